Context: an optimization exercise on an open-source flow, tuned for small area. The choices shown serve that exercise and are no tape-out recipe. RTL that was checked went through simulation tests only; none was proved equivalent to the original. Runs are listed by start time; runs that overlapped did not see each other's results, and the first one shown may already differ from the original design. Some runs may be left out. An edit can pass the tests and still lose a function that they never use. For runs 5 to 7, only the layout was checked, not whether the RTL still works. The clock cells of runs 7 to 16 come from the design's own scripts or RTL, not from TritonCTS. The clock input has no modelled driver; a real chip could not lean on it and would need a root buffer or a full tree.

==> flow/config.mk <==
export PLATFORM = sky130hd
export DESIGN_NAME = UART_top
export DESIGN_NICKNAME = UART_top
export VERILOG_FILES = /design/flow/design.v
export SDC_FILE = /design/flow/constraint.sdc
export NUM_CORES = 4
export LEC_CHECK = 0
export CAP_MARGIN = 20
export CORE_MARGIN = 2
export CORE_UTILIZATION = 40
export SLEW_MARGIN = 20
==> flow/constraint.sdc <==
create_clock -name core_clock -period 10.0 [get_ports {clk}]
set_input_delay 2.0000 -clock core_clock [delete_from_list [all_inputs] [get_ports {clk}]]
set_output_delay 2.0000 -clock core_clock [all_outputs]
set_load 0.01 [all_outputs]
==> flow/design.v <==
`timescale 1ns/10ps
module  UART_RXer(
                 clk,
		           res,
                 RX,
                 data_out,
                 en_data_out
                  );
input            clk;
input            res;
input            RX;
output[7:0]      data_out;      
output           en_data_out;   
reg[7:0]         data_out;
reg[7:0]         state ;        
reg[12:0]        con;          
reg[3:0]         con_bits ;     
reg              RX_delay;     
reg              en_data_out;
always@(posedge clk or negedge res )
   if (~res )begin 
   state<=0; con<=0;con_bits<=0; RX_delay<=0;
   data_out<=0;en_data_out<=0;
   end
   else begin 
      RX_delay <=RX;
      case(state)
      0: 
        begin 
        if (con==4999)begin
            con<=0; 
            end 
        else begin 
            con<=con+1; 
            end 
        if(con==0) begin
           if (RX) begin 
               con_bits<=con_bits+1;
               end
            else begin 
               con_bits<=0;
               end
         if (con_bits==12)begin 
            state<=1;
            end 
        end
        end 
      1: 
        begin 
        en_data_out<=0;  
        if (~RX & RX_delay)begin 
            state<=2;
            end
        end
      2:  
        begin 
        if (con==7500-1)begin 
              con<=0;
              data_out[0]<=RX;
              state<=3;
              end
        else begin 
             con<=con+1;
             end
        end 
        3:  
        begin 
          if (con==5000-1)begin 
              con<=0;
              data_out[1]<=RX;
              state<=4;
              end
          else begin 
             con<=con+1;
             end
        end
       4:  
        begin 
          if (con==5000-1)begin 
              con<=0;
              data_out[2]<=RX;
              state<=5;
              end
          else begin 
             con<=con+1;
             end
        end
        5:  
        begin 
          if (con==5000-1)begin 
              con<=0;
              data_out[3]<=RX;
              state<=6;
              end
          else begin 
             con<=con+1;
             end
        end
        6:  
        begin 
          if (con==5000-1)begin 
              con<=0;
              data_out[4]<=RX;
              state<=7;
              end
          else begin 
             con<=con+1;
             end
        end
        7:  
        begin 
          if (con==5000-1)begin 
              con<=0;
              data_out[5]<=RX;
              state<=8;
              end
          else begin 
             con<=con+1;
             end
        end
        8:  
        begin 
          if (con==5000-1)begin 
              con<=0;
              data_out[6]<=RX;
              state<=9;
              end
          else begin 
             con<=con+1;
             end
        end
        9:  
        begin 
          if (con==5000-1)begin 
              con<=0;
              data_out[7]<=RX;
              state<=10;
              end
          else begin 
             con<=con+1;
             end
        end
        10: 
        begin
          en_data_out<=1;
          state<=1;
        end 
        default:
        begin 
           state<=0;
           con<=0;
           con_bits<=0;
           en_data_out<=0;
        end
        endcase
   end
endmodule
`timescale 1ns/10ps
module  UART_TXer(
                 clk,
		             res,           
                 data_in,
                 en_data_in,
                 TX,
                 rdy
                  );
input            clk;
input            res;
input[7:0]       data_in;      
input            en_data_in;   
output           rdy;          
output           TX;   
reg[3:0]         state ;        
reg[10:0]        send_buf;      
reg[12:0]        con;           
assign            TX=send_buf[0];  
reg[9:0]           send_flag;  
reg                rdy;
always@(posedge clk or negedge res )
   if (~res )begin 
   state<=0; send_buf<=11'h7ff;con<=0;  
  send_flag<= 10'b10_0000_0000;
   rdy<=0;
   end
   else begin 
      case(state)
      0: 
        begin 
        if (en_data_in)begin
            send_buf={1'b1,data_in,1'b0} ;
            con<=1;  
            send_flag<= 10'b10_0000_0000;
            rdy<=1;
            state<=1; 
            end 
        end 
      1: 
        begin 
            if (con==5000-1)begin 
                  con<=0;
                  end
            else begin 
                 con<=con+1;
                 end
            if (con==0)begin 
                send_buf[8:0]<=send_buf[9:1];
                send_flag[8:0]<=send_flag[9:1];
            end
            if (send_flag[0]) begin 
                rdy<=0;
                state<=0;
            end 
        end 
        endcase
   end
endmodule
`timescale 1ns/10ps
module  cmd_pro(
                 clk,
		         res,           
                 din_pro,
                 en_din_pro,
                 dout_pro,
                 en_dout_pro,
                 rdy
                  );
input            clk;
input            res;
input[7:0]       din_pro;     
input            en_din_pro;  
output[7:0]      dout_pro;    
output           en_dout_pro; 
output           rdy;         
reg              en_dout_pro;
reg[2:0]         state ;      
reg[7:0]         cmd_reg,A_reg,B_reg; 
reg[7:0]         dout_pro;
parameter        add_ab=8'h0a;
parameter        sub_ab=8'h0b;
parameter        and_ab=8'h0c;
parameter        or_ab =8'h0d;
always@(posedge clk or negedge res )
   if (~res )begin 
   state<=0; 
   cmd_reg<=0;A_reg<=0;B_reg<=0;dout_pro<=0;
   en_dout_pro<=0;
   end
   else begin 
      case(state)
      0: 
        begin 
        en_dout_pro<=0;
        if (en_din_pro)begin
            cmd_reg<=din_pro;
            state<=1; 
            end 
        end 
      1: 
        begin 
            if (en_din_pro)begin 
                   A_reg<=din_pro;
                   state<=2;
                  end
        end 
      2: 
        begin 
            if (en_din_pro)begin 
                   B_reg<=din_pro;
                   state<=3;
                  end
        end 
      3: 
        begin 
            state<=4;
            case(cmd_reg)
            add_ab:begin dout_pro<=A_reg+B_reg;  end
            sub_ab:begin dout_pro<=A_reg-B_reg;  end
            and_ab:begin dout_pro<=A_reg&B_reg;  end
            or_ab:begin  dout_pro<=A_reg|B_reg;  end
            endcase
        end 
        4: 
        begin 
            if (~rdy)begin 
                   en_dout_pro<=1;
                   state<=0;
                  end
        end 
        default:
        begin 
        state <=0;
        en_dout_pro<=0;
        end 
        endcase
   end
endmodule
`timescale 1ns/10ps
module UART_top(
                 clk,
                 res,
                 RX,
                 TX
);
 input           clk;
 input           res;
 input           RX;
 output          TX;
wire[7:0]        din_pro;
wire             en_din_pro;
wire[7:0]        dout_pro;
wire             en_dout_pro;
wire             rdy;
UART_RXer  UART_RXer(
                      .clk(clk),
                      .res(res),
                      .RX(RX),
                      .data_out(din_pro),
                      .en_data_out(en_din_pro)
                  ); 
UART_TXer  UART_TXer(
                      .clk(clk),
                      .res(res),
                      .data_in(dout_pro),
                      .en_data_in(en_dout_pro),
                      .TX(TX),
                      .rdy(rdy)
                  );
cmd_pro  cmd_pro(
                .clk(clk),
                .res(res),          
                .din_pro(din_pro),
                .en_din_pro(en_din_pro),
                .dout_pro(dout_pro),
                .en_dout_pro(en_dout_pro),
                .rdy(rdy)
                  );
endmodule
==> flow/run.sh <==
#!/bin/bash
# synth_recipe.tcl (not shown) runs the flow's synth.tcl, then flattens the netlist and writes it again
# the make line also repeats each setting of config.mk as NAME=value (left out here)
make -C /OpenROAD-flow-scripts/flow DESIGN_CONFIG=/design/flow/config.mk WORK_HOME=/design/flow/orfs CLKGATE_MAP_FILE= SYNTH_SCRIPT=/design/flow/synth_recipe.tcl finish
==> results_dict.tcl, run 1 <==
set metrics [dict create \
    clkLatencyLatePin_ns 0.35 \
    synthXorXnorAreaFrac_pct 3.17 \
    drc_errors 0 \
    r2r_slack_ns 6.83 \
    maxCapViolCount 0 \
    synth.distinct_cells 59 \
    slew_violations 0 \
    setup_violations 0 \
    hold_buffers 0 \
    grt_pass1_vias 3549 \
    synth-simple-area-share_pct 18.2 \
    rsz0062_at_grt "false" \
    layout_common_cells "dfrtp_1 (90), nand2_1 (65), o21ai_0 (57)" \
    synthMuxAreaShare_pct 7.95 \
    synth_top_family_by_area "simple AND/OR/NAND/NOR gates" \
    drtIter0Drc 264 \
    avgSynthCellArea_sq_um 9.62 \
    viasPerCell 5.31 \
    path_class "input pin to flop" \
    worst_pin_slew_ns 0.978 \
    relSlewSlack_pct 34.7 \
    grt_antenna_before_repair 0 \
    ys_ff_latch 99 \
    ys.flop_type "dfrtp_1" \
    clockBufferDepth 2 \
    grt_first_pass_wirelength_microns 17200 \
    cts.repair.resized 0 \
    cp-start-kind "input pin" \
    gp_routability_congestion 0.819 \
    post_drt_wl_per_cell_microns 13.8 \
    drive_above_1_share_pct 12.8 \
    fillers 1259 \
    dieArea_sq_um 14100 \
    crit_fanout 11 \
    drt_wl_total_microns 9910 \
    hpwl_microns 6860 \
    reg.largest.list "UART_RXer.con (13), UART_TXer.con (13)" \
    synth_compound_area_share_pct 16.2 \
    initial_core_util_pct 41.3 \
    synth-edff-count 0 \
    ys_seq_area_share_pct 47.4 \
    synth_adder_area_share_pct 4.19 \
    nets 561 \
    r2r-end "cmd_pro.dout_pro[7]" \
    tritoncts "built" \
    post-route-min-period_ns 3.45 \
    rows 41 \
    path_clk_slew_ns 0.07 \
    period_share_pct 34.5 \
    numClockSinks 99 \
    yosysWarnings 3 \
    finClkSkew_ns 0.00583 \
    grt_max_degree 64 \
    post_cts_buffers 0 \
    overflow 0 \
    worst_ep_arrival_time_ns 3.68 \
    fin_util_pct 45.2 \
    max_freq_ghz 0.290 \
    yosysTopAreaCellShare_pct 42.9 \
    root_buffer "clkbuf_16" \
    die_y_microns 119 \
    syn-instance-count 546 \
    layout_commonest_cell "dfrtp_1" \
    via_count 3809 \
    holdPathStages 1 \
    async_flop_share_pct 100 \
    crit_required_ns 10.23 \
    hold_path_end "UART_TXer.state[0]" \
    synth_area_leaders "dfrtp_1 (43%), mux2_2 (6.2%), o21ai_0 (5.5%)" \
    r2r_cells 10 \
    htree_levels 3 \
    r2r_start "cmd_pro.cmd_reg[5]" \
    ant_nets 0 \
    status "finished clean" \
    port_buffers 3 \
    finalHoldViolCount 0 \
    yosys.area.top_type "dfrtp_1" \
    dr.pass1.iters 5 \
    die_w_microns 119 \
    antennaDiodeCount 0 \
    cts_buffers 9 \
    syn_area_sq_um 5260 \
    worstSetupEndpointType "flop" \
    synth_fp_nets 566 \
    grt_usage_pct 14.8 \
    pin_count 4 \
    hold_start "UART_TXer.send_flag[0]" \
    coreArea_sq_um 12700 \
    fin_setup_tns_ns 0 \
    min_path_type "flop to flop" \
    area_growth_pct 9.40 \
]
[area by class of cell]
cell class	instances	area (sq um)	share of cell area [%]
multi-input combinational	408	2620	45.5
sequential	99	2490	43.3
clock buffer	12	256	4.46
tap	172	215	3.74
timing repair buffer	7	65.1	1.13
inverter	16	60.1	1.04
clock inverter	4	48.8	0.849
[cells in the mapped netlist, drive strengths merged, types with 8 or more instances]
library cell  number
dfrtp             90
nand2             65
o21ai             59
a21oi             37
nor2              33
mux2              30
clkbuf            20
ha                16
inv               16
nand2b            16
nand3             13
and3              12
o22ai             12
nor3              11
xor2              11
nor2b             10
dfstp              9
mux2i              8
nor4               8
xnor2              8
[worst max-delay path: stages]
cell	delay [ns]
clkdlybuf4s50_1	0.56
nand2b_1	0.22
a32o_1	0.30
nor3b_2	0.25
mux2_1	0.34
[per-layer routing]
| metal | vias to the layer above | share of wire (%) | track usage (%) |
|---|---|---|---|
| met5 | - | 0 | 0 |
| met4 | 0 | 1.6 | 5.21 |
| met3 | 13 | 2.7 | 4.05 |
| met2 | 33 | 45 | 22.3 |
| met1 | 1833 | 51 | 20.5 |
| li1 | 1930 | - | - |
[kinds of logic after synthesis]
group / count (synthesis)
compound gates: 143
xor+xnor: 19
fa+ha+maj: 17
buf+inv: 39
flops: 99
mux: 38
simple gates: 191
[how the worst max path moves through the flow]
stage,from,to,cells past startpoint
2_1_floorplan,RX,UART_RXer.state[0],5
3_3_place_gp,RX,UART_RXer.state[0],5
3_5_place_dp,RX,UART_RXer.state[0],5
4_1_cts,RX,UART_RXer.state[0],5
5_1_grt,RX,UART_RXer.state[0],5
6_report,RX,UART_RXer.state[0],5
[per-stage QoR]
stage	instances	hold slack, ns	area (sq um)	worst slack [ns]
finish	718	0.453	5750	6.55
CTS	717	0.453	5730	6.55
global placement	701	0.438	5420	6.26
floorplan	546	0.423	5260	6.76
global route	718	0.503	5750	6.48
detailed placement	701	0.448	5420	6.17
Power of run 1 is not shown: the default activity estimate is doubtful for this run.
==> inputs of run 2 (changes only) <==
==> flow/design.v (replaced) <==
`timescale 1ns/10ps
module UART_top(
    input  clk,
    input  res,
    input  RX,
    output TX
);
localparam [12:0] K5000 = 13'd4999;
localparam [12:0] K7500 = 13'd7499;
localparam [12:0] K7499 = 13'd7498;
reg  [4:0]  rs;
reg  [12:0] rc;
reg         rxd;
wire        rtc   = (rc == 13'd0);
wire        init  = (rs == 5'h1f);
wire        idle  = rs[4];
wire        recv  = ~rs[4] & rs[3];
wire        waitst = ~rs[4] & ~rs[3] & ~rs[1];
wire        samp  = recv & rtc;
wire        last  = samp & (rs[2:0] == 3'd7);
wire [3:0]  cb    = init ? 4'd0 : rs[3:0];
always @(posedge clk or negedge res)
  if (~res) rs <= 5'h1f;
  else if (idle) begin
    if (init | rtc) rs <= (cb == 4'd12) ? 5'd1 : (RX ? {1'b1, cb + 4'd1} : 5'h10);
  end else if (waitst) begin
    if (~RX & rxd) rs <= 5'd8;
  end else if (recv) begin
    if (rtc) rs <= (rs[2:0] == 3'd7) ? 5'd2 : rs + 5'd1;
  end else
    rs <= 5'd0;
always @(posedge clk) begin
  rxd <= RX;
  if ((idle & init) | (rtc & (idle | recv))) rc <= K5000;
  else if (waitst & ~RX & rxd) rc <= rs[0] ? K7499 : K7500;
  else rc <= rc - 13'd1;
end
reg [1:0] bc;           
reg       o0, o2, v;    
reg       c;            
reg [7:0] R;            
wire sub = o0 & ~o2;
wire a   = R[0];
wire bb  = RX ^ sub;
wire f   = o2 ? (o0 ? (a | RX) : (a & RX)) : (a ^ bb ^ c);
wire co  = (a & bb) | (a & c) | (bb & c);
reg  [3:0]  t;          
reg  [12:0] tcnt;
wire ttc    = (tcnt == 13'd0);
wire active = t[3] | (t == 4'd7);
wire rot    = t[3] & ttc;
always @(posedge clk or negedge res)
  if (~res) bc <= 2'd0;
  else if (last) bc <= (bc == 2'd2) ? 2'd0 : bc + 2'd1;
always @(posedge clk) begin
  if (samp & (bc == 2'd0)) begin
    case (rs[2:0])
      3'd0: begin o0 <= RX; v <= 1'b1; end
      3'd1: o2 <= RX;
      3'd2: begin v <= v & (RX ^ o2); o2 <= RX; end
      3'd3: v <= v & RX;
      default: v <= v & ~RX;
    endcase
  end
  if (samp & (bc == 2'd1)) c <= sub;
  else if (samp & (bc == 2'd2) & v) c <= co;
end
always @(posedge clk or negedge res)
  if (~res) R <= 8'd0;
  else if (rot) R <= {R[0], R[7:1]};
  else if (samp & v & (bc == 2'd1)) R <= {RX, R[7:1]};
  else if (samp & v & (bc == 2'd2)) R <= {f, R[7:1]};
always @(posedge clk or negedge res)
  if (~res) t <= 4'd0;
  else if (last & (bc == 2'd2)) t <= 4'd2;
  else if ((t != 4'd0 & ~active) | (active & ttc)) t <= t + 4'd1;
always @(posedge clk)
  if (~active | ttc) tcnt <= K5000;
  else tcnt <= tcnt - 13'd1;
assign TX = t[3] ? R[0] : (t != 4'd7);
endmodule
==> results_dict.tcl, run 2 <==
set metrics [dict create \
    relSlewSlack_pct 38.8 \
    die_y_microns 86.6 \
    synth_fp_nets 312 \
    synth.most_common_cell "nor2_1" \
    drt_wl_total_microns 5110 \
    use_met3_pct 3.43 \
    overflow 0 \
    port_buffers 3 \
    max_freq_ghz 0.263 \
    synth-edff-count 4 \
    numClockSinks 50 \
    hold_buffers 0 \
    rows 30 \
    worst_ep_arrival_time_ns 4.05 \
    ant_nets 0 \
    grt_first_pass_wirelength_microns 9180 \
    r2r_slack_ns 7.66 \
    layout_commonest_cell "nor2_1" \
    ys.flop_type "dfxtp_1" \
    yosysWarnings 1 \
    root_buffer "clkbuf_8" \
    grt_max_degree 20 \
    yosys.area.top_type "dfxtp_1" \
    cts.repair.resized 0 \
    nets 316 \
    met1_usage_pct 21.1 \
    maxCapViolCount 0 \
    clkLatencyLatePin_ns 0.31 \
    rsz0062_at_grt "false" \
    initial_core_util_pct 40.8 \
    post-route-min-period_ns 3.81 \
    via_count 1993 \
    top_usage_layer "met2" \
    reg.largest.list "rc (13), tcnt (13), R (8)" \
    drive_above_1_share_pct 7.38 \
    die_w_microns 86.6 \
    coreArea_sq_um 6680 \
    dr.pass1.iters 4 \
    dieArea_sq_um 7500 \
    clockBufferDepth 2 \
    path_class "input pin to flop" \
    setup_violations 0 \
    hpwl_microns 3750 \
    worst_pin_slew_ns 0.910 \
    grt_pass1_vias 1928 \
    fin_setup_tns_ns 0 \
    grt_antenna_before_repair 0 \
    antennaDiodeCount 0 \
    htree_levels 2 \
    post_drt_wl_per_cell_microns 13.5 \
    drc_errors 0 \
    avgSynthCellArea_sq_um 9.31 \
    worstSetupEndpointType "flop" \
    cts_buffers 5 \
    grtUsageMet2_pct 24.1 \
    crit_required_ns 10.25 \
    synthTopCellsByCount "nor2_1 (33), dfxtp_1 (27), nand2_1 (27)" \
    yosysTopAreaCellShare_pct 19.8 \
    path_clk_slew_ns 0.10 \
    viasPerCell 5.27 \
    synth_area_leaders "dfxtp_1 (20%), dfrtp_1 (13%), ha_1 (6.9%)" \
    drtIter0Drc 94 \
    status "finished clean" \
    gp_routability_congestion 0.784 \
    finClkSkew_ns 0.0126 \
    syn_area_sq_um 2730 \
    finalHoldViolCount 0 \
    ys_seq_area_share_pct 41.9 \
    min_path_type "flop to flop" \
    slew_violations 0 \
    synth.distinct_cells 54 \
    syn-instance-count 293 \
    period_share_pct 38.1 \
    cp-start-kind "input pin" \
    area_growth_pct 7.06 \
    crit_fanout 15 \
    layout_common_cells "nor2_1 (33), nand2_1 (27), dfxtp_1 (27)" \
    async_flop_share_pct 38.0 \
    pin_count 4 \
    tritoncts "built" \
    grt_usage_pct 15.3 \
    ys_ff_latch 50 \
    post_cts_buffers 0 \
]
[run 2: cell types whose count changed after synthesis, moves of 15 or more]
| cell | before | now |
|---|---|---|
| clkbuf_1 | 20 | 5 |
| o21ai_0 | 58 | 11 |
| dfxtp_1 | 0 | 27 |
| nand2_1 | 65 | 27 |
| a21oi_1 | 37 | 15 |
| dfrtp_1 | 90 | 14 |
| mux2_2 | 29 | 2 |
[run 2: layer usage]
layer	wire, microns	up-vias	share of wire, %
met5	0	-	0
met4	59	0	1.2
met3	97	7	1.9
met2	2280	10	45
met1	2670	933	52
li1	-	1043	-
[run 2: cell type report]
| class | count | area, sq um |
|---|---|---|
| clock inverters | 2 | 13.8 |
| repair buffers | 3 | 30.0 |
| well taps | 80 | 100 |
| clock buffers | 6 | 72.6 |
| inverters | 13 | 48.8 |
| multi-input cells | 224 | 1510 |
| flip-flops and latches | 50 | 1140 |
| fillers | 663 | 3760 |
[run 2: cells by family (layout without fill, tap and decap cells)]
group                      count (synthesis)  in the layout  synth area share [%]
muxes                                      9              9                  3.71
buffers and inverters                     19             24                  2.66
and+or+nand+nor                          122            122                  23.9
adders and majority gates                 16             16                  7.61
DFF                                       50             50                  41.9
AOI/OAI and AO/OA                         54             54                  12.9
xor gates and xnor gates                  23             23                  7.38
[run 2: path summary, 6_finish.rpt]
kind,startpoint,endpoint,depth (start not counted)
worst max-delay path,RX,R[7],8
worst min-delay path,tcnt[0],tcnt[0],1
worst max register to register,rs[1],rs[2],10
worst min register to register,tcnt[0],tcnt[0],1
max in group asynchronous,res,bc[0],1
min in group asynchronous,res,R[2],1
[run 2: stage by stage]
step / worst slack [ns] / util [%] / cells / instance area (sq um) / hold WS (ns)
2_1_floorplan: 6.48 / - / 293 / 2730 / 0.382
3_3_place_gp: 5.89 / 42.4 / 370 / 2840 / 0.400
3_5_place_dp: 5.87 / 42.4 / 370 / 2840 / 0.405
4_1_cts: 6.19 / 43.7 / 378 / 2920 / 0.427
5_1_grt: 6.00 / 43.7 / 378 / 2920 / 0.449
6_report: 6.19 / 43.7 / 378 / 2920 / 0.421
[run 2: critical path: stages]
cell and delay, ns:
clkdlybuf4s50_1 0.79, xnor2_1 0.20, fa_1 0.44, nand2b_1 0.08, a22o_1 0.12, nand2_1 0.05, a211o_1 0.27, a21oi_1 0.11
Power of run 2 is not shown: the default activity estimate is doubtful for this run.
==> inputs of run 3 (changes only) <==
==> flow/design.v (replaced) <==
`timescale 1ns/10ps
module UART_top(
    input  clk,
    input  res,
    input  RX,
    output TX
);
localparam [12:0] T_RX   = 13'b1111111111111;
localparam [12:0] K5000  = 13'b0100001011111;
localparam [12:0] K7500  = 13'b0000110011100;
localparam [12:0] K7499  = 13'b0001100111000;
localparam [12:0] T_TX   = 13'b1111111111111;
localparam [12:0] KT5000 = 13'b0100001011111;
function [12:0] step(input [12:0] x);
  step = {x[11:0], x[12] ^ x[3] ^ x[2] ^ x[0]};
endfunction
reg  [4:0]  rs;
reg  [12:0] rc;
reg         rxd;
wire        rtc    = (rc == T_RX);
wire        init   = (rs == 5'd0);
wire        idle   = rs[4];
wire        recv   = ~rs[4] & rs[3];
wire        waitst = ~rs[4] & ~rs[3] & rs[0];
wire        det    = waitst & ~RX & rxd;
wire        samp   = recv & rtc;
wire        last   = samp & (rs[2:0] == 3'd7);
always @(posedge clk or negedge res)
  if (~res) rs <= 5'd0;
  else if (init) rs <= {4'b1000, RX};
  else if (idle) begin
    if (rtc) rs <= (rs[3:0] == 4'd12) ? 5'd1 : (RX ? rs + 5'd1 : 5'h10);
  end else if (waitst) begin
    if (~RX & rxd) rs <= 5'd8;
  end else if (recv) begin
    if (rtc) rs <= (rs[2:0] == 3'd7) ? 5'd2 : rs + 5'd1;
  end else
    rs <= 5'd3;
always @(posedge clk) begin
  rxd <= RX;
  if (init | (rtc & (idle | recv))) rc <= K5000;
  else if (det) rc <= rs[1] ? K7500 : K7499;
  else rc <= step(rc);
end
reg [1:0] bc;           
reg       o0, o2, v;    
reg       c;            
reg [7:0] R;            
wire sub = o0 & ~o2;
wire a   = R[0];
wire bb  = RX ^ sub;
wire f   = o2 ? (o0 ? (a | RX) : (a & RX)) : (a ^ bb ^ c);
wire co  = (a & bb) | (a & c) | (bb & c);
reg  [3:0]  t;          
reg  [12:0] tcnt;
wire ttc    = (tcnt == T_TX);
wire active = t[3] | (t == 4'd7);
wire rot    = t[3] & ttc;
always @(posedge clk or negedge res)
  if (~res) bc <= 2'd0;
  else if (last) bc <= (bc == 2'd2) ? 2'd0 : bc + 2'd1;
always @(posedge clk) begin
  if (samp & (bc == 2'd0)) begin
    case (rs[2:0])
      3'd0: begin o0 <= RX; v <= 1'b1; end
      3'd1: o2 <= RX;
      3'd2: begin v <= v & (RX ^ o2); o2 <= RX; end
      3'd3: v <= v & RX;
      default: v <= v & ~RX;
    endcase
  end
  if (samp & (bc == 2'd1)) c <= sub;
  else if (samp & (bc == 2'd2) & v) c <= co;
end
always @(posedge clk or negedge res)
  if (~res) R <= 8'd0;
  else if (rot) R <= {R[0], R[7:1]};
  else if (samp & v & (bc == 2'd1)) R <= {RX, R[7:1]};
  else if (samp & v & (bc == 2'd2)) R <= {f, R[7:1]};
always @(posedge clk or negedge res)
  if (~res) t <= 4'd0;
  else if (last & (bc == 2'd2)) t <= 4'd2;
  else if ((t != 4'd0 & ~active) | (active & ttc)) t <= t + 4'd1;
always @(posedge clk)
  if (~active | ttc) tcnt <= KT5000;
  else tcnt <= step(tcnt);
assign TX = t[3] ? R[0] : (t != 4'd7);
endmodule
==> results_dict.tcl, run 3 <==
set metrics [dict create \
    gp_routability_congestion 0.821 \
    rows 27 \
    status "finished clean" \
    hold_path_end "tcnt[6]" \
    path_class "flop to output pin" \
    via_count 1647 \
    min_path_type "flop to flop" \
    slew_violations 0 \
    async_flop_share_pct 38.0 \
    synthTopCellsByCount "dfxtp_1 (27), nand2_1 (21), dfrtp_1 (19)" \
    synth_compound_area_share_pct 11.8 \
    ys_seq_area_share_pct 48.2 \
    crit_fanout 4 \
    dr.pass1.iters 4 \
    ys_ff_latch 50 \
    yosys.area.top_type "dfxtp_1" \
    synth_fp_nets 246 \
    initial_core_util_pct 42.0 \
    post-route-min-period_ns 3.78 \
    area_growth_pct 8.28 \
    fin_ws_ns 6.22 \
    crit_required_ns 8.00 \
    synth.distinct_cells 49 \
    layout_common_cells "dfxtp_1 (27), nand2_1 (21), dfrtp_1 (19)" \
    r2r_start "rs[0]" \
    synth-simple-area-share_pct 23.4 \
    worstSetupEndpointType "output pin" \
    antennaDiodeCount 0 \
    clkLatencyLatePin_ns 0.31 \
    die_y_microns 80.8 \
    reg.largest.list "rc (13), tcnt (13), R (8)" \
    port_buffers 3 \
    synthMuxAreaShare_pct 5.68 \
    coreArea_sq_um 5610 \
    synth_top_family_by_area "simple AND/OR/NAND/NOR gates" \
    hpwl_microns 2960 \
    period_share_pct 37.8 \
    syn_area_sq_um 2360 \
    pin_count 4 \
    grt_pass1_vias 1605 \
    numClockSinks 50 \
    drc_errors 0 \
    synth.most_common_cell "dfxtp_1" \
    tritoncts "built" \
    grt_max_degree 20 \
    hold_ws_ns 0.454 \
    post-place-ws_ns 5.92 \
    syn-instance-count 235 \
    r2r_cells 7 \
    die_w_microns 80.8 \
    grt_antenna_before_repair 0 \
    cp-start-kind "flop" \
    finalHoldViolCount 0 \
    ys.flop_type "dfxtp_1" \
    post_drt_wl_per_cell_microns 13.1 \
    drtIter0Drc 63 \
    finClkSkew_ns 0.00900 \
    setup_violations 0 \
    ant_nets 0 \
    holdPathStages 1 \
    htree_levels 2 \
    grt_first_pass_wirelength_microns 7530 \
    yosysTopAreaCellShare_pct 22.9 \
    viasPerCell 5.26 \
    worst_ep_arrival_time_ns 1.78 \
    maxCapViolCount 0 \
    clockBufferDepth 2 \
    hold_buffers 0 \
    cts_buffers 5 \
    yosysWarnings 1 \
    max_freq_ghz 0.265 \
    fin_setup_tns_ns 0 \
    drt_wl_total_microns 4120 \
    path_clk_slew_ns 0.10 \
    post_cts_buffers 0 \
    fillers 556 \
    grt_usage_pct 14.9 \
    r2r-end "rs[3]" \
    drive_above_1_share_pct 11.6 \
    synthXorXnorAreaFrac_pct 3.34 \
    synth-edff-count 4 \
    nets 251 \
    hold_start "tcnt[5]" \
    layout_commonest_cell "dfxtp_1" \
    r2r_slack_ns 7.96 \
    cts.repair.resized 0 \
    fin_util_pct 45.5 \
    synth_area_leaders "dfxtp_1 (23%), dfrtp_1 (20%), mux2_2 (5.3%)" \
    relSlewSlack_pct 41.0 \
    dieArea_sq_um 6520 \
    rsz0062_at_grt "false" \
    avgSynthCellArea_sq_um 10.0 \
    overflow 0 \
    synth_adder_area_share_pct 4.99 \
    root_buffer "clkbuf_8" \
    worst_pin_slew_ns 0.882 \
]
-- run 3: metal layers --
layer  global-route usage, %  part of all wire [%]  vias to the layer above
li1                        -                     -                      843
met1                    20.0                    52                      782
met2                    23.1                    44                       16
met3                    4.78                   3.4                        6
met4                    4.41                   1.2                        0
met5                       0                     0                        -
-- run 3: through the flow --
stage               cells  area (sq um)
global placement      305          2450
global route          313          2550
detailed placement    305          2450
floorplan             235          2360
finish                313          2550
CTS                   313          2550
-- run 3: worst max-delay path by stage --
stage	start	end	depth (start not counted)
final	t[1]	TX	5
after global routing	t[1]	TX	5
after CTS	t[1]	TX	5
after detailed placement	RX	R[7]	7
after global placement	RX	R[7]	7
after floorplan	RX	R[7]	7
-- run 3: final cells by class --
type | count | area (sq um) | share of cell area (%)
sequential | 50 | 1140 | 44.5
clock inverter | 3 | 28.8 | 1.13
tap | 72 | 90.1 | 3.53
inverter | 10 | 37.5 | 1.47
clock buffer | 5 | 68.8 | 2.70
timing repair buffer | 3 | 30.0 | 1.18
multi-input combinational | 170 | 1160 | 45.5
-- run 3: logic make-up (layout without fill, tap and decap cells) --
| family | after synthesis | in the layout |
|---|---|---|
| multiplexers | 12 | 12 |
| XOR/XNOR | 9 | 9 |
| adder cells (fa/ha/maj) | 9 | 9 |
| AO/OA/AOI/OAI | 40 | 40 |
| flip-flops | 50 | 50 |
| AND/OR/NAND/NOR | 100 | 100 |
| buffers and inverters | 15 | 21 |
-- run 3: worst max-delay path, stage by stage (launching register included) --
cell and delay (ns):
dfrtp_1 0.43, ha_1 0.23, nand2_1 0.07, nor2_1 0.04, a21oi_1 0.14, clkdlybuf4s50_1 0.55
Power of run 3 is not shown: the default activity estimate is doubtful for this run.
==> inputs of run 4 (changes only) <==
==> flow/design.v (replaced) <==
`timescale 1ns/10ps
module UART_top(
    input  clk,
    input  res,
    input  RX,
    output TX
);
localparam [12:0] T_RX   = 13'b1000100010000;
localparam [12:0] K5000  = 13'b1000010110000;
localparam [12:0] T_TX   = 13'b1000100010000;
localparam [12:0] KT5000 = 13'b1000010110000;
function [12:0] step(input [12:0] x);
  step = {x[11:0], x[12] ^ x[9] ^ x[7] ^ x[4]};
endfunction
reg  [5:0]  s;
reg  [12:0] rc;
reg         rxd;
wire        idle  = s[5];
wire        init  = s[5] & s[4];
wire [1:0]  bc    = s[4:3];
wire [2:0]  bi    = s[2:0];
wire        rtc   = (rc == T_RX);
wire        wt    = ~idle & (rc == 13'd0);
wire        det   = wt & ~RX & rxd;
wire        first = (bc == 2'd3);
wire        samp  = ~idle & rtc;
wire        last  = samp & (bi == 3'd7);
wire        leave = idle & rtc & (s[3:0] == 4'd12);
wire        clr   = last | leave;
always @(posedge clk or negedge res)
  if (~res) s <= 6'b110000;
  else if (init) s <= {5'b10000, RX};
  else if (idle) begin
    if (rtc) s <= leave ? 6'b011000 : (RX ? {2'b10, s[3:0] + 4'd1} : 6'b100000);
  end else if (det & first) s <= 6'b000000;
  else if (samp) begin
    if (bi == 3'd7) s <= {1'b0, (bc == 2'd2) ? 2'd0 : bc + 2'd1, 3'd0};
    else s <= s + 6'd1;
  end
wire [12:0] rs = step(rc);
always @(posedge clk) begin
  rxd <= RX & ~last;
  if (init | (rtc & ~clr)) rc <= K5000;
  else rc <= {rs[12:10], rs[9] & ~clr, rs[8:6], rs[5] & ~clr, rs[4],
              rs[3] | (det & first), rs[2] | (det & ~first), rs[1:0]};
end
reg       o0, o2, v;    
reg       c;            
reg [7:0] R;            
wire sub = o0 & ~o2;
wire a   = R[0];
wire bb  = RX ^ sub;
wire f   = o2 ? (o0 ? (a | RX) : (a & RX)) : (a ^ bb ^ c);
wire co  = (a & bb) | (a & c) | (bb & c);
reg  [3:0]  t;          
reg  [12:0] tcnt;
wire ttc    = (tcnt == T_TX);
wire active = t[3] | (t == 4'd7);
wire rot    = t[3] & ttc;
always @(posedge clk) begin
  if (samp & (bc == 2'd0)) begin
    case (bi)
      3'd0: begin o0 <= RX; v <= 1'b1; end
      3'd1: o2 <= RX;
      3'd2: begin v <= v & (RX ^ o2); o2 <= RX; end
      3'd3: v <= v & RX;
      default: v <= v & ~RX;
    endcase
  end
  if (samp & (bc == 2'd1)) c <= sub;
  else if (samp & (bc == 2'd2) & v) c <= co;
end
always @(posedge clk or negedge res)
  if (~res) R <= 8'd0;
  else if (rot) R <= {R[0], R[7:1]};
  else if (samp & v & (bc == 2'd1)) R <= {RX, R[7:1]};
  else if (samp & v & (bc == 2'd2)) R <= {f, R[7:1]};
always @(posedge clk or negedge res)
  if (~res) t <= 4'd0;
  else if (last & (bc == 2'd2)) t <= 4'd2;
  else if ((t != 4'd0 & ~active) | (active & ttc)) t <= t + 4'd1;
always @(posedge clk)
  if (~active | ttc) tcnt <= KT5000;
  else tcnt <= step(tcnt);
assign TX = t[3] ? R[0] : (t != 4'd7);
endmodule
==> results_dict.tcl, run 4 <==
set metrics [dict create \
    min_path_type "flop to flop" \
    fin_ws_ns 6.20 \
    path_clk_slew_ns 0.09 \
    ant_nets 0 \
    ys_seq_area_share_pct 47.6 \
    post-route-min-period_ns 3.80 \
    synth_area_leaders "dfxtp_1 (23%), dfrtp_1 (17%), edfxtp_1 (5.1%)" \
    port_buffers 3 \
    hpwl_microns 2920 \
    root_buffer "clkbuf_8" \
    synth.most_common_cell "dfxtp_1" \
    fin_util_pct 45.0 \
    drtIter0Drc 93 \
    cts_buffers 5 \
    yosysWarnings 1 \
    initial_core_util_pct 42.0 \
    coreArea_sq_um 5570 \
    dr.pass1.iters 4 \
    grt_usage_pct 14.6 \
    clkLatencyLatePin_ns 0.30 \
    hold_ws_ns 0.450 \
    crit_chain "clkdlybuf4s50_1 -> xnor2_1 -> fa_1 -> nor2b_1 -> a31oi_1 -> mux2i_1 -> o31ai_1" \
    status "finished clean" \
    die_y_microns 80.5 \
    synthTopCellsByCount "dfxtp_1 (27), dfrtp_1 (16), nor2_1 (16)" \
    post-place-ws_ns 5.90 \
    period_share_pct 38.0 \
    layout_commonest_cell "dfxtp_1" \
    fillers 549 \
    avgSynthCellArea_sq_um 10.2 \
    fin_setup_tns_ns 0 \
    via_count 1574 \
    yosysTopAreaCellShare_pct 23.1 \
    htree_levels 2 \
    setup_violations 0 \
    reg.largest.list "rc (13), tcnt (13), R (8)" \
    tritoncts "built" \
    rows 27 \
    layout_common_cells "dfxtp_1 (27), dfrtp_1 (16), nor2_1 (16)" \
    synth.distinct_cells 49 \
    relSlewSlack_pct 45.9 \
    finClkSkew_ns 0.00673 \
    grt_antenna_before_repair 0 \
    path_delay_family "buffers and inverters" \
    cts.repair.resized 0 \
    max_freq_ghz 0.263 \
    pin_count 4 \
    ys.flop_type "dfxtp_1" \
    grt_pass1_vias 1541 \
    syn_area_sq_um 2340 \
    crit_path_top_delay_cell "clkdlybuf4s50_1" \
    post_cts_buffers 0 \
    post_drt_wl_per_cell_microns 13.4 \
    overflow 0 \
    area_growth_pct 7.27 \
    ys_ff_latch 49 \
    path_buf_inv 1 \
    dieArea_sq_um 6480 \
    grt_max_degree 19 \
    drt_wl_total_microns 4090 \
    drive_above_1_share_pct 12.0 \
    async_flop_share_pct 36.7 \
    worstSetupEndpointType "flop" \
    worst_pin_slew_ns 0.809 \
    cp-start-kind "input pin" \
    slew_violations 0 \
    crit_fanout 15 \
    viasPerCell 5.16 \
    drc_errors 0 \
    grt_first_pass_wirelength_microns 7270 \
    path_class "input pin to flop" \
    nets 244 \
    clockBufferDepth 2 \
    cp_slowest_stage_delay_ns 0.68 \
    worst_ep_arrival_time_ns 4.01 \
    yosys.area.top_type "dfxtp_1" \
    synth_fp_nets 242 \
    hold_buffers 0 \
    numClockSinks 49 \
    gp_routability_congestion 0.808 \
    syn-instance-count 230 \
    crit_required_ns 10.21 \
    maxCapViolCount 0 \
    die_w_microns 80.5 \
    synth-edff-count 4 \
    finalHoldViolCount 0 \
    antennaDiodeCount 0 \
    rsz0062_at_grt "false" \
]
==> run 4: changes by cell type in the layout (fill, tap and decap cells not counted), sizes merged, moves of 4 or more <==
cell	previous run	this run
nand2	22	12
a21o	7	0
a21oi	9	14
and2	8	12
mux2	11	7
o22ai	4	0
==> run 4: final cells by class <==
| class | count | area (sq um) | area share (%) |
|---|---|---|---|
| multi-input combinational | 162 | 1150 | 45.8 |
| sequential | 49 | 1110 | 44.4 |
| tap | 72 | 90.1 | 3.59 |
| clock buffer | 7 | 76.3 | 3.04 |
| inverter | 11 | 41.3 | 1.65 |
| timing repair buffer | 3 | 30.0 | 1.20 |
| clock inverter | 1 | 8.76 | 0.349 |
==> run 4: path summary, 6_finish.rpt <==
check	to	startpoint	slack, ns	depth (start not counted)
worst min-delay path	tcnt[4]	tcnt[3]	0.45	1
max in group asynchronous	s[1]	res	7.33	1
min in group asynchronous	t[3]	res	2.16	1
worst min register to register	tcnt[4]	tcnt[3]	0.45	1
worst max register to register	rc[9]	s[0]	7.95	7
worst max-delay path	R[7]	RX	6.20	7
==> run 4: logic make-up (layout without fill, tap and decap cells) <==
logic type / count (synthesis) / after routing / synth area share, %
AOI/OAI and AO/OA: 38 / 38 / 11.0
xor gates and xnor gates: 10 / 10 / 3.74
muxes: 9 / 9 / 4.22
adders and majority gates: 9 / 9 / 5.13
and+or+nand+nor: 96 / 96 / 25.0
buffers and inverters: 19 / 22 / 3.26
DFF: 49 / 49 / 47.6
==> run 4: per-stage QoR <==
| step | std cells | area (sq um) |
|---|---|---|
| CTS | 305 | 2510 |
| detailed placement | 297 | 2420 |
| global placement | 297 | 2420 |
| finish | 305 | 2510 |
| floorplan | 230 | 2340 |
| global route | 305 | 2510 |
==> run 4: metal layers <==
| metal | share of wire [%] | GRT usage, % |
|---|---|---|
| met2 | 45 | 22.3 |
| met4 | 1.8 | 6.10 |
| met1 | 51 | 19.9 |
| met5 | 0 | 0 |
| met3 | 2.8 | 3.37 |
Power of run 4 is not shown: the default activity estimate is doubtful for this run.
==> inputs of run 5 (changes only) <==
--- a/flow/design.v
+++ b/flow/design.v
@@ -12,9 +12,11 @@
 function [12:0] step(input [12:0] x);
   step = {x[11:0], x[12] ^ x[9] ^ x[7] ^ x[4]};
 endfunction
+localparam [12:0] P = 13'b1010101010101;
 reg  [5:0]  s;
-reg  [12:0] rc;
+reg  [12:0] rcq;          
 reg         rxd;
+wire [12:0] rc    = rcq ^ P;
 wire        idle  = s[5];
 wire        init  = s[5] & s[4];
 wire [1:0]  bc    = s[4:3];
@@ -40,9 +42,9 @@
 wire [12:0] rs = step(rc);
 always @(posedge clk) begin
   rxd <= RX & ~last;
-  if (init | (rtc & ~clr)) rc <= K5000;
-  else rc <= {rs[12:10], rs[9] & ~clr, rs[8:6], rs[5] & ~clr, rs[4],
-              rs[3] | (det & first), rs[2] | (det & ~first), rs[1:0]};
+  if (init | (rtc & ~clr)) rcq <= K5000 ^ P;
+  else rcq <= {rs[12:10], rs[9] & ~clr, rs[8:6], rs[5] & ~clr, rs[4],
+               rs[3] | (det & first), rs[2] | (det & ~first), rs[1:0]} ^ P;
 end
 reg       o0, o2, v;    
 reg       c;            
@@ -53,7 +55,8 @@
 wire f   = o2 ? (o0 ? (a | RX) : (a & RX)) : (a ^ bb ^ c);
 wire co  = (a & bb) | (a & c) | (bb & c);
 reg  [3:0]  t;          
-reg  [12:0] tcnt;
+reg  [12:0] tq;           
+wire [12:0] tcnt = tq ^ P;
 wire ttc    = (tcnt == T_TX);
 wire active = t[3] | (t == 4'd7);
 wire rot    = t[3] & ttc;
@@ -80,7 +83,7 @@
   else if (last & (bc == 2'd2)) t <= 4'd2;
   else if ((t != 4'd0 & ~active) | (active & ttc)) t <= t + 4'd1;
 always @(posedge clk)
-  if (~active | ttc) tcnt <= KT5000;
-  else tcnt <= step(tcnt);
+  if (~active | ttc) tq <= KT5000 ^ P;
+  else tq <= step(tcnt) ^ P;
 assign TX = t[3] ? R[0] : (t != 4'd7);
 endmodule
--- a/flow/config.mk
+++ b/flow/config.mk
@@ -8,4 +8,7 @@
 export CAP_MARGIN = 20
 export CORE_MARGIN = 2
 export CORE_UTILIZATION = 40
+export CTS_BUF_LIST = sky130_fd_sc_hd__clkbuf_4 sky130_fd_sc_hd__clkbuf_8
+export CTS_CLUSTER_DIAMETER = 300
+export CTS_CLUSTER_SIZE = 60
 export SLEW_MARGIN = 20
==> results_dict.tcl, run 5 <==
set metrics [dict create \
    viasPerCell 5.35 \
    finalHoldViolCount 0 \
    initial_core_util_pct 41.0 \
    ant_nets 0 \
    ys.flop_type "dfxtp_1" \
    reg.largest.list "rcq (13), tq (13), R (8)" \
    grt_antenna_before_repair 0 \
    setup_violations 0 \
    relSlewSlack_pct 34.6 \
    synth.most_common_cell "dfxtp_1" \
    max_freq_ghz 0.245 \
    min_path_type "flop to flop" \
    drtIter0Drc 56 \
    slew_violations 0 \
    post_cts_buffers 0 \
    numClockSinks 49 \
    worst_pin_slew_ns 0.977 \
    htree_levels 2 \
    crit_required_ns 10.23 \
    yosys.area.top_type "dfxtp_1" \
    gp_routability_congestion 0.758 \
    grt_pass1_vias 1648 \
    rows 28 \
    drt_wl_total_microns 4700 \
    die_y_microns 81.5 \
    cts_buffers 5 \
    worst_ep_arrival_time_ns 4.32 \
    post_drt_wl_per_cell_microns 14.3 \
    ys_ff_latch 49 \
    drive_above_1_share_pct 8.66 \
    finClkSkew_ns 0.00732 \
    worstSetupEndpointType "flop" \
    rsz0062_at_grt "false" \
    pin_count 4 \
    area_growth_pct 7.66 \
    syn-instance-count 252 \
    clockBufferDepth 2 \
    dr.pass1.iters 5 \
    status "finished clean" \
    via_count 1761 \
    avgSynthCellArea_sq_um 9.53 \
    grt_usage_pct 15.6 \
    path_class "input pin to flop" \
    coreArea_sq_um 5850 \
    fin_setup_tns_ns 0 \
    path_clk_slew_ns 0.09 \
    async_flop_share_pct 36.7 \
    ys_seq_area_share_pct 46.4 \
    yosysWarnings 1 \
    yosysTopAreaCellShare_pct 22.5 \
    synth_area_leaders "dfxtp_1 (23%), dfrtp_1 (17%), edfxtp_1 (5.0%)" \
    grt_max_degree 19 \
    hpwl_microns 3290 \
    port_buffers 3 \
    hold_buffers 0 \
    dieArea_sq_um 6640 \
    grt_first_pass_wirelength_microns 7880 \
    overflow 0 \
    antennaDiodeCount 0 \
    tritoncts "built" \
    crit_fanout 15 \
    synth.distinct_cells 50 \
    maxCapViolCount 0 \
    post-route-min-period_ns 4.09 \
    cts.repair.resized 0 \
    clkLatencyLatePin_ns 0.31 \
    root_buffer "clkbuf_8" \
    die_w_microns 81.5 \
    cp-start-kind "input pin" \
    layout_commonest_cell "dfxtp_1" \
    syn_area_sq_um 2400 \
    nets 265 \
    synth-edff-count 4 \
    period_share_pct 40.9 \
    synthTopCellsByCount "dfxtp_1 (27), nand2_1 (26), nor2_1 (21)" \
    layout_common_cells "dfxtp_1 (27), nand2_1 (26), nor2_1 (21)" \
    drc_errors 0 \
    synth_fp_nets 264 \
]
-- run 5: worst max-delay path, cell delays in order --
cell	delay, ns
clkdlybuf4s50_1	0.71
xnor2_1	0.33
fa_1	0.44
nor2_1	0.13
a211oi_1	0.06
or4_1	0.48
a31oi_1	0.16
-- run 5: logic make-up (layout without fill, tap and decap cells) --
| group | Yosys count | count (layout) | share of synthesized area, % |
|---|---|---|---|
| AOI/OAI and AO/OA | 53 | 53 | 13.2 |
| DFF | 49 | 49 | 46.4 |
| buffers and inverters | 20 | 22 | 3.23 |
| xor gates and xnor gates | 9 | 9 | 3.28 |
| muxes | 12 | 12 | 5.42 |
| and+or+nand+nor | 99 | 99 | 23.0 |
| adders and majority gates | 10 | 10 | 5.42 |
-- run 5: layout make-up --
type,count,area [sq um]
timing repair buffer,3,30.0
clock buffer,6,82.6
clock inverter,2,13.8
sequential,49,1110
inverter,11,41.3
tap,75,93.8
fill,569,3270
multi-input combinational,183,1210
-- run 5: per-layer routing --
layer	GRT usage, %	wire length (microns)	vias to the layer above
met1	20.0	2300	832
li1	-	-	900
met2	26.3	2200	21
met5	0	0	-
met4	5.08	69	0
met3	3.30	130	8
-- run 5: path summary, 6_finish.rpt --
| check | startpoint | end | slack, ns | depth (start not counted) |
|---|---|---|---|---|
| max | RX | R[7] | 5.91 | 7 |
| min | rcq[6] | rcq[7] | 0.39 | 1 |
| max reg2reg | rcq[7] | R[2] | 7.62 | 4 |
| min reg2reg | rcq[6] | rcq[7] | 0.39 | 1 |
| max in group asynchronous | res | R[2] | 7.18 | 1 |
| min in group asynchronous | res | t[0] | 2.22 | 1 |
-- run 5: per-stage QoR --
stage	util, %	instances	worst slack [ns]	instance area [sq um]	hold slack [ns]
CTS	44.2	329	5.91	2580	0.403
global route	44.2	329	5.74	2580	0.416
global placement	42.5	321	5.66	2490	0.374
floorplan	-	252	6.31	2400	0.359
finish	44.2	329	5.91	2580	0.392
detailed placement	42.5	321	5.63	2490	0.381
Power of run 5 is not shown: the default activity estimate is doubtful for this run.
==> inputs of run 6 (changes only) <==
--- a/flow/design.v
+++ b/flow/design.v
@@ -46,14 +46,15 @@
   else rcq <= {rs[12:10], rs[9] & ~clr, rs[8:6], rs[5] & ~clr, rs[4],
                rs[3] | (det & first), rs[2] | (det & ~first), rs[1:0]} ^ P;
 end
-reg       o0, o2, v;    
-reg       c;            
+reg       o0, o2, c;
+reg       rz;           
 reg [7:0] R;            
-wire sub = o0 & ~o2;
+wire ok  = ~(o2 & o0);
 wire a   = R[0];
-wire bb  = RX ^ sub;
-wire f   = o2 ? (o0 ? (a | RX) : (a & RX)) : (a ^ bb ^ c);
+wire bb  = RX ^ o0;
+wire f   = o2 ? (c ? (a | RX) : (a & RX)) : (a ^ bb ^ c);
 wire co  = (a & bb) | (a & c) | (bb & c);
+wire vf  = c & ~RX;
 reg  [3:0]  t;          
 reg  [12:0] tq;           
 wire [12:0] tcnt = tq ^ P;
@@ -63,21 +64,23 @@
 always @(posedge clk) begin
   if (samp & (bc == 2'd0)) begin
     case (bi)
-      3'd0: begin o0 <= RX; v <= 1'b1; end
+      3'd0: begin o0 <= RX; c <= 1'b1; end
       3'd1: o2 <= RX;
-      3'd2: begin v <= v & (RX ^ o2); o2 <= RX; end
-      3'd3: v <= v & RX;
-      default: v <= v & ~RX;
+      3'd2: begin c <= c & (RX ^ o2); o2 <= RX; end
+      3'd3: c <= c & RX;
+      3'd7: begin o2 <= o2 | ~vf; o0 <= ~vf | (~o2 & o0); c <= o0; end
+      default: c <= c & ~RX;
     endcase
   end
-  if (samp & (bc == 2'd1)) c <= sub;
-  else if (samp & (bc == 2'd2) & v) c <= co;
+  if (samp & (bc == 2'd2) & ~o2) c <= co;
 end
 always @(posedge clk or negedge res)
-  if (~res) R <= 8'd0;
-  else if (rot) R <= {R[0], R[7:1]};
-  else if (samp & v & (bc == 2'd1)) R <= {RX, R[7:1]};
-  else if (samp & v & (bc == 2'd2)) R <= {f, R[7:1]};
+  if (~res) rz <= 1'b0;
+  else if (samp & (bc == 2'd1) & ok) rz <= 1'b1;
+always @(posedge clk)
+  if (rot) R <= {R[0], R[7:1]};
+  else if (samp & ok & (bc == 2'd1)) R <= {RX, R[7:1]};
+  else if (samp & ok & (bc == 2'd2)) R <= {f, R[7:1]};
 always @(posedge clk or negedge res)
   if (~res) t <= 4'd0;
   else if (last & (bc == 2'd2)) t <= 4'd2;
@@ -85,5 +88,5 @@
 always @(posedge clk)
   if (~active | ttc) tq <= KT5000 ^ P;
   else tq <= step(tcnt) ^ P;
-assign TX = t[3] ? R[0] : (t != 4'd7);
+assign TX = t[3] ? (R[0] & rz) : (t != 4'd7);
 endmodule
==> flow/flow/run.sh (new file) <==
#!/bin/bash
# Own layout flow: the standard flow (standard.sh), with two changes:
#  - synthesis maps the logic with an area-oriented ABC script (flow/area.abc)
#    instead of ORFS's speed script, and without ORFS's adder extraction;
#    the Yosys script is otherwise the standard flow's own (synth_recipe.tcl), so the
#    registers, their names and cell types are those of the standard synthesis;
#  - clock tree synthesis builds a small tree (no dummy loads).
# Each tool's output goes to a log file in this folder.
set -euo pipefail
W=$PWD
sed '/^source \$::env(SCRIPTS_DIR)\/synth_preamble.tcl/a set abc_args [lreplace $abc_args 1 1 $::env(MY_ABC_SCRIPT)]' \
  "$FLOW_HOME/scripts/synth.tcl" > "$W/synth_area.tcl"
grep -q 'MY_ABC_SCRIPT' "$W/synth_area.tcl"
sed "s#source \$::env(SCRIPTS_DIR)/synth.tcl#source $W/synth_area.tcl#" "$W/synth_recipe.tcl" > "$W/my_synth.tcl"
grep -q "synth_area.tcl" "$W/my_synth.tcl"
CTS="-sink_clustering_enable -repair_clock_nets -dont_use_dummy_load ${MY_CTS_EXTRA:-}"
bash "$W/standard.sh" SYNTH_SCRIPT="$W/my_synth.tcl" MY_ABC_SCRIPT="$W/flow/area.abc" ADDER_MAP_FILE= \
  "CTS_ARGS=$CTS" finish > "$W/flow_make.log" 2>&1
==> flow/flow/area.abc (new file) <==
strash
dch -f
amap
strash
dch -f
amap
strash
dch -f
amap
==> flow/standard.sh (new file) <==
#!/bin/bash
# synth_recipe.tcl (not shown) runs the flow's synth.tcl, then flattens the netlist and writes it again
# the make line also repeats each setting of config.mk as NAME=value (left out here)
make -C /OpenROAD-flow-scripts/flow DESIGN_CONFIG=/design/flow/config.mk WORK_HOME=/design/flow/orfs CLKGATE_MAP_FILE= SYNTH_SCRIPT=/design/flow/synth_recipe.tcl "${@:-finish}"
removed: flow/run.sh
==> results_dict.tcl, run 6 <==
set metrics [dict create \
    status "finished clean" \
    clkLatencyLatePin_ns 0.30 \
    drive_above_1_share_pct 3.26 \
    drtIter0Drc 91 \
    slew_violations 0 \
    stdcell_count 269 \
    gp_routability_congestion 0.866 \
    yosys.area.top_type "dfxtp_1" \
    drt_wl_total_microns 3430 \
    path_clk_slew_ns 0.09 \
    synth_fp_nets 210 \
    dp.cells 264 \
    reg.largest.list "rcq (13), tq (13), R (8)" \
    setup_violations 0 \
    finalHoldViolCount 0 \
    die_y_microns 73.3 \
    antennaDiodeCount 0 \
    fillers 470 \
    coreArea_sq_um 4690 \
    synth.most_common_cell "nor2_1" \
    clockBufferDepth 2 \
    ys_ff_latch 49 \
    htree_levels 2 \
    syn-instance-count 207 \
    worst_pin_slew_ns 0.981 \
    yosysTopAreaCellShare_pct 28.1 \
    area_growth_pct 8.66 \
    crit_path_frequent_cell "or3_1" \
    post_drt_wl_per_cell_microns 12.7 \
    crit_path_top_delay_cell "clkdlybuf4s50_1" \
    finClkSkew_ns 0.0195 \
    synth_area_leaders "dfxtp_1 (28%), edfxtp_1 (17%), dfrtp_1 (12%)" \
    post-route-min-period_ns 3.71 \
    root_buffer "clkbuf_8" \
    max_freq_ghz 0.269 \
    yosysWarnings 1 \
    fin_setup_tns_ns 0 \
    crit_fanout 7 \
    die_w_microns 73.3 \
    dieArea_sq_um 5380 \
    rows 25 \
    grt_antenna_before_repair 0 \
    grt_pass1_vias 1405 \
    grt_first_pass_wirelength_microns 6160 \
    hold_buffers 0 \
    initial_core_util_pct 41.0 \
    cp_slowest_stage_delay_ns 0.53 \
    synth-edff-count 11 \
    synthTopCellsByCount "nor2_1 (38), dfxtp_1 (27), nand2_1 (21)" \
    nets 220 \
    worst_ep_arrival_time_ns 3.88 \
    ys_seq_area_share_pct 59.8 \
    layout_commonest_cell "nor2_1" \
    grt_max_degree 16 \
    numClockSinks 49 \
    viasPerCell 5.29 \
    cts_buffers 5 \
    dr.pass1.iters 4 \
    overflow 0 \
    path_class "input pin to flop" \
    drc_errors 0 \
    worstSetupEndpointType "flop" \
    post_cts_buffers 0 \
    pin_count 4 \
    crit_chain "clkdlybuf4s50_1 -> clkinv_1 -> nand4_1 -> or3_1 -> or3_1 -> a311oi_1 -> nor2_1" \
    synth.distinct_cells 31 \
    syn_area_sq_um 1920 \
    async_flop_share_pct 22.4 \
    tritoncts "built" \
    maxCapViolCount 0 \
    ant_nets 0 \
    grt_usage_pct 15.2 \
    avgSynthCellArea_sq_um 9.28 \
    period_share_pct 37.1 \
    cts.repair.resized 0 \
    ys.flop_type "dfxtp_1" \
    crit_required_ns 10.17 \
    relSlewSlack_pct 33.9 \
    via_count 1422 \
    cp-start-kind "input pin" \
    rsz0062_at_grt "false" \
    port_buffers 3 \
    layout_common_cells "nor2_1 (38), dfxtp_1 (27), nand2_1 (21)" \
    min_path_type "flop to flop" \
    hpwl_microns 2520 \
]
## run 6: cell count changes after synthesis, moves of 7 or more
cell / change
inv_1: -11
mux2_2: -8
edfxtp_1: +7
clkbuf_1: -7
ha_1: -8
clkinv_1: +20
dfrtp_1: -7
nor2_1: +17
## run 6: through the flow
stage / util [%] / hold slack (ns) / setup WS, ns / cell area (sq um)
detailed placement: 43.0 / 0.366 / 6.01 / 2020
global placement: 43.0 / 0.364 / 6.03 / 2020
global route: 44.5 / 0.396 / 6.16 / 2090
finish: 44.5 / 0.383 / 6.29 / 2090
floorplan: - / 0.358 / 6.71 / 1920
CTS: 44.5 / 0.387 / 6.30 / 2090
## run 6: metal layers
layer / track usage, % / wire (microns)
met5: 0 / 0
met4: 6.67 / 63
met2: 22.9 / 1500
met3: 4.94 / 106
met1: 19.8 / 1760
## run 6: cells by family (layout without fill, tap and decap cells)
group                     count (synthesis)  in the layout  synth area share, %
DFF                                      49             49                 59.8
buffers and inverters                    20             28                 3.91
and+or+nand+nor                          91             91                 21.0
xor gates and xnor gates                  1              1                0.456
AOI/OAI and AO/OA                        46             46                 14.8
## run 6: worst paths after layout
path,startpoint,to,slack [ns],depth (start not counted)
worst max-delay path,RX,s[3],6.29,7
worst min-delay path,tq[1],tq[2],0.38,1
worst max register to register,rcq[4],rcq[5],6.97,8
worst min register to register,tq[1],tq[2],0.38,1
max in group asynchronous,res,s[4],7.59,1
min in group asynchronous,res,rz,2.03,1
## run 6: final cells by class
type                            instances  area (sq um)  share of cell area, %
Timing Repair Buffer                    3          30.0                   1.44
Inverter                               20          75.1                   3.59
Clock buffer                            5          68.8                   3.30
Tap cell                               54          67.6                   3.24
Multi-Input combinational cell        138           698                   33.4
Sequential cell                        49          1150                   55.0
## run 6: critical path, delay by kind of cell
kind / cells / cell delay, ns
buf+inv: 2 / 0.70
compound gates: 1 / 0.28
simple gates: 4 / 0.89
Power of run 6 is not shown: the default activity estimate is doubtful for this run.
==> inputs of run 7 (changes only) <==
==> flow/flow/run.sh (replaced) <==
#!/bin/bash
# Own layout flow: the standard flow (standard.sh, all ORFS steps), with:
#  - synthesis mapping the logic with an area-oriented ABC script (flow/area.abc)
#    instead of ORFS's speed script, and without ORFS's adder extraction; the
#    Yosys script is otherwise the standard flow's own (synth_recipe.tcl), so the registers,
#    their names and cell types are those of the standard synthesis;
#  - the smallest buffer (buf_1) on the input and output ports;
#  - the clock buffered by flow/cts_pre.tcl (one clkbuf per cluster of
#    flip-flops) in place of TritonCTS's H-tree.
# The make output goes to flow_make.log, each step's tool log to orfs/logs/.
set -euo pipefail
export CLK_BUFS=${CLK_BUFS:-3} CLK_BUF_CELL=${CLK_BUF_CELL:-sky130_fd_sc_hd__clkbuf_8}
W=$PWD
F=$W/flow
sed '/^source \$::env(SCRIPTS_DIR)\/synth_preamble.tcl/a set abc_args [lreplace $abc_args 1 1 $::env(MY_ABC_SCRIPT)]' \
  "$FLOW_HOME/scripts/synth.tcl" > "$W/synth_area.tcl"
grep -q 'MY_ABC_SCRIPT' "$W/synth_area.tcl"
sed "s#source \$::env(SCRIPTS_DIR)/synth.tcl#source $W/synth_area.tcl#" "$W/synth_recipe.tcl" > "$W/my_synth.tcl"
grep -q "synth_area.tcl" "$W/my_synth.tcl"
bash "$W/standard.sh" SYNTH_SCRIPT="$W/my_synth.tcl" MY_ABC_SCRIPT="$F/area.abc" ADDER_MAP_FILE= \
  "BUFFER_PORTS_ARGS=-buffer_cell sky130_fd_sc_hd__buf_1" PRE_CTS_TCL="$F/cts_pre.tcl" \
  finish > "$W/flow_make.log" 2>&1
==> flow/flow/clk_split.tcl (new file) <==
# Drive the clock's register pins through N buffers of type CELL, one per group of
# registers split by position (k-means on the pin locations), each buffer placed at
# its group's centroid.
proc clk_split {N CELL} {
  set block [ord::get_db_block]
  set net [$block findNet clk]
  set pins {}
  foreach it [$net getITerms] {
    if {[$it isInputSignal] || [[$it getMTerm] getSigType] eq "CLOCK" || 1} {
      set inst [$it getInst]
      if {[[$inst getMaster] isBlock]} continue
      lassign [$it getAvgXY] ok x y
      if {!$ok} { lassign [$inst getLocation] x y }
      lappend pins [list $it $x $y]
    }
  }
  # k-means with N centers, initialized along x
  set sorted [lsort -real -index 1 $pins]
  set n [llength $sorted]
  set centers {}
  for {set k 0} {$k < $N} {incr k} {
    set p [lindex $sorted [expr {int(($k + 0.5) * $n / $N)}]]
    lappend centers [list [lindex $p 1] [lindex $p 2]]
  }
  for {set iter 0} {$iter < 20} {incr iter} {
    set groups {}
    for {set k 0} {$k < $N} {incr k} { lappend groups {} }
    foreach p $pins {
      set best 0; set bd 1e30
      for {set k 0} {$k < $N} {incr k} {
        lassign [lindex $centers $k] cx cy
        set d [expr {abs([lindex $p 1]-$cx) + abs([lindex $p 2]-$cy)}]
        if {$d < $bd} { set bd $d; set best $k }
      }
      lset groups $best [concat [lindex $groups $best] [list $p]]
    }
    set centers {}
    foreach g $groups {
      set sx 0; set sy 0
      foreach p $g { set sx [expr {$sx + [lindex $p 1]}]; set sy [expr {$sy + [lindex $p 2]}] }
      set m [expr {max(1, [llength $g])}]
      lappend centers [list [expr {$sx / $m}] [expr {$sy / $m}]]
    }
  }
  set master [[ord::get_db] findMaster $CELL]
  if {$master eq "NULL" || $master eq ""} { error "clk_split: no cell $CELL" }
  set k 0
  foreach g $groups c $centers {
    if {[llength $g] == 0} continue
    set inst [odb::dbInst_create $block $master "clkbuf_m$k"]
    set onet [odb::dbNet_create $block "clknet_m$k"]
    $onet setSigType CLOCK
    [$inst findITerm A] connect $net
    [$inst findITerm X] connect $onet
    foreach p $g {
      set it [lindex $p 0]
      $it disconnect
      $it connect $onet
    }
    lassign $c cx cy
    $inst setLocation [expr {int($cx)}] [expr {int($cy)}]
    $inst setPlacementStatus PLACED
    puts "clk_split: buffer $k ($CELL) drives [llength $g] pins"
    incr k
  }
  set left [llength [$net getITerms]]
  puts "clk_split: clock port net now has $left cell pins"
  if {$left != $k} { error "clk_split: $left cell pins left on the clock net, expected $k" }
}
==> flow/flow/cts_pre.tcl (new file) <==
# Sourced by ORFS's cts.tcl just before clock_tree_synthesis (PRE_CTS_TCL).
# The design has few flip-flops in a small area, so instead of TritonCTS's
# H-tree the clock port drives CLK_BUFS buffers (default one), each placed at
# the centroid of the flip-flop clock pins it drives; clock_tree_synthesis is
# then skipped.
source [file join [file dirname [info script]] clk_split.tcl]
set nbuf [expr {[info exists ::env(CLK_BUFS)] ? $::env(CLK_BUFS) : 1}]
set cell [expr {[info exists ::env(CLK_BUF_CELL)] ? $::env(CLK_BUF_CELL) : "sky130_fd_sc_hd__clkbuf_8"}]
clk_split $nbuf $cell
rename clock_tree_synthesis orig_clock_tree_synthesis
proc clock_tree_synthesis {args} { puts "clock_tree_synthesis skipped: clock buffered by cts_pre.tcl" }
--- a/flow/config.mk
+++ b/flow/config.mk
@@ -8,7 +8,4 @@
 export CAP_MARGIN = 20
 export CORE_MARGIN = 2
 export CORE_UTILIZATION = 40
-export CTS_BUF_LIST = sky130_fd_sc_hd__clkbuf_4 sky130_fd_sc_hd__clkbuf_8
-export CTS_CLUSTER_DIAMETER = 300
-export CTS_CLUSTER_SIZE = 60
 export SLEW_MARGIN = 20
==> results_dict.tcl, run 7 <==
set metrics [dict create \
    finalHoldViolCount 0 \
    synth.most_common_cell "nor2_1" \
    status "finished clean" \
    fin_setup_tns_ns 0 \
    cp_slowest_stage_delay_ns 0.39 \
    grt_antenna_before_repair 0 \
    cp-start-kind "input pin" \
    period_share_pct 34.1 \
    path_clk_slew_ns 0.11 \
    path_delay_family "simple AND/OR/NAND/NOR gates" \
    drtIter0Drc 96 \
    grt_first_pass_wirelength_microns 6130 \
    rows 25 \
    syn-instance-count 207 \
    area_growth_pct 6.25 \
    max_freq_ghz 0.293 \
    yosysTopAreaCellShare_pct 28.1 \
    viasPerCell 5.40 \
    yosys.area.top_type "dfxtp_1" \
    coreArea_sq_um 4690 \
    hold_buffers 0 \
    drive_above_1_share_pct 2.35 \
    grt_usage_pct 13.6 \
    crit_chain "buf_1 -> clkinv_1 -> nand4_1 -> or3_1 -> or3_1 -> a311oi_1 -> nor2_1" \
    post-route-min-period_ns 3.41 \
    grt_max_degree 21 \
    synth_area_leaders "dfxtp_1 (28%), edfxtp_1 (17%), dfrtp_1 (12%)" \
    ys_ff_latch 49 \
    crit_path_top_delay_cell "or3_1" \
    yosysWarnings 1 \
    port_buffers 3 \
    synth_fp_nets 210 \
    avgSynthCellArea_sq_um 9.28 \
    crit_required_ns 10.06 \
    worst_ep_arrival_time_ns 3.47 \
    synth-edff-count 11 \
    pin_count 4 \
    die_y_microns 73.3 \
    ys.flop_type "dfxtp_1" \
    finClkSkew_ns 0.0312 \
    drc_errors 0 \
    crit_fanout 7 \
    slew_violations 0 \
    ys_seq_area_share_pct 59.8 \
    reg.largest.list "rcq (13), tq (13), R (8)" \
    clkLatencyLatePin_ns 0.17 \
    post_cts_buffers 0 \
    overflow 0 \
    min_path_type "flop to flop" \
    worstSetupEndpointType "flop" \
    initial_core_util_pct 41.0 \
    path_class "input pin to flop" \
    ant_nets 0 \
    nets 218 \
    dieArea_sq_um 5380 \
    syn_area_sq_um 1920 \
    post_drt_wl_per_cell_microns 12.8 \
    antennaDiodeCount 0 \
    cts.repair.resized 0 \
    grt_pass1_vias 1367 \
    dr.pass1.iters 4 \
    rsz0062_at_grt "false" \
    fillers 471 \
    synth.distinct_cells 31 \
    setup_violations 0 \
    hpwl_microns 2550 \
    maxCapViolCount 0 \
    gp_routability_congestion 0.862 \
    path_buf_inv 2 \
    synthTopCellsByCount "nor2_1 (38), dfxtp_1 (27), nand2_1 (21)" \
    layout_commonest_cell "nor2_1" \
    die_w_microns 73.3 \
    drt_wl_total_microns 3430 \
    layout_common_cells "nor2_1 (38), dfxtp_1 (27), nand2_1 (21)" \
    via_count 1441 \
    crit_path_frequent_cell "or3_1" \
    async_flop_share_pct 22.4 \
    worst_pin_slew_ns 0.884 \
    relSlewSlack_pct 40.4 \
]
## run 7: changes by cell type in the layout (fill, tap and decap cells not counted), sizes merged
| cell | before | now |
|---|---|---|
| clkbuf | 5 | 3 |
| buf | 0 | 3 |
| clkdlybuf4s50 | 3 | 0 |
## run 7: worst reg2reg max path, stage by stage, from the launching register on
cell	delay [ns]
dfxtp_1	0.36
or3_1	0.37
or4_1	0.59
or2_0	0.27
nor4_1	0.40
or2_0	0.23
o21ai_0	0.31
clkinv_1	0.24
o21ai_0	0.11
## run 7: logic make-up (layout without fill, tap and decap cells)
| group | Yosys count | after routing | share of synthesized area (%) |
|---|---|---|---|
| buf+inv | 20 | 26 | 3.91 |
| compound gates | 46 | 46 | 14.8 |
| simple gates | 91 | 91 | 21.0 |
| xor+xnor | 1 | 1 | 0.456 |
| flops | 49 | 49 | 59.8 |
## run 7: final cells by class
class | instances | area (sq um) | share of cell area [%]
multi-input combinational | 138 | 698 | 34.2
sequential | 49 | 1150 | 56.2
tap | 54 | 67.6 | 3.31
inverter | 20 | 75.1 | 3.68
buffer | 3 | 41.3 | 2.02
timing repair buffer | 3 | 11.3 | 0.551
## run 7: per-stage QoR
step / cells / cell area, sq um / setup WS (ns) / utilization, % / hold slack (ns)
after CTS: 267 / 2040 / 6.40 / 43.5 / 0.370
final: 267 / 2040 / 6.59 / 43.5 / 0.381
after floorplan: 207 / 1920 / 6.71 / - / 0.358
after global placement: 264 / 2000 / 6.44 / 42.6 / 0.365
after global routing: 267 / 2040 / 6.50 / 43.5 / 0.393
after detailed placement: 264 / 2000 / 6.40 / 42.6 / 0.369
## run 7: layer usage
metal | up-vias | track usage (%) | wire (microns)
li1 | 744 | - | -
met1 | 677 | 19.7 | 1700
met2 | 17 | 23.2 | 1600
met5 | - | 0 | 0
met4 | 0 | 1.21 | 40
met3 | 3 | 1.23 | 95
## run 7: path summary, 6_finish.rpt
path	slack (ns)	startpoint	depth (start not counted)	to
max in group asynchronous	7.79	res	1	t[3]
max reg2reg	7.02	rcq[4]	8	rcq[2]
max	6.59	RX	7	s[3]
min	0.38	tq[1]	1	tq[2]
min in group asynchronous	1.80	res	1	s[1]
min reg2reg	0.38	tq[1]	1	tq[2]
Power of run 7 is not shown: the default activity estimate is doubtful for this run.
==> inputs of run 8 (changes only) <==
--- a/flow/design.v
+++ b/flow/design.v
@@ -47,7 +47,6 @@
                rs[3] | (det & first), rs[2] | (det & ~first), rs[1:0]} ^ P;
 end
 reg       o0, o2, c;
-reg       rz;           
 reg [7:0] R;            
 wire ok  = ~(o2 & o0);
 wire a   = R[0];
@@ -74,11 +73,9 @@
   end
   if (samp & (bc == 2'd2) & ~o2) c <= co;
 end
-always @(posedge clk or negedge res)
-  if (~res) rz <= 1'b0;
-  else if (samp & (bc == 2'd1) & ok) rz <= 1'b1;
 always @(posedge clk)
-  if (rot) R <= {R[0], R[7:1]};
+  if (idle & rtc) R <= {1'b0, R[7:1]};
+  else if (rot) R <= {R[0], R[7:1]};
   else if (samp & ok & (bc == 2'd1)) R <= {RX, R[7:1]};
   else if (samp & ok & (bc == 2'd2)) R <= {f, R[7:1]};
 always @(posedge clk or negedge res)
@@ -88,5 +85,5 @@
 always @(posedge clk)
   if (~active | ttc) tq <= KT5000 ^ P;
   else tq <= step(tcnt) ^ P;
-assign TX = t[3] ? (R[0] & rz) : (t != 4'd7);
+assign TX = t[3] ? R[0] : (t != 4'd7);
 endmodule
==> flow/flow/run.sh (replaced) <==
#!/bin/bash
# Own layout flow: the standard flow (standard.sh, all ORFS steps), with:
#  - synthesis: the standard flow's own Yosys script (synth_recipe.tcl, ORFS synth.tcl),
#    except that ABC maps the logic with each area-oriented script in flow/abc/
#    and the smallest result is kept (flow/abc_multi.tcl), and ORFS's adder
#    extraction is off.  Flip-flops are mapped before ABC, so the registers,
#    their names and cell types are those of the standard synthesis;
#  - the smallest buffer (buf_1) on the input and output ports;
#  - the clock port drives CLK_BUFS clock buffers, each at the centroid of its
#    cluster of flip-flops (flow/cts_pre.tcl, flow/clk_split.tcl), in place of
#    TritonCTS's H-tree.
# The make output goes to flow_make.log; each step's tool log to orfs/logs/.
set -euo pipefail
export CLK_BUFS=${CLK_BUFS:-3} CLK_BUF_CELL=${CLK_BUF_CELL:-sky130_fd_sc_hd__clkbuf_8}
W=$PWD
F=$W/flow
sed -e "/^source \$::env(SCRIPTS_DIR)\/synth_preamble.tcl/a source $F/abc_multi.tcl" \
    -e 's/^  log_cmd abc {\*}\$abc_args/  abc_multi $abc_args/' \
  "$FLOW_HOME/scripts/synth.tcl" > "$W/synth_multi.tcl"
[ "$(grep -c 'abc_multi' "$W/synth_multi.tcl")" = 2 ]
sed "s#source \$::env(SCRIPTS_DIR)/synth.tcl#source $W/synth_multi.tcl#" "$W/synth_recipe.tcl" > "$W/my_synth.tcl"
grep -q "synth_multi.tcl" "$W/my_synth.tcl"
bash "$W/standard.sh" SYNTH_SCRIPT="$W/my_synth.tcl" "MY_ABC_SCRIPTS=$(echo $F/abc/*.abc)" ADDER_MAP_FILE= \
  "BUFFER_PORTS_ARGS=-buffer_cell sky130_fd_sc_hd__buf_1" PRE_CTS_TCL="$F/cts_pre.tcl" \
  finish > "$W/flow_make.log" 2>&1
==> flow/flow/abc/a1.abc (new file) <==
strash
dch -f
amap
strash
dch -f
amap
strash
dch -f
amap
==> flow/flow/abc/a2.abc (new file) <==
strash
dch -f
amap
strash
dch -f
amap
==> flow/flow/abc/a3.abc (new file) <==
strash
balance
rewrite
refactor
balance
rewrite
rewrite -z
balance
refactor -z
rewrite -z
balance
dch -f
amap
strash
dch -f
amap
==> flow/flow/abc/a4.abc (new file) <==
strash
dch -f
amap
strash
dch -f
map -a
==> flow/flow/abc/a5.abc (new file) <==
strash
dch -f
map -a
strash
dch -f
map -a
==> flow/flow/abc/d1.abc (new file) <==
strash
&get -n
&deepsyn -J 200
&put
dch -f
amap
==> flow/flow/abc/d2.abc (new file) <==
strash
&get -n
&deepsyn -J 200 -S 2
&put
dch -f
amap
==> flow/flow/abc/d3.abc (new file) <==
strash
&get -n
&deepsyn -J 200 -S 3
&put
dch -f
amap
==> flow/flow/abc/d4.abc (new file) <==
strash
&get -n
&deepsyn -J 1000
&put
dch -f
amap
==> flow/flow/abc_multi.tcl (new file) <==
# Runs ABC once per script in $::env(MY_ABC_SCRIPTS) (a list of files) on the same
# design and keeps the smallest result by liberty cell area. Only the combinational
# logic changes between the tries: ABC does not touch the mapped flip-flops.
proc abc_multi {abc_args} {
  puts "abc_multi: scripts $::env(MY_ABC_SCRIPTS)"
  set lib [lindex $abc_args [expr {[lsearch $abc_args -liberty] + 1}]]
  design -save my_pre_abc
  set best ""
  set best_area 1e30
  foreach s $::env(MY_ABC_SCRIPTS) {
    design -load my_pre_abc
    abc {*}[lreplace $abc_args 1 1 $s]
    opt_clean
    set st [tee -q -s result.string stat -liberty $lib]
    if {![regexp {Chip area for module [^:]*: ([0-9.]+)} $st -> area]} { error "abc_multi: no area for $s" }
    puts "abc_multi: $s area $area"
    if {$area < $best_area} { set best_area $area; set best $s; design -save my_best_abc }
  }
  design -load my_best_abc
  puts "abc_multi: kept $best area $best_area"
}
removed: flow/flow/area.abc
==> results_dict.tcl, run 8 <==
set metrics [dict create \
    worst_pin_slew_ns 0.906 \
    die_y_microns 72.4 \
    crit_path_top_delay_cell "or3_1" \
    hold_buffers 0 \
    dr.pass1.iters 4 \
    overflow 0 \
    viasPerCell 5.25 \
    maxCapViolCount 0 \
    drtIter0Drc 34 \
    syn-instance-count 203 \
    hpwl_microns 2490 \
    synthTopCellsByCount "nor2_1 (36), dfxtp_1 (28), clkinv_1 (24)" \
    synth_fp_nets 206 \
    finClkSkew_ns 0.0197 \
    crit_chain "buf_1 -> clkinv_1 -> nand4_1 -> or3_1 -> nor4_1 -> nor2_1 -> o21ai_0 -> nand2_1 -> o21ai_0 -> o31a_1" \
    crit_path_frequent_cell "o21ai_0" \
    relSlewSlack_pct 39.0 \
    post-route-min-period_ns 3.52 \
    ys.flop_type "dfxtp_1" \
    layout_common_cells "nor2_1 (36), dfxtp_1 (28), clkinv_1 (24)" \
    min_path_type "flop to flop" \
    worst_ep_arrival_time_ns 3.61 \
    synth-edff-count 10 \
    nets 214 \
    grt_antenna_before_repair 0 \
    via_count 1370 \
    antennaDiodeCount 0 \
    synth.distinct_cells 32 \
    grt_usage_pct 13.4 \
    gp_routability_congestion 0.782 \
    grt_max_degree 20 \
    path_class "input pin to flop" \
    grtUsageMet2_pct 22.8 \
    post_drt_wl_per_cell_microns 12.6 \
    die_w_microns 72.4 \
    met1_usage_pct 19.4 \
    initial_core_util_pct 42.1 \
    yosys.area.top_type "dfxtp_1" \
    finalHoldViolCount 0 \
    crit_path_start "RX" \
    worstSetupEndpointType "flop" \
    top_usage_layer "met2" \
    holdPathStages 1 \
    hold_start "tq[5]" \
    async_flop_share_pct 20.8 \
    layout_commonest_cell "nor2_1" \
    post_cts_buffers 0 \
    rows 24 \
    fillers 442 \
    status "finished clean" \
    dieArea_sq_um 5240 \
    use_met3_pct 0.972 \
    ys_ff_latch 48 \
    r2r_cells 8 \
    period_share_pct 35.2 \
    clkLatencyLatePin_ns 0.16 \
    drc_errors 0 \
    pin_count 4 \
    port_buffers 3 \
    synth_area_leaders "dfxtp_1 (30%), edfxtp_1 (16%), dfrtp_1 (11%)" \
    path_clk_slew_ns 0.11 \
    syn_area_sq_um 1870 \
    avgSynthCellArea_sq_um 9.21 \
    setup_violations 0 \
    slew_violations 0 \
    ant_nets 0 \
    crit_required_ns 10.09 \
    max_freq_ghz 0.284 \
    drive_above_1_share_pct 2.39 \
    grt_first_pass_wirelength_microns 5890 \
    seq_area_sq_um 1110 \
    multi_input_area_sq_um 667 \
    fin_setup_tns_ns 0 \
    drt_wl_total_microns 3280 \
    cp-start-kind "input pin" \
    yosysWarnings 1 \
    r2r-end "R[7]" \
    crit_fanout 7 \
    coreArea_sq_um 4440 \
    area_growth_pct 6.29 \
    r2r_start "rcq[9]" \
    grt_pass1_vias 1312 \
    hold_path_end "tq[6]" \
    rsz0062_at_grt "false" \
    cts.repair.resized 0 \
    cp_slowest_stage_delay_ns 0.33 \
    reg.largest.list "rcq (13), tq (13), R (8)" \
    synth.most_common_cell "nor2_1" \
    r2r_slack_ns 7.03 \
    yosysTopAreaCellShare_pct 30.0 \
    ys_seq_area_share_pct 59.5 \
]
-- run 8: layout make-up --
| class | instances | area share [%] |
|---|---|---|
| Buffer | 3 | 2.08 |
| Inverter | 24 | 4.53 |
| Multi-Input combinational cell | 131 | 33.5 |
| Sequential cell | 48 | 56.0 |
| Tap cell | 52 | 3.27 |
| Timing Repair Buffer | 3 | 0.566 |
-- run 8: cell families (layout without fill, tap and decap cells) --
kind of cell    Yosys count  in the layout  share of synthesized area, %
buf+inv                  24             30                          4.82
simple gates             88             88                          20.8
flops                    48             48                          59.5
compound gates           43             43                          14.9
-- run 8: per-stage QoR --
stage | utilization, % | hold WS (ns) | cells | cell area (sq um) | worst slack (ns)
6_report | 44.7 | 0.391 | 261 | 1990 | 6.48
5_1_grt | 44.7 | 0.416 | 261 | 1990 | 6.26
4_1_cts | 44.7 | 0.368 | 261 | 1990 | 6.32
3_5_place_dp | 43.8 | 0.367 | 258 | 1950 | 6.33
3_3_place_gp | 43.8 | 0.366 | 258 | 1950 | 6.38
2_1_floorplan | - | 0.358 | 203 | 1870 | 6.68
-- run 8: critical path, delay by kind of cell --
family | cells | cell delay, ns
and+or+nand+nor | 5 | 0.94
buffers and inverters | 2 | 0.29
AOI/OAI and AO/OA | 3 | 0.37
-- run 8: routing by layer --
metal / wire length [microns] / vias to the layer above
met2: 1480 / 14
met5: 0 / -
li1: - / 729
met1: 1680 / 623
met3: 95 / 4
met4: 29 / 0
-- run 8: worst max-delay path by stage --
| stage | end | slack, ns | cells past startpoint |
|---|---|---|---|
| floorplan | s[3] | 6.68 | 9 |
| global placement | s[3] | 6.38 | 10 |
| detailed placement | s[3] | 6.33 | 10 |
| CTS | s[3] | 6.32 | 10 |
| global route | s[3] | 6.26 | 10 |
| finish | s[3] | 6.48 | 10 |
Power of run 8 is not shown: the default activity estimate is doubtful for this run.
==> inputs of run 9 (changes only) <==
--- a/flow/design.v
+++ b/flow/design.v
@@ -7,22 +7,24 @@
 );
 localparam [12:0] T_RX   = 13'b1000100010000;
 localparam [12:0] K5000  = 13'b1000010110000;
-localparam [12:0] T_TX   = 13'b1000100010000;
-localparam [12:0] KT5000 = 13'b1000010110000;
+localparam [12:0] T_TX   = 13'b0000100101110;
+localparam [12:0] M_TX   = 13'b1011011111101;   
+localparam [12:0] KT5    = 13'b0110000010010;
+localparam [12:0] KT5000 = 13'b0110010010010;
 function [12:0] step(input [12:0] x);
   step = {x[11:0], x[12] ^ x[9] ^ x[7] ^ x[4]};
 endfunction
 localparam [12:0] P = 13'b1010101010101;
 reg  [5:0]  s;
 reg  [12:0] rcq;          
-reg         rxd;
 wire [12:0] rc    = rcq ^ P;
+wire        rxd   = rc[0];
 wire        idle  = s[5];
 wire        init  = s[5] & s[4];
 wire [1:0]  bc    = s[4:3];
 wire [2:0]  bi    = s[2:0];
 wire        rtc   = (rc == T_RX);
-wire        wt    = ~idle & (rc == 13'd0);
+wire        wt    = ~idle & (rc[12:1] == 12'd0);
 wire        det   = wt & ~RX & rxd;
 wire        first = (bc == 2'd3);
 wire        samp  = ~idle & rtc;
@@ -41,10 +43,10 @@
   end
 wire [12:0] rs = step(rc);
 always @(posedge clk) begin
-  rxd <= RX & ~last;
   if (init | (rtc & ~clr)) rcq <= K5000 ^ P;
   else rcq <= {rs[12:10], rs[9] & ~clr, rs[8:6], rs[5] & ~clr, rs[4],
-               rs[3] | (det & first), rs[2] | (det & ~first), rs[1:0]} ^ P;
+               rs[3] | (det & first), rs[2] | (det & ~first), rs[1] & ~wt,
+               (wt | leave) ? RX : rs[0]} ^ P;
 end
 reg       o0, o2, c;
 reg [7:0] R;            
@@ -55,10 +57,9 @@
 wire co  = (a & bb) | (a & c) | (bb & c);
 wire vf  = c & ~RX;
 reg  [3:0]  t;          
-reg  [12:0] tq;           
+reg  [12:0] tq;         
 wire [12:0] tcnt = tq ^ P;
-wire ttc    = (tcnt == T_TX);
-wire active = t[3] | (t == 4'd7);
+wire ttc    = ((tcnt & M_TX) == (T_TX & M_TX));  
 wire rot    = t[3] & ttc;
 always @(posedge clk) begin
   if (samp & (bc == 2'd0)) begin
@@ -80,10 +81,11 @@
   else if (samp & ok & (bc == 2'd2)) R <= {f, R[7:1]};
 always @(posedge clk or negedge res)
   if (~res) t <= 4'd0;
-  else if (last & (bc == 2'd2)) t <= 4'd2;
-  else if ((t != 4'd0 & ~active) | (active & ttc)) t <= t + 4'd1;
+  else if (last & (bc == 2'd2)) t <= 4'd6;
+  else if ((t != 4'd0) & ttc) t <= t + 4'd1;
 always @(posedge clk)
-  if (~active | ttc) tq <= KT5000 ^ P;
+  if (t == 4'd0) tq <= KT5 ^ P;
+  else if (ttc) tq <= KT5000 ^ P;
   else tq <= step(tcnt) ^ P;
 assign TX = t[3] ? R[0] : (t != 4'd7);
 endmodule
==> flow/flow/abc/d0.abc (new file) <==
strash
&get -n
&deepsyn -J 200 -S 0
&put
dch -f
amap
==> flow/flow/abc/d1.abc (replaced) <==
strash
&get -n
&deepsyn -J 200 -S 1
&put
dch -f
amap
==> flow/flow/abc/d5.abc (new file) <==
strash
&get -n
&deepsyn -J 200 -S 5
&put
dch -f
amap
==> flow/flow/abc/d7.abc (new file) <==
strash
&get -n
&deepsyn -J 200 -S 7
&put
dch -f
amap
==> flow/flow/abc/e0.abc (new file) <==
strash
&get -n
&deepsyn -J 200 -S 0
&put
dch
amap
==> flow/flow/abc/e1.abc (new file) <==
strash
&get -n
&deepsyn -J 200 -S 1
&put
dch
amap
==> flow/flow/abc/e2.abc (new file) <==
strash
&get -n
&deepsyn -J 200 -S 2
&put
dch
amap
==> flow/flow/abc/e3.abc (new file) <==
strash
&get -n
&deepsyn -J 200 -S 3
&put
dch
amap
==> flow/flow/abc/e5.abc (new file) <==
strash
&get -n
&deepsyn -J 200 -S 5
&put
dch
amap
==> flow/flow/abc/e7.abc (new file) <==
strash
&get -n
&deepsyn -J 200 -S 7
&put
dch
amap
==> flow/flow/abc/j1000.abc (new file) <==
strash
&get -n
&deepsyn -J 1000
&put
dch -f
amap
removed: flow/flow/abc/a4.abc
removed: flow/flow/abc/a5.abc
removed: flow/flow/abc/d4.abc
==> results_dict.tcl, run 9 <==
set metrics [dict create \
    status "finished clean" \
    hold_buffers 0 \
    dr.pass1.iters 4 \
    drive_above_1_share_pct 2.42 \
    reg.largest.list "rcq (13), tq (13), R (8)" \
    synth_area_leaders "dfxtp_1 (30%), edfxtp_1 (16%), dfrtp_1 (11%)" \
    finClkSkew_ns 0.0222 \
    synthTopCellsByCount "nor2_1 (39), nand2_1 (29), dfxtp_1 (27)" \
    crit_path_top_delay_cell "a221oi_1" \
    finalHoldViolCount 0 \
    yosysTopAreaCellShare_pct 29.6 \
    maxCapViolCount 0 \
    cp-start-kind "input pin" \
    die_y_microns 71.5 \
    coreArea_sq_um 4380 \
    dp.cells 256 \
    slew_violations 0 \
    fin_setup_tns_ns 0 \
    min_path_type "flop to flop" \
    relSlewSlack_pct 50.8 \
    ys_ff_latch 47 \
    nets 212 \
    grt_first_pass_wirelength_microns 5550 \
    synth.most_common_cell "nor2_1" \
    synth_fp_nets 204 \
    layout_commonest_cell "nor2_1" \
    path_clk_slew_ns 0.10 \
    worstSetupEndpointType "flop" \
    via_count 1345 \
    port_buffers 3 \
    fin_util_pct 44.3 \
    hpwl_microns 2390 \
    area_growth_pct 6.45 \
    avgSynthCellArea_sq_um 9.07 \
    post_drt_wl_per_cell_microns 12.1 \
    crit_required_ns 10.05 \
    viasPerCell 5.19 \
    drt_wl_total_microns 3140 \
    rows 24 \
    crit_path_frequent_cell "o21ai_0" \
    grt_pass1_vias 1231 \
    pin_count 4 \
    crit_chain "buf_1 -> clkinv_1 -> o22ai_1 -> nand2_1 -> o21ai_0 -> o221ai_1 -> nand3_1 -> o21ai_0 -> a221oi_1" \
    ant_nets 0 \
    post-route-min-period_ns 3.38 \
    worst_pin_slew_ns 0.719 \
    async_flop_share_pct 21.3 \
    worst_ep_arrival_time_ns 3.43 \
    initial_core_util_pct 41.6 \
    gp_routability_congestion 0.882 \
    syn-instance-count 201 \
    overflow 0 \
    crit_fanout 8 \
    yosys.area.top_type "dfxtp_1" \
    synth-edff-count 10 \
    dieArea_sq_um 5110 \
    antennaDiodeCount 0 \
    setup_violations 0 \
    yosysWarnings 1 \
    syn_area_sq_um 1820 \
    stdcell_count 259 \
    grt_usage_pct 13.0 \
    path_class "input pin to flop" \
    drtIter0Drc 160 \
    rsz0062_at_grt "false" \
    post_cts_buffers 0 \
    drc_errors 0 \
    cts.repair.resized 0 \
    clkLatencyLatePin_ns 0.16 \
    cp_slowest_stage_delay_ns 0.27 \
    layout_common_cells "nor2_1 (39), nand2_1 (29), dfxtp_1 (27)" \
    max_freq_ghz 0.296 \
    ys.flop_type "dfxtp_1" \
    grt_antenna_before_repair 0 \
    ys_seq_area_share_pct 60.0 \
    synth.distinct_cells 31 \
    die_w_microns 71.5 \
    period_share_pct 33.8 \
    grt_max_degree 18 \
]
run 9: layout make-up:
| class | count | area [sq um] |
|---|---|---|
| Buffer | 3 | 41.3 |
| Tap cell | 52 | 65.1 |
| Fill cell | 440 | 2440 |
| Multi-Input combinational cell | 132 | 647 |
| Sequential cell | 47 | 1090 |
| Timing Repair Buffer | 3 | 11.3 |
| Inverter | 22 | 82.6 |
run 9: worst max-delay path: cells and delay by family:
family	cells	cell delay, ns
simple gates	2	0.18
buf+inv	2	0.39
compound gates	5	0.85
run 9: cell families after synthesis:
| kind of cell | count (synthesis) | share of synthesized area, % |
|---|---|---|
| xor+xnor | 1 | 0.481 |
| buf+inv | 22 | 4.53 |
| flops | 47 | 60.0 |
| simple gates | 90 | 20.9 |
| compound gates | 41 | 14.1 |
run 9: path summary, 6_finish.rpt:
kind,endpoint,cells after the start,start,slack [ns]
min in group asynchronous,s[3],1,res,1.78
hold / removal,tq[12],1,tq[11],0.38
setup reg to reg,R[1],7,rcq[7],7.17
setup / recovery,R[7],9,RX,6.62
max in group asynchronous,s[0],1,res,7.84
hold reg to reg,tq[12],1,tq[11],0.38
run 9: per-layer routing:
layer | wire, microns | global-route usage, %
met5 | 0 | 0
met4 | 45 | 2.10
met3 | 185 | 1.55
met2 | 1350 | 20.1
met1 | 1560 | 20.0
run 9: per-stage QoR:
step	setup WS [ns]	area [sq um]	hold WS, ns
final	6.62	1940	0.380
after global routing	6.35	1940	0.388
after CTS	6.47	1940	0.354
after detailed placement	6.47	1900	0.354
after global placement	6.55	1900	0.346
after floorplan	6.96	1820	0.343
Power of run 9 is not shown: the default activity estimate is doubtful for this run.
==> inputs of run 10 (changes only) <==
==> flow/design.v (replaced) <==
`timescale 1ns/10ps
module UART_top(
    input  clk,
    input  res,
    input  RX,
    output TX
);
localparam [12:0] T_RX   = 13'b1000100010000;
localparam [12:0] K5000  = 13'b1000010110000;
localparam [12:0] T_TX   = 13'b0000100101110;
localparam [12:0] M_TX   = 13'b1011011111101;   
localparam [12:0] KT5    = 13'b0110000010010;
localparam [12:0] KT5000 = 13'b0110010010010;
function [12:0] step(input [12:0] x);
  step = {x[11:0], x[12] ^ x[9] ^ x[7] ^ x[4]};
endfunction
localparam [12:0] P = 13'b1010101010101;
reg  [5:0]  sq;             
localparam [5:0] S0 = 6'b110000;
wire [5:0]  s     = sq ^ S0;
reg  [12:0] rcq;          
wire [12:0] rc    = rcq ^ P;
wire        rxd   = rc[0];
wire        idle  = s[5];
wire        init  = s[5] & s[4];
wire [2:0]  bi    = s[2:0];
wire        bop   = ~s[4] & ~s[3];
wire        ba    = s[3];
wire        bb    = s[4];
wire        first = s[4] & s[3];    
wire        b7    = s[2] & s[1] & s[0];
wire        rtc   = ((rc & 13'b1101111111111) == (T_RX & 13'b1101111111111));  
wire        wt    = ~idle & (rc[10:1] == 10'd0);   
wire        det   = wt & ~RX & rxd;
wire        samp  = ~idle & rtc;
wire        last  = samp & b7;
wire        leave = idle & rtc & s[3] & s[2];     
wire        clr   = last | leave;
always @(posedge clk or negedge res)
  if (~res) sq <= 6'd0;
  else if (init) sq <= {5'b10000, RX} ^ S0;
  else if (idle) begin
    if (rtc) sq <= (leave ? 6'b011000 : (RX ? {2'b10, s[3:0] + 4'd1} : 6'b100000)) ^ S0;
  end else if (det & first) sq <= S0;
  else if (samp) begin
    if (b7) sq <= {1'b0, s[3], bop, 3'd0} ^ S0;
    else sq <= {s[5:3], bi + 3'd1} ^ S0;
  end
wire [12:0] rs = step(rc);
always @(posedge clk) begin
  if (init | (rtc & ~clr)) rcq <= K5000 ^ P;
  else rcq <= {rs[12:10], rs[9] & ~clr, rs[8:6], rs[5] & ~clr, rs[4],
               rs[3] | (det & first), rs[2] | (det & ~first), rs[1] & ~wt,
               (wt | leave) ? RX : rs[0]} ^ P;
end
reg       o0, o2, c;
reg [7:0] R;            
wire ok  = ~(o2 & o0);
wire a   = R[0];
wire bx  = RX ^ o0;
wire f   = o2 ? (c ? (a | RX) : (a & RX)) : (a ^ bx ^ c);
wire co  = (a & bx) | (a & c) | (bx & c);
wire vf  = c & ~RX;
reg  [3:0]  t;          
reg  [12:0] tq;         
wire [12:0] tcnt = tq ^ P;
wire ttc    = ((tcnt & M_TX) == (T_TX & M_TX));  
wire rot    = t[3] & ttc;
wire tidle  = ~t[3] & ~t[2];       
always @(posedge clk) begin
  if (samp & bop) begin
    case (bi)
      3'd0: begin o0 <= RX; c <= 1'b1; end
      3'd1: o2 <= RX;
      3'd2: begin c <= c & (RX ^ o2); o2 <= RX; end
      3'd3: c <= c & RX;
      3'd7: begin o2 <= o2 | ~vf; o0 <= ~vf | (~o2 & o0); c <= o0; end
      default: c <= c & ~RX;
    endcase
  end
  if (samp & bb & ~o2) c <= co;
end
always @(posedge clk)
  if (idle & rtc) R <= {1'b0, R[7:1]};
  else if (rot) R <= {R[0], R[7:1]};
  else if (samp & ok & ba) R <= {RX, R[7:1]};
  else if (samp & ok & bb) R <= {f, R[7:1]};
always @(posedge clk or negedge res)
  if (~res) t <= 4'd0;
  else if (last & bb) t <= 4'd6;
  else if (~tidle & ttc) t <= t + 4'd1;
always @(posedge clk)
  if (tidle) tq <= KT5 ^ P;
  else if (ttc) tq <= KT5000 ^ P;
  else tq <= step(tcnt) ^ P;
assign TX = t[3] ? R[0] : ~t[0];    
endmodule
==> flow/flow/run.sh (replaced) <==
#!/bin/bash
# Own layout flow: the standard flow (standard.sh, all ORFS steps), with:
#  - synthesis: the standard flow's own Yosys script (synth_recipe.tcl, ORFS synth.tcl),
#    except that ABC maps the logic with area-oriented scripts (flow/abc/) and
#    the smallest result is kept (flow/abc_multi.tcl), and ORFS's adder
#    extraction is off.  The scripts are first tried in four parallel
#    synthesis runs (try0..try3, logs in try*.log and try*/logs/); the layout's
#    synthesis then runs the best one.  Flip-flops are mapped before ABC, so the
#    registers, their names and cell types are those of the standard synthesis;
#  - the smallest buffer (buf_1) on the input and output ports;
#  - the clock port drives CLK_BUFS clock buffers, each at the centroid of its
#    cluster of flip-flops (flow/cts_pre.tcl, flow/clk_split.tcl), in place of
#    TritonCTS's H-tree.
# The layout's make output goes to flow_make.log; each step's tool log to orfs/logs/.
set -euo pipefail
export CLK_BUFS=${CLK_BUFS:-3} CLK_BUF_CELL=${CLK_BUF_CELL:-sky130_fd_sc_hd__clkbuf_8}
W=$PWD
F=$W/flow
sed -e "/^source \$::env(SCRIPTS_DIR)\/synth_preamble.tcl/a source $F/abc_multi.tcl" \
    -e 's/^  log_cmd abc {\*}\$abc_args/  abc_multi $abc_args/' \
  "$FLOW_HOME/scripts/synth.tcl" > "$W/synth_multi.tcl"
[ "$(grep -c 'abc_multi' "$W/synth_multi.tcl")" = 2 ]
sed "s#source \$::env(SCRIPTS_DIR)/synth.tcl#source $W/synth_multi.tcl#" "$W/synth_recipe.tcl" > "$W/my_synth.tcl"
grep -q "synth_multi.tcl" "$W/my_synth.tcl"

# try the ABC scripts in four parallel synthesis runs
scripts=("$F"/abc/*.abc)
for i in 0 1 2 3; do
  group=""
  for ((j = i; j < ${#scripts[@]}; j += 4)); do group="$group ${scripts[j]}"; done
  make -C "$FLOW_HOME" DESIGN_CONFIG="$W/config.mk" WORK_HOME="$W/try$i" CLKGATE_MAP_FILE= \
    SYNTH_SCRIPT="$W/my_synth.tcl" "MY_ABC_SCRIPTS=$group" ADDER_MAP_FILE= synth > "$W/try$i.log" 2>&1 &
done
wait
grep -h '^abc_multi: /.* area ' "$W"/try*/logs/*/*/*/1_2_yosys.log | sort -t' ' -k4,4g -k2,2 > "$W/abc_tries.txt"
best=$(head -1 "$W/abc_tries.txt" | cut -d' ' -f2)
[ -f "$best" ]
echo "best ABC script: $best" >> "$W/abc_tries.txt"

bash "$W/standard.sh" SYNTH_SCRIPT="$W/my_synth.tcl" "MY_ABC_SCRIPTS=$best" ADDER_MAP_FILE= \
  "BUFFER_PORTS_ARGS=-buffer_cell sky130_fd_sc_hd__buf_1" PRE_CTS_TCL="$F/cts_pre.tcl" \
  finish > "$W/flow_make.log" 2>&1
==> flow/flow/abc/d10.abc (new file) <==
strash
&get -n
&deepsyn -J 200 -S 10
&put
dch -f
amap
==> flow/flow/abc/d4.abc (new file) <==
strash
&get -n
&deepsyn -J 200 -S 4
&put
dch -f
amap
==> flow/flow/abc/d6.abc (new file) <==
strash
&get -n
&deepsyn -J 200 -S 6
&put
dch -f
amap
==> flow/flow/abc/d8.abc (new file) <==
strash
&get -n
&deepsyn -J 200 -S 8
&put
dch -f
amap
==> flow/flow/abc/d9.abc (new file) <==
strash
&get -n
&deepsyn -J 200 -S 9
&put
dch -f
amap
==> flow/flow/abc/e10.abc (new file) <==
strash
&get -n
&deepsyn -J 200 -S 10
&put
dch
amap
==> flow/flow/abc/e4.abc (new file) <==
strash
&get -n
&deepsyn -J 200 -S 4
&put
dch
amap
==> flow/flow/abc/e6.abc (new file) <==
strash
&get -n
&deepsyn -J 200 -S 6
&put
dch
amap
==> flow/flow/abc/e8.abc (new file) <==
strash
&get -n
&deepsyn -J 200 -S 8
&put
dch
amap
==> flow/flow/abc/e9.abc (new file) <==
strash
&get -n
&deepsyn -J 200 -S 9
&put
dch
amap
==> results_dict.tcl, run 10 <==
set metrics [dict create \
    layout_common_cells "nor2_1 (34), dfxtp_1 (27), clkinv_1 (24)" \
    worst_ep_arrival_time_ns 3.44 \
    ys_seq_area_share_pct 59.9 \
    async_flop_share_pct 21.3 \
    drt_wl_total_microns 3200 \
    dieArea_sq_um 5110 \
    layout_commonest_cell "nor2_1" \
    port_buffers 3 \
    synth_area_leaders "dfxtp_1 (30%), edfxtp_1 (16%), dfrtp_1 (14%)" \
    fillers 441 \
    grt_usage_pct 13.1 \
    post-route-min-period_ns 3.40 \
    status "finished clean" \
    rows 24 \
    grt_first_pass_wirelength_microns 5630 \
    finClkSkew_ns 0.0208 \
    syn_area_sq_um 1820 \
    nets 207 \
    ys_ff_latch 47 \
    hpwl_microns 2480 \
    ys.flop_type "dfxtp_1" \
    drc_errors 0 \
    grt_max_degree 19 \
    synth-edff-count 10 \
    drive_above_1_share_pct 1.49 \
    initial_core_util_pct 41.5 \
    yosys.area.top_type "dfxtp_1" \
    gp_routability_congestion 0.851 \
    coreArea_sq_um 4380 \
    yosysTopAreaCellShare_pct 29.7 \
    ant_nets 0 \
    cp-start-kind "input pin" \
    maxCapViolCount 0 \
    finalHoldViolCount 0 \
    min_path_type "flop to flop" \
    synth_fp_nets 199 \
    drtIter0Drc 53 \
    period_share_pct 34.0 \
    syn-instance-count 196 \
    path_clk_slew_ns 0.09 \
    relSlewSlack_pct 36.5 \
    via_count 1328 \
    reg.largest.list "rcq (13), tq (13), R (8)" \
    clkLatencyLatePin_ns 0.16 \
    crit_fanout 10 \
    worst_pin_slew_ns 0.942 \
    pin_count 4 \
    dr.pass1.iters 4 \
    crit_required_ns 10.04 \
    area_growth_pct 6.46 \
    yosysWarnings 1 \
    die_y_microns 71.5 \
    hold_buffers 0 \
    placed_area_sq_um 1900 \
    worstSetupEndpointType "flop" \
    die_w_microns 71.5 \
    grt_pass1_vias 1235 \
    max_freq_ghz 0.294 \
    overflow 0 \
    synth.most_common_cell "nor2_1" \
    path_class "input pin to flop" \
    antennaDiodeCount 0 \
    synthTopCellsByCount "nor2_1 (34), dfxtp_1 (27), clkinv_1 (24)" \
    setup_violations 0 \
    avgSynthCellArea_sq_um 9.29 \
    rsz0062_at_grt "false" \
    fin_setup_tns_ns 0 \
    final_area_sq_um 1940 \
    viasPerCell 5.23 \
    synth.distinct_cells 28 \
    post_cts_buffers 0 \
    post_drt_wl_per_cell_microns 12.6 \
    grt_antenna_before_repair 0 \
    cts.repair.resized 0 \
    slew_violations 0 \
]
-- run 10: changes by cell type after synthesis, sizes merged, moves of 3 or more --
cell,delta
nand2,-10
nor2,-5
nand3,-4
o22ai,+4
a21oi,+3
nand4b,+3
-- run 10: cell type report --
| cell class | count | area [sq um] | share of cell area [%] |
|---|---|---|---|
| Buffer | 3 | 41.3 | 2.13 |
| Inverter | 24 | 90.1 | 4.65 |
| Multi-Input combinational cell | 125 | 639 | 33.0 |
| Sequential cell | 47 | 1090 | 56.3 |
| Tap cell | 52 | 65.1 | 3.36 |
| Timing Repair Buffer | 3 | 11.3 | 0.581 |
-- run 10: worst paths after layout --
check	startpoint	cells past startpoint	slack (ns)	endpoint
worst min register to register	tq[8]	1	0.37	tq[9]
worst min-delay path	tq[8]	1	0.37	tq[9]
worst max register to register	rcq[0]	4	6.90	R[2]
max in group asynchronous	res	1	7.85	sq[3]
worst max-delay path	RX	6	6.60	sq[3]
min in group asynchronous	res	1	1.78	sq[4]
-- run 10: kinds of logic after synthesis --
logic type	synth area share [%]
AND/OR/NAND/NOR	19.2
AO/OA/AOI/OAI	15.9
flip-flops	59.9
buffers and inverters	4.95
-- run 10: worst max-delay path, cell delays in order --
cell and delay (ns):
buf_1 0.21, nor4b_1 0.44, nor2_1 0.13, o21ai_0 0.38
a31oi_1 0.09, a21o_1 0.19
-- run 10: through the flow --
step | hold slack (ns) | setup slack (ns) | std cells | util [%]
2_1_floorplan | 0.343 | 6.87 | 196 | -
3_3_place_gp | 0.354 | 6.45 | 251 | 43.3
3_5_place_dp | 0.363 | 6.45 | 251 | 43.3
4_1_cts | 0.357 | 6.44 | 254 | 44.2
5_1_grt | 0.401 | 6.36 | 254 | 44.2
6_report | 0.369 | 6.60 | 254 | 44.2
-- run 10: layer usage --
layer  wire length, microns  global-route usage [%]
met1                   1730                    20.7
met2                   1360                    20.7
met3                     66                   0.985
met4                     42                    1.26
met5                      0                       0
Power of run 10 is not shown: the default activity estimate is doubtful for this run.
==> inputs of run 11 (changes only) <==
--- a/flow/flow/run.sh
+++ b/flow/flow/run.sh
@@ -1,19 +1,19 @@
 #!/bin/bash
 # Own layout flow: the standard flow (standard.sh, all ORFS steps), with:
 #  - synthesis: the standard flow's own Yosys script (synth_recipe.tcl, ORFS synth.tcl),
-#    except that ABC maps the logic with area-oriented scripts (flow/abc/) and
+#    except that ABC maps the logic with area-oriented scripts (written to abc/) and
 #    the smallest result is kept (flow/abc_multi.tcl), and ORFS's adder
 #    extraction is off.  The scripts are first tried in four parallel
 #    synthesis runs (try0..try3, logs in try*.log and try*/logs/); the layout's
 #    synthesis then runs the best one.  Flip-flops are mapped before ABC, so the
 #    registers, their names and cell types are those of the standard synthesis;
 #  - the smallest buffer (buf_1) on the input and output ports;
-#  - the clock port drives CLK_BUFS clock buffers, each at the centroid of its
+#  - the clock port drives a few clock buffers, each at the centroid of its
 #    cluster of flip-flops (flow/cts_pre.tcl, flow/clk_split.tcl), in place of
 #    TritonCTS's H-tree.
 # The layout's make output goes to flow_make.log; each step's tool log to orfs/logs/.
 set -euo pipefail
-export CLK_BUFS=${CLK_BUFS:-3} CLK_BUF_CELL=${CLK_BUF_CELL:-sky130_fd_sc_hd__clkbuf_8}
+
 W=$PWD
 F=$W/flow
 sed -e "/^source \$::env(SCRIPTS_DIR)\/synth_preamble.tcl/a source $F/abc_multi.tcl" \
@@ -23,8 +23,26 @@
 sed "s#source \$::env(SCRIPTS_DIR)/synth.tcl#source $W/synth_multi.tcl#" "$W/synth_recipe.tcl" > "$W/my_synth.tcl"
 grep -q "synth_multi.tcl" "$W/my_synth.tcl"
 
+# the ABC scripts: plain area mapping, and DAG-aware resynthesis (&deepsyn)
+# with several seeds before area mapping, once or twice in a row
+A=$W/abc
+mkdir -p "$A"
+R2='balance\nrewrite\nrefactor\nbalance\nrewrite\nrewrite -z\nbalance\nrefactor -z\nrewrite -z\nbalance\n'
+printf 'strash\ndch -f\namap\nstrash\ndch -f\namap\nstrash\ndch -f\namap\n' > "$A/a1.abc"
+printf 'strash\ndch -f\namap\nstrash\ndch -f\namap\n' > "$A/a2.abc"
+printf "strash\n${R2}dch -f\namap\nstrash\ndch -f\namap\n" > "$A/a3.abc"
+printf 'strash\n&get -n\n&deepsyn -J 1000\n&put\ndch -f\namap\n' > "$A/j1000.abc"
+for S in 0 1 2 3 4 5 6 7 8 9 10; do
+  printf 'strash\n&get -n\n&deepsyn -J 200 -S %d\n&put\ndch -f\namap\n' $S > "$A/d$S.abc"
+  printf 'strash\n&get -n\n&deepsyn -J 200 -S %d\n&put\ndch\namap\n' $S > "$A/e$S.abc"
+done
+for S in 1 2 3 4 5 6 7 8; do
+  printf 'strash\n&get -n\n&deepsyn -J 200\n&put\ndch\namap\nstrash\n&get -n\n&deepsyn -J 200 -S %d\n&put\ndch\namap\n' $S > "$A/c$S.abc"
+  printf 'strash\n&get -n\n&deepsyn -J 200 -S 8\n&put\ndch\namap\nstrash\n&get -n\n&deepsyn -J 200 -S %d\n&put\ndch -f\namap\n' $S > "$A/g$S.abc"
+done
+
 # try the ABC scripts in four parallel synthesis runs
-scripts=("$F"/abc/*.abc)
+scripts=("$A"/*.abc)
 for i in 0 1 2 3; do
   group=""
   for ((j = i; j < ${#scripts[@]}; j += 4)); do group="$group ${scripts[j]}"; done
==> flow/flow/clk_split.tcl (replaced) <==
# Clock buffering for a small design: the clock port drives a few buffers, each
# placed at the centroid of a cluster of flip-flop clock pins (k-means on the pin
# locations) and driving that cluster.

# Flip-flop clock pins on the clock net: list of {iterm x y}.
proc clk_pins {net} {
  set pins {}
  foreach it [$net getITerms] {
    set inst [$it getInst]
    lassign [$it getAvgXY] ok x y
    if {!$ok} { lassign [$inst getLocation] x y }
    lappend pins [list $it $x $y]
  }
  return $pins
}

# k-means into N groups; the initial centers are spread along x (init 0),
# y (1), x+y (2) or x-y (3).
proc clk_kmeans {pins N init} {
  set keyed {}
  foreach p $pins {
    lassign $p it x y
    set key [lindex [list $x $y [expr {$x + $y}] [expr {$x - $y}]] $init]
    lappend keyed [list $key $p]
  }
  set sorted {}
  foreach kp [lsort -real -index 0 $keyed] { lappend sorted [lindex $kp 1] }
  set n [llength $sorted]
  set centers {}
  for {set k 0} {$k < $N} {incr k} {
    set p [lindex $sorted [expr {int(($k + 0.5) * $n / $N)}]]
    lappend centers [list [lindex $p 1] [lindex $p 2]]
  }
  for {set iter 0} {$iter < 30} {incr iter} {
    set groups {}
    for {set k 0} {$k < $N} {incr k} { lappend groups {} }
    foreach p $pins {
      set best 0; set bd 1e30
      for {set k 0} {$k < $N} {incr k} {
        lassign [lindex $centers $k] cx cy
        set d [expr {hypot([lindex $p 1] - $cx, [lindex $p 2] - $cy)}]
        if {$d < $bd} { set bd $d; set best $k }
      }
      lset groups $best [concat [lindex $groups $best] [list $p]]
    }
    set centers {}
    foreach g $groups {
      set sx 0; set sy 0
      foreach p $g { set sx [expr {$sx + [lindex $p 1]}]; set sy [expr {$sy + [lindex $p 2]}] }
      set m [expr {max(1, [llength $g])}]
      lappend centers [list [expr {$sx / $m}] [expr {$sy / $m}]]
    }
  }
  return [list $groups $centers]
}

# Inserts one buffer of type CELL per group; returns the new instances.
proc clk_insert {net groups centers CELL} {
  set block [ord::get_db_block]
  set master [[ord::get_db] findMaster $CELL]
  if {$master eq "NULL" || $master eq ""} { error "clk_split: no cell $CELL" }
  set insts {}
  set k 0
  foreach g $groups c $centers {
    if {[llength $g] == 0} continue
    set inst [odb::dbInst_create $block $master "clkbuf_m$k"]
    set onet [odb::dbNet_create $block "clknet_m$k"]
    $onet setSigType CLOCK
    [$inst findITerm A] connect $net
    [$inst findITerm X] connect $onet
    foreach p $g {
      set it [lindex $p 0]
      $it disconnect
      $it connect $onet
    }
    lassign $c cx cy
    $inst setLocation [expr {int($cx)}] [expr {int($cy)}]
    $inst setPlacementStatus PLACED
    lappend insts $inst
    incr k
  }
  return $insts
}

# Undoes clk_insert.
proc clk_remove {net insts} {
  foreach inst $insts {
    set onet [[$inst findITerm X] getNet]
    foreach it [$onet getITerms] {
      if {[$it getInst] eq $inst} continue
      $it disconnect
      $it connect $net
    }
    [$inst findITerm A] disconnect
    [$inst findITerm X] disconnect
    odb::dbInst_destroy $inst
    odb::dbNet_destroy $onet
  }
}

# Largest slew (ps) at flip-flop clock pins, rise or fall, early or late,
# with placement-estimated parasitics.
proc clk_max_slew {} {
  estimate_parasitics -placement
  set mx 0
  foreach pin [all_registers -clock_pins -edge_triggered] {
    foreach edge {rise fall} {
      foreach a {min max} {
        set s [expr {[sta::time_ui_sta [get_property $pin slew_${a}_$edge]] * 1e12}]
        if {$s > $mx} { set mx $s }
      }
    }
  }
  return $mx
}

proc clk_split_auto {configs LIMIT} {
  set block [ord::get_db_block]
  set net [$block findNet clk]
  set_propagated_clock [all_clocks]
  set pins [clk_pins $net]
  foreach cfg $configs {
    lassign $cfg N CELL
    set best_s 1e30; set best_init -1
    foreach init {0 1 2 3} {
      lassign [clk_kmeans $pins $N $init] groups centers
      set insts [clk_insert $net $groups $centers $CELL]
      set s [clk_max_slew]
      puts "clk_split: $N x $CELL (init $init): estimated clock pin slew [format %.1f $s] ps"
      clk_remove $net $insts
      if {$s < $best_s} { set best_s $s; set best_init $init }
    }
    if {$best_s <= $LIMIT} {
      # legalize the buffers' places and check again
      lassign [clk_kmeans $pins $N $best_init] groups centers
      set insts [clk_insert $net $groups $centers $CELL]
      detailed_placement
      set s [clk_max_slew]
      puts "clk_split: $N x $CELL placed: estimated clock pin slew [format %.1f $s] ps"
      if {$s <= $LIMIT} {
        puts "clk_split: using $N x $CELL"
        set left [llength [$net getITerms]]
        if {$left != [llength $insts]} { error "clk_split: $left cell pins left on the clock net" }
        return
      }
      clk_remove $net $insts
    }
  }
  error "clk_split: no configuration meets $LIMIT ps"
}
==> flow/flow/cts_pre.tcl (replaced) <==
source [file join [file dirname [info script]] clk_split.tcl]
clk_split_auto {
  {3 sky130_fd_sc_hd__clkbuf_4}
  {2 sky130_fd_sc_hd__clkbuf_8}
  {4 sky130_fd_sc_hd__clkbuf_4}
  {3 sky130_fd_sc_hd__clkbuf_8}
  {2 sky130_fd_sc_hd__clkbuf_16}
  {4 sky130_fd_sc_hd__clkbuf_8}
  {3 sky130_fd_sc_hd__clkbuf_16}
  {4 sky130_fd_sc_hd__clkbuf_16}
} 118
rename clock_tree_synthesis orig_clock_tree_synthesis
proc clock_tree_synthesis {args} { puts "clock_tree_synthesis skipped: clock buffered by cts_pre.tcl" }
removed: flow/flow/abc/a1.abc
removed: flow/flow/abc/a2.abc
removed: flow/flow/abc/a3.abc
removed: flow/flow/abc/d0.abc
removed: flow/flow/abc/d1.abc
removed: flow/flow/abc/d10.abc
removed: flow/flow/abc/d2.abc
removed: flow/flow/abc/d3.abc
removed: flow/flow/abc/d4.abc
removed: flow/flow/abc/d5.abc
removed: flow/flow/abc/d6.abc
removed: flow/flow/abc/d7.abc
removed: flow/flow/abc/d8.abc
removed: flow/flow/abc/d9.abc
removed: flow/flow/abc/e0.abc
removed: flow/flow/abc/e1.abc
removed: flow/flow/abc/e10.abc
removed: flow/flow/abc/e2.abc
removed: flow/flow/abc/e3.abc
removed: flow/flow/abc/e4.abc
removed: flow/flow/abc/e5.abc
removed: flow/flow/abc/e6.abc
removed: flow/flow/abc/e7.abc
removed: flow/flow/abc/e8.abc
removed: flow/flow/abc/e9.abc
removed: flow/flow/abc/j1000.abc
==> results_dict.tcl, run 11 <==
set metrics [dict create \
    status "finished clean" \
    synthTopCellsByCount "nor2_1 (45), dfxtp_1 (27), clkinv_1 (23)" \
    pin_count 4 \
    syn-instance-count 200 \
    drtIter0Drc 49 \
    layout_common_cells "nor2_1 (45), dfxtp_1 (27), clkinv_1 (23)" \
    reg.largest.list "rcq (13), tq (13), R (8)" \
    drc_errors 0 \
    ys.flop_type "dfxtp_1" \
    route.met2.wl_microns 1360 \
    slew_violations 0 \
    min_path_type "flop to flop" \
    grt_first_pass_wirelength_microns 5510 \
    dr.pass1.iters 4 \
    nets 211 \
    fillers 436 \
    finalHoldViolCount 0 \
    post_drt_wl_per_cell_microns 12.3 \
    post-route-min-period_ns 3.61 \
    async_flop_share_pct 21.3 \
    grt_usage_pct 12.9 \
    crit_required_ns 10.07 \
    placed_area_sq_um 1890 \
    worst_ep_arrival_time_ns 3.68 \
    synth.most_common_cell "nor2_1" \
    synth_fp_nets 203 \
    fin_setup_tns_ns 0 \
    grt_max_degree 21 \
    gp_routability_congestion 0.804 \
    area_growth_pct 6.49 \
    worst_pin_slew_ns 0.774 \
    die_y_microns 71.3 \
    path_class "input pin to flop" \
    antennaDiodeCount 0 \
    met1Wirelength_microns 1690 \
    synth.distinct_cells 27 \
    final_area_sq_um 1930 \
    maxCapViolCount 0 \
    yosys.area.top_type "dfxtp_1" \
    dieArea_sq_um 5090 \
    worstSetupEndpointType "flop" \
    avgSynthCellArea_sq_um 9.06 \
    syn_area_sq_um 1810 \
    drt_wl_total_microns 3170 \
    hpwl_microns 2440 \
    initial_core_util_pct 41.6 \
    ys_seq_area_share_pct 60.2 \
    rsz0062_at_grt "false" \
    r2r_start "rcq[8]" \
    cts.repair.resized 0 \
    hold_start "tq[11]" \
    synth-edff-count 10 \
    coreArea_sq_um 4350 \
    finClkSkew_ns 0.0411 \
    grt_antenna_before_repair 0 \
    viasPerCell 5.11 \
    ant_nets 0 \
    rows 24 \
    cp-start-kind "input pin" \
    yosysTopAreaCellShare_pct 29.8 \
    post_cts_buffers 0 \
    port_buffers 3 \
    relSlewSlack_pct 47.9 \
    maxUsedRoutingLayer "met4" \
    clkLatencyLatePin_ns 0.17 \
    setup_violations 0 \
    synth_area_leaders "dfxtp_1 (30%), edfxtp_1 (17%), dfrtp_1 (14%)" \
    crit_path_start "RX" \
    hold_ws_ns 0.380 \
    via_count 1318 \
    r2r_slack_ns 7.43 \
    die_w_microns 71.3 \
    max_freq_ghz 0.277 \
    yosysWarnings 1 \
    hold_buffers 0 \
    grt_pass1_vias 1193 \
    ys_ff_latch 47 \
    layout_commonest_cell "nor2_1" \
    path_clk_slew_ns 0.11 \
    dr_wl_met3_microns 73 \
    drive_above_1_share_pct 1.46 \
    crit_fanout 7 \
    overflow 0 \
    period_share_pct 36.1 \
]
[run 11: cell count changes after synthesis, moves of 2 or more]
cell and delta:
a211oi_1 -3, a221oi_1 +3, a22oi_1 +2, a31oi_1 -3, nand2_1 +3, nand3b_1 +2
nand4b_1 -2, nor2_1 +11, nor3_1 -3, nor4b_1 -2, o21ai_0 -4
[run 11: cells by family after synthesis]
| kind of cell | count (synthesis) | share of synthesized area [%] |
|---|---|---|
| buffers and inverters | 23 | 4.76 |
| and+or+nand+nor | 87 | 20.4 |
| DFF | 47 | 60.2 |
| AOI/OAI and AO/OA | 43 | 14.6 |
[run 11: worst max-delay path, cell delays in order]
cell	delay, ns
buf_1	0.19
clkinv_1	0.22
a21oi_1	0.22
clkinv_1	0.11
a22oi_1	0.28
a22oi_1	0.14
o22ai_1	0.13
o221ai_1	0.12
a221oi_1	0.27
[run 11: layout make-up]
cell class	instances	area, sq um	share of cell area [%]
Sequential cell	47	1090	56.5
Multi-Input combinational cell	130	636	32.9
Inverter	23	86.3	4.47
Tap cell	52	65.1	3.37
Buffer	3	41.3	2.14
Timing Repair Buffer	3	11.3	0.583
[run 11: path summary, 6_finish.rpt]
check	cells after the start	endpoint
hold / removal	1	tq[12]
max in group asynchronous	1	t[3]
setup / recovery	9	R[7]
hold reg to reg	1	tq[12]
min in group asynchronous	1	sq[4]
setup reg to reg	6	R[6]
[run 11: through the flow]
stage	worst slack [ns]	utilization, %	instances
after floorplan	6.67	-	200
after global placement	6.32	43.4	255
after detailed placement	6.23	43.4	255
after CTS	6.40	44.3	258
after global routing	6.18	44.3	258
final	6.39	44.3	258
[run 11: routing by layer]
layer | GRT usage (%) | vias to the layer above
li1 | - | 701
met1 | 20.4 | 603
met2 | 20.0 | 11
met3 | 1.13 | 3
met4 | 1.47 | 0
met5 | 0 | -
Power of run 11 is not shown: the default activity estimate is doubtful for this run.
==> inputs of run 12 (changes only) <==
==> flow/design.v: back to that of run 9 <==
==> results_dict.tcl, run 12 <==
set metrics [dict create \
    r2r_slack_ns 7.17 \
    path_clk_slew_ns 0.10 \
    grt_usage_pct 13.0 \
    post_cts_buffers 0 \
    finClkSkew_ns 0.0222 \
    avgSynthCellArea_sq_um 9.07 \
    fillers 440 \
    layout_common_cells "nor2_1 (39), nand2_1 (29), dfxtp_1 (27)" \
    synth.most_common_cell "nor2_1" \
    viasPerCell 5.19 \
    syn_area_sq_um 1820 \
    rsz0062_at_grt "false" \
    synthTopCellsByCount "nor2_1 (39), nand2_1 (29), dfxtp_1 (27)" \
    post_drt_wl_per_cell_microns 12.1 \
    reg.largest.list "rcq (13), tq (13), R (8)" \
    finalHoldViolCount 0 \
    rows 24 \
    drtIter0Drc 160 \
    stdcell_count 259 \
    crit_required_ns 10.05 \
    relSlewSlack_pct 50.8 \
    worst_pin_slew_ns 0.719 \
    synth-edff-count 10 \
    hold_buffers 0 \
    dieArea_sq_um 5110 \
    period_share_pct 33.8 \
    ant_nets 0 \
    min_path_type "flop to flop" \
    grt_pass1_vias 1231 \
    grt_first_pass_wirelength_microns 5550 \
    die_w_microns 71.5 \
    cp-start-kind "input pin" \
    placed_area_sq_um 1900 \
    cts.repair.resized 0 \
    top_usage_layer "met2" \
    worst_ep_arrival_time_ns 3.43 \
    dp.cells 256 \
    crit_fanout 8 \
    initial_core_util_pct 41.6 \
    grt_antenna_before_repair 0 \
    r2r_cells 7 \
    setup_violations 0 \
    met1_usage_pct 20.0 \
    antennaDiodeCount 0 \
    synth.distinct_cells 31 \
    gp_routability_congestion 0.882 \
    overflow 0 \
    hold_start "tq[11]" \
    max_freq_ghz 0.296 \
    holdPathStages 1 \
    ys_ff_latch 47 \
    r2r-end "R[1]" \
    ys.flop_type "dfxtp_1" \
    syn-instance-count 201 \
    r2r_start "rcq[7]" \
    fin_setup_tns_ns 0 \
    yosysWarnings 1 \
    area_growth_pct 6.45 \
    die_y_microns 71.5 \
    synth_area_leaders "dfxtp_1 (30%), edfxtp_1 (16%), dfrtp_1 (11%)" \
    worstSetupEndpointType "flop" \
    drt_wl_total_microns 3140 \
    ys_seq_area_share_pct 60.0 \
    slew_violations 0 \
    hpwl_microns 2390 \
    pin_count 4 \
    yosysTopAreaCellShare_pct 29.6 \
    via_count 1345 \
    grtUsageMet2_pct 20.1 \
    drive_above_1_share_pct 2.42 \
    final_area_sq_um 1940 \
    seq_area_sq_um 1090 \
    clkLatencyLatePin_ns 0.16 \
    layout_commonest_cell "nor2_1" \
    drc_errors 0 \
    maxCapViolCount 0 \
    nets 212 \
    async_flop_share_pct 21.3 \
    fin_util_pct 44.3 \
    grt_max_degree 18 \
    use_met3_pct 1.55 \
    coreArea_sq_um 4380 \
    multi_input_area_sq_um 647 \
    synth_fp_nets 204 \
    path_class "input pin to flop" \
    post-route-min-period_ns 3.38 \
    yosys.area.top_type "dfxtp_1" \
    port_buffers 3 \
    dr.pass1.iters 4 \
    hold_path_end "tq[12]" \
    status "finished clean" \
]
==> run 12: changes by cell type in the layout (fill, tap and decap cells not counted), moves of 3 or more <==
cell      previous run  this run
a221oi_1             4         1
a21oi_1             12         8
nand3_1              2         6
nand2_1             22        29
o21a_1               0         3
o22ai_1              8         3
nor2_1              45        39
==> run 12: metal layers <==
metal  vias up  routed length (microns)
li1        703                        -
met1       612                     1560
met2        28                     1350
met3         2                      185
met4         0                       45
met5         -                        0
==> run 12: layout make-up <==
cell class / count / share of cell area (%)
tap: 52 / 3.35
multi-input combinational: 132 / 33.3
buffer: 3 / 2.13
timing repair buffer: 3 / 0.580
sequential: 47 / 56.4
inverter: 22 / 4.26
==> run 12: worst max-delay path: stages <==
cell	delay [ns]
buf_1	0.25
clkinv_1	0.14
o22ai_1	0.22
nand2_1	0.09
o21ai_0	0.13
o221ai_1	0.15
nand3_1	0.09
o21ai_0	0.08
a221oi_1	0.27
==> run 12: cells by family (layout without fill, tap and decap cells) <==
family / Yosys count / after routing / synth area share [%]
simple gates: 90 / 90 / 20.9
flops: 47 / 47 / 60.0
compound gates: 41 / 41 / 14.1
buf+inv: 22 / 28 / 4.53
xor+xnor: 1 / 1 / 0.481
==> run 12: how the worst max path moves through the flow <==
stage | slack [ns] | end | startpoint
detailed placement | 6.47 | R[7] | RX
floorplan | 6.96 | R[7] | RX
CTS | 6.62 | R[7] | RX
global placement | 6.55 | R[7] | RX
finish | 6.62 | R[7] | RX
global route | 6.35 | R[7] | RX
==> run 12: metrics by stage <==
step | setup slack (ns) | hold WS (ns)
floorplan | 6.96 | 0.343
global placement | 6.55 | 0.346
detailed placement | 6.47 | 0.354
CTS | 6.62 | 0.377
global route | 6.35 | 0.388
finish | 6.62 | 0.380
Power of run 12 is not shown: the default activity estimate is doubtful for this run.
==> inputs of run 13 (changes only) <==
==> flow/design.v: back to that of run 10 <==
--- a/flow/flow/run.sh
+++ b/flow/flow/run.sh
@@ -32,11 +32,11 @@
 printf 'strash\ndch -f\namap\nstrash\ndch -f\namap\n' > "$A/a2.abc"
 printf "strash\n${R2}dch -f\namap\nstrash\ndch -f\namap\n" > "$A/a3.abc"
 printf 'strash\n&get -n\n&deepsyn -J 1000\n&put\ndch -f\namap\n' > "$A/j1000.abc"
-for S in 0 1 2 3 4 5 6 7 8 9 10; do
+for S in 0 1 2 3 4 5 6 7 8 9 10 11 12 13 14 15; do
   printf 'strash\n&get -n\n&deepsyn -J 200 -S %d\n&put\ndch -f\namap\n' $S > "$A/d$S.abc"
   printf 'strash\n&get -n\n&deepsyn -J 200 -S %d\n&put\ndch\namap\n' $S > "$A/e$S.abc"
 done
-for S in 1 2 3 4 5 6 7 8; do
+for S in 1 2 3 4 5 6 7 8 9 10 11 12; do
   printf 'strash\n&get -n\n&deepsyn -J 200\n&put\ndch\namap\nstrash\n&get -n\n&deepsyn -J 200 -S %d\n&put\ndch\namap\n' $S > "$A/c$S.abc"
   printf 'strash\n&get -n\n&deepsyn -J 200 -S 8\n&put\ndch\namap\nstrash\n&get -n\n&deepsyn -J 200 -S %d\n&put\ndch -f\namap\n' $S > "$A/g$S.abc"
 done
==> results_dict.tcl, run 13 <==
set metrics [dict create \
    status "finished clean" \
    hold_buffers 0 \
    drt_wl_total_microns 3170 \
    min_path_type "flop to flop" \
    post_cts_buffers 0 \
    port_buffers 3 \
    worst_pin_slew_ns 0.774 \
    cts.repair.resized 0 \
    area_growth_pct 6.49 \
    synth-edff-count 10 \
    worstSetupEndpointType "flop" \
    hpwl_microns 2440 \
    r2r-end "R[6]" \
    r2r_cells 6 \
    rsz0062_at_grt "false" \
    crit_required_ns 10.07 \
    grt_max_degree 21 \
    slew_violations 0 \
    crit_fanout 7 \
    crit_path_top_delay_cell "a22oi_1" \
    viasPerCell 5.11 \
    coreArea_sq_um 4350 \
    setup_violations 0 \
    holdPathStages 1 \
    avgSynthCellArea_sq_um 9.06 \
    reg.largest.list "rcq (13), tq (13), R (8)" \
    cp_slowest_stage_delay_ns 0.28 \
    nets 211 \
    clkLatencyLatePin_ns 0.17 \
    async_flop_share_pct 21.3 \
    max_freq_ghz 0.277 \
    r2r_start "rcq[8]" \
    synthTopCellsByCount "nor2_1 (45), dfxtp_1 (27), clkinv_1 (23)" \
    grt_antenna_before_repair 0 \
    path_class "input pin to flop" \
    antennaDiodeCount 0 \
    rows 24 \
    via_count 1318 \
    yosysWarnings 1 \
    post_drt_wl_per_cell_microns 12.3 \
    pin_count 4 \
    ys.flop_type "dfxtp_1" \
    ys_ff_latch 47 \
    fin_util_pct 44.3 \
    post-route-min-period_ns 3.61 \
    synth_fp_nets 203 \
    fillers 436 \
    syn-instance-count 200 \
    maxCapViolCount 0 \
    fin_setup_tns_ns 0 \
    synth_area_leaders "dfxtp_1 (30%), edfxtp_1 (17%), dfrtp_1 (14%)" \
    synth.most_common_cell "nor2_1" \
    syn_area_sq_um 1810 \
    dp.cells 255 \
    hold_start "tq[11]" \
    grt_first_pass_wirelength_microns 5510 \
    ant_nets 0 \
    path_clk_slew_ns 0.11 \
    drc_errors 0 \
    drtIter0Drc 49 \
    hold_path_end "tq[12]" \
    grt_usage_pct 12.9 \
    relSlewSlack_pct 47.9 \
    overflow 0 \
    dieArea_sq_um 5090 \
    synth.distinct_cells 27 \
    initial_core_util_pct 41.6 \
    grt_pass1_vias 1193 \
    drive_above_1_share_pct 1.46 \
    worst_ep_arrival_time_ns 3.68 \
    stdcell_count 258 \
    die_y_microns 71.3 \
    period_share_pct 36.1 \
    r2r_slack_ns 7.43 \
    layout_common_cells "nor2_1 (45), dfxtp_1 (27), clkinv_1 (23)" \
    layout_commonest_cell "nor2_1" \
    finalHoldViolCount 0 \
    dr.pass1.iters 4 \
    crit_chain "buf_1 -> clkinv_1 -> a21oi_1 -> clkinv_1 -> a22oi_1 -> a22oi_1 -> o22ai_1 -> o221ai_1 -> a221oi_1" \
    gp_routability_congestion 0.804 \
    cp-start-kind "input pin" \
    yosysTopAreaCellShare_pct 29.8 \
    ys_seq_area_share_pct 60.2 \
    finClkSkew_ns 0.0411 \
    yosys.area.top_type "dfxtp_1" \
    die_w_microns 71.3 \
]
[run 13: per-stage QoR]
stage	cell area [sq um]	worst slack (ns)	hold slack (ns)
2_1_floorplan	1810	6.67	0.343
3_3_place_gp	1890	6.32	0.346
3_5_place_dp	1890	6.23	0.354
4_1_cts	1930	6.40	0.382
5_1_grt	1930	6.18	0.395
6_report	1930	6.39	0.380
[run 13: worst max-delay path by stage]
| stage | from | to | slack, ns | cells past startpoint |
|---|---|---|---|---|
| finish | RX | R[7] | 6.39 | 9 |
| global route | RX | R[7] | 6.18 | 9 |
| CTS | RX | R[7] | 6.40 | 9 |
| detailed placement | RX | R[7] | 6.23 | 9 |
| global placement | RX | R[7] | 6.32 | 9 |
| floorplan | RX | R[7] | 6.67 | 8 |
[run 13: cells by family (layout without fill, tap and decap cells)]
kind of cell           count (synthesis)  after routing  share of synthesized area, %
and+or+nand+nor                       87             87                          20.4
DFF                                   47             47                          60.2
AOI/OAI and AO/OA                     43             43                          14.6
buffers and inverters                 23             29                          4.76
[run 13: layout make-up]
| cell class | count | area [sq um] | area share (%) |
|---|---|---|---|
| Sequential cell | 47 | 1090 | 56.5 |
| Multi-Input combinational cell | 130 | 636 | 32.9 |
| Inverter | 23 | 86.3 | 4.47 |
| Tap cell | 52 | 65.1 | 3.37 |
| Buffer | 3 | 41.3 | 2.14 |
| Timing Repair Buffer | 3 | 11.3 | 0.583 |
[run 13: critical path: cells and delay by family]
kind / cells / cell delay (ns)
AO/OA/AOI/OAI: 6 / 1.16
buffers and inverters: 3 / 0.52
[run 13: layer usage]
| layer | track usage [%] | up-vias | wire length, microns |
|---|---|---|---|
| met4 | 1.47 | 0 | 45 |
| met2 | 20.0 | 11 | 1360 |
| li1 | - | 701 | - |
| met5 | 0 | - | 0 |
| met1 | 20.4 | 603 | 1690 |
| met3 | 1.13 | 3 | 73 |
Power of run 13 is not shown: the default activity estimate is doubtful for this run.
==> inputs of run 14 (changes only) <==
--- a/flow/design.v
+++ b/flow/design.v
@@ -27,8 +27,8 @@
 wire        bop   = ~s[4] & ~s[3];
 wire        ba    = s[3];
 wire        bb    = s[4];
-wire        first = s[4] & s[3];    
 wire        b7    = s[2] & s[1] & s[0];
+wire        first = b7;             
 wire        rtc   = ((rc & 13'b1101111111111) == (T_RX & 13'b1101111111111));  
 wire        wt    = ~idle & (rc[10:1] == 10'd0);   
 wire        det   = wt & ~RX & rxd;
@@ -40,8 +40,8 @@
   if (~res) sq <= 6'd0;
   else if (init) sq <= {5'b10000, RX} ^ S0;
   else if (idle) begin
-    if (rtc) sq <= (leave ? 6'b011000 : (RX ? {2'b10, s[3:0] + 4'd1} : 6'b100000)) ^ S0;
-  end else if (det & first) sq <= S0;
+    if (rtc) sq <= (leave ? 6'b000111 : (RX ? {2'b10, s[3:0] + 4'd1} : 6'b100000)) ^ S0;
+  end else if (det & first) sq <= {s[5:3], 3'd0} ^ S0;
   else if (samp) begin
     if (b7) sq <= {1'b0, s[3], bop, 3'd0} ^ S0;
     else sq <= {s[5:3], bi + 3'd1} ^ S0;
==> results_dict.tcl, run 14 <==
set metrics [dict create \
    layout_common_cells "nor2_1 (34), dfxtp_1 (27), clkinv_1 (23)" \
    synth.most_common_cell "nor2_1" \
    path_clk_slew_ns 0.10 \
    worst_pin_slew_ns 0.669 \
    avgSynthCellArea_sq_um 9.35 \
    via_count 1343 \
    synth_fp_nets 197 \
    dieArea_sq_um 5090 \
    max_freq_ghz 0.282 \
    synth_area_leaders "dfxtp_1 (30%), edfxtp_1 (17%), dfrtp_1 (14%)" \
    pin_count 4 \
    rows 24 \
    grt_max_degree 19 \
    rsz0062_at_grt "false" \
    post_cts_buffers 0 \
    dr.pass1.iters 4 \
    path_class "input pin to flop" \
    fin_setup_tns_ns 0 \
    setup_violations 0 \
    reg.largest.list "rcq (13), tq (13), R (8)" \
    status "finished clean" \
    async_flop_share_pct 21.3 \
    slew_violations 0 \
    drt_wl_total_microns 3170 \
    clkLatencyLatePin_ns 0.16 \
    cts.repair.resized 0 \
    finClkSkew_ns 0.0201 \
    initial_core_util_pct 41.7 \
    worstSetupEndpointType "flop" \
    ant_nets 0 \
    cp-start-kind "input pin" \
    syn-instance-count 194 \
    ys_ff_latch 47 \
    synth-edff-count 10 \
    layout_commonest_cell "nor2_1" \
    viasPerCell 5.33 \
    worst_ep_arrival_time_ns 3.60 \
    ys.flop_type "dfxtp_1" \
    yosysWarnings 1 \
    drive_above_1_share_pct 1.50 \
    drc_errors 0 \
    crit_chain "buf_1 -> clkinv_1 -> a21oi_1 -> o32ai_1 -> clkinv_1 -> a21oi_1 -> nand2_1 -> a32o_1" \
    maxCapViolCount 0 \
    relSlewSlack_pct 55.0 \
    yosysTopAreaCellShare_pct 29.8 \
    die_y_microns 71.3 \
    crit_required_ns 10.05 \
    grt_usage_pct 13.0 \
    yosys.area.top_type "dfxtp_1" \
    crit_path_top_delay_cell "o32ai_1" \
    hold_buffers 0 \
    antennaDiodeCount 0 \
    cp_slowest_stage_delay_ns 0.41 \
    gp_routability_congestion 0.791 \
    synthTopCellsByCount "nor2_1 (34), dfxtp_1 (27), clkinv_1 (23)" \
    min_path_type "flop to flop" \
    hpwl_microns 2330 \
    die_w_microns 71.3 \
    grt_first_pass_wirelength_microns 5620 \
    synth.distinct_cells 30 \
    coreArea_sq_um 4350 \
    area_growth_pct 6.48 \
    port_buffers 3 \
    overflow 0 \
    grt_pass1_vias 1239 \
    nets 205 \
    ys_seq_area_share_pct 60.1 \
    post-route-min-period_ns 3.55 \
    period_share_pct 35.5 \
    grt_antenna_before_repair 0 \
    crit_fanout 6 \
    finalHoldViolCount 0 \
    syn_area_sq_um 1810 \
    post_drt_wl_per_cell_microns 12.6 \
    drtIter0Drc 102 \
]
[run 14: metrics by stage]
stage               hold WS (ns)  instances  utilization, %  cell area, sq um  setup WS [ns]
global route               0.411        252            44.4              1930           6.21
detailed placement         0.376        249            43.4              1890           6.31
global placement           0.366        249            43.4              1890           6.39
finish                     0.389        252            44.4              1930           6.45
CTS                        0.393        252            44.4              1930           6.48
floorplan                  0.358        194               -              1810           6.71
[run 14: cells by family after synthesis]
family                 Yosys count  synth area share (%)
and+or+nand+nor                 77                  18.8
buffers and inverters           23                  4.76
DFF                             47                  60.1
AOI/OAI and AO/OA               47                  16.3
[run 14: path summary, 6_finish.rpt]
| path | slack [ns] | from | cells after the start | end |
|---|---|---|---|---|
| max | 6.45 | RX | 8 | sq[2] |
| min | 0.39 | tq[8] | 1 | tq[9] |
| max reg2reg | 7.11 | rcq[8] | 9 | sq[2] |
| min reg2reg | 0.39 | tq[8] | 1 | tq[9] |
| max in group asynchronous | 7.74 | res | 1 | t[0] |
| min in group asynchronous | 1.83 | res | 1 | t[2] |
[run 14: metal layers]
metal	track usage (%)	part of all wire (%)	wire (microns)
met3	1.55	3.9	122
met5	0	0	0
met2	20.7	43	1370
met1	19.7	51	1630
met4	1.68	1.5	48
[run 14: final cells by class]
type	count	area, sq um
timing repair buffer	3	11.3
multi-input combinational	124	637
sequential	47	1090
tap	52	65.1
buffer	3	41.3
inverter	23	86.3
fill	422	2420
[run 14: worst max-delay path, delay by kind of cell]
family                 cells  cell delay [ns]
AO/OA/AOI/OAI              4             0.98
buffers and inverters      3             0.49
AND/OR/NAND/NOR            1             0.12
Power of run 14 is not shown: the default activity estimate is doubtful for this run.
==> inputs of run 15 (changes only) <==
--- a/flow/design.v
+++ b/flow/design.v
@@ -7,10 +7,10 @@
 );
 localparam [12:0] T_RX   = 13'b1000100010000;
 localparam [12:0] K5000  = 13'b1000010110000;
-localparam [12:0] T_TX   = 13'b0000100101110;
-localparam [12:0] M_TX   = 13'b1011011111101;   
-localparam [12:0] KT5    = 13'b0110000010010;
-localparam [12:0] KT5000 = 13'b0110010010010;
+localparam [12:0] T_TX   = 13'b0000000101100;
+localparam [12:0] M_TX   = 13'b1011111010011;   
+localparam [12:0] KT5    = 13'b0101000000010;
+localparam [12:0] KT5000 = 13'b1001001001100;
 function [12:0] step(input [12:0] x);
   step = {x[11:0], x[12] ^ x[9] ^ x[7] ^ x[4]};
 endfunction
@@ -27,8 +27,8 @@
 wire        bop   = ~s[4] & ~s[3];
 wire        ba    = s[3];
 wire        bb    = s[4];
+wire        first = s[4] & s[3];    
 wire        b7    = s[2] & s[1] & s[0];
-wire        first = b7;             
 wire        rtc   = ((rc & 13'b1101111111111) == (T_RX & 13'b1101111111111));  
 wire        wt    = ~idle & (rc[10:1] == 10'd0);   
 wire        det   = wt & ~RX & rxd;
@@ -40,8 +40,8 @@
   if (~res) sq <= 6'd0;
   else if (init) sq <= {5'b10000, RX} ^ S0;
   else if (idle) begin
-    if (rtc) sq <= (leave ? 6'b000111 : (RX ? {2'b10, s[3:0] + 4'd1} : 6'b100000)) ^ S0;
-  end else if (det & first) sq <= {s[5:3], 3'd0} ^ S0;
+    if (rtc) sq <= (leave ? 6'b011000 : (RX ? {2'b10, s[3:0] + 4'd1} : 6'b100000)) ^ S0;
+  end else if (det & first) sq <= S0;
   else if (samp) begin
     if (b7) sq <= {1'b0, s[3], bop, 3'd0} ^ S0;
     else sq <= {s[5:3], bi + 3'd1} ^ S0;
==> results_dict.tcl, run 15 <==
set metrics [dict create \
    dr.pass1.iters 4 \
    crit_path_frequent_cell "o21ai_0" \
    synth_area_leaders "dfxtp_1 (30%), edfxtp_1 (16%), dfrtp_1 (14%)" \
    layout_common_cells "nor2_1 (29), dfxtp_1 (27), clkinv_1 (22)" \
    crit_chain "buf_1 -> o21a_1 -> o21ai_0 -> or2_0 -> o21ai_0 -> a21oi_1 -> o31ai_1" \
    initial_core_util_pct 41.5 \
    area_growth_pct 6.87 \
    grt_usage_pct 13.2 \
    worst_pin_slew_ns 0.640 \
    cp_slowest_stage_delay_ns 0.36 \
    avgSynthCellArea_sq_um 9.43 \
    relSlewSlack_pct 57.3 \
    die_y_microns 71.5 \
    rows 24 \
    finalHoldViolCount 0 \
    ant_nets 0 \
    grt_first_pass_wirelength_microns 5690 \
    gp_routability_congestion 0.751 \
    synth.distinct_cells 27 \
    yosysWarnings 1 \
    cts.repair.resized 0 \
    hold_buffers 0 \
    grt_antenna_before_repair 0 \
    worstSetupEndpointType "flop" \
    hpwl_microns 2430 \
    post_drt_wl_per_cell_microns 12.8 \
    reg.largest.list "rcq (13), tq (13), R (8)" \
    port_buffers 3 \
    synth_fp_nets 196 \
    finClkSkew_ns 0.0125 \
    maxCapViolCount 0 \
    crit_path_top_delay_cell "buf_1" \
    viasPerCell 5.31 \
    die_w_microns 71.5 \
    coreArea_sq_um 4380 \
    yosys.area.top_type "dfxtp_1" \
    antennaDiodeCount 0 \
    drc_errors 0 \
    yosysTopAreaCellShare_pct 29.7 \
    async_flop_share_pct 21.3 \
    min_path_type "flop to flop" \
    max_freq_ghz 0.289 \
    dieArea_sq_um 5110 \
    syn-instance-count 193 \
    ys_seq_area_share_pct 59.9 \
    crit_fanout 10 \
    drt_wl_total_microns 3230 \
    grt_max_degree 19 \
    fin_setup_tns_ns 0 \
    synth-edff-count 10 \
    synth.most_common_cell "nor2_1" \
    ys_ff_latch 47 \
    drive_above_1_share_pct 2.00 \
    rsz0062_at_grt "false" \
    ys.flop_type "dfxtp_1" \
    post-route-min-period_ns 3.46 \
    cp-start-kind "input pin" \
    grt_pass1_vias 1249 \
    clkLatencyLatePin_ns 0.15 \
    path_clk_slew_ns 0.09 \
    overflow 0 \
    syn_area_sq_um 1820 \
    layout_commonest_cell "nor2_1" \
    period_share_pct 34.6 \
    slew_violations 0 \
    setup_violations 0 \
    drtIter0Drc 51 \
    synthTopCellsByCount "nor2_1 (29), dfxtp_1 (27), clkinv_1 (22)" \
    pin_count 4 \
    post_cts_buffers 0 \
    crit_required_ns 10.05 \
    worst_ep_arrival_time_ns 3.51 \
    via_count 1338 \
    status "finished clean" \
    nets 205 \
    path_class "input pin to flop" \
]
==> run 15: path summary, 6_finish.rpt <==
check                         from     end  slack, ns  cells past startpoint
setup / recovery                RX   sq[3]       6.54                      7
hold / removal               tq[0]   tq[1]       0.39                      1
setup reg to reg           rcq[12]  rcq[1]       6.98                     10
hold reg to reg              tq[0]   tq[1]       0.39                      1
max in group asynchronous      res   sq[4]       7.75                      1
min in group asynchronous      res    t[3]       1.83                      1
==> run 15: per-stage QoR <==
step / area, sq um / std cells / hold slack, ns / setup WS (ns) / util (%)
floorplan: 1820 / 193 / 0.353 / 6.96 / -
global placement: 1900 / 249 / 0.369 / 6.44 / 43.4
detailed placement: 1900 / 249 / 0.368 / 6.44 / 43.4
CTS: 1950 / 252 / 0.391 / 6.60 / 44.4
global route: 1950 / 252 / 0.410 / 6.40 / 44.4
finish: 1950 / 252 / 0.388 / 6.54 / 44.4
==> run 15: cells by family (layout without fill, tap and decap cells) <==
kind of cell / after synthesis / after routing / synth area share [%]
simple gates: 72 / 72 / 18.1
buf+inv: 22 / 29 / 4.54
compound gates: 52 / 52 / 17.4
flops: 47 / 47 / 59.9
==> run 15: final cells by class <==
cell class	count	area, sq um
Tap cell	52	65.1
Timing Repair Buffer	4	18.8
Multi-Input combinational cell	124	647
Buffer	3	41.3
Inverter	22	82.6
Sequential cell	47	1090
Fill cell	430	2440
==> run 15: worst max-delay path, delay by kind of cell <==
family | cells | cell delay [ns]
AND/OR/NAND/NOR | 1 | 0.25
AO/OA/AOI/OAI | 5 | 0.89
buffers and inverters | 1 | 0.36
==> run 15: per-layer routing <==
| metal | vias to the layer above | track usage [%] | wire, microns |
|---|---|---|---|
| met5 | - | 0 | 0 |
| met4 | 0 | 1.26 | 37 |
| met3 | 5 | 1.13 | 106 |
| met2 | 16 | 20.9 | 1380 |
| met1 | 619 | 20.5 | 1710 |
| li1 | 698 | - | - |
Power of run 15 is not shown: the default activity estimate is doubtful for this run.
==> inputs of run 16 (changes only) <==
--- a/flow/design.v
+++ b/flow/design.v
@@ -7,10 +7,10 @@
 );
 localparam [12:0] T_RX   = 13'b1000100010000;
 localparam [12:0] K5000  = 13'b1000010110000;
-localparam [12:0] T_TX   = 13'b0000000101100;
-localparam [12:0] M_TX   = 13'b1011111010011;   
-localparam [12:0] KT5    = 13'b0101000000010;
-localparam [12:0] KT5000 = 13'b1001001001100;
+localparam [12:0] T_TX   = 13'b0000100101110;
+localparam [12:0] M_TX   = 13'b1011011111101;   
+localparam [12:0] KT5    = 13'b0110000010010;
+localparam [12:0] KT5000 = 13'b0110010010010;
 function [12:0] step(input [12:0] x);
   step = {x[11:0], x[12] ^ x[9] ^ x[7] ^ x[4]};
 endfunction
@@ -30,7 +30,7 @@
 wire        first = s[4] & s[3];    
 wire        b7    = s[2] & s[1] & s[0];
 wire        rtc   = ((rc & 13'b1101111111111) == (T_RX & 13'b1101111111111));  
-wire        wt    = ~idle & (rc[10:1] == 10'd0);   
+wire        wt    = (rc[10:1] == 10'd0);   
 wire        det   = wt & ~RX & rxd;
 wire        samp  = ~idle & rtc;
 wire        last  = samp & b7;
@@ -81,7 +81,7 @@
   if (samp & bb & ~o2) c <= co;
 end
 always @(posedge clk)
-  if (idle & rtc) R <= {1'b0, R[7:1]};
+  if (idle) R <= {1'b0, R[7:1]};
   else if (rot) R <= {R[0], R[7:1]};
   else if (samp & ok & ba) R <= {RX, R[7:1]};
   else if (samp & ok & bb) R <= {f, R[7:1]};
==> results_dict.tcl, run 16 <==
set metrics [dict create \
    syn_area_sq_um 1820 \
    cp_slowest_stage_delay_ns 0.27 \
    ys_seq_area_share_pct 59.8 \
    clkLatencyLatePin_ns 0.16 \
    via_count 1364 \
    relSlewSlack_pct 56.5 \
    max_freq_ghz 0.296 \
    r2r_start "rcq[2]" \
    post_drt_wl_per_cell_microns 12.7 \
    hold_ws_ns 0.377 \
    synth_fp_nets 201 \
    synth.distinct_cells 31 \
    yosys.area.top_type "dfxtp_1" \
    min_path_type "flop to flop" \
    r2r-end "rcq[1]" \
    r2r_cells 11 \
    hold_buffers 0 \
    synth.most_common_cell "nor2_1" \
    setup_violations 0 \
    pin_count 4 \
    viasPerCell 5.33 \
    grt_max_degree 20 \
    synth-edff-count 10 \
    synth_area_leaders "dfxtp_1 (30%), edfxtp_1 (16%), dfrtp_1 (14%)" \
    post-route-min-period_ns 3.38 \
    holdPathStages 1 \
    grt_usage_pct 12.7 \
    crit_path_top_delay_cell "clkinv_1" \
    syn-instance-count 198 \
    crit_required_ns 10.01 \
    nets 209 \
    coreArea_sq_um 4380 \
    crit_path_start "RX" \
    dieArea_sq_um 5120 \
    crit_fanout 7 \
    fin_setup_tns_ns 0 \
    worstSetupEndpointType "flop" \
    port_buffers 3 \
    antennaDiodeCount 0 \
    layout_commonest_cell "nor2_1" \
    gp_routability_congestion 0.880 \
    post_cts_buffers 0 \
    ys_ff_latch 47 \
    grt_first_pass_wirelength_microns 5550 \
    hpwl_microns 2420 \
    slew_violations 0 \
    die_y_microns 71.5 \
    yosysTopAreaCellShare_pct 29.6 \
    cts.repair.resized 0 \
    avgSynthCellArea_sq_um 9.21 \
    grt_pass1_vias 1254 \
    rsz0062_at_grt "false" \
    initial_core_util_pct 41.6 \
    ys.flop_type "dfxtp_1" \
    drc_errors 0 \
    status "finished clean" \
    overflow 0 \
    layout_common_cells "nor2_1 (39), dfxtp_1 (27), clkinv_1 (23), nand2_1 (23), o21ai_0 (13)" \
    r2r_slack_ns 6.95 \
    grt_antenna_before_repair 0 \
    drive_above_1_share_pct 1.47 \
    hold_start "tq[1]" \
    cp-start-kind "input pin" \
    rows 24 \
    die_w_microns 71.5 \
    drtIter0Drc 65 \
    ant_nets 0 \
    crit_chain "buf_1 -> clkinv_1 -> nand2_1 -> nand2b_1 -> nor3_1 -> nor2_1 -> a31oi_1 -> o22ai_1" \
    period_share_pct 33.8 \
    maxCapViolCount 0 \
    worst_ep_arrival_time_ns 3.39 \
    finClkSkew_ns 0.0273 \
    reg.largest.list "rcq (13), tq (13), R (8)" \
    synthTopCellsByCount "nor2_1 (39), dfxtp_1 (27), clkinv_1 (23), nand2_1 (23), o21ai_0 (13)" \
    async_flop_share_pct 21.3 \
    dr.pass1.iters 4 \
    finalHoldViolCount 0 \
    path_class "input pin to flop" \
    drt_wl_total_microns 3240 \
    worst_pin_slew_ns 0.643 \
    hold_path_end "tq[2]" \
    path_clk_slew_ns 0.11 \
    yosysWarnings 1 \
    area_growth_pct 6.45 \
]
-- run 16: cell types whose count changed after synthesis, sizes merged, moves of 2 or more --
cell    delta
nor2      +10
a21oi      -6
nand2      +5
nor3       +4
o21a       -4
o21ai      -4
nand3      -3
a221oi     -2
nand4      -2
nand4b     +2
o22ai      +2
or2        -2
-- run 16: layer usage --
metal,vias to the layer above,wire length (microns),global-route usage (%)
met5,-,0,0
met4,0,47,2.31
met3,5,119,1.41
met2,22,1360,20.0
met1,631,1710,19.2
li1,706,-,-
-- run 16: cell type report --
class | instances | area, sq um
Buffer | 3 | 41.3
Fill cell | 435 | 2440
Inverter | 23 | 86.3
Multi-Input combinational cell | 128 | 647
Sequential cell | 47 | 1090
Tap cell | 52 | 65.1
Timing Repair Buffer | 3 | 11.3
-- run 16: worst max path at each step --
stage             to  slack [ns]  cells after the start
6_report       sq[3]        6.62                      8
5_1_grt        sq[3]        6.40                      8
4_1_cts        sq[3]        6.67                      8
3_5_place_dp   sq[3]        6.52                      8
3_3_place_gp   sq[3]        6.59                      8
2_1_floorplan  sq[3]        6.99                      5
-- run 16: cell families after synthesis --
| group | Yosys count | share of synthesized area (%) |
|---|---|---|
| AND/OR/NAND/NOR | 87 | 21.3 |
| flip-flops | 47 | 59.8 |
| AO/OA/AOI/OAI | 41 | 14.2 |
| buffers and inverters | 23 | 4.73 |
-- run 16: critical path: cells and delay by family --
family / cells / cell delay (ns)
and+or+nand+nor: 4 / 0.58
buffers and inverters: 2 / 0.53
AOI/OAI and AO/OA: 2 / 0.28
-- run 16: metrics by stage --
stage / instance area, sq um / setup WS [ns] / std cells / utilization (%)
3_5_place_dp: 1900 / 6.52 / 253 / 43.4
4_1_cts: 1940 / 6.67 / 256 / 44.3
6_report: 1940 / 6.62 / 256 / 44.3
5_1_grt: 1940 / 6.40 / 256 / 44.3
3_3_place_gp: 1900 / 6.59 / 253 / 43.4
2_1_floorplan: 1820 / 6.99 / 198 / -
Power of run 16 is not shown: the default activity estimate is doubtful for this run.

[afterwards: timing with drivers on the ports]
In the flow no input, the clock included, has a driving cell. The finished layouts below were timed again as built, in two steps. Step 1 sets driving cells, clkbuf_16 on the clock port and buf_2 on the other inputs (assumed; they add their load-dependent delay and slew). Step 2 adds t to the input delays and takes it off the output delays; t is the mean of the earliest and latest rising clock arrival at the registers after step 1. Input paths then give back, and output paths get back, about the clock's delay inside the block. a / b / c = no drivers / after step 1 / after step 2; a / b = the first two.
| run | t (ns) | setup WS [ns] | hold slack, ns | cell pins on the clock port's net |
|---|---|---|---|---|
| run 1 | 0.384 | 6.553 / 6.567 / 6.190 | 0.453 / 0.453 / 0.453 | 1 |
| run 2 | 0.331 | 6.193 / 6.173 / 5.867 | 0.421 / 0.421 / 0.421 | 1 |
| run 3 | 0.337 | 6.224 / 6.196 / 5.924 | 0.454 / 0.454 / 0.454 | 1 |
| run 4 | 0.324 | 6.200 / 6.205 / 5.881 | 0.450 / 0.450 / 0.450 | 1 |
| run 5 | 0.333 | 5.913 / 5.920 / 5.588 | 0.392 / 0.392 / 0.392 | 1 |
| run 6 | 0.322 | 6.287 / 6.293 / 5.971 | 0.383 / 0.383 / 0.383 | 1 |
| run 7 | 0.200 | 6.585 / 6.612 / 6.412 | 0.381 / 0.381 / 0.381 | 3 |
| run 8 | 0.196 | 6.481 / 6.501 / 6.305 | 0.391 / 0.391 / 0.391 | 3 |
| run 9 | 0.192 | 6.617 / 6.639 / 6.447 | 0.380 / 0.380 / 0.380 | 3 |
| run 10 | 0.195 | 6.603 / 6.621 / 6.426 | 0.369 / 0.369 / 0.369 | 3 |
| run 11 | 0.192 | 6.394 / 6.419 / 6.227 | 0.380 / 0.380 / 0.380 | 3 |
| run 12 | 0.192 | 6.617 / 6.639 / 6.447 | 0.380 / 0.380 / 0.380 | 3 |
| run 13 | 0.192 | 6.394 / 6.419 / 6.227 | 0.380 / 0.380 / 0.380 | 3 |
| run 14 | 0.196 | 6.450 / 6.476 / 6.280 | 0.389 / 0.389 / 0.389 | 3 |
| run 15 | 0.193 | 6.544 / 6.567 / 6.374 | 0.388 / 0.388 / 0.388 | 3 |
| run 16 | 0.191 | 6.618 / 6.634 / 6.443 | 0.377 / 0.377 / 0.377 | 3 |
After both steps every run listed still meets setup and hold. For run 1, which loses most, drivers alone change the setup slack by +0.014 ns; drivers and shift together by -0.363 ns.
